Background: an optimization exercise with open tools, aiming at small area. Do not read the settings as production practice.
RTL that was checked went through simulation tests only; none was proved equivalent to the original.
The runs stand in the order in which they began. Some may have run side by side, so a run need not build on the results above it, and the first need not be the original design.
Not every run is shown, and edits may drop behaviour that the tests do not exercise.
No functional check of the RTL was part of run 2.

$ cat flow/config.mk
export PLATFORM = sky130hd
export DESIGN_NAME = CNN_Two_Layer
export DESIGN_NICKNAME = CNN_Two_Layer
export VERILOG_FILES = /design/flow/design.v
export SDC_FILE = /design/flow/constraint.sdc
export NUM_CORES = 4
export LEC_CHECK = 0
export ABC_AREA = 1
export CAP_MARGIN = 20
export CORE_MARGIN = 2
export CORE_UTILIZATION = 40
export SLEW_MARGIN = 20
$ cat flow/constraint.sdc
create_clock -name core_clock -period 8.0 [get_ports {clk}]
set_input_delay 1.6000 -clock core_clock [delete_from_list [all_inputs] [get_ports {clk}]]
set_output_delay 1.6000 -clock core_clock [all_outputs]
set_load 0.01 [all_outputs]
$ cat flow/design.v
`timescale 1ns / 1ps
module ReLU(d_in, d_out);
  parameter Z = 10;
  input signed [Z-1:0] d_in;
  output [Z-2:0] d_out;
  assign d_out = d_in[Z-1] ? {(Z-1){1'b0}} : d_in[Z-2:0];
endmodule
`timescale 1ns / 1ps
module ADDER(data1, data2, data3, out);
  parameter PW = 8;
  parameter SW = 9;
  input signed [PW-1:0] data1, data2, data3;
  output [SW-1:0] out;
  wire signed [SW:0] sum = data1 + data2 + data3;
  ReLU #(.Z(SW+1)) ReLU (.d_in(sum), .d_out(out));
endmodule
`timescale 1ns / 1ps
module Multiplicator(din0, din1, dout);
  parameter IW = 4;
  parameter FW = 4;
  parameter PW = 8;
  input [IW-1:0] din0;
  input signed [FW-1:0] din1;
  output signed [PW-1:0] dout;
  wire signed [IW+FW:0] full = $signed({1'b0, din0}) * din1;
  assign dout = full[PW-1:0];
endmodule
`timescale 1ns / 1ps
module RegisterFile(clk, Start, WriteState, WriteData, Group, GroupSum);
  parameter PW = 8;
  parameter SW = 9;
  input clk;
  input Start;
  input [3:0] WriteState;
  input signed [PW-1:0] WriteData;
  input [4:0] Group;
  output [SW-1:0] GroupSum;
  function [3:0] entry_state;
    input integer k;
    integer i;
    reg [3:0] s;
    begin
      s = 4'b0001;
      for (i = 0; i < k; i = i + 1) s = {s[2:0], s[3] ^ s[2]};
      entry_state = s;
    end
  endfunction
  reg [PW-1:0] P [0:14];
  reg [PW-1:0] Rd1, Rd2, Rd3;
  genvar k;
  generate
    for (k = 0; k < 15; k = k + 1) begin : entry
      always @(posedge clk)
        if (Start && WriteState == entry_state(k)) P[k] <= WriteData;
    end
  endgenerate
  integer g;
  always @(*) begin
    Rd1 = {PW{1'b0}};
    Rd2 = {PW{1'b0}};
    Rd3 = {PW{1'b0}};
    for (g = 0; g < 5; g = g + 1) begin
      Rd1 = Rd1 | ({PW{Group[g]}} & P[3*g]);
      Rd2 = Rd2 | ({PW{Group[g]}} & P[3*g+1]);
      Rd3 = Rd3 | ({PW{Group[g]}} & P[3*g+2]);
    end
  end
  ADDER #(.PW(PW), .SW(SW)) ADDER (.data1(Rd1), .data2(Rd2), .data3(Rd3), .out(GroupSum));
endmodule
`timescale 1ns / 1ps
module AddressCounter(clk, rst_n, Start, ReadEn, WriteState, Group);
  input clk, rst_n;
  input Start;
  input ReadEn;
  output reg [3:0] WriteState;
  output reg [4:0] Group;
  always @(posedge clk or negedge rst_n) begin
    if (!rst_n) begin
      WriteState <= 4'b0001;
      Group <= 5'b00001;
    end else begin
      if (Start) WriteState <= {WriteState[2:0], WriteState[3] ^ WriteState[2]};
      if (ReadEn) Group <= {Group[3:0], Group[4]};
    end
  end
endmodule
`timescale 1ns / 1ps
module CNN_Single_Layer(clk, rst_n, Start, Image, Filter, ReadEn, ConvResult);
    parameter IW = 4;    
    parameter FW = 4;    
    parameter PW = 8;    
    parameter SW = 9;    
    input clk;
    input rst_n;
    input Start;
    input [IW-1:0] Image;
    input signed [FW-1:0] Filter;
    input ReadEn;
    output [SW-1:0] ConvResult;
    wire [3:0] WriteState;
    wire [4:0] Group;
    wire signed [PW-1:0] MultValue;
    wire [SW-1:0] GroupSum;
    reg  [SW-1:0] T, S;
    Multiplicator #(.IW(IW), .FW(FW), .PW(PW)) Multiplicator (.din0(Image), .din1(Filter), .dout(MultValue));
    AddressCounter AddressCounter (.clk(clk), .rst_n(rst_n), .Start(Start), .ReadEn(ReadEn),
        .WriteState(WriteState), .Group(Group));
    RegisterFile #(.PW(PW), .SW(SW)) RegisterFile (.clk(clk), .Start(Start), .WriteState(WriteState),
        .WriteData(MultValue), .Group(Group), .GroupSum(GroupSum));
    always @(posedge clk or negedge rst_n) begin
        if (!rst_n) begin
            T <= {SW{1'b0}};
            S <= {SW{1'b0}};
        end else begin
            if (ReadEn) T <= GroupSum;
            S <= T;
        end
    end
    assign ConvResult = S;
endmodule
`timescale 1ns / 1ps
module CNN_Two_Layer( 
clk, rst_n,
Start1, Image, Filter1, ReadEn1,
Start2, Filter2, ReadEn2,
ConvResult
    );
    input clk;
    input rst_n;
    input Start1;
    input [3:0] Image;
    input signed [3:0] Filter1;
    input ReadEn1;
    input Start2;
    input signed [9:0] Filter2;
    input ReadEn2;
    output signed [21:0] ConvResult;
    wire [8:0]  layer1_to_layer2;
    wire [18:0] layer2_out;
    CNN_Single_Layer #(.IW(4), .FW(4), .PW(8), .SW(9)) Layer1(.clk(clk), .rst_n(rst_n),
        .Start(Start1), .Image(Image), .Filter(Filter1), .ReadEn(ReadEn1), .ConvResult(layer1_to_layer2));
    CNN_Single_Layer #(.IW(9), .FW(10), .PW(19), .SW(19)) Layer2(.clk(clk), .rst_n(rst_n),
        .Start(Start2), .Image(layer1_to_layer2), .Filter(Filter2), .ReadEn(ReadEn2), .ConvResult(layer2_out));
    assign ConvResult = {3'b000, layer2_out};
endmodule
$ cat flow/run.sh
#!/bin/bash
# synth_recipe.tcl (not shown) runs the flow's synth.tcl, then flattens the netlist and writes it again
# the make line also repeats each setting of config.mk as NAME=value (left out here)
make -C /OpenROAD-flow-scripts/flow DESIGN_CONFIG=/design/flow/config.mk WORK_HOME=/design/flow/orfs CLKGATE_MAP_FILE= SYNTH_SCRIPT=/design/flow/synth_recipe.tcl finish
==> results_dict.tcl, run 1 <==
set metrics [dict create \
    status "finished clean" \
    cts_resized 0 \
    min_from "Layer2.T[17]" \
    worstSetupStartpoint "Filter2[1]" \
    syn_avg_cell_area_sq_um 11.74 \
    cts_buffer_depth 3 \
    dieArea_sq_um 59460 \
    cpLargestDelayFamily "adder cells" \
    setup_tns_ns 0 \
    timing.final.crit_share 0.8388 \
    numPortBuffers 42 \
    crit_type "primary input to flip-flop" \
    clock_sinks 479 \
    cts_setup_buffers 0 \
    cp_num_buf_inv 6 \
    htree_levels 2 \
    grt_pass1_wl_microns 81100 \
    insertion_delay_ns 0.60 \
    ant_nets 0 \
    setup_viol 0 \
    hold_viol 0 \
    worst_slew_pin_slew_ns 1.053 \
    drtPass1Iterations 5 \
    grt_pass1_vias 14490 \
    wire_per_inst_microns 18.55 \
    pin_count 46 \
    cp_cell_sequence "clkdlybuf4s50_1, nand2_1, fa_1, inv_1, fa_1, inv_1, fa_1, inv_1, fa_1, inv_1, fa_1, inv_1, ha_1, a21o_1, a21oi_1, o21ai_0, xor2_1" \
    fillers 5198 \
    ys_seq_area_frac 0.6092 \
    worst_setup_path_start_kind "primary input" \
    yosysTopAreaCell "edfxtp_1" \
    critical_path.reg2reg.startpoint "Layer1.S[7]" \
    finClkSkew_ns 0.03275 \
    root_buffer "clkbuf_16" \
    min_period_ns 6.710 \
    ys_ff_latch 479 \
    path_max_fanout 15 \
    die_y_microns 243.8 \
    clk_pin_slew_worst_paths_ns 0.06 \
    gp_congestion 0.8340 \
    cp.required_ns 8.23 \
    routed_wl_microns 51710 \
    max_clock_freq_mhz 149.0 \
    maxCapViolCount 0 \
    finalNetCount 2214 \
    vias 14100 \
    yosysWarnings 7 \
    vias_per_cell 5.056 \
    dr.first_iter.drc_count 995 \
    cts_tree "built" \
    die_width_microns 243.8 \
    cts_made_buffers 48 \
    rsz0062_at_grt "no" \
    synth_area_sq_um 23010 \
    maxSlewHeadroom 0.2955 \
    antenna_found_initial 2 \
    synth_top_area_frac 0.5285 \
    synthTopCellsByArea "edfxtp_1, nand2_1, fa_1, dfrtp_1, ha_1" \
    postLayoutCellArea_sq_um 25970 \
    num_rows 87 \
    crit_path_top_delay_cell "xor2_1" \
    endpoint_kind "flip-flop" \
    hpwl_microns 32230 \
    drc 0 \
    cts_hold_buf 0 \
    max_stage_delay_ns 0.84 \
    min_path_type "flip-flop to flip-flop" \
    grt_usage 0.1762 \
    slew_viol_final 0 \
    overflow 0 \
    initial_core_util 0.4065 \
    cp.arrival_ns 6.94 \
    design.core.area_sq_um 56600 \
    synth_cells 1960 \
    yosysUniqueCellTypes 38 \
    grt_max_degree 75 \
    syn_to_final_growth_pct 12.87 \
    drive_above_1_share 0.06647 \
    placed_cell_area_sq_um 24310 \
]
-- cell usage after synthesis --
library cell / instances
nand2_1: 561
edfxtp_1: 405
inv_1: 227
ha_1: 110
fa_1: 89
nor2_1: 87
a221oi_1: 81
nand3_1: 77
dfrtp_1: 70
clkbuf_1: 68
a21oi_1: 45
o21ai_0: 33
a22o_1: 26
xor2_1: 16
xnor2_1: 14
or2_2: 7
nor3_1: 5
buf_1: 4
dfstp_2: 4
nand2_2: 4
nand3b_1: 4
o21bai_1: 4
buf_4: 3
and2_2: 2
a211oi_1: 1
a21o_1: 1
a21oi_2: 1
a31oi_1: 1
buf_2: 1
buf_6: 1
clkinv_1: 1
conb_1: 1
nand2_4: 1
nand3_2: 1
nand4_1: 1
nand4_2: 1
nor2_2: 1
nor2_4: 1
-- sequential cells by signal, summed over array words and instances, names as in the netlist --
signal and cells:
Layer1.AddressCounter.WriteState 4, Layer1.S 9, Layer2.RegisterFile.P 285, Layer1.T 9
Layer1.AddressCounter.Group 5, Layer2.T 19, Layer2.S 19, Layer1.RegisterFile.P 120
Layer2.AddressCounter.Group 5, Layer2.AddressCounter.WriteState 4
-- cell usage in the layout, fill, tap and decap left out, types with 7 or more instances in the layout --
cell,n
buf_4,15
clkbuf_1,13
nor2_1,72
clkbuf_16,48
dfrtp_1,66
xor2_1,13
edfxtp_1,405
clkdlybuf4s50_1,41
nand2_1,561
xnor2_1,12
a22o_1,26
inv_1,227
clkinv_2,8
o21ai_0,33
or2_2,7
a221oi_1,81
bufinv_16,7
fa_1,89
ha_1,110
a21oi_1,45
nand3_1,77
nor2_4,16
-- through the flow --
| step | util | cells | hold WS (ns) | worst slack, ns |
|---|---|---|---|---|
| after floorplan | - | 1962 | 0.3540 | 1.654 |
| after global placement | 0.4293 | 2697 | 0.3621 | 0.8656 |
| after detailed placement | 0.4295 | 2697 | 0.3607 | 0.6641 |
| after CTS | 0.4584 | 2787 | 0.3759 | 1.293 |
| after global routing | 0.4588 | 2787 | 0.3854 | 1.011 |
| final | 0.4588 | 2788 | 0.3731 | 1.290 |
-- routing by layer --
metal | part of all wire | wire, microns | up-vias | track usage
met2 | 0.50 | 25710 | 335 | 0.3051
met5 | 0.00025 | 13 | - | 0
met3 | 0.052 | 2701 | 83 | 0.02875
met4 | 0.022 | 1158 | 2 | 0.05291
met1 | 0.43 | 22120 | 6982 | 0.2272
li1 | - | - | 6695 | -
-- kinds of logic (layout without fill, tap and decap cells) --
| group | after synthesis | count (layout) | synth area share |
|---|---|---|---|
| other | 1 | 4 | 0.0001630 |
| buffers and inverters | 305 | 374 | 0.05062 |
| DFF | 479 | 479 | 0.6092 |
| xor gates and xnor gates | 30 | 30 | 0.01142 |
| and+or+nand+nor | 753 | 753 | 0.1310 |
| adders and majority gates | 199 | 199 | 0.1372 |
| AOI/OAI and AO/OA | 193 | 193 | 0.06031 |
-- worst register-to-register path, delay by kind of cell (launching register included) --
family | cells | cell delay [ns]
AOI/OAI and AO/OA | 3 | 0.57
adders and majority gates | 6 | 2.83
DFF | 1 | 0.61
buffers and inverters | 5 | 0.24
xor gates and xnor gates | 1 | 0.84
and+or+nand+nor | 1 | 0.16
-- path summary, 6_finish.rpt --
kind / endpoint / slack (ns) / cells after the start
setup / recovery: Layer2.RegisterFile.P[7][11] / 1.29 / 17
max in group asynchronous: Layer2.AddressCounter.Group[1] / 6.13 / 1
setup reg to reg: Layer2.RegisterFile.P[7][11] / 2.38 / 16
hold / removal: Layer2.S[17] / 0.37 / 0
min in group asynchronous: Layer2.S[0] / 1.18 / 1
hold reg to reg: Layer2.S[17] / 0.37 / 0
-- area by class of cell --
class / count / area [sq um] / area share
well taps: 756 / 945.9 / 0.03642
clock buffers: 64 / 1291 / 0.04972
multi-input cells: 1178 / 7984 / 0.3074
diodes: 1 / 2.502 / 0.00009635
inverters: 228 / 855.8 / 0.03295
flip-flops and latches: 479 / 14020 / 0.5400
clock inverters: 26 / 345.3 / 0.01330
repair buffers: 56 / 523.0 / 0.02014
Power of run 1 is not shown: the default activity estimate is doubtful for this run.
==> run 2: changes to the inputs <==
==> flow/design.v (replaced) <==
`timescale 1ns / 1ps
`timescale 1ns / 1ps
module Add3Relu8(x, y, z, r);
  input [7:0] x, y, z;
  output [8:0] r;
  wire [9:0] s;
  wire n1;
  wire n2;
  wire n3;
  wire n4;
  wire n5;
  wire n6;
  wire n7;
  wire n8;
  wire n9;
  wire n10;
  wire n11;
  wire n12;
  wire n13;
  wire n14;
  wire n15;
  wire n16;
  wire n17;
  wire n18;
  wire n19;
  wire n20;
  wire n21;
  wire n22;
  wire n23;
  wire n24;
  wire n25;
  wire n26;
  wire n27;
  wire n28;
  wire n29;
  wire n30;
  wire n31;
  wire n32;
  wire n33;
  wire n34;
  assign n1 = x[0] ^ y[0] ^ z[0];
  assign n2 = (x[0] & y[0]) | (x[0] & z[0]) | (y[0] & z[0]);
  assign n3 = x[1] ^ y[1] ^ z[1];
  assign n4 = (x[1] & y[1]) | (x[1] & z[1]) | (y[1] & z[1]);
  assign n5 = n2 ^ n3;
  assign n6 = n2 & n3;
  assign n7 = x[2] ^ y[2] ^ z[2];
  assign n8 = (x[2] & y[2]) | (x[2] & z[2]) | (y[2] & z[2]);
  assign n9 = n4 ^ n7 ^ n6;
  assign n10 = (n4 & n7) | (n4 & n6) | (n7 & n6);
  assign n11 = x[3] ^ y[3] ^ z[3];
  assign n12 = (x[3] & y[3]) | (x[3] & z[3]) | (y[3] & z[3]);
  assign n13 = n8 ^ n11 ^ n10;
  assign n14 = (n8 & n11) | (n8 & n10) | (n11 & n10);
  assign n15 = x[4] ^ y[4] ^ z[4];
  assign n16 = (x[4] & y[4]) | (x[4] & z[4]) | (y[4] & z[4]);
  assign n17 = n12 ^ n15 ^ n14;
  assign n18 = (n12 & n15) | (n12 & n14) | (n15 & n14);
  assign n19 = x[5] ^ y[5] ^ z[5];
  assign n20 = (x[5] & y[5]) | (x[5] & z[5]) | (y[5] & z[5]);
  assign n21 = n16 ^ n19 ^ n18;
  assign n22 = (n16 & n19) | (n16 & n18) | (n19 & n18);
  assign n23 = x[6] ^ y[6] ^ z[6];
  assign n24 = (x[6] & y[6]) | (x[6] & z[6]) | (y[6] & z[6]);
  assign n25 = n20 ^ n23 ^ n22;
  assign n26 = (n20 & n23) | (n20 & n22) | (n23 & n22);
  assign n27 = ~x[7] ^ ~y[7] ^ ~z[7];
  assign n28 = (~x[7] & ~y[7]) | (~x[7] & ~z[7]) | (~y[7] & ~z[7]);
  assign n29 = n24 ^ n27 ^ n26;
  assign n30 = (n24 & n27) | (n24 & n26) | (n27 & n26);
  assign n31 = ~n29;
  assign n32 = n28 ^ n30 ^ n29;
  assign n33 = (n28 & n30) | (n28 & n29) | (n30 & n29);
  assign n34 = ~n33;
  assign s = {n34, n32, n31, n25, n21, n17, n13, n9, n5, n1};
  assign r = s[9] ? 9'd0 : s[8:0];
endmodule
module Add3Relu19(x, y, z, r);
  input [18:0] x, y, z;
  output [18:0] r;
  wire [19:0] s;
  wire n1;
  wire n2;
  wire n3;
  wire n4;
  wire n5;
  wire n6;
  wire n7;
  wire n8;
  wire n9;
  wire n10;
  wire n11;
  wire n12;
  wire n13;
  wire n14;
  wire n15;
  wire n16;
  wire n17;
  wire n18;
  wire n19;
  wire n20;
  wire n21;
  wire n22;
  wire n23;
  wire n24;
  wire n25;
  wire n26;
  wire n27;
  wire n28;
  wire n29;
  wire n30;
  wire n31;
  wire n32;
  wire n33;
  wire n34;
  wire n35;
  wire n36;
  wire n37;
  wire n38;
  wire n39;
  wire n40;
  wire n41;
  wire n42;
  wire n43;
  wire n44;
  wire n45;
  wire n46;
  wire n47;
  wire n48;
  wire n49;
  wire n50;
  wire n51;
  wire n52;
  wire n53;
  wire n54;
  wire n55;
  wire n56;
  wire n57;
  wire n58;
  wire n59;
  wire n60;
  wire n61;
  wire n62;
  wire n63;
  wire n64;
  wire n65;
  wire n66;
  wire n67;
  wire n68;
  wire n69;
  wire n70;
  wire n71;
  wire n72;
  wire n73;
  wire n74;
  wire n75;
  wire n76;
  assign n1 = x[0] ^ y[0] ^ z[0];
  assign n2 = (x[0] & y[0]) | (x[0] & z[0]) | (y[0] & z[0]);
  assign n3 = x[1] ^ y[1] ^ z[1];
  assign n4 = (x[1] & y[1]) | (x[1] & z[1]) | (y[1] & z[1]);
  assign n5 = n2 ^ n3;
  assign n6 = n2 & n3;
  assign n7 = x[2] ^ y[2] ^ z[2];
  assign n8 = (x[2] & y[2]) | (x[2] & z[2]) | (y[2] & z[2]);
  assign n9 = n4 ^ n7 ^ n6;
  assign n10 = (n4 & n7) | (n4 & n6) | (n7 & n6);
  assign n11 = x[3] ^ y[3] ^ z[3];
  assign n12 = (x[3] & y[3]) | (x[3] & z[3]) | (y[3] & z[3]);
  assign n13 = n8 ^ n11 ^ n10;
  assign n14 = (n8 & n11) | (n8 & n10) | (n11 & n10);
  assign n15 = x[4] ^ y[4] ^ z[4];
  assign n16 = (x[4] & y[4]) | (x[4] & z[4]) | (y[4] & z[4]);
  assign n17 = n12 ^ n15 ^ n14;
  assign n18 = (n12 & n15) | (n12 & n14) | (n15 & n14);
  assign n19 = x[5] ^ y[5] ^ z[5];
  assign n20 = (x[5] & y[5]) | (x[5] & z[5]) | (y[5] & z[5]);
  assign n21 = n16 ^ n19 ^ n18;
  assign n22 = (n16 & n19) | (n16 & n18) | (n19 & n18);
  assign n23 = x[6] ^ y[6] ^ z[6];
  assign n24 = (x[6] & y[6]) | (x[6] & z[6]) | (y[6] & z[6]);
  assign n25 = n20 ^ n23 ^ n22;
  assign n26 = (n20 & n23) | (n20 & n22) | (n23 & n22);
  assign n27 = x[7] ^ y[7] ^ z[7];
  assign n28 = (x[7] & y[7]) | (x[7] & z[7]) | (y[7] & z[7]);
  assign n29 = n24 ^ n27 ^ n26;
  assign n30 = (n24 & n27) | (n24 & n26) | (n27 & n26);
  assign n31 = x[8] ^ y[8] ^ z[8];
  assign n32 = (x[8] & y[8]) | (x[8] & z[8]) | (y[8] & z[8]);
  assign n33 = n28 ^ n31 ^ n30;
  assign n34 = (n28 & n31) | (n28 & n30) | (n31 & n30);
  assign n35 = x[9] ^ y[9] ^ z[9];
  assign n36 = (x[9] & y[9]) | (x[9] & z[9]) | (y[9] & z[9]);
  assign n37 = n32 ^ n35 ^ n34;
  assign n38 = (n32 & n35) | (n32 & n34) | (n35 & n34);
  assign n39 = x[10] ^ y[10] ^ z[10];
  assign n40 = (x[10] & y[10]) | (x[10] & z[10]) | (y[10] & z[10]);
  assign n41 = n36 ^ n39 ^ n38;
  assign n42 = (n36 & n39) | (n36 & n38) | (n39 & n38);
  assign n43 = x[11] ^ y[11] ^ z[11];
  assign n44 = (x[11] & y[11]) | (x[11] & z[11]) | (y[11] & z[11]);
  assign n45 = n40 ^ n43 ^ n42;
  assign n46 = (n40 & n43) | (n40 & n42) | (n43 & n42);
  assign n47 = x[12] ^ y[12] ^ z[12];
  assign n48 = (x[12] & y[12]) | (x[12] & z[12]) | (y[12] & z[12]);
  assign n49 = n44 ^ n47 ^ n46;
  assign n50 = (n44 & n47) | (n44 & n46) | (n47 & n46);
  assign n51 = x[13] ^ y[13] ^ z[13];
  assign n52 = (x[13] & y[13]) | (x[13] & z[13]) | (y[13] & z[13]);
  assign n53 = n48 ^ n51 ^ n50;
  assign n54 = (n48 & n51) | (n48 & n50) | (n51 & n50);
  assign n55 = x[14] ^ y[14] ^ z[14];
  assign n56 = (x[14] & y[14]) | (x[14] & z[14]) | (y[14] & z[14]);
  assign n57 = n52 ^ n55 ^ n54;
  assign n58 = (n52 & n55) | (n52 & n54) | (n55 & n54);
  assign n59 = x[15] ^ y[15] ^ z[15];
  assign n60 = (x[15] & y[15]) | (x[15] & z[15]) | (y[15] & z[15]);
  assign n61 = n56 ^ n59 ^ n58;
  assign n62 = (n56 & n59) | (n56 & n58) | (n59 & n58);
  assign n63 = x[16] ^ y[16] ^ z[16];
  assign n64 = (x[16] & y[16]) | (x[16] & z[16]) | (y[16] & z[16]);
  assign n65 = n60 ^ n63 ^ n62;
  assign n66 = (n60 & n63) | (n60 & n62) | (n63 & n62);
  assign n67 = x[17] ^ y[17] ^ z[17];
  assign n68 = (x[17] & y[17]) | (x[17] & z[17]) | (y[17] & z[17]);
  assign n69 = n64 ^ n67 ^ n66;
  assign n70 = (n64 & n67) | (n64 & n66) | (n67 & n66);
  assign n71 = ~x[18] ^ ~y[18] ^ ~z[18];
  assign n72 = (~x[18] & ~y[18]) | (~x[18] & ~z[18]) | (~y[18] & ~z[18]);
  assign n73 = n68 ^ n71 ^ n70;
  assign n74 = (n68 & n71) | (n68 & n70) | (n71 & n70);
  assign n75 = ~n73;
  assign n76 = n72 ^ n74 ^ n73;
  assign s = {n76, n75, n69, n65, n61, n57, n53, n49, n45, n41, n37, n33, n29, n25, n21, n17, n13, n9, n5, n1};
  assign r = s[19] ? 19'd0 : s[18:0];
endmodule
`timescale 1ns / 1ps
module MulU4S4(a, b, p);
  input [3:0] a;
  input [3:0] b;
  output [7:0] p;
  wire n1;
  wire n2;
  wire n3;
  wire n4;
  wire n5;
  wire n6;
  wire n7;
  wire n8;
  wire n9;
  wire n10;
  wire n11;
  wire n12;
  wire n13;
  wire n14;
  wire n15;
  wire n16;
  wire n17;
  wire n18;
  wire n19;
  wire n20;
  wire n21;
  wire n22;
  wire n23;
  wire n24;
  wire n25;
  assign n1 = (a[1] & b[0]) ^ (a[0] & b[1]);
  assign n2 = (a[1] & b[0]) & (a[0] & b[1]);
  assign n3 = (a[2] & b[0]) ^ (a[1] & b[1]) ^ (a[0] & b[2]);
  assign n4 = ((a[2] & b[0]) & (a[1] & b[1])) | ((a[2] & b[0]) & (a[0] & b[2])) | ((a[1] & b[1]) & (a[0] & b[2]));
  assign n5 = n2 ^ n3;
  assign n6 = n2 & n3;
  assign n7 = (a[3] & b[0]) ^ (a[2] & b[1]) ^ (a[1] & b[2]);
  assign n8 = ((a[3] & b[0]) & (a[2] & b[1])) | ((a[3] & b[0]) & (a[1] & b[2])) | ((a[2] & b[1]) & (a[1] & b[2]));
  assign n9 = ~(a[0] & b[3]) ^ n4 ^ n7;
  assign n10 = (~(a[0] & b[3]) & n4) | (~(a[0] & b[3]) & n7) | (n4 & n7);
  assign n11 = ~(n6 ^ n9);
  assign n12 = n6 | n9;
  assign n13 = (a[3] & b[1]) ^ (a[2] & b[2]) ^ ~(a[1] & b[3]);
  assign n14 = ((a[3] & b[1]) & (a[2] & b[2])) | ((a[3] & b[1]) & ~(a[1] & b[3])) | ((a[2] & b[2]) & ~(a[1] & b[3]));
  assign n15 = n8 ^ n13 ^ n10;
  assign n16 = (n8 & n13) | (n8 & n10) | (n13 & n10);
  assign n17 = n12 ^ n15;
  assign n18 = n12 & n15;
  assign n19 = (a[3] & b[2]) ^ ~(a[2] & b[3]) ^ n14;
  assign n20 = ((a[3] & b[2]) & ~(a[2] & b[3])) | ((a[3] & b[2]) & n14) | (~(a[2] & b[3]) & n14);
  assign n21 = n19 ^ n16 ^ n18;
  assign n22 = (n19 & n16) | (n19 & n18) | (n16 & n18);
  assign n23 = ~(a[3] & b[3]) ^ n20 ^ n22;
  assign n24 = (~(a[3] & b[3]) & n20) | (~(a[3] & b[3]) & n22) | (n20 & n22);
  assign n25 = ~n24;
  assign p = {n25, n23, n21, n17, n11, n5, n1, (a[0] & b[0])};
endmodule
module MulU9S10(a, b, p);
  input [8:0] a;
  input [9:0] b;
  output [18:0] p;
  wire n1;
  wire n2;
  wire n3;
  wire n4;
  wire n5;
  wire n6;
  wire n7;
  wire n8;
  wire n9;
  wire n10;
  wire n11;
  wire n12;
  wire n13;
  wire n14;
  wire n15;
  wire n16;
  wire n17;
  wire n18;
  wire n19;
  wire n20;
  wire n21;
  wire n22;
  wire n23;
  wire n24;
  wire n25;
  wire n26;
  wire n27;
  wire n28;
  wire n29;
  wire n30;
  wire n31;
  wire n32;
  wire n33;
  wire n34;
  wire n35;
  wire n36;
  wire n37;
  wire n38;
  wire n39;
  wire n40;
  wire n41;
  wire n42;
  wire n43;
  wire n44;
  wire n45;
  wire n46;
  wire n47;
  wire n48;
  wire n49;
  wire n50;
  wire n51;
  wire n52;
  wire n53;
  wire n54;
  wire n55;
  wire n56;
  wire n57;
  wire n58;
  wire n59;
  wire n60;
  wire n61;
  wire n62;
  wire n63;
  wire n64;
  wire n65;
  wire n66;
  wire n67;
  wire n68;
  wire n69;
  wire n70;
  wire n71;
  wire n72;
  wire n73;
  wire n74;
  wire n75;
  wire n76;
  wire n77;
  wire n78;
  wire n79;
  wire n80;
  wire n81;
  wire n82;
  wire n83;
  wire n84;
  wire n85;
  wire n86;
  wire n87;
  wire n88;
  wire n89;
  wire n90;
  wire n91;
  wire n92;
  wire n93;
  wire n94;
  wire n95;
  wire n96;
  wire n97;
  wire n98;
  wire n99;
  wire n100;
  wire n101;
  wire n102;
  wire n103;
  wire n104;
  wire n105;
  wire n106;
  wire n107;
  wire n108;
  wire n109;
  wire n110;
  wire n111;
  wire n112;
  wire n113;
  wire n114;
  wire n115;
  wire n116;
  wire n117;
  wire n118;
  wire n119;
  wire n120;
  wire n121;
  wire n122;
  wire n123;
  wire n124;
  wire n125;
  wire n126;
  wire n127;
  wire n128;
  wire n129;
  wire n130;
  wire n131;
  wire n132;
  wire n133;
  wire n134;
  wire n135;
  wire n136;
  wire n137;
  wire n138;
  wire n139;
  wire n140;
  wire n141;
  wire n142;
  wire n143;
  wire n144;
  wire n145;
  wire n146;
  wire n147;
  wire n148;
  wire n149;
  wire n150;
  wire n151;
  wire n152;
  wire n153;
  wire n154;
  wire n155;
  wire n156;
  wire n157;
  wire n158;
  wire n159;
  wire n160;
  wire n161;
  wire n162;
  assign n1 = (a[1] & b[0]) ^ (a[0] & b[1]);
  assign n2 = (a[1] & b[0]) & (a[0] & b[1]);
  assign n3 = (a[2] & b[0]) ^ (a[1] & b[1]) ^ (a[0] & b[2]);
  assign n4 = ((a[2] & b[0]) & (a[1] & b[1])) | ((a[2] & b[0]) & (a[0] & b[2])) | ((a[1] & b[1]) & (a[0] & b[2]));
  assign n5 = n2 ^ n3;
  assign n6 = n2 & n3;
  assign n7 = (a[3] & b[0]) ^ (a[2] & b[1]) ^ (a[1] & b[2]);
  assign n8 = ((a[3] & b[0]) & (a[2] & b[1])) | ((a[3] & b[0]) & (a[1] & b[2])) | ((a[2] & b[1]) & (a[1] & b[2]));
  assign n9 = (a[0] & b[3]) ^ n4 ^ n7;
  assign n10 = ((a[0] & b[3]) & n4) | ((a[0] & b[3]) & n7) | (n4 & n7);
  assign n11 = n6 ^ n9;
  assign n12 = n6 & n9;
  assign n13 = (a[4] & b[0]) ^ (a[3] & b[1]) ^ (a[2] & b[2]);
  assign n14 = ((a[4] & b[0]) & (a[3] & b[1])) | ((a[4] & b[0]) & (a[2] & b[2])) | ((a[3] & b[1]) & (a[2] & b[2]));
  assign n15 = (a[1] & b[3]) ^ (a[0] & b[4]) ^ n8;
  assign n16 = ((a[1] & b[3]) & (a[0] & b[4])) | ((a[1] & b[3]) & n8) | ((a[0] & b[4]) & n8);
  assign n17 = n13 ^ n10 ^ n15;
  assign n18 = (n13 & n10) | (n13 & n15) | (n10 & n15);
  assign n19 = n12 ^ n17;
  assign n20 = n12 & n17;
  assign n21 = (a[5] & b[0]) ^ (a[4] & b[1]) ^ (a[3] & b[2]);
  assign n22 = ((a[5] & b[0]) & (a[4] & b[1])) | ((a[5] & b[0]) & (a[3] & b[2])) | ((a[4] & b[1]) & (a[3] & b[2]));
  assign n23 = (a[2] & b[3]) ^ (a[1] & b[4]) ^ (a[0] & b[5]);
  assign n24 = ((a[2] & b[3]) & (a[1] & b[4])) | ((a[2] & b[3]) & (a[0] & b[5])) | ((a[1] & b[4]) & (a[0] & b[5]));
  assign n25 = n14 ^ n21 ^ n23;
  assign n26 = (n14 & n21) | (n14 & n23) | (n21 & n23);
  assign n27 = n16 ^ n25 ^ n18;
  assign n28 = (n16 & n25) | (n16 & n18) | (n25 & n18);
  assign n29 = n20 ^ n27;
  assign n30 = n20 & n27;
  assign n31 = (a[6] & b[0]) ^ (a[5] & b[1]) ^ (a[4] & b[2]);
  assign n32 = ((a[6] & b[0]) & (a[5] & b[1])) | ((a[6] & b[0]) & (a[4] & b[2])) | ((a[5] & b[1]) & (a[4] & b[2]));
  assign n33 = (a[3] & b[3]) ^ (a[2] & b[4]) ^ (a[1] & b[5]);
  assign n34 = ((a[3] & b[3]) & (a[2] & b[4])) | ((a[3] & b[3]) & (a[1] & b[5])) | ((a[2] & b[4]) & (a[1] & b[5]));
  assign n35 = (a[0] & b[6]) ^ n22 ^ n24;
  assign n36 = ((a[0] & b[6]) & n22) | ((a[0] & b[6]) & n24) | (n22 & n24);
  assign n37 = n31 ^ n33 ^ n26;
  assign n38 = (n31 & n33) | (n31 & n26) | (n33 & n26);
  assign n39 = n35 ^ n37 ^ n28;
  assign n40 = (n35 & n37) | (n35 & n28) | (n37 & n28);
  assign n41 = n30 ^ n39;
  assign n42 = n30 & n39;
  assign n43 = (a[7] & b[0]) ^ (a[6] & b[1]) ^ (a[5] & b[2]);
  assign n44 = ((a[7] & b[0]) & (a[6] & b[1])) | ((a[7] & b[0]) & (a[5] & b[2])) | ((a[6] & b[1]) & (a[5] & b[2]));
  assign n45 = (a[4] & b[3]) ^ (a[3] & b[4]) ^ (a[2] & b[5]);
  assign n46 = ((a[4] & b[3]) & (a[3] & b[4])) | ((a[4] & b[3]) & (a[2] & b[5])) | ((a[3] & b[4]) & (a[2] & b[5]));
  assign n47 = (a[1] & b[6]) ^ (a[0] & b[7]) ^ n32;
  assign n48 = ((a[1] & b[6]) & (a[0] & b[7])) | ((a[1] & b[6]) & n32) | ((a[0] & b[7]) & n32);
  assign n49 = n34 ^ n43 ^ n45;
  assign n50 = (n34 & n43) | (n34 & n45) | (n43 & n45);
  assign n51 = n36 ^ n47 ^ n49;
  assign n52 = (n36 & n47) | (n36 & n49) | (n47 & n49);
  assign n53 = n38 ^ n51 ^ n40;
  assign n54 = (n38 & n51) | (n38 & n40) | (n51 & n40);
  assign n55 = n42 ^ n53;
  assign n56 = n42 & n53;
  assign n57 = (a[8] & b[0]) ^ (a[7] & b[1]) ^ (a[6] & b[2]);
  assign n58 = ((a[8] & b[0]) & (a[7] & b[1])) | ((a[8] & b[0]) & (a[6] & b[2])) | ((a[7] & b[1]) & (a[6] & b[2]));
  assign n59 = (a[5] & b[3]) ^ (a[4] & b[4]) ^ (a[3] & b[5]);
  assign n60 = ((a[5] & b[3]) & (a[4] & b[4])) | ((a[5] & b[3]) & (a[3] & b[5])) | ((a[4] & b[4]) & (a[3] & b[5]));
  assign n61 = (a[2] & b[6]) ^ (a[1] & b[7]) ^ (a[0] & b[8]);
  assign n62 = ((a[2] & b[6]) & (a[1] & b[7])) | ((a[2] & b[6]) & (a[0] & b[8])) | ((a[1] & b[7]) & (a[0] & b[8]));
  assign n63 = n44 ^ n46 ^ n57;
  assign n64 = (n44 & n46) | (n44 & n57) | (n46 & n57);
  assign n65 = n59 ^ n61 ^ n48;
  assign n66 = (n59 & n61) | (n59 & n48) | (n61 & n48);
  assign n67 = n50 ^ n63 ^ n65;
  assign n68 = (n50 & n63) | (n50 & n65) | (n63 & n65);
  assign n69 = n52 ^ n67 ^ n54;
  assign n70 = (n52 & n67) | (n52 & n54) | (n67 & n54);
  assign n71 = n56 ^ n69;
  assign n72 = n56 & n69;
  assign n73 = (a[8] & b[1]) ^ (a[7] & b[2]) ^ (a[6] & b[3]);
  assign n74 = ((a[8] & b[1]) & (a[7] & b[2])) | ((a[8] & b[1]) & (a[6] & b[3])) | ((a[7] & b[2]) & (a[6] & b[3]));
  assign n75 = (a[5] & b[4]) ^ (a[4] & b[5]) ^ (a[3] & b[6]);
  assign n76 = ((a[5] & b[4]) & (a[4] & b[5])) | ((a[5] & b[4]) & (a[3] & b[6])) | ((a[4] & b[5]) & (a[3] & b[6]));
  assign n77 = (a[2] & b[7]) ^ (a[1] & b[8]) ^ ~(a[0] & b[9]);
  assign n78 = ((a[2] & b[7]) & (a[1] & b[8])) | ((a[2] & b[7]) & ~(a[0] & b[9])) | ((a[1] & b[8]) & ~(a[0] & b[9]));
  assign n79 = n58 ^ n60 ^ n62;
  assign n80 = (n58 & n60) | (n58 & n62) | (n60 & n62);
  assign n81 = n73 ^ n75 ^ n77;
  assign n82 = (n73 & n75) | (n73 & n77) | (n75 & n77);
  assign n83 = n64 ^ n79 ^ n81;
  assign n84 = (n64 & n79) | (n64 & n81) | (n79 & n81);
  assign n85 = n66 ^ n83 ^ n68;
  assign n86 = (n66 & n83) | (n66 & n68) | (n83 & n68);
  assign n87 = n85 ^ n70 ^ n72;
  assign n88 = (n85 & n70) | (n85 & n72) | (n70 & n72);
  assign n89 = ~n87;
  assign n90 = (a[8] & b[2]) ^ (a[7] & b[3]) ^ (a[6] & b[4]);
  assign n91 = ((a[8] & b[2]) & (a[7] & b[3])) | ((a[8] & b[2]) & (a[6] & b[4])) | ((a[7] & b[3]) & (a[6] & b[4]));
  assign n92 = (a[5] & b[5]) ^ (a[4] & b[6]) ^ (a[3] & b[7]);
  assign n93 = ((a[5] & b[5]) & (a[4] & b[6])) | ((a[5] & b[5]) & (a[3] & b[7])) | ((a[4] & b[6]) & (a[3] & b[7]));
  assign n94 = (a[2] & b[8]) ^ ~(a[1] & b[9]) ^ n74;
  assign n95 = ((a[2] & b[8]) & ~(a[1] & b[9])) | ((a[2] & b[8]) & n74) | (~(a[1] & b[9]) & n74);
  assign n96 = n76 ^ n78 ^ n90;
  assign n97 = (n76 & n78) | (n76 & n90) | (n78 & n90);
  assign n98 = n92 ^ n80 ^ n82;
  assign n99 = (n92 & n80) | (n92 & n82) | (n80 & n82);
  assign n100 = n94 ^ n96 ^ n84;
  assign n101 = (n94 & n96) | (n94 & n84) | (n96 & n84);
  assign n102 = n98 ^ n100 ^ n86;
  assign n103 = (n98 & n100) | (n98 & n86) | (n100 & n86);
  assign n104 = n102 ^ n88 ^ n87;
  assign n105 = (n102 & n88) | (n102 & n87) | (n88 & n87);
  assign n106 = (a[8] & b[3]) ^ (a[7] & b[4]) ^ (a[6] & b[5]);
  assign n107 = ((a[8] & b[3]) & (a[7] & b[4])) | ((a[8] & b[3]) & (a[6] & b[5])) | ((a[7] & b[4]) & (a[6] & b[5]));
  assign n108 = (a[5] & b[6]) ^ (a[4] & b[7]) ^ (a[3] & b[8]);
  assign n109 = ((a[5] & b[6]) & (a[4] & b[7])) | ((a[5] & b[6]) & (a[3] & b[8])) | ((a[4] & b[7]) & (a[3] & b[8]));
  assign n110 = ~(a[2] & b[9]) ^ n91 ^ n93;
  assign n111 = (~(a[2] & b[9]) & n91) | (~(a[2] & b[9]) & n93) | (n91 & n93);
  assign n112 = n106 ^ n108 ^ n95;
  assign n113 = (n106 & n108) | (n106 & n95) | (n108 & n95);
  assign n114 = n97 ^ n110 ^ n99;
  assign n115 = (n97 & n110) | (n97 & n99) | (n110 & n99);
  assign n116 = n112 ^ n101 ^ n114;
  assign n117 = (n112 & n101) | (n112 & n114) | (n101 & n114);
  assign n118 = n116 ^ n103 ^ n105;
  assign n119 = (n116 & n103) | (n116 & n105) | (n103 & n105);
  assign n120 = (a[8] & b[4]) ^ (a[7] & b[5]) ^ (a[6] & b[6]);
  assign n121 = ((a[8] & b[4]) & (a[7] & b[5])) | ((a[8] & b[4]) & (a[6] & b[6])) | ((a[7] & b[5]) & (a[6] & b[6]));
  assign n122 = (a[5] & b[7]) ^ (a[4] & b[8]) ^ ~(a[3] & b[9]);
  assign n123 = ((a[5] & b[7]) & (a[4] & b[8])) | ((a[5] & b[7]) & ~(a[3] & b[9])) | ((a[4] & b[8]) & ~(a[3] & b[9]));
  assign n124 = n107 ^ n109 ^ n120;
  assign n125 = (n107 & n109) | (n107 & n120) | (n109 & n120);
  assign n126 = n122 ^ n111 ^ n124;
  assign n127 = (n122 & n111) | (n122 & n124) | (n111 & n124);
  assign n128 = n113 ^ n126 ^ n115;
  assign n129 = (n113 & n126) | (n113 & n115) | (n126 & n115);
  assign n130 = n117 ^ n128 ^ n119;
  assign n131 = (n117 & n128) | (n117 & n119) | (n128 & n119);
  assign n132 = (a[8] & b[5]) ^ (a[7] & b[6]) ^ (a[6] & b[7]);
  assign n133 = ((a[8] & b[5]) & (a[7] & b[6])) | ((a[8] & b[5]) & (a[6] & b[7])) | ((a[7] & b[6]) & (a[6] & b[7]));
  assign n134 = (a[5] & b[8]) ^ ~(a[4] & b[9]) ^ n121;
  assign n135 = ((a[5] & b[8]) & ~(a[4] & b[9])) | ((a[5] & b[8]) & n121) | (~(a[4] & b[9]) & n121);
  assign n136 = n123 ^ n132 ^ n125;
  assign n137 = (n123 & n132) | (n123 & n125) | (n132 & n125);
  assign n138 = n134 ^ n127 ^ n136;
  assign n139 = (n134 & n127) | (n134 & n136) | (n127 & n136);
  assign n140 = n138 ^ n129 ^ n131;
  assign n141 = (n138 & n129) | (n138 & n131) | (n129 & n131);
  assign n142 = (a[8] & b[6]) ^ (a[7] & b[7]) ^ (a[6] & b[8]);
  assign n143 = ((a[8] & b[6]) & (a[7] & b[7])) | ((a[8] & b[6]) & (a[6] & b[8])) | ((a[7] & b[7]) & (a[6] & b[8]));
  assign n144 = ~(a[5] & b[9]) ^ n133 ^ n142;
  assign n145 = (~(a[5] & b[9]) & n133) | (~(a[5] & b[9]) & n142) | (n133 & n142);
  assign n146 = n135 ^ n144 ^ n137;
  assign n147 = (n135 & n144) | (n135 & n137) | (n144 & n137);
  assign n148 = n139 ^ n146 ^ n141;
  assign n149 = (n139 & n146) | (n139 & n141) | (n146 & n141);
  assign n150 = (a[8] & b[7]) ^ (a[7] & b[8]) ^ ~(a[6] & b[9]);
  assign n151 = ((a[8] & b[7]) & (a[7] & b[8])) | ((a[8] & b[7]) & ~(a[6] & b[9])) | ((a[7] & b[8]) & ~(a[6] & b[9]));
  assign n152 = n143 ^ n150 ^ n145;
  assign n153 = (n143 & n150) | (n143 & n145) | (n150 & n145);
  assign n154 = n152 ^ n147 ^ n149;
  assign n155 = (n152 & n147) | (n152 & n149) | (n147 & n149);
  assign n156 = (a[8] & b[8]) ^ ~(a[7] & b[9]) ^ n151;
  assign n157 = ((a[8] & b[8]) & ~(a[7] & b[9])) | ((a[8] & b[8]) & n151) | (~(a[7] & b[9]) & n151);
  assign n158 = n156 ^ n153 ^ n155;
  assign n159 = (n156 & n153) | (n156 & n155) | (n153 & n155);
  assign n160 = ~(a[8] & b[9]) ^ n157 ^ n159;
  assign n161 = (~(a[8] & b[9]) & n157) | (~(a[8] & b[9]) & n159) | (n157 & n159);
  assign n162 = ~n161;
  assign p = {n162, n160, n158, n154, n148, n140, n130, n118, n104, n89, n71, n55, n41, n29, n19, n11, n5, n1, (a[0] & b[0])};
endmodule
`timescale 1ns / 1ps
module RegisterFile(clk, Start, WriteState, WriteData, Group, ReadData1, ReadData2, ReadData3);
  parameter PW = 8;
  input clk;
  input Start;
  input [3:0] WriteState;
  input [PW-1:0] WriteData;
  input [4:0] Group;
  output reg [PW-1:0] ReadData1, ReadData2, ReadData3;
  function [3:0] entry_state;
    input integer k;
    integer i;
    reg [3:0] s;
    begin
      s = 4'b0001;
      for (i = 0; i < k; i = i + 1) s = {s[2:0], s[3] ^ s[2]};
      entry_state = s;
    end
  endfunction
  reg [PW-1:0] P [0:14];
  genvar k;
  generate
    for (k = 0; k < 15; k = k + 1) begin : entry
      always @(posedge clk)
        if (Start && WriteState == entry_state(k)) P[k] <= WriteData;
    end
  endgenerate
  integer g;
  always @(*) begin
    ReadData1 = {PW{1'b0}};
    ReadData2 = {PW{1'b0}};
    ReadData3 = {PW{1'b0}};
    for (g = 0; g < 5; g = g + 1) begin
      ReadData1 = ReadData1 | ({PW{Group[g]}} & P[3*g]);
      ReadData2 = ReadData2 | ({PW{Group[g]}} & P[3*g+1]);
      ReadData3 = ReadData3 | ({PW{Group[g]}} & P[3*g+2]);
    end
  end
endmodule
`timescale 1ns / 1ps
module AddressCounter(clk, rst_n, Start, ReadEn, WriteState, Group);
  input clk, rst_n;
  input Start;
  input ReadEn;
  output reg [3:0] WriteState;
  output reg [4:0] Group;
  always @(posedge clk or negedge rst_n) begin
    if (!rst_n) begin
      WriteState <= 4'b0001;
      Group <= 5'b00001;
    end else begin
      if (Start) WriteState <= {WriteState[2:0], WriteState[3] ^ WriteState[2]};
      if (ReadEn) Group <= {Group[3:0], Group[4]};
    end
  end
endmodule
`timescale 1ns / 1ps
module CNN_Single_Layer(clk, rst_n, Start, Image, Filter, ReadEn, ConvResult);
    parameter L  = 1;
    parameter IW = 4;    
    parameter FW = 4;    
    parameter PW = 8;    
    parameter SW = 9;    
    input clk;
    input rst_n;
    input Start;
    input [IW-1:0] Image;
    input signed [FW-1:0] Filter;
    input ReadEn;
    output [SW-1:0] ConvResult;
    wire [3:0] WriteState;
    wire [4:0] Group;
    wire [PW-1:0] MultValue;
    wire [PW-1:0] Rd1, Rd2, Rd3;
    wire [SW-1:0] GroupSum;
    reg  [SW-1:0] T, S;
    generate
      if (L == 1) begin : l1
        MulU4S4 Multiplicator (.a(Image), .b(Filter), .p(MultValue));
        Add3Relu8 ADDER (.x(Rd1), .y(Rd2), .z(Rd3), .r(GroupSum));
      end else begin : l2
        MulU9S10 Multiplicator (.a(Image), .b(Filter), .p(MultValue));
        Add3Relu19 ADDER (.x(Rd1), .y(Rd2), .z(Rd3), .r(GroupSum));
      end
    endgenerate
    AddressCounter AddressCounter (.clk(clk), .rst_n(rst_n), .Start(Start), .ReadEn(ReadEn),
        .WriteState(WriteState), .Group(Group));
    RegisterFile #(.PW(PW)) RegisterFile (.clk(clk), .Start(Start), .WriteState(WriteState),
        .WriteData(MultValue), .Group(Group), .ReadData1(Rd1), .ReadData2(Rd2), .ReadData3(Rd3));
    always @(posedge clk or negedge rst_n) begin
        if (!rst_n) begin
            T <= {SW{1'b0}};
            S <= {SW{1'b0}};
        end else begin
            if (ReadEn) T <= GroupSum;
            S <= T;
        end
    end
    assign ConvResult = S;
endmodule
`timescale 1ns / 1ps
module CNN_Two_Layer( 
clk, rst_n,
Start1, Image, Filter1, ReadEn1,
Start2, Filter2, ReadEn2,
ConvResult
    );
    input clk;
    input rst_n;
    input Start1;
    input [3:0] Image;
    input signed [3:0] Filter1;
    input ReadEn1;
    input Start2;
    input signed [9:0] Filter2;
    input ReadEn2;
    output signed [21:0] ConvResult;
    wire [8:0]  layer1_to_layer2;
    wire [18:0] layer2_out;
    CNN_Single_Layer #(.L(1), .IW(4), .FW(4), .PW(8), .SW(9)) Layer1(.clk(clk), .rst_n(rst_n),
        .Start(Start1), .Image(Image), .Filter(Filter1), .ReadEn(ReadEn1), .ConvResult(layer1_to_layer2));
    CNN_Single_Layer #(.L(2), .IW(9), .FW(10), .PW(19), .SW(19)) Layer2(.clk(clk), .rst_n(rst_n),
        .Start(Start2), .Image(layer1_to_layer2), .Filter(Filter2), .ReadEn(ReadEn2), .ConvResult(layer2_out));
    assign ConvResult = {3'b000, layer2_out};
endmodule
--- a/flow/config.mk
+++ b/flow/config.mk
@@ -10,3 +10,5 @@
 export CORE_MARGIN = 2
-export CORE_UTILIZATION = 40
+export CORE_UTILIZATION = 60
+export CTS_BUF_LIST = sky130_fd_sc_hd__clkbuf_4 sky130_fd_sc_hd__clkbuf_8
+export CTS_CLUSTER_SIZE = 20
 export SLEW_MARGIN = 20
==> run 2 against run 1 <==
The layout now fails its checks (negative setup slack). Critical endpoint is now Layer2.T[6]. Sequential share of layout area increased by 2.4 points. First-iteration DRC count decreased by 5.8%. Non-clock buffer count increased by 49. Cell area decreased by 4.2%. Cell count decreased by 10%. Via count decreased by 8.9%. Synthesized area decreased by 4.7%. Synthesized cell count decreased by 4.8%. Clock skew decreased by 0.0070 ns.
==> results_dict.tcl, run 2 <==
set metrics [dict create \
    finClkSkew_ns 0.02574 \
    die_width_microns 195.2 \
    hpwl_microns 29700 \
    synth_top_family_by_area "simple AND/OR/NAND/NOR gates" \
    worst_slew_pin_slew_ns 0.9857 \
    ys_ff_latch 479 \
    path_common_cell "fa_2" \
    yosysTopAreaCell "edfxtp_1" \
    yosysUniqueCellTypes 24 \
    cts_tree "built" \
    antenna_found_initial 0 \
    cts_made_buffers 80 \
    largest_reg_flops 285 \
    synthMostInstantiatedCell "nand2_1" \
    top_register "Layer2.RegisterFile.P" \
    min_path_type "flip-flop to flip-flop" \
    synth_cells 1866 \
    drive_above_1_share 0.1450 \
    setup_tns_ns -6.242 \
    numPortBuffers 42 \
    cp.arrival_ns 8.88 \
    synthAdderAreaFrac 0.1327 \
    final_util 0.6860 \
    grt_usage 0.2610 \
    root_buffer "clkbuf_8" \
    dieArea_sq_um 38090 \
    worst_setup_path_start_kind "flip-flop" \
    pin_count 46 \
    timing.final.crit_share 1.046 \
    synthArstFlopShare 0.1545 \
    grt_max_degree 75 \
    endpoint_kind "flip-flop" \
    cp.required_ns 8.51 \
    cts_hold_buf 0 \
    top_regs "Layer2.RegisterFile.P (285), Layer1.RegisterFile.P (120)" \
    initial_core_util 0.6047 \
    rsz0062_at_grt "yes" \
    syn_avg_cell_area_sq_um 11.75 \
    slew_viol_final 0 \
    overflow 0 \
    max_clock_freq_mhz 119.5 \
    setup_viol 19 \
    yosysWarnings 7 \
    synth_area_sq_um 21930 \
    synthTopCellsByArea "edfxtp_1, fa_1, nand2_1, dfrtp_1, inv_1" \
    cpLargestDelayFamily "adder cells" \
    hold_viol 0 \
    max_stage_delay_ns 0.58 \
    vias 12840 \
    dr.first_iter.drc_count 937 \
    crit_type "flip-flop to flip-flop" \
    num_rows 70 \
    hold_ws_ns 0.3671 \
    crit_path_top_delay_cell "dfstp_2" \
    syn_to_final_growth_pct 13.44 \
    die_y_microns 195.2 \
    path_max_fanout 8 \
    min_period_ns 8.371 \
    multiInputGateArea_sq_um 6873 \
    insertion_delay_ns 0.63 \
    violatedChecks "negative setup slack" \
    vias_per_cell 5.114 \
    postLayoutSetupSlackWorst_ns -0.3709 \
    wire_per_inst_microns 18.86 \
    htree_levels 3 \
    status "complete, but fails checks" \
    gp_congestion 0.8289 \
    final_common_cell "nand2_1" \
    synth_ff_type "edfxtp_1" \
    clock_sinks 479 \
    grt_pass1_vias 13000 \
    drc 0 \
    maxSlewHeadroom 0.3404 \
    synth_xor_xnor_area_share 0.0003994 \
    final_cell_mix "nand2_1, edfxtp_1, inv_1" \
    synth_top_area_frac 0.5546 \
    drtPass1Iterations 8 \
    muxShareOfSynthArea 0 \
    synth-edff-count 405 \
    finalNetCount 2154 \
    ys_seq_area_frac 0.6393 \
    grt_pass1_wl_microns 73220 \
    ant_nets 0 \
    maxCapViolCount 0 \
    seq_area_sq_um 14020 \
    routed_wl_microns 47340 \
    fillers 2706 \
    cts_buffer_depth 3 \
    design.core.area_sq_um 36260 \
    synth_compound_area_frac 0.005250 \
    synth-simple-area-share 0.1638 \
    clk_pin_slew_worst_paths_ns 0.06 \
    cp_num_buf_inv 6 \
    synthTopCellsByCount "nand2_1, edfxtp_1, inv_1, fa_1, nor2_1" \
]
==> run 2: cell count changes after synthesis, moves of 26 or more <==
cell and change:
a21oi_1 -45, a221oi_1 -81, a22o_1 -26, buf_2 +38, clkbuf_1 -50, fa_1 +42
ha_1 -87, nand2_1 +137
==> run 2: area by class of cell <==
class / instances / area share
antenna: 1 / 0.0001006
inverter: 223 / 0.03370
tap: 468 / 0.02354
sequential: 479 / 0.5638
clock buffer: 121 / 0.05915
clock inverter: 26 / 0.006841
timing repair buffer: 105 / 0.03662
multi-input combinational: 1087 / 0.2763
==> run 2: worst register-to-register path: cells and delay by family, from the launching register on <==
kind | cells | cell delay, ns
buffers and inverters | 6 | 0.44
AND/OR/NAND/NOR | 5 | 0.32
adder cells (fa/ha/maj) | 20 | 6.93
flip-flops | 1 | 0.58
==> run 2: per-layer routing <==
layer	wire, microns	vias to the layer above	global-route usage
li1	-	6133	-
met1	19780	6257	0.3431
met2	23610	351	0.4369
met5	0	-	0
met3	2530	96	0.05095
met4	1428	0	0.09782
==> run 2: path summary, 6_finish.rpt <==
kind	startpoint	endpoint	slack (ns)	cells past startpoint
max reg2reg	Layer2.AddressCounter.Group[0]	Layer2.T[6]	-0.37	31
min	Layer1.T[2]	Layer1.S[2]	0.37	0
min reg2reg	Layer1.T[2]	Layer1.S[2]	0.37	0
min in group asynchronous	rst_n	Layer2.S[3]	1.12	1
max	Layer2.AddressCounter.Group[0]	Layer2.T[6]	-0.37	31
max in group asynchronous	rst_n	Layer2.AddressCounter.Group[2]	6.19	1
==> run 2: metrics by stage <==
stage	worst slack (ns)	cell area, sq um	instances
final	-0.3709	24880	2510
after global routing	-0.6237	24870	2509
after CTS	-0.4260	24830	2506
after detailed placement	-0.8368	23190	2359
after global placement	-0.7224	23190	2359
after floorplan	-0.2827	22080	1868
==> run 2: repair_timing <==
action / CTS / global route
setup endpoints to repair: 49 / 64
pin swaps: 1 / 3
gates resized for setup: 2 / 9
endpoints found under the hold margin: 0 / 0
buffers inserted: 0 / 3
==> run 2: logic make-up after synthesis <==
| group | after synthesis |
|---|---|
| and+or+nand+nor | 906 |
| DFF | 479 |
| buffers and inverters | 302 |
| adders and majority gates | 154 |
| AOI/OAI and AO/OA | 23 |
| xor gates and xnor gates | 1 |
| other | 1 |
Power of run 2 is not shown: the default activity estimate is doubtful for this run.
==> run 3: changes to the inputs <==
==> flow/design.v (replaced) <==
`timescale 1ns / 1ps
`timescale 1ns / 1ps
module Add3Relu8(x, y, z, r);
  input [7:0] x, y, z;
  output [8:0] r;
  wire [9:0] s;
  wire n1;
  wire n2;
  wire n3;
  wire n4;
  wire n5;
  wire n6;
  wire n7;
  wire n8;
  wire n9;
  wire n10;
  wire n11;
  wire n12;
  wire n13;
  wire n14;
  wire n15;
  wire n16;
  wire n17;
  wire n18;
  wire n19;
  wire n20;
  wire n21;
  wire n22;
  wire n23;
  wire n24;
  wire n25;
  wire n26;
  wire n27;
  wire n28;
  wire n29;
  wire n30;
  wire n31;
  wire n32;
  wire n33;
  wire n34;
  wire n35;
  assign n1 = x[0] ^ y[0] ^ z[0];
  assign n2 = (x[0] & y[0]) | (x[0] & z[0]) | (y[0] & z[0]);
  assign n3 = x[1] ^ y[1] ^ z[1];
  assign n4 = (x[1] & y[1]) | (x[1] & z[1]) | (y[1] & z[1]);
  assign n5 = x[2] ^ y[2] ^ z[2];
  assign n6 = (x[2] & y[2]) | (x[2] & z[2]) | (y[2] & z[2]);
  assign n7 = x[3] ^ y[3] ^ z[3];
  assign n8 = (x[3] & y[3]) | (x[3] & z[3]) | (y[3] & z[3]);
  assign n9 = x[4] ^ y[4] ^ z[4];
  assign n10 = (x[4] & y[4]) | (x[4] & z[4]) | (y[4] & z[4]);
  assign n11 = x[5] ^ y[5] ^ z[5];
  assign n12 = (x[5] & y[5]) | (x[5] & z[5]) | (y[5] & z[5]);
  assign n13 = x[6] ^ y[6] ^ z[6];
  assign n14 = (x[6] & y[6]) | (x[6] & z[6]) | (y[6] & z[6]);
  assign n15 = ~x[7] ^ ~y[7] ^ ~z[7];
  assign n16 = (~x[7] & ~y[7]) | (~x[7] & ~z[7]) | (~y[7] & ~z[7]);
  assign n17 = n14 ^ n15 ^ 1;
  assign n18 = (n14 & n15) | (n14 & 1) | (n15 & 1);
  assign n19 = n2 ^ n3;
  assign n20 = n2 & n3;
  assign n21 = n4 ^ n5 ^ n20;
  assign n22 = (n4 & n5) | (n4 & n20) | (n5 & n20);
  assign n23 = n6 ^ n7 ^ n22;
  assign n24 = (n6 & n7) | (n6 & n22) | (n7 & n22);
  assign n25 = n8 ^ n9 ^ n24;
  assign n26 = (n8 & n9) | (n8 & n24) | (n9 & n24);
  assign n27 = n10 ^ n11 ^ n26;
  assign n28 = (n10 & n11) | (n10 & n26) | (n11 & n26);
  assign n29 = n12 ^ n13 ^ n28;
  assign n30 = (n12 & n13) | (n12 & n28) | (n13 & n28);
  assign n31 = n17 ^ n30;
  assign n32 = n17 & n30;
  assign n33 = n16 ^ n18 ^ n32;
  assign n34 = (n16 & n18) | (n16 & n32) | (n18 & n32);
  assign n35 = 1 ^ n34;
  assign s = {n35, n33, n31, n29, n27, n25, n23, n21, n19, n1};
  assign r = s[9] ? 9'd0 : s[8:0];
endmodule
module Add3Relu19(x, y, z, r);
  input [18:0] x, y, z;
  output [18:0] r;
  wire [19:0] s;
  wire n1;
  wire n2;
  wire n3;
  wire n4;
  wire n5;
  wire n6;
  wire n7;
  wire n8;
  wire n9;
  wire n10;
  wire n11;
  wire n12;
  wire n13;
  wire n14;
  wire n15;
  wire n16;
  wire n17;
  wire n18;
  wire n19;
  wire n20;
  wire n21;
  wire n22;
  wire n23;
  wire n24;
  wire n25;
  wire n26;
  wire n27;
  wire n28;
  wire n29;
  wire n30;
  wire n31;
  wire n32;
  wire n33;
  wire n34;
  wire n35;
  wire n36;
  wire n37;
  wire n38;
  wire n39;
  wire n40;
  wire n41;
  wire n42;
  wire n43;
  wire n44;
  wire n45;
  wire n46;
  wire n47;
  wire n48;
  wire n49;
  wire n50;
  wire n51;
  wire n52;
  wire n53;
  wire n54;
  wire n55;
  wire n56;
  wire n57;
  wire n58;
  wire n59;
  wire n60;
  wire n61;
  wire n62;
  wire n63;
  wire n64;
  wire n65;
  wire n66;
  wire n67;
  wire n68;
  wire n69;
  wire n70;
  wire n71;
  wire n72;
  wire n73;
  wire n74;
  wire n75;
  wire n76;
  wire n77;
  wire n78;
  wire n79;
  wire n80;
  wire n81;
  wire n82;
  wire n83;
  wire n84;
  wire n85;
  wire n86;
  wire n87;
  wire n88;
  wire n89;
  wire n90;
  wire n91;
  wire n92;
  wire n93;
  wire n94;
  wire n95;
  wire n96;
  wire n97;
  wire n98;
  wire n99;
  assign n1 = x[0] ^ y[0] ^ z[0];
  assign n2 = (x[0] & y[0]) | (x[0] & z[0]) | (y[0] & z[0]);
  assign n3 = x[1] ^ y[1] ^ z[1];
  assign n4 = (x[1] & y[1]) | (x[1] & z[1]) | (y[1] & z[1]);
  assign n5 = x[2] ^ y[2] ^ z[2];
  assign n6 = (x[2] & y[2]) | (x[2] & z[2]) | (y[2] & z[2]);
  assign n7 = x[3] ^ y[3] ^ z[3];
  assign n8 = (x[3] & y[3]) | (x[3] & z[3]) | (y[3] & z[3]);
  assign n9 = x[4] ^ y[4] ^ z[4];
  assign n10 = (x[4] & y[4]) | (x[4] & z[4]) | (y[4] & z[4]);
  assign n11 = x[5] ^ y[5] ^ z[5];
  assign n12 = (x[5] & y[5]) | (x[5] & z[5]) | (y[5] & z[5]);
  assign n13 = x[6] ^ y[6] ^ z[6];
  assign n14 = (x[6] & y[6]) | (x[6] & z[6]) | (y[6] & z[6]);
  assign n15 = x[7] ^ y[7] ^ z[7];
  assign n16 = (x[7] & y[7]) | (x[7] & z[7]) | (y[7] & z[7]);
  assign n17 = x[8] ^ y[8] ^ z[8];
  assign n18 = (x[8] & y[8]) | (x[8] & z[8]) | (y[8] & z[8]);
  assign n19 = x[9] ^ y[9] ^ z[9];
  assign n20 = (x[9] & y[9]) | (x[9] & z[9]) | (y[9] & z[9]);
  assign n21 = x[10] ^ y[10] ^ z[10];
  assign n22 = (x[10] & y[10]) | (x[10] & z[10]) | (y[10] & z[10]);
  assign n23 = x[11] ^ y[11] ^ z[11];
  assign n24 = (x[11] & y[11]) | (x[11] & z[11]) | (y[11] & z[11]);
  assign n25 = x[12] ^ y[12] ^ z[12];
  assign n26 = (x[12] & y[12]) | (x[12] & z[12]) | (y[12] & z[12]);
  assign n27 = x[13] ^ y[13] ^ z[13];
  assign n28 = (x[13] & y[13]) | (x[13] & z[13]) | (y[13] & z[13]);
  assign n29 = x[14] ^ y[14] ^ z[14];
  assign n30 = (x[14] & y[14]) | (x[14] & z[14]) | (y[14] & z[14]);
  assign n31 = x[15] ^ y[15] ^ z[15];
  assign n32 = (x[15] & y[15]) | (x[15] & z[15]) | (y[15] & z[15]);
  assign n33 = x[16] ^ y[16] ^ z[16];
  assign n34 = (x[16] & y[16]) | (x[16] & z[16]) | (y[16] & z[16]);
  assign n35 = x[17] ^ y[17] ^ z[17];
  assign n36 = (x[17] & y[17]) | (x[17] & z[17]) | (y[17] & z[17]);
  assign n37 = ~x[18] ^ ~y[18] ^ ~z[18];
  assign n38 = (~x[18] & ~y[18]) | (~x[18] & ~z[18]) | (~y[18] & ~z[18]);
  assign n39 = n36 ^ n37 ^ 1;
  assign n40 = (n36 & n37) | (n36 & 1) | (n37 & 1);
  assign n41 = n2 ^ n3;
  assign n42 = n2 & n3;
  assign n43 = n4 ^ n5 ^ n42;
  assign n44 = (n4 & n5) | (n4 & n42) | (n5 & n42);
  assign n45 = n6 ^ n7 ^ n44;
  assign n46 = (n6 & n7) | (n6 & n44) | (n7 & n44);
  assign n47 = n8 ^ n9 ^ n46;
  assign n48 = (n8 & n9) | (n8 & n46) | (n9 & n46);
  assign n49 = n10 ^ n11 ^ n48;
  assign n50 = (n10 & n11) | (n10 & n48) | (n11 & n48);
  assign n51 = n12 ^ n13 ^ n50;
  assign n52 = (n12 & n13) | (n12 & n50) | (n13 & n50);
  assign n53 = n14 ^ n15 ^ n52;
  assign n54 = (n14 & n15) | (n14 & n52) | (n15 & n52);
  assign n55 = n16 ^ n17 ^ n54;
  assign n56 = (n16 & n17) | (n16 & n54) | (n17 & n54);
  assign n57 = n18 ^ n19;
  assign n58 = n18 & n19;
  assign n59 = n20 ^ n21 ^ n58;
  assign n60 = (n20 & n21) | (n20 & n58) | (n21 & n58);
  assign n61 = n22 ^ n23 ^ n60;
  assign n62 = (n22 & n23) | (n22 & n60) | (n23 & n60);
  assign n63 = n24 ^ n25 ^ n62;
  assign n64 = (n24 & n25) | (n24 & n62) | (n25 & n62);
  assign n65 = n26 ^ n27 ^ n64;
  assign n66 = (n26 & n27) | (n26 & n64) | (n27 & n64);
  assign n67 = n28 ^ n29 ^ n66;
  assign n68 = (n28 & n29) | (n28 & n66) | (n29 & n66);
  assign n69 = n30 ^ n31 ^ n68;
  assign n70 = (n30 & n31) | (n30 & n68) | (n31 & n68);
  assign n71 = n32 ^ n33 ^ n70;
  assign n72 = (n32 & n33) | (n32 & n70) | (n33 & n70);
  assign n73 = n34 ^ n35 ^ n72;
  assign n74 = (n34 & n35) | (n34 & n72) | (n35 & n72);
  assign n75 = n39 ^ n74;
  assign n76 = n39 & n74;
  assign n77 = n38 ^ n40 ^ n76;
  assign n78 = (n38 & n40) | (n38 & n76) | (n40 & n76);
  assign n79 = n57 ^ n56;
  assign n80 = n57 & n56;
  assign n81 = n59 ^ n80;
  assign n82 = n59 & n80;
  assign n83 = n61 ^ n82;
  assign n84 = n61 & n82;
  assign n85 = n63 ^ n84;
  assign n86 = n63 & n84;
  assign n87 = n65 ^ n86;
  assign n88 = n65 & n86;
  assign n89 = n67 ^ n88;
  assign n90 = n67 & n88;
  assign n91 = n69 ^ n90;
  assign n92 = n69 & n90;
  assign n93 = n71 ^ n92;
  assign n94 = n71 & n92;
  assign n95 = n73 ^ n94;
  assign n96 = n73 & n94;
  assign n97 = n75 ^ n96;
  assign n98 = n75 & n96;
  assign n99 = n77 ^ n98;
  assign s = {n99, n97, n95, n93, n91, n89, n87, n85, n83, n81, n79, n55, n53, n51, n49, n47, n45, n43, n41, n1};
  assign r = s[19] ? 19'd0 : s[18:0];
endmodule
`timescale 1ns / 1ps
module MulU4S4(a, b, p);
  input [3:0] a;
  input [3:0] b;
  output [7:0] p;
  wire n1;
  wire n2;
  wire n3;
  wire n4;
  wire n5;
  wire n6;
  wire n7;
  wire n8;
  wire n9;
  wire n10;
  wire n11;
  wire n12;
  wire n13;
  wire n14;
  wire n15;
  wire n16;
  wire n17;
  wire n18;
  wire n19;
  wire n20;
  wire n21;
  wire n22;
  wire n23;
  wire n24;
  wire n25;
  assign n1 = (a[2] & b[0]) ^ (a[1] & b[1]) ^ (a[0] & b[2]);
  assign n2 = ((a[2] & b[0]) & (a[1] & b[1])) | ((a[2] & b[0]) & (a[0] & b[2])) | ((a[1] & b[1]) & (a[0] & b[2]));
  assign n3 = (a[3] & b[0]) ^ (a[2] & b[1]) ^ (a[1] & b[2]);
  assign n4 = ((a[3] & b[0]) & (a[2] & b[1])) | ((a[3] & b[0]) & (a[1] & b[2])) | ((a[2] & b[1]) & (a[1] & b[2]));
  assign n5 = ~(a[0] & b[3]) ^ n2 ^ n3;
  assign n6 = (~(a[0] & b[3]) & n2) | (~(a[0] & b[3]) & n3) | (n2 & n3);
  assign n7 = (a[3] & b[1]) ^ (a[2] & b[2]) ^ ~(a[1] & b[3]);
  assign n8 = ((a[3] & b[1]) & (a[2] & b[2])) | ((a[3] & b[1]) & ~(a[1] & b[3])) | ((a[2] & b[2]) & ~(a[1] & b[3]));
  assign n9 = n4 ^ n7 ^ n6;
  assign n10 = (n4 & n7) | (n4 & n6) | (n7 & n6);
  assign n11 = (a[3] & b[2]) ^ ~(a[2] & b[3]) ^ n8;
  assign n12 = ((a[3] & b[2]) & ~(a[2] & b[3])) | ((a[3] & b[2]) & n8) | (~(a[2] & b[3]) & n8);
  assign n13 = (a[1] & b[0]) ^ (a[0] & b[1]);
  assign n14 = (a[1] & b[0]) & (a[0] & b[1]);
  assign n15 = n1 ^ n14;
  assign n16 = n1 & n14;
  assign n17 = 1 ^ n5 ^ n16;
  assign n18 = (1 & n5) | (1 & n16) | (n5 & n16);
  assign n19 = n9 ^ n18;
  assign n20 = n9 & n18;
  assign n21 = n10 ^ n11 ^ n20;
  assign n22 = (n10 & n11) | (n10 & n20) | (n11 & n20);
  assign n23 = ~(a[3] & b[3]) ^ n12 ^ n22;
  assign n24 = (~(a[3] & b[3]) & n12) | (~(a[3] & b[3]) & n22) | (n12 & n22);
  assign n25 = 1 ^ n24;
  assign p = {n25, n23, n21, n19, n17, n15, n13, (a[0] & b[0])};
endmodule
module MulU9S10(a, b, p);
  input [8:0] a;
  input [9:0] b;
  output [18:0] p;
  wire n1;
  wire n2;
  wire n3;
  wire n4;
  wire n5;
  wire n6;
  wire n7;
  wire n8;
  wire n9;
  wire n10;
  wire n11;
  wire n12;
  wire n13;
  wire n14;
  wire n15;
  wire n16;
  wire n17;
  wire n18;
  wire n19;
  wire n20;
  wire n21;
  wire n22;
  wire n23;
  wire n24;
  wire n25;
  wire n26;
  wire n27;
  wire n28;
  wire n29;
  wire n30;
  wire n31;
  wire n32;
  wire n33;
  wire n34;
  wire n35;
  wire n36;
  wire n37;
  wire n38;
  wire n39;
  wire n40;
  wire n41;
  wire n42;
  wire n43;
  wire n44;
  wire n45;
  wire n46;
  wire n47;
  wire n48;
  wire n49;
  wire n50;
  wire n51;
  wire n52;
  wire n53;
  wire n54;
  wire n55;
  wire n56;
  wire n57;
  wire n58;
  wire n59;
  wire n60;
  wire n61;
  wire n62;
  wire n63;
  wire n64;
  wire n65;
  wire n66;
  wire n67;
  wire n68;
  wire n69;
  wire n70;
  wire n71;
  wire n72;
  wire n73;
  wire n74;
  wire n75;
  wire n76;
  wire n77;
  wire n78;
  wire n79;
  wire n80;
  wire n81;
  wire n82;
  wire n83;
  wire n84;
  wire n85;
  wire n86;
  wire n87;
  wire n88;
  wire n89;
  wire n90;
  wire n91;
  wire n92;
  wire n93;
  wire n94;
  wire n95;
  wire n96;
  wire n97;
  wire n98;
  wire n99;
  wire n100;
  wire n101;
  wire n102;
  wire n103;
  wire n104;
  wire n105;
  wire n106;
  wire n107;
  wire n108;
  wire n109;
  wire n110;
  wire n111;
  wire n112;
  wire n113;
  wire n114;
  wire n115;
  wire n116;
  wire n117;
  wire n118;
  wire n119;
  wire n120;
  wire n121;
  wire n122;
  wire n123;
  wire n124;
  wire n125;
  wire n126;
  wire n127;
  wire n128;
  wire n129;
  wire n130;
  wire n131;
  wire n132;
  wire n133;
  wire n134;
  wire n135;
  wire n136;
  wire n137;
  wire n138;
  wire n139;
  wire n140;
  wire n141;
  wire n142;
  wire n143;
  wire n144;
  wire n145;
  wire n146;
  wire n147;
  wire n148;
  wire n149;
  wire n150;
  wire n151;
  wire n152;
  wire n153;
  wire n154;
  wire n155;
  wire n156;
  wire n157;
  wire n158;
  wire n159;
  wire n160;
  wire n161;
  wire n162;
  wire n163;
  wire n164;
  wire n165;
  wire n166;
  wire n167;
  wire n168;
  wire n169;
  wire n170;
  wire n171;
  wire n172;
  wire n173;
  wire n174;
  wire n175;
  wire n176;
  wire n177;
  assign n1 = (a[2] & b[0]) ^ (a[1] & b[1]) ^ (a[0] & b[2]);
  assign n2 = ((a[2] & b[0]) & (a[1] & b[1])) | ((a[2] & b[0]) & (a[0] & b[2])) | ((a[1] & b[1]) & (a[0] & b[2]));
  assign n3 = (a[3] & b[0]) ^ (a[2] & b[1]) ^ (a[1] & b[2]);
  assign n4 = ((a[3] & b[0]) & (a[2] & b[1])) | ((a[3] & b[0]) & (a[1] & b[2])) | ((a[2] & b[1]) & (a[1] & b[2]));
  assign n5 = (a[0] & b[3]) ^ n2 ^ n3;
  assign n6 = ((a[0] & b[3]) & n2) | ((a[0] & b[3]) & n3) | (n2 & n3);
  assign n7 = (a[4] & b[0]) ^ (a[3] & b[1]) ^ (a[2] & b[2]);
  assign n8 = ((a[4] & b[0]) & (a[3] & b[1])) | ((a[4] & b[0]) & (a[2] & b[2])) | ((a[3] & b[1]) & (a[2] & b[2]));
  assign n9 = (a[1] & b[3]) ^ (a[0] & b[4]) ^ n4;
  assign n10 = ((a[1] & b[3]) & (a[0] & b[4])) | ((a[1] & b[3]) & n4) | ((a[0] & b[4]) & n4);
  assign n11 = n7 ^ n6 ^ n9;
  assign n12 = (n7 & n6) | (n7 & n9) | (n6 & n9);
  assign n13 = (a[5] & b[0]) ^ (a[4] & b[1]) ^ (a[3] & b[2]);
  assign n14 = ((a[5] & b[0]) & (a[4] & b[1])) | ((a[5] & b[0]) & (a[3] & b[2])) | ((a[4] & b[1]) & (a[3] & b[2]));
  assign n15 = (a[2] & b[3]) ^ (a[1] & b[4]) ^ (a[0] & b[5]);
  assign n16 = ((a[2] & b[3]) & (a[1] & b[4])) | ((a[2] & b[3]) & (a[0] & b[5])) | ((a[1] & b[4]) & (a[0] & b[5]));
  assign n17 = n8 ^ n13 ^ n15;
  assign n18 = (n8 & n13) | (n8 & n15) | (n13 & n15);
  assign n19 = n10 ^ n17 ^ n12;
  assign n20 = (n10 & n17) | (n10 & n12) | (n17 & n12);
  assign n21 = (a[6] & b[0]) ^ (a[5] & b[1]) ^ (a[4] & b[2]);
  assign n22 = ((a[6] & b[0]) & (a[5] & b[1])) | ((a[6] & b[0]) & (a[4] & b[2])) | ((a[5] & b[1]) & (a[4] & b[2]));
  assign n23 = (a[3] & b[3]) ^ (a[2] & b[4]) ^ (a[1] & b[5]);
  assign n24 = ((a[3] & b[3]) & (a[2] & b[4])) | ((a[3] & b[3]) & (a[1] & b[5])) | ((a[2] & b[4]) & (a[1] & b[5]));
  assign n25 = (a[0] & b[6]) ^ n14 ^ n16;
  assign n26 = ((a[0] & b[6]) & n14) | ((a[0] & b[6]) & n16) | (n14 & n16);
  assign n27 = n21 ^ n23 ^ n18;
  assign n28 = (n21 & n23) | (n21 & n18) | (n23 & n18);
  assign n29 = n25 ^ n27 ^ n20;
  assign n30 = (n25 & n27) | (n25 & n20) | (n27 & n20);
  assign n31 = (a[7] & b[0]) ^ (a[6] & b[1]) ^ (a[5] & b[2]);
  assign n32 = ((a[7] & b[0]) & (a[6] & b[1])) | ((a[7] & b[0]) & (a[5] & b[2])) | ((a[6] & b[1]) & (a[5] & b[2]));
  assign n33 = (a[4] & b[3]) ^ (a[3] & b[4]) ^ (a[2] & b[5]);
  assign n34 = ((a[4] & b[3]) & (a[3] & b[4])) | ((a[4] & b[3]) & (a[2] & b[5])) | ((a[3] & b[4]) & (a[2] & b[5]));
  assign n35 = (a[1] & b[6]) ^ (a[0] & b[7]) ^ n22;
  assign n36 = ((a[1] & b[6]) & (a[0] & b[7])) | ((a[1] & b[6]) & n22) | ((a[0] & b[7]) & n22);
  assign n37 = n24 ^ n31 ^ n33;
  assign n38 = (n24 & n31) | (n24 & n33) | (n31 & n33);
  assign n39 = n26 ^ n35 ^ n37;
  assign n40 = (n26 & n35) | (n26 & n37) | (n35 & n37);
  assign n41 = n28 ^ n39 ^ n30;
  assign n42 = (n28 & n39) | (n28 & n30) | (n39 & n30);
  assign n43 = (a[8] & b[0]) ^ (a[7] & b[1]) ^ (a[6] & b[2]);
  assign n44 = ((a[8] & b[0]) & (a[7] & b[1])) | ((a[8] & b[0]) & (a[6] & b[2])) | ((a[7] & b[1]) & (a[6] & b[2]));
  assign n45 = (a[5] & b[3]) ^ (a[4] & b[4]) ^ (a[3] & b[5]);
  assign n46 = ((a[5] & b[3]) & (a[4] & b[4])) | ((a[5] & b[3]) & (a[3] & b[5])) | ((a[4] & b[4]) & (a[3] & b[5]));
  assign n47 = (a[2] & b[6]) ^ (a[1] & b[7]) ^ (a[0] & b[8]);
  assign n48 = ((a[2] & b[6]) & (a[1] & b[7])) | ((a[2] & b[6]) & (a[0] & b[8])) | ((a[1] & b[7]) & (a[0] & b[8]));
  assign n49 = n32 ^ n34 ^ n43;
  assign n50 = (n32 & n34) | (n32 & n43) | (n34 & n43);
  assign n51 = n45 ^ n47 ^ n36;
  assign n52 = (n45 & n47) | (n45 & n36) | (n47 & n36);
  assign n53 = n38 ^ n49 ^ n51;
  assign n54 = (n38 & n49) | (n38 & n51) | (n49 & n51);
  assign n55 = n40 ^ n53 ^ n42;
  assign n56 = (n40 & n53) | (n40 & n42) | (n53 & n42);
  assign n57 = (a[8] & b[1]) ^ (a[7] & b[2]) ^ (a[6] & b[3]);
  assign n58 = ((a[8] & b[1]) & (a[7] & b[2])) | ((a[8] & b[1]) & (a[6] & b[3])) | ((a[7] & b[2]) & (a[6] & b[3]));
  assign n59 = (a[5] & b[4]) ^ (a[4] & b[5]) ^ (a[3] & b[6]);
  assign n60 = ((a[5] & b[4]) & (a[4] & b[5])) | ((a[5] & b[4]) & (a[3] & b[6])) | ((a[4] & b[5]) & (a[3] & b[6]));
  assign n61 = (a[2] & b[7]) ^ (a[1] & b[8]) ^ ~(a[0] & b[9]);
  assign n62 = ((a[2] & b[7]) & (a[1] & b[8])) | ((a[2] & b[7]) & ~(a[0] & b[9])) | ((a[1] & b[8]) & ~(a[0] & b[9]));
  assign n63 = n44 ^ n46 ^ n48;
  assign n64 = (n44 & n46) | (n44 & n48) | (n46 & n48);
  assign n65 = n57 ^ n59 ^ n61;
  assign n66 = (n57 & n59) | (n57 & n61) | (n59 & n61);
  assign n67 = n50 ^ n63 ^ n65;
  assign n68 = (n50 & n63) | (n50 & n65) | (n63 & n65);
  assign n69 = n52 ^ n67 ^ n54;
  assign n70 = (n52 & n67) | (n52 & n54) | (n67 & n54);
  assign n71 = n69 ^ n56 ^ 1;
  assign n72 = (n69 & n56) | (n69 & 1) | (n56 & 1);
  assign n73 = (a[8] & b[2]) ^ (a[7] & b[3]) ^ (a[6] & b[4]);
  assign n74 = ((a[8] & b[2]) & (a[7] & b[3])) | ((a[8] & b[2]) & (a[6] & b[4])) | ((a[7] & b[3]) & (a[6] & b[4]));
  assign n75 = (a[5] & b[5]) ^ (a[4] & b[6]) ^ (a[3] & b[7]);
  assign n76 = ((a[5] & b[5]) & (a[4] & b[6])) | ((a[5] & b[5]) & (a[3] & b[7])) | ((a[4] & b[6]) & (a[3] & b[7]));
  assign n77 = (a[2] & b[8]) ^ ~(a[1] & b[9]) ^ n58;
  assign n78 = ((a[2] & b[8]) & ~(a[1] & b[9])) | ((a[2] & b[8]) & n58) | (~(a[1] & b[9]) & n58);
  assign n79 = n60 ^ n62 ^ n73;
  assign n80 = (n60 & n62) | (n60 & n73) | (n62 & n73);
  assign n81 = n75 ^ n64 ^ n66;
  assign n82 = (n75 & n64) | (n75 & n66) | (n64 & n66);
  assign n83 = n77 ^ n79 ^ n68;
  assign n84 = (n77 & n79) | (n77 & n68) | (n79 & n68);
  assign n85 = n81 ^ n83 ^ n70;
  assign n86 = (n81 & n83) | (n81 & n70) | (n83 & n70);
  assign n87 = (a[8] & b[3]) ^ (a[7] & b[4]) ^ (a[6] & b[5]);
  assign n88 = ((a[8] & b[3]) & (a[7] & b[4])) | ((a[8] & b[3]) & (a[6] & b[5])) | ((a[7] & b[4]) & (a[6] & b[5]));
  assign n89 = (a[5] & b[6]) ^ (a[4] & b[7]) ^ (a[3] & b[8]);
  assign n90 = ((a[5] & b[6]) & (a[4] & b[7])) | ((a[5] & b[6]) & (a[3] & b[8])) | ((a[4] & b[7]) & (a[3] & b[8]));
  assign n91 = ~(a[2] & b[9]) ^ n74 ^ n76;
  assign n92 = (~(a[2] & b[9]) & n74) | (~(a[2] & b[9]) & n76) | (n74 & n76);
  assign n93 = n87 ^ n89 ^ n78;
  assign n94 = (n87 & n89) | (n87 & n78) | (n89 & n78);
  assign n95 = n80 ^ n91 ^ n82;
  assign n96 = (n80 & n91) | (n80 & n82) | (n91 & n82);
  assign n97 = n93 ^ n95 ^ n84;
  assign n98 = (n93 & n95) | (n93 & n84) | (n95 & n84);
  assign n99 = (a[8] & b[4]) ^ (a[7] & b[5]) ^ (a[6] & b[6]);
  assign n100 = ((a[8] & b[4]) & (a[7] & b[5])) | ((a[8] & b[4]) & (a[6] & b[6])) | ((a[7] & b[5]) & (a[6] & b[6]));
  assign n101 = (a[5] & b[7]) ^ (a[4] & b[8]) ^ ~(a[3] & b[9]);
  assign n102 = ((a[5] & b[7]) & (a[4] & b[8])) | ((a[5] & b[7]) & ~(a[3] & b[9])) | ((a[4] & b[8]) & ~(a[3] & b[9]));
  assign n103 = n88 ^ n90 ^ n99;
  assign n104 = (n88 & n90) | (n88 & n99) | (n90 & n99);
  assign n105 = n101 ^ n92 ^ n103;
  assign n106 = (n101 & n92) | (n101 & n103) | (n92 & n103);
  assign n107 = n94 ^ n105 ^ n96;
  assign n108 = (n94 & n105) | (n94 & n96) | (n105 & n96);
  assign n109 = (a[8] & b[5]) ^ (a[7] & b[6]) ^ (a[6] & b[7]);
  assign n110 = ((a[8] & b[5]) & (a[7] & b[6])) | ((a[8] & b[5]) & (a[6] & b[7])) | ((a[7] & b[6]) & (a[6] & b[7]));
  assign n111 = (a[5] & b[8]) ^ ~(a[4] & b[9]) ^ n100;
  assign n112 = ((a[5] & b[8]) & ~(a[4] & b[9])) | ((a[5] & b[8]) & n100) | (~(a[4] & b[9]) & n100);
  assign n113 = n102 ^ n109 ^ n104;
  assign n114 = (n102 & n109) | (n102 & n104) | (n109 & n104);
  assign n115 = n111 ^ n106 ^ n113;
  assign n116 = (n111 & n106) | (n111 & n113) | (n106 & n113);
  assign n117 = (a[8] & b[6]) ^ (a[7] & b[7]) ^ (a[6] & b[8]);
  assign n118 = ((a[8] & b[6]) & (a[7] & b[7])) | ((a[8] & b[6]) & (a[6] & b[8])) | ((a[7] & b[7]) & (a[6] & b[8]));
  assign n119 = ~(a[5] & b[9]) ^ n110 ^ n117;
  assign n120 = (~(a[5] & b[9]) & n110) | (~(a[5] & b[9]) & n117) | (n110 & n117);
  assign n121 = n112 ^ n119 ^ n114;
  assign n122 = (n112 & n119) | (n112 & n114) | (n119 & n114);
  assign n123 = (a[8] & b[7]) ^ (a[7] & b[8]) ^ ~(a[6] & b[9]);
  assign n124 = ((a[8] & b[7]) & (a[7] & b[8])) | ((a[8] & b[7]) & ~(a[6] & b[9])) | ((a[7] & b[8]) & ~(a[6] & b[9]));
  assign n125 = n118 ^ n123 ^ n120;
  assign n126 = (n118 & n123) | (n118 & n120) | (n123 & n120);
  assign n127 = (a[8] & b[8]) ^ ~(a[7] & b[9]) ^ n124;
  assign n128 = ((a[8] & b[8]) & ~(a[7] & b[9])) | ((a[8] & b[8]) & n124) | (~(a[7] & b[9]) & n124);
  assign n129 = (a[1] & b[0]) ^ (a[0] & b[1]);
  assign n130 = (a[1] & b[0]) & (a[0] & b[1]);
  assign n131 = n1 ^ n130;
  assign n132 = n1 & n130;
  assign n133 = n5 ^ n132;
  assign n134 = n5 & n132;
  assign n135 = n11 ^ n134;
  assign n136 = n11 & n134;
  assign n137 = n19 ^ n136;
  assign n138 = n19 & n136;
  assign n139 = n29 ^ n138;
  assign n140 = n29 & n138;
  assign n141 = n41 ^ n140;
  assign n142 = n41 & n140;
  assign n143 = n55 ^ n142;
  assign n144 = n55 & n142;
  assign n145 = n71 ^ n144;
  assign n146 = n71 & n144;
  assign n147 = n72 ^ n85 ^ n146;
  assign n148 = (n72 & n85) | (n72 & n146) | (n85 & n146);
  assign n149 = n86 ^ n97 ^ n148;
  assign n150 = (n86 & n97) | (n86 & n148) | (n97 & n148);
  assign n151 = n98 ^ n107;
  assign n152 = n98 & n107;
  assign n153 = n108 ^ n115 ^ n152;
  assign n154 = (n108 & n115) | (n108 & n152) | (n115 & n152);
  assign n155 = n116 ^ n121 ^ n154;
  assign n156 = (n116 & n121) | (n116 & n154) | (n121 & n154);
  assign n157 = n122 ^ n125 ^ n156;
  assign n158 = (n122 & n125) | (n122 & n156) | (n125 & n156);
  assign n159 = n126 ^ n127 ^ n158;
  assign n160 = (n126 & n127) | (n126 & n158) | (n127 & n158);
  assign n161 = ~(a[8] & b[9]) ^ n128 ^ n160;
  assign n162 = (~(a[8] & b[9]) & n128) | (~(a[8] & b[9]) & n160) | (n128 & n160);
  assign n163 = 1 ^ n162;
  assign n164 = 1 & n162;
  assign n165 = n151 ^ n150;
  assign n166 = n151 & n150;
  assign n167 = n153 ^ n166;
  assign n168 = n153 & n166;
  assign n169 = n155 ^ n168;
  assign n170 = n155 & n168;
  assign n171 = n157 ^ n170;
  assign n172 = n157 & n170;
  assign n173 = n159 ^ n172;
  assign n174 = n159 & n172;
  assign n175 = n161 ^ n174;
  assign n176 = n161 & n174;
  assign n177 = n163 ^ n176;
  assign p = {n177, n175, n173, n171, n169, n167, n165, n149, n147, n145, n143, n141, n139, n137, n135, n133, n131, n129, (a[0] & b[0])};
endmodule
`timescale 1ns / 1ps
module RegisterFile(clk, Start, WriteState, WriteData, Group, ReadData1, ReadData2, ReadData3);
  parameter PW = 8;
  input clk;
  input Start;
  input [3:0] WriteState;
  input [PW-1:0] WriteData;
  input [4:0] Group;
  output reg [PW-1:0] ReadData1, ReadData2, ReadData3;
  function [3:0] entry_state;
    input integer k;
    integer i;
    reg [3:0] s;
    begin
      s = 4'b0001;
      for (i = 0; i < k; i = i + 1) s = {s[2:0], s[3] ^ s[2]};
      entry_state = s;
    end
  endfunction
  reg [PW-1:0] P [0:14];
  genvar k;
  generate
    for (k = 0; k < 15; k = k + 1) begin : entry
      always @(posedge clk)
        if (Start && WriteState == entry_state(k)) P[k] <= WriteData;
    end
  endgenerate
  integer g;
  always @(*) begin
    ReadData1 = {PW{1'b0}};
    ReadData2 = {PW{1'b0}};
    ReadData3 = {PW{1'b0}};
    for (g = 0; g < 5; g = g + 1) begin
      ReadData1 = ReadData1 | ({PW{Group[g]}} & P[3*g]);
      ReadData2 = ReadData2 | ({PW{Group[g]}} & P[3*g+1]);
      ReadData3 = ReadData3 | ({PW{Group[g]}} & P[3*g+2]);
    end
  end
endmodule
`timescale 1ns / 1ps
module AddressCounter(clk, rst_n, Start, ReadEn, WriteState, Group);
  input clk, rst_n;
  input Start;
  input ReadEn;
  output reg [3:0] WriteState;
  output reg [4:0] Group;
  always @(posedge clk or negedge rst_n) begin
    if (!rst_n) begin
      WriteState <= 4'b0001;
      Group <= 5'b00001;
    end else begin
      if (Start) WriteState <= {WriteState[2:0], WriteState[3] ^ WriteState[2]};
      if (ReadEn) Group <= {Group[3:0], Group[4]};
    end
  end
endmodule
`timescale 1ns / 1ps
module CNN_Single_Layer(clk, rst_n, Start, Image, Filter, ReadEn, ConvResult);
    parameter L  = 1;
    parameter IW = 4;    
    parameter FW = 4;    
    parameter PW = 8;    
    parameter SW = 9;    
    input clk;
    input rst_n;
    input Start;
    input [IW-1:0] Image;
    input signed [FW-1:0] Filter;
    input ReadEn;
    output [SW-1:0] ConvResult;
    wire [3:0] WriteState;
    wire [4:0] Group;
    wire [PW-1:0] MultValue;
    wire [PW-1:0] Rd1, Rd2, Rd3;
    wire [SW-1:0] GroupSum;
    reg  [SW-1:0] T, S;
    generate
      if (L == 1) begin : l1
        MulU4S4 Multiplicator (.a(Image), .b(Filter), .p(MultValue));
        Add3Relu8 ADDER (.x(Rd1), .y(Rd2), .z(Rd3), .r(GroupSum));
      end else begin : l2
        MulU9S10 Multiplicator (.a(Image), .b(Filter), .p(MultValue));
        Add3Relu19 ADDER (.x(Rd1), .y(Rd2), .z(Rd3), .r(GroupSum));
      end
    endgenerate
    AddressCounter AddressCounter (.clk(clk), .rst_n(rst_n), .Start(Start), .ReadEn(ReadEn),
        .WriteState(WriteState), .Group(Group));
    RegisterFile #(.PW(PW)) RegisterFile (.clk(clk), .Start(Start), .WriteState(WriteState),
        .WriteData(MultValue), .Group(Group), .ReadData1(Rd1), .ReadData2(Rd2), .ReadData3(Rd3));
    always @(posedge clk or negedge rst_n) begin
        if (!rst_n) begin
            T <= {SW{1'b0}};
            S <= {SW{1'b0}};
        end else begin
            if (ReadEn) T <= GroupSum;
            S <= T;
        end
    end
    assign ConvResult = S;
endmodule
`timescale 1ns / 1ps
module CNN_Two_Layer( 
clk, rst_n,
Start1, Image, Filter1, ReadEn1,
Start2, Filter2, ReadEn2,
ConvResult
    );
    input clk;
    input rst_n;
    input Start1;
    input [3:0] Image;
    input signed [3:0] Filter1;
    input ReadEn1;
    input Start2;
    input signed [9:0] Filter2;
    input ReadEn2;
    output signed [21:0] ConvResult;
    wire [8:0]  layer1_to_layer2;
    wire [18:0] layer2_out;
    CNN_Single_Layer #(.L(1), .IW(4), .FW(4), .PW(8), .SW(9)) Layer1(.clk(clk), .rst_n(rst_n),
        .Start(Start1), .Image(Image), .Filter(Filter1), .ReadEn(ReadEn1), .ConvResult(layer1_to_layer2));
    CNN_Single_Layer #(.L(2), .IW(9), .FW(10), .PW(19), .SW(19)) Layer2(.clk(clk), .rst_n(rst_n),
        .Start(Start2), .Image(layer1_to_layer2), .Filter(Filter2), .ReadEn(ReadEn2), .ConvResult(layer2_out));
    assign ConvResult = {3'b000, layer2_out};
endmodule
==> run 3 against run 2 <==
Synthesized area down 0.25%. Critical path depth shrank 6. Worst hold slack better by 0.0031 ns. Non-clock buffer count down 30. Flip-flop and latch count is the same. Critical endpoint is now Layer2.RegisterFile.P[1][18]. Fmax up 11%. Register-to-register slack gained 1.1 ns. Die area is 0.24% lower. Highest routed layer unchanged. Cell area fell by 1.8%. Now clean on timing, DRC and antenna.
==> results_dict.tcl, run 3 <==
set metrics [dict create \
    status "finished clean" \
    path_max_fanout 15 \
    min_from "Layer1.T[4]" \
    grt-busiest-layer "met2" \
    numPortBuffers 42 \
    fillers 2669 \
    maxSlewHeadroom 0.3233 \
    postLayoutCellArea_sq_um 24420 \
    synth_area_sq_um 21870 \
    top_register "Layer2.RegisterFile.P" \
    maxCapViolCount 0 \
    rsz0062_at_grt "no" \
    ant_nets 0 \
    cts_made_buffers 78 \
    cts_setup_buffers 0 \
    clk_pin_slew_worst_paths_ns 0.05 \
    ys_ff_latch 479 \
    die_width_microns 194.9 \
    fin_cells 2390 \
    min_period_ns 7.524 \
    syn_to_final_growth_pct 11.66 \
    synthTopCellsByArea "edfxtp_1, fa_1, nand2_1, dfrtp_1, inv_1" \
    num_rows 69 \
    wire_per_inst_microns 20.28 \
    critical_path.reg2reg.startpoint "Layer2.AddressCounter.Group[0]" \
    initial_core_util 0.6120 \
    timing.final.crit_share 0.9405 \
    vias 12930 \
    dieArea_sq_um 38000 \
    drive_above_1_share 0.09647 \
    dp.cells 2250 \
    synth-edff-count 405 \
    hpwl_microns 30380 \
    synth_ff_type "edfxtp_1" \
    final_util 0.6834 \
    crit_type "primary input to flip-flop" \
    final_common_cell "nand2_1" \
    cp.required_ns 8.33 \
    root_buffer "clkbuf_8" \
    hold_viol 0 \
    antenna_found_initial 0 \
    synthTopCellsByCount "nand2_1, edfxtp_1, inv_1, fa_1, a21oi_1" \
    grt_max_degree 75 \
    setup_viol 0 \
    yosysWarnings 7 \
    synthArstFlopShare 0.1545 \
    cts_hold_buf 0 \
    cp.arrival_ns 7.86 \
    placed_cell_area_sq_um 22810 \
    dr.first_iter.drc_count 861 \
    ys_seq_area_frac 0.6409 \
    worst_slew_pin_slew_ns 1.011 \
    grt_pass1_vias 13210 \
    routed_wl_microns 48480 \
    synthMostInstantiatedCell "nand2_1" \
    gp_congestion 0.8149 \
    pin_count 46 \
    largest_reg_flops 285 \
    overflow 0 \
    worstSetupStartpoint "Filter2[0]" \
    htree_levels 3 \
    cts_tree "built" \
    top_regs "Layer2.RegisterFile.P (285), Layer1.RegisterFile.P (120)" \
    syn_avg_cell_area_sq_um 12.19 \
    grtUsageMet2 0.4415 \
    yosysUniqueCellTypes 25 \
    synth_top_area_frac 0.5560 \
    met1_usage 0.3798 \
    drc 0 \
    insertion_delay_ns 0.64 \
    met3_usage 0.04026 \
    clock_sinks 479 \
    min_path_type "flip-flop to flip-flop" \
    vias_per_cell 5.409 \
    drtPass1Iterations 5 \
    cts_resized 0 \
    finClkSkew_ns 0.02959 \
    slew_viol_final 0 \
    finalNetCount 2066 \
    yosysTopAreaCell "edfxtp_1" \
    grt_usage 0.2693 \
    worst_setup_path_start_kind "primary input" \
    final_cell_mix "nand2_1, edfxtp_1, inv_1" \
    grt_pass1_wl_microns 76510 \
    cts_buffer_depth 3 \
    synth_cells 1794 \
    die_y_microns 194.9 \
    endpoint_kind "flip-flop" \
    max_clock_freq_mhz 132.9 \
    design.core.area_sq_um 35740 \
]
[run 3: cell types whose count changed after synthesis, sizes merged, moves of 2 or more]
| cell | change |
|---|---|
| a21oi | +83 |
| buf | -11 |
| clkbuf | +13 |
| fa | -5 |
| ha | +23 |
| inv | +34 |
| nand2 | -152 |
| nand3 | -37 |
| nand4 | +54 |
| nor2 | -75 |
| o21ai | -3 |
| o22ai | +3 |
| xnor2 | +2 |
[run 3: stage by stage]
step | hold slack, ns | worst slack [ns] | TNS [ns]
2_1_floorplan | 0.3537 | 0.4583 | 0
3_3_place_gp | 0.3595 | -0.4850 | -7.267
4_1_cts | 0.3728 | 0.1106 | 0
5_1_grt | 0.3821 | 0.1827 | 0
3_5_place_dp | 0.3600 | -0.5786 | -8.671
6_report | 0.3702 | 0.4763 | 0
[run 3: metal layers]
metal,vias to the layer above,wire (microns)
met5,-,0
met4,0,951
met3,83,2709
met2,359,23630
met1,6497,21190
li1,5989,-
[run 3: cell families after synthesis]
family | synth area share
buffers and inverters | 0.06252
other | 0.0001714
muxes | 0.0005148
AOI/OAI and AO/OA | 0.02443
and+or+nand+nor | 0.1290
DFF | 0.6409
adders and majority gates | 0.1416
xor gates and xnor gates | 0.0008010
[run 3: worst max-delay path, stage by stage]
cell,delay [ns]
clkdlybuf4s50_1,0.43
nand2_1,0.07
inv_1,0.06
fa_1,0.41
inv_1,0.07
fa_1,0.43
fa_1,0.40
fa_1,0.43
fa_1,0.41
fa_1,0.38
inv_1,0.08
fa_1,0.41
ha_1,0.22
ha_1,0.17
inv_1,0.06
fa_1,0.15
inv_1,0.05
fa_1,0.37
ha_1,0.19
ha_1,0.18
ha_1,0.18
ha_1,0.19
ha_1,0.19
ha_1,0.22
xnor2_2,0.51
[run 3: path summary, 6_finish.rpt]
check | to | slack, ns | depth (start not counted)
max | Layer2.RegisterFile.P[1][18] | 0.48 | 25
min in group asynchronous | Layer2.AddressCounter.Group[2] | 0.94 | 1
min | Layer1.S[4] | 0.37 | 0
max in group asynchronous | Layer1.AddressCounter.WriteState[0] | 6.37 | 2
min reg2reg | Layer1.S[4] | 0.37 | 0
max reg2reg | Layer2.T[13] | 0.68 | 29
[run 3: layout make-up]
cell class                 count  area [sq um]  share of cell area
antenna                        1         2.502           0.0001025
clock buffer                 112          1391             0.05696
clock inverter                26         196.4            0.008043
inverter                     256         960.9             0.03934
multi-input combinational    980          6595              0.2700
sequential                   479         14020              0.5741
tap                          461         576.8             0.02362
timing repair buffer          75         678.2             0.02776
Power of run 3 is not shown: the default activity estimate is doubtful for this run.
==> run 4: changes to the inputs <==
--- a/flow/config.mk
+++ b/flow/config.mk
@@ -10,4 +10,5 @@
 export CORE_MARGIN = 2
-export CORE_UTILIZATION = 60
-export CTS_BUF_LIST = sky130_fd_sc_hd__clkbuf_4 sky130_fd_sc_hd__clkbuf_8
+export CORE_UTILIZATION = 70
+export CTS_BUF_LIST = sky130_fd_sc_hd__clkbuf_8
+export CTS_CLUSTER_DIAMETER = 50
 export CTS_CLUSTER_SIZE = 20
==> run 4 against run 3 <==
Via count shrank 1.3%. Fmax up 0.60%. Cell area fell by 4.0%. Synthesized cell count unchanged. Clock skew up 0.011 ns. Register-to-register slack better by 0.10 ns. Critical path depth is 1 higher.
==> results_dict.tcl, run 4 <==
set metrics [dict create \
    cts_tree "built" \
    overflow 0 \
    synth_top_area_frac 0.5560 \
    antenna_found_initial 0 \
    yosysTopAreaCell "edfxtp_1" \
    htree_levels 2 \
    routed_wl_microns 45840 \
    ant_nets 0 \
    min_path_type "flip-flop to flip-flop" \
    grt_pass1_vias 12860 \
    path_max_fanout 15 \
    root_buffer "clkbuf_8" \
    clock_sinks 479 \
    cts_hold_buf 0 \
    synth_cells 1794 \
    worst_setup_path_start_kind "primary input" \
    syn_avg_cell_area_sq_um 12.19 \
    drive_above_1_share 0.06199 \
    slew_viol_final 0 \
    ys_ff_latch 479 \
    synthTopCellsByCount "nand2_1, edfxtp_1, inv_1, fa_1, a21oi_1" \
    grt_pass1_wl_microns 72310 \
    setup_tns_ns 0 \
    synth_ff_type "edfxtp_1" \
    hold_viol 0 \
    finClkSkew_ns 0.04045 \
    wire_per_inst_microns 20.37 \
    endpoint_kind "flip-flop" \
    design.core.area_sq_um 30670 \
    synth_area_sq_um 21870 \
    worst_slew_pin_slew_ns 0.9973 \
    postLayoutSetupSlackWorst_ns 0.5210 \
    numPortBuffers 42 \
    insertion_delay_ns 0.58 \
    status "finished clean" \
    pin_count 46 \
    num_rows 64 \
    timing.final.crit_share 0.9349 \
    maxCapViolCount 0 \
    dp_slack_ns -0.05433 \
    largest_reg_flops 285 \
    hpwl_microns 29810 \
    yosysUniqueCellTypes 25 \
    gp_congestion 0.8278 \
    synth-edff-count 405 \
    cp.required_ns 8.31 \
    synthArstFlopShare 0.1545 \
    placed_cell_area_sq_um 22720 \
    min_period_ns 7.479 \
    grt_max_degree 75 \
    grt_usage 0.2927 \
    synthTopCellsByArea "edfxtp_1, fa_1, nand2_1, dfrtp_1, inv_1" \
    final_cell_mix "nand2_1, edfxtp_1, inv_1" \
    rsz0062_at_grt "no" \
    drtPass1Iterations 5 \
    cts_made_buffers 36 \
    die_y_microns 180.8 \
    cts_resized 0 \
    clk_pin_slew_worst_paths_ns 0.10 \
    max_clock_freq_mhz 133.7 \
    synthMostInstantiatedCell "nand2_1" \
    drc 0 \
    cp.arrival_ns 7.78 \
    antenna_cells 0 \
    fillers 1933 \
    yosysWarnings 7 \
    top_regs "Layer2.RegisterFile.P (285), Layer1.RegisterFile.P (120)" \
    vias 12770 \
    top_register "Layer2.RegisterFile.P" \
    crit_type "primary input to flip-flop" \
    cts_buffer_depth 3 \
    finalNetCount 2023 \
    die_width_microns 180.8 \
    maxSlewHeadroom 0.3351 \
    cts_setup_buffers 0 \
    initial_core_util 0.7132 \
    postLayoutCellArea_sq_um 23440 \
    dieArea_sq_um 32680 \
    ys_seq_area_frac 0.6409 \
    syn_to_final_growth_pct 7.162 \
    setup_viol 0 \
    vias_per_cell 5.671 \
    dr.first_iter.drc_count 1081 \
    final_common_cell "nand2_1" \
]
## run 4: metal layers
layer | vias up | global-route usage | share of wire
li1 | 5874 | - | -
met1 | 6367 | 0.4101 | 0.41
met2 | 455 | 0.5037 | 0.51
met3 | 70 | 0.03326 | 0.061
met4 | 0 | 0.06839 | 0.021
met5 | - | 0 | 0
## run 4: cells by family after synthesis
family                     count (synthesis)  share of synthesized area
and+or+nand+nor                          696                     0.1290
AOI/OAI and AO/OA                        106                    0.02443
DFF                                      479                     0.6409
buffers and inverters                    337                    0.06252
muxes                                      1                  0.0005148
xor gates and xnor gates                   2                  0.0008010
adders and majority gates                172                     0.1416
other                                      1                  0.0001714
## run 4: layout make-up
class / count / area [sq um] / area share
sequential: 479 / 14020 / 0.5983
multi-input combinational: 980 / 6578 / 0.2806
tap: 396 / 495.5 / 0.02114
clock buffer: 38 / 523.0 / 0.02231
inverter: 256 / 960.9 / 0.04099
clock inverter: 28 / 201.4 / 0.008594
timing repair buffer: 74 / 658.1 / 0.02808
## run 4: worst paths after layout
check / from / endpoint / slack (ns) / cells after the start
min reg2reg: Layer1.T[8] / Layer1.S[8] / 0.37 / 0
min in group asynchronous: rst_n / Layer2.AddressCounter.Group[3] / 1.15 / 1
max reg2reg: Layer2.AddressCounter.Group[0] / Layer2.T[10] / 0.78 / 29
min: Layer1.T[8] / Layer1.S[8] / 0.37 / 0
max: Filter2[0] / Layer2.RegisterFile.P[6][18] / 0.52 / 26
max in group asynchronous: rst_n / Layer1.AddressCounter.Group[4] / 6.15 / 1
## run 4: critical path, cell delays in order
cell,delay (ns)
clkdlybuf4s50_1,0.43
nand2_1,0.07
inv_1,0.06
fa_1,0.41
inv_1,0.07
fa_1,0.42
fa_1,0.40
fa_1,0.42
fa_1,0.44
fa_1,0.38
inv_1,0.09
fa_1,0.42
ha_1,0.21
ha_1,0.18
inv_1,0.06
fa_1,0.15
inv_1,0.05
fa_1,0.39
ha_1,0.21
ha_1,0.18
ha_1,0.23
ha_1,0.20
ha_1,0.18
ha_1,0.20
xnor2_1,0.14
buf_4,0.19
## run 4: metrics by stage
step / std cells / hold WS, ns / util
floorplan: 1796 / 0.3537 / -
global placement: 2185 / 0.3566 / 0.7407
detailed placement: 2185 / 0.3590 / 0.7407
CTS: 2251 / 0.3801 / 0.7643
global route: 2251 / 0.3965 / 0.7643
finish: 2251 / 0.3721 / 0.7643
Power of run 4 is not shown: the default activity estimate is doubtful for this run.
==> run 5: changes to the inputs <==
--- a/flow/config.mk
+++ b/flow/config.mk
@@ -10,6 +10,6 @@
 export CORE_MARGIN = 2
-export CORE_UTILIZATION = 70
+export CORE_UTILIZATION = 60
 export CTS_BUF_LIST = sky130_fd_sc_hd__clkbuf_8
-export CTS_CLUSTER_DIAMETER = 50
-export CTS_CLUSTER_SIZE = 20
+export CTS_CLUSTER_DIAMETER = 60
+export CTS_CLUSTER_SIZE = 16
 export SLEW_MARGIN = 20
==> run 5 against run 4 <==
Cell count is 3.0% higher. Register-to-register slack worse by 0.07 ns. Flip-flop and latch count unchanged. Via count fell by 0.78%. Die area increased by 16%. Synthesized area stayed put. Clock skew shrank 0.0091 ns. Worst setup slack worse by 0.048 ns. First-iteration DRC count is 26% lower. Highest routed layer unchanged.
==> results_dict.tcl, run 5 <==
set metrics [dict create \
    synthTopCellsByArea "edfxtp_1, fa_1, nand2_1, dfrtp_1, inv_1" \
    die_width_microns 194.9 \
    r2r_setup_slack_ns 0.71 \
    cp.arrival_ns 7.87 \
    min_from "Layer2.T[12]" \
    setup_viol 0 \
    insertion_delay_ns 0.63 \
    whs_path_depth 0 \
    synthTopCellsByCount "nand2_1, edfxtp_1, inv_1, fa_1, a21oi_1" \
    die_y_microns 194.9 \
    wire_per_inst_microns 20.62 \
    synthArstFlopShare 0.1545 \
    drive_above_1_share 0.05813 \
    path_common_cell "fa_1" \
    antenna_cells 0 \
    num_rows 69 \
    clk_pin_slew_worst_paths_ns 0.09 \
    syn_to_final_growth_pct 7.499 \
    syn_avg_cell_area_sq_um 12.19 \
    drtPass1Iterations 5 \
    pin_count 46 \
    rsz0062_at_grt "no" \
    crit_type "primary input to flip-flop" \
    routed_wl_microns 47810 \
    grt_pass1_wl_microns 74890 \
    yosysTopAreaCell "edfxtp_1" \
    synth_ff_type "edfxtp_1" \
    synth-edff-count 405 \
    hold_viol 0 \
    vias_per_cell 5.462 \
    worstRegToRegCells 29 \
    crit_path_top_delay_cell "xnor2_2" \
    top_register "Layer2.RegisterFile.P" \
    synth_cells 1794 \
    maxSlewHeadroom 0.3376 \
    vias 12670 \
    synth_area_sq_um 21870 \
    placed_cell_area_sq_um 22810 \
    final_cell_mix "nand2_1, edfxtp_1, inv_1" \
    yosysWarnings 7 \
    htree_levels 2 \
    finalNetCount 2025 \
    cts_setup_buffers 0 \
    drc 0 \
    worst_slew_pin_slew_ns 0.9900 \
    synth_top_area_frac 0.5560 \
    status "finished clean" \
    cts_hold_buf 0 \
    grt_usage 0.2636 \
    final_common_cell "nand2_1" \
    finClkSkew_ns 0.03136 \
    timing.final.crit_share 0.9409 \
    cts_resized 0 \
    design.core.area_sq_um 35740 \
    cts_made_buffers 37 \
    clock_sinks 479 \
    max_stage_delay_ns 0.52 \
    min_period_ns 7.527 \
    max_clock_freq_mhz 132.8 \
    ys_seq_area_frac 0.6409 \
    gp_congestion 0.8149 \
    endpoint_kind "flip-flop" \
    postLayoutCellArea_sq_um 23510 \
    synthMostInstantiatedCell "nand2_1" \
    top_regs "Layer2.RegisterFile.P (285), Layer1.RegisterFile.P (120)" \
    dr.first_iter.drc_count 802 \
    ant_nets 0 \
    yosysUniqueCellTypes 25 \
    hpwl_microns 30380 \
    initial_core_util 0.6120 \
    root_buffer "clkbuf_8" \
    worstHoldEndpoint "Layer2.S[12]" \
    numPortBuffers 42 \
    dieArea_sq_um 38000 \
    cts_buffer_depth 3 \
    slew_viol_final 0 \
    rr_endpoint "Layer2.T[13]" \
    grt_max_degree 75 \
    critical_path.reg2reg.startpoint "Layer2.AddressCounter.Group[0]" \
    min_path_type "flip-flop to flip-flop" \
    cp.required_ns 8.34 \
    overflow 0 \
    largest_reg_flops 285 \
    worst_setup_path_start_kind "primary input" \
    cts_tree "built" \
    grt_pass1_vias 12740 \
    path_max_fanout 15 \
    maxCapViolCount 0 \
    setup_tns_ns 0 \
    ys_ff_latch 479 \
    antenna_found_initial 0 \
]
[run 5: changes by cell type in the layout (fill, tap and decap cells not counted), sizes merged]
cell and change:
inv +6, clkinv -4, clkbuf +2, buf +1, bufinv -1, clkinvlp -1
[run 5: how the worst max path moves through the flow]
stage | from | endpoint | slack, ns | depth (start not counted)
after global placement | Filter2[0] | Layer2.RegisterFile.P[14][18] | -0.49 | 25
after detailed placement | Filter2[0] | Layer2.RegisterFile.P[14][18] | -0.58 | 25
final | Filter2[0] | Layer2.RegisterFile.P[3][18] | 0.47 | 25
after floorplan | Filter2[0] | Layer2.RegisterFile.P[0][18] | 0.46 | 25
after global routing | Filter2[0] | Layer2.RegisterFile.P[3][18] | 0.17 | 25
after CTS | Filter2[0] | Layer2.RegisterFile.P[3][18] | 0.12 | 25
[run 5: layout make-up]
type                    count  area [sq um]
repair buffers             75         678.2
clock buffers              40         550.5
multi-input cells         980          6595
well taps                 461         576.8
flip-flops and latches    479         14020
inverters                 256         960.9
fillers                  2732         12230
clock inverters            28         128.9
[run 5: worst max-delay path, delay by kind of cell]
kind,cells,cell delay [ns]
and+or+nand+nor,1,0.07
xor gates and xnor gates,1,0.52
adders and majority gates,17,4.93
buffers and inverters,6,0.75
[run 5: logic make-up (layout without fill, tap and decap cells)]
kind of cell	after synthesis	count (layout)	share of synthesized area
buffers and inverters	337	399	0.06252
other	1	3	0.0001714
XOR/XNOR	2	2	0.0008010
AND/OR/NAND/NOR	696	696	0.1290
flip-flops	479	479	0.6409
adder cells (fa/ha/maj)	172	172	0.1416
multiplexers	1	1	0.0005148
AO/OA/AOI/OAI	106	106	0.02443
[run 5: metrics by stage]
stage	instances	utilization	setup WS, ns	hold slack (ns)
final	2319	0.6579	0.4726	0.3817
after CTS	2318	0.6571	0.1195	0.3828
after detailed placement	2250	0.6381	-0.5786	0.3600
after global placement	2250	0.6381	-0.4850	0.3595
after floorplan	1796	-	0.4583	0.3537
after global routing	2319	0.6579	0.1678	0.3902
[run 5: metal layers]
metal / vias up / global-route usage / wire length, microns
met5: - / 0 / 0
met4: 0 / 0.06531 / 864
met3: 56 / 0.03141 / 2393
met2: 317 / 0.4366 / 23190
met1: 6421 / 0.3788 / 21360
li1: 5873 / - / -
Power of run 5 is not shown: the default activity estimate is doubtful for this run.
==> run 6: changes to the inputs <==
==> flow/flow/run.sh (new file) <==
#!/bin/bash
# Layout flow: the standard flow, with three changes:
#  * after the standard synthesis, flow/polarity.py removes the inverters that
#    synthesis leaves around full adders (it uses full adders in inverted form
#    where that saves inverters); registers and all other cells are untouched;
#  * ports are buffered with buf_1 cells;
#  * clock tree synthesis inserts no dummy loads.
# Each tool's output goes to a log file of its own in this folder.
set -euo pipefail
cd "$(dirname "$0")/.."
WORK=$(pwd)
RES="$WORK/orfs/results/sky130hd/CNN_Two_Layer/base"

export BUFFER_PORTS_ARGS="-buffer_cell sky130_fd_sc_hd__buf_1"
export CTS_ARGS="-sink_clustering_enable -repair_clock_nets -sink_clustering_size 16 -sink_clustering_max_diameter 60 -buf_list sky130_fd_sc_hd__clkbuf_8 -dont_use_dummy_load"

bash standard.sh "$RES/1_2_yosys.v" > "$WORK/synth.log" 2>&1
cp "$RES/1_2_yosys.v" "$WORK/1_2_yosys.standard.v"
python3 flow/polarity.py "$RES/1_2_yosys.v" > "$WORK/polarity.log" 2>&1
bash standard.sh > "$WORK/layout.log" 2>&1
==> flow/flow/polarity.py (new file) <==
#!/usr/bin/env python3
"""Removes inverters around full adders in a mapped sky130hd netlist.

A full adder is self-dual: FA(~a, ~b, ~c) = (~sum, ~cout). Synthesis often
leaves full adders whose inputs or outputs pass through inverters. This script
collapses every inverter chain to signals with a polarity, chooses for each
full adder whether to use it in inverted form (local search on the number of
inverters needed), and writes the netlist back with one inverter per signal
that some load needs inverted. A NAND2 whose only load is such an inverter
becomes an AND2. Registers and all other cells are kept as they are.

usage: polarity.py netlist.v  (rewrites it in place; prints a summary)
"""
import re
import sys
import random

PFX = "sky130_fd_sc_hd__"
OUT_PINS = {"X", "Y", "Q", "Q_N", "COUT", "SUM", "HI", "LO"}

path = sys.argv[1]
text = open(path).read()

m_mod = re.search(r"^module .*?;\n", text, re.M | re.S)
end = text.rindex("endmodule")
body = text[m_mod.end():end]

# split body into declarations and cell instances
inst_re = re.compile(r"^\s*(" + PFX + r"\w+)\s+(\S+)\s*\((.*?)\);\n", re.M | re.S)
pin_re = re.compile(r"\.(\w+)\(\s*(.*?)\s*\)(?=\s*,|\s*$)", re.S)

cells = []   # dict(type, name, pins{pin: net})
decls = []
pos = 0
for m in inst_re.finditer(body):
    decls.append(body[pos:m.start()])
    pos = m.end()
    pins = {}
    for pm in pin_re.finditer(m.group(3)):
        pins[pm.group(1)] = pm.group(2).strip()
    cells.append({"type": m.group(1)[len(PFX):], "name": m.group(2), "pins": pins})
decls.append(body[pos:])
if any(re.search(r"\bassign\b", d) for d in decls):
    sys.exit("polarity.py: netlist has assign statements; left unchanged")
decl_text = "".join(decls)

port_nets = set()
for m in re.finditer(r"^\s*(input|output)\s+(\[\d+:\d+\]\s+)?(\S+?)\s*;", decl_text, re.M):
    port_nets.add(m.group(3))


def is_port(net):
    base = net.split("[")[0].strip()
    return base in port_nets or net in port_nets


def is_inv(c):
    return c["type"].startswith("inv_") or c["type"].startswith("clkinv_")


driver = {}
loads = {}
for i, c in enumerate(cells):
    for p, n in c["pins"].items():
        if p in OUT_PINS:
            driver[n] = (i, p)
        else:
            loads.setdefault(n, []).append((i, p))

# inverters we may remove: input and output are internal nets, and the output is not a port
removable = set()
for i, c in enumerate(cells):
    if is_inv(c):
        a, y = c["pins"]["A"], c["pins"]["Y"]
        if not is_port(y) and not a.startswith("1'"):
            removable.add(i)


def root_of(net):
    """(root net, polarity): follows removable inverters back to a non-inverter driver."""
    pol = 0
    seen = 0
    while True:
        d = driver.get(net)
        if d is None or d[0] not in removable or seen > 50:
            return net, pol
        net = cells[d[0]]["pins"]["A"]
        pol ^= 1
        seen += 1


fa_ids = [i for i, c in enumerate(cells) if c["type"].startswith("fa_")]
fa_index = {i: k for k, i in enumerate(fa_ids)}

# every load pin of a non-removable cell, expressed against a root
# demand[root] = list of (cell id, pin, polarity wanted relative to root)
demand = {}
for i, c in enumerate(cells):
    if i in removable:
        continue
    for p, n in c["pins"].items():
        if p in OUT_PINS or n.startswith("1'") or n == "":
            continue
        r, pol = root_of(n)
        demand.setdefault(r, []).append((i, p, pol))

roots = list(demand.keys())
# root driven by an FA output?
root_fa = {}
for r in roots:
    d = driver.get(r)
    if d is not None and d[0] in fa_index:
        root_fa[r] = d[0]

flip = [0] * len(fa_ids)


def root_cost(r):
    dpol = flip[fa_index[root_fa[r]]] if r in root_fa else 0
    need = set()
    for (i, p, pol) in demand[r]:
        q = pol ^ (flip[fa_index[i]] if i in fa_index else 0)
        need.add(q ^ dpol)
    return 1 if 1 in need else 0


# roots touching each FA
touch = {k: set() for k in range(len(fa_ids))}
for r in roots:
    if r in root_fa:
        touch[fa_index[root_fa[r]]].add(r)
    for (i, p, pol) in demand[r]:
        if i in fa_index:
            touch[fa_index[i]].add(r)

cost_before = sum(root_cost(r) for r in roots)
before_invs = len(removable)


def local_search():
    improved = True
    while improved:
        improved = False
        for k in range(len(fa_ids)):
            rs = touch[k]
            old = sum(root_cost(r) for r in rs)
            flip[k] ^= 1
            new = sum(root_cost(r) for r in rs)
            if new < old:
                improved = True
            else:
                flip[k] ^= 1


local_search()
best = list(flip)
best_cost = sum(root_cost(r) for r in roots)
rng = random.Random(1)
for _ in range(30):
    # perturb and descend again
    for k in rng.sample(range(len(fa_ids)), max(1, len(fa_ids) // 10)):
        flip[k] ^= 1
    local_search()
    c = sum(root_cost(r) for r in roots)
    if c < best_cost:
        best_cost, best = c, list(flip)
    else:
        flip[:] = best
flip[:] = best

# rebuild: remove removable inverters, then reconnect each demand
new_cells = [c for i, c in enumerate(cells)]
keep = [i not in removable for i in range(len(cells))]
inv_count = 0
and_merges = 0
extra_wires = []


def new_net():
    global inv_count
    inv_count += 1
    n = f"_pol{inv_count}_"
    extra_wires.append(n)
    return n


for r in roots:
    dpol = flip[fa_index[root_fa[r]]] if r in root_fa else 0
    inv_net = None
    want_inv = []
    for (i, p, pol) in demand[r]:
        q = pol ^ (flip[fa_index[i]] if i in fa_index else 0)
        if q ^ dpol:
            want_inv.append((i, p))
        else:
            cells[i]["pins"][p] = r
    if want_inv:
        d = driver.get(r)
        # NAND2 (or NOR2) whose only use is inverted: make it AND2 (OR2)
        only = all(True for _ in want_inv) and len(want_inv) == len(demand[r]) and not is_port(r)
        if only and d is not None and cells[d[0]]["type"] in ("nand2_1", "nor2_1") and keep[d[0]]:
            cells[d[0]]["type"] = "and2_1" if cells[d[0]]["type"] == "nand2_1" else "or2_1"
            cells[d[0]]["pins"]["X"] = cells[d[0]]["pins"].pop("Y")
            for (i, p) in want_inv:
                cells[i]["pins"][p] = r
            and_merges += 1
            continue
        inv_net = new_net()
        cells.append({"type": "inv_1", "name": f"_polinv{inv_count}_",
                      "pins": {"A": r, "Y": inv_net}})
        keep.append(True)
        for (i, p) in want_inv:
            cells[i]["pins"][p] = inv_net

# FA flips: nothing changes in the FA cell itself; its nets now carry the other polarity,
# which the demand wiring above already accounts for.

out = [text[:m_mod.end()], decl_text.rstrip("\n") + "\n"]
for n in extra_wires:
    out.append(f"  wire {n};\n")
for i, c in enumerate(cells):
    if not keep[i]:
        continue
    pins = ",\n".join(f"    .{p}({n}{' ' if n.startswith(chr(92)) else ''})"
                       for p, n in c["pins"].items())
    out.append(f"  {PFX}{c['type']} {c['name']} (\n{pins}\n  );\n")
out.append(text[end:])
open(path, "w").write("".join(out))
after = sum(1 for i, c in enumerate(cells) if keep[i] and is_inv(c))
print(f"polarity.py: {sum(flip)} of {len(fa_ids)} full adders flipped; inverters "
      f"{sum(1 for c in cells[:len(removable)] if False) or before_invs} removable before, "
      f"{inv_count - and_merges if False else inv_count} placed after; {and_merges} NAND2/NOR2 -> AND2/OR2; "
      f"model cost {cost_before} -> {best_cost}; inverters in netlist now {after}")
==> flow/standard.sh (new file) <==
#!/bin/bash
# synth_recipe.tcl (not shown) runs the flow's synth.tcl, then flattens the netlist and writes it again
# the make line also repeats each setting of config.mk as NAME=value (left out here)
make -C /OpenROAD-flow-scripts/flow DESIGN_CONFIG=/design/flow/config.mk WORK_HOME=/design/flow/orfs CLKGATE_MAP_FILE= SYNTH_SCRIPT=/design/flow/synth_recipe.tcl "${@:-finish}"
--- a/flow/config.mk
+++ b/flow/config.mk
@@ -7,3 +7,3 @@
 export LEC_CHECK = 0
-export ABC_AREA = 1
+export ABC_AREA = 0
 export CAP_MARGIN = 20
removed: flow/run.sh
==> run 6 against run 5 <==
Global-route usage fell by 0.17 points. Wire length fell by 2.5%. Cell count fell by 22%. Worst setup slack better by 0.041 ns. Cell area fell by 3.7%. Sequential share of layout area is 2.3 points higher. Highest routed layer unchanged.
==> results_dict.tcl, run 6 <==
set metrics [dict create \
    setup_viol 0 \
    routed_wl_microns 46610 \
    cts_buffer_depth 3 \
    hpwl_microns 29130 \
    rsz0062_at_grt "no" \
    clock_sinks 479 \
    timing.final.crit_share 0.9358 \
    endpoint_kind "flip-flop" \
    ant_nets 0 \
    dieArea_sq_um 37070 \
    top_register "Layer2.RegisterFile.P" \
    maxCapViolCount 0 \
    worst_setup_path_start_kind "primary input" \
    crit_type "primary input to flip-flop" \
    wire_per_inst_microns 25.76 \
    overflow 0 \
    fillers 2580 \
    synth_cells 1292 \
    largest_reg_flops 285 \
    design.core.area_sq_um 35310 \
    grt_pass1_vias 11230 \
    cts_made_buffers 38 \
    min_period_ns 7.486 \
    yosysWarnings 7 \
    syn_to_final_growth_pct 6.207 \
    dr.max_layer_used "met4" \
    num_rows 69 \
    gp_congestion 0.8018 \
    min_path_type "flip-flop to flip-flop" \
    final_common_cell "edfxtp_1" \
    route.layer.met1.wl_microns 20590 \
    antenna_found_initial 0 \
    drive_above_1_share 0.1320 \
    final_cell_mix "edfxtp_1, inv_1, fa_1" \
    slew_viol_final 0 \
    grt_usage 0.2619 \
    cts_hold_buf 0 \
    pin_count 46 \
    path_max_fanout 15 \
    wl_met3_microns 3329 \
    top_regs "Layer2.RegisterFile.P (285), Layer1.RegisterFile.P (120)" \
    die_y_microns 192.5 \
    hold_viol 0 \
    clk_pin_slew_worst_paths_ns 0.09 \
    cp.required_ns 8.31 \
    numPortBuffers 42 \
    drtPass1Iterations 9 \
    status "finished clean" \
    initial_core_util 0.6039 \
    root_buffer "clkbuf_8" \
    insertion_delay_ns 0.63 \
    maxSlewHeadroom 0.2695 \
    syn_avg_cell_area_sq_um 16.51 \
    final_util 0.6414 \
    vias_per_cell 6.154 \
    dr_wl_met2_microns 21910 \
    drc 0 \
    die_width_microns 192.5 \
    cp.arrival_ns 7.80 \
    antenna_cells 0 \
    htree_levels 2 \
    grt_max_degree 65 \
    dr.first_iter.drc_count 1257 \
    synth_area_sq_um 21330 \
    grt_pass1_wl_microns 69740 \
    finClkSkew_ns 0.06745 \
    max_clock_freq_mhz 133.6 \
    finalNetCount 1546 \
    vias 11130 \
    worst_slew_pin_slew_ns 1.096 \
    cts_tree "built" \
]
run 6: cell types whose count changed in the layout (fill, tap and decap cells not counted), sizes merged, moves of 27 or more:
cell           previous run  this run
a21oi                    83         0
a221oi                    0        54
a222oi                    0        81
a22oi                     0        27
and2                      0        85
buf                      34        83
clkdlybuf4s50            41         0
inv                     279       148
nand2                   554        87
nand3                    52         8
nand4                    54         0
run 6: timing repair:
item,in CTS,in global routing
endpoints found under the setup margin,0,9
hold endpoints to repair,0,0
resized for setup,0,1
setup buffers,0,0
run 6: layer usage:
layer,GRT usage,up-vias
met3,0.04546,55
li1,-,4856
met1,0.4032,5832
met2,0.3996,390
met5,0,-
met4,0.05285,0
run 6: worst paths after layout:
check | from | endpoint | slack (ns) | depth (start not counted)
min in group asynchronous | rst_n | Layer2.AddressCounter.WriteState[3] | 0.86 | 1
min | Layer1.T[4] | Layer1.S[4] | 0.38 | 0
max reg2reg | Layer2.AddressCounter.Group[0] | Layer2.T[13] | 0.59 | 29
min reg2reg | Layer1.T[4] | Layer1.S[4] | 0.38 | 0
max | Filter2[0] | Layer2.RegisterFile.P[11][18] | 0.51 | 20
max in group asynchronous | rst_n | Layer2.T[13] | 5.92 | 2
run 6: area by class of cell:
cell class,count,area [sq um],area share
Multi-Input combinational cell,598,6485,0.2863
Timing Repair Buffer,85,485.5,0.02143
Tap cell,461,576.8,0.02547
Clock buffer,38,523.0,0.02309
Inverter,148,555.5,0.02453
Sequential cell,479,14020,0.6192
run 6: worst max-delay path, cell delays in order:
cell and delay, ns:
buf_1 0.11, and2_1 0.16, fa_1 0.52, fa_1 0.41
fa_1 0.42, fa_1 0.41, fa_1 0.40, fa_1 0.39
fa_1 0.45, ha_1 0.21, ha_1 0.18, fa_1 0.38
fa_1 0.38, ha_1 0.20, ha_1 0.18, ha_1 0.18
ha_1 0.18, ha_1 0.19, ha_1 0.21, xnor2_2 0.61
run 6: metrics by stage:
stage / hold slack, ns / setup TNS, ns / worst slack [ns] / area, sq um / std cells
floorplan: 0.3537 / 0 / 0.4416 / 21330 / 1294
global placement: 0.3587 / -6.935 / -0.4625 / 22110 / 1771
detailed placement: 0.3604 / -1.784 / -0.1192 / 22120 / 1771
CTS: 0.3800 / 0 / 0.2762 / 22640 / 1809
global route: 0.3935 / 0 / 0.1938 / 22650 / 1809
finish: 0.3788 / 0 / 0.5139 / 22650 / 1809
Power of run 6 is not shown: the default activity estimate is doubtful for this run.
==> run 7: changes to the inputs <==
==> flow/run.sh (new file) <==
#!/bin/bash
# synth_recipe.tcl (not shown) runs the flow's synth.tcl, then flattens the netlist and writes it again
# the make line also repeats each setting of config.mk as NAME=value (left out here)
make -C /OpenROAD-flow-scripts/flow DESIGN_CONFIG=/design/flow/config.mk WORK_HOME=/design/flow/orfs CLKGATE_MAP_FILE= SYNTH_SCRIPT=/design/flow/synth_recipe.tcl finish
--- a/flow/config.mk
+++ b/flow/config.mk
@@ -8,3 +8,3 @@
 export ABC_AREA = 0
-export CAP_MARGIN = 20
+export CAP_MARGIN = 0
 export CORE_MARGIN = 2
@@ -14,2 +14,2 @@
 export CTS_CLUSTER_SIZE = 16
-export SLEW_MARGIN = 20
+export SLEW_MARGIN = 0
removed: flow/flow/run.sh
removed: flow/flow/polarity.py
removed: flow/standard.sh
==> run 7 against run 6 <==
Still clean on timing, DRC and antenna. Worst setup slack improved by 0.070 ns. Flip-flop and latch count did not move. Utilization rose by 1.7 points. Count of clock-buffer cells in the layout rose by 2. Via count rose by 2.5%. Non-clock buffer count fell by 12. Wire length fell by 2.1%. Clock skew fell by 0.040 ns. Register-to-register slack barely moved. Critical path type is now flip-flop to flip-flop. Critical endpoint is now Layer2.T[0].
==> results_dict.tcl, run 7 <==
set metrics [dict create \
    crit_type "flip-flop to flip-flop" \
    min_period_ns 7.416 \
    worst_slew_pin_slew_ns 1.020 \
    path_max_fanout 27 \
    yosysTopAreaCell "edfxtp_1" \
    ant_nets 0 \
    worst_setup_path_start_kind "flip-flop" \
    synth-edff-count 405 \
    die_y_microns 193.8 \
    root_buffer "clkbuf_8" \
    syn_to_final_growth_pct 7.999 \
    path_common_cell "ha_1" \
    cp.required_ns 8.43 \
    synth_ff_type "edfxtp_1" \
    num_rows 69 \
    gp_congestion 0.8056 \
    yosysUniqueCellTypes 30 \
    min_path_type "flip-flop to flip-flop" \
    drive_above_1_share 0.1250 \
    ys_seq_area_frac 0.6485 \
    hold_viol 0 \
    status "finished clean" \
    rsz0062_at_grt "no" \
    drc 0 \
    final_common_cell "edfxtp_1" \
    setup_viol 0 \
    pin_count 46 \
    final_util 0.6580 \
    vias_per_cell 5.979 \
    cts_made_buffers 39 \
    top_regs "Layer2.RegisterFile.P (285), Layer1.RegisterFile.P (120)" \
    setup_tns_ns 0 \
    endpoint_kind "flip-flop" \
    clock_sinks 479 \
    max_clock_freq_mhz 134.8 \
    top_register "Layer2.RegisterFile.P" \
    synth_cells 1373 \
    maxCapViolCount 0 \
    synthArstFlopShare 0.1545 \
    dr.first_iter.drc_count 1023 \
    clk_pin_slew_worst_paths_ns 0.10 \
    final_cell_mix "edfxtp_1, inv_1, fa_1" \
    fillers 2567 \
    yosysWarnings 7 \
    antenna_cells 0 \
    synthMostInstantiatedCell "edfxtp_1" \
    wire_per_inst_microns 23.90 \
    grt_pass1_vias 12080 \
    cts_buffer_depth 3 \
    cp.arrival_ns 7.85 \
    finClkSkew_ns 0.02723 \
    initial_core_util 0.6092 \
    synthTopCellsByArea "edfxtp_1, fa_1, dfrtp_1, inv_1, a222oi_1" \
    vias 11410 \
    hpwl_microns 28260 \
    die_width_microns 193.8 \
    maxSlewHeadroom 0.3199 \
    cts_tree "built" \
    crit_path_top_delay_cell "dfrtp_2" \
    htree_levels 2 \
    slew_viol_final 0 \
    timing.final.crit_share 0.9270 \
    dieArea_sq_um 37560 \
    numPortBuffers 42 \
    grt_usage 0.2523 \
    routed_wl_microns 45620 \
    grt_pass1_wl_microns 71380 \
    largest_reg_flops 285 \
    ys_ff_latch 479 \
    insertion_delay_ns 0.60 \
    cts_hold_buf 0 \
    grt_max_degree 75 \
    max_stage_delay_ns 0.87 \
    antenna_found_initial 0 \
    design.core.area_sq_um 35480 \
    synth_area_sq_um 21620 \
    synthTopCellsByCount "edfxtp_1, inv_1, fa_1, nand2_1, a222oi_1" \
    drtPass1Iterations 6 \
    overflow 0 \
    finalNetCount 1616 \
    syn_avg_cell_area_sq_um 15.74 \
    synth_top_area_frac 0.5626 \
]
run 7: cell types whose count changed in the layout (fill, tap and decap cells not counted), sizes merged, moves of 6 or more:
cell           change
clkdlybuf4s50     +40
buf               -50
clkinv             +6
inv               +98
run 7: path summary, 6_finish.rpt:
path,from,to,slack [ns],depth (start not counted)
setup / recovery,Layer2.AddressCounter.Group[4],Layer2.T[0],0.58,29
setup reg to reg,Layer2.AddressCounter.Group[4],Layer2.T[0],0.58,29
min in group asynchronous,rst_n,Layer2.T[2],1.16,1
max in group asynchronous,rst_n,Layer2.AddressCounter.Group[4],6.12,1
hold reg to reg,Layer1.T[7],Layer1.S[7],0.37,0
hold / removal,Layer1.T[7],Layer1.S[7],0.37,0
run 7: through the flow:
step	hold WS (ns)	cells	setup WS [ns]	instance area, sq um
after floorplan	0.3537	1375	0.6014	21620
after global placement	0.3589	1840	-0.3053	22600
after detailed placement	0.3635	1840	-0.3802	22600
after CTS	0.3643	1909	0.2585	23340
after global routing	0.3635	1909	0.1721	23350
final	0.3652	1909	0.5838	23350
run 7: area by class of cell:
cell class	instances	area, sq um	area share
Timing Repair Buffer	73	658.1	0.02819
Sequential cell	479	14020	0.6007
Tap cell	461	576.8	0.02471
Inverter	229	859.6	0.03682
Clock inverter	29	191.4	0.008200
Clock buffer	40	550.5	0.02358
Multi-Input combinational cell	598	6486	0.2778
run 7: timing repair:
item | 4_1_cts | 5_1_grt
setup buffers | 0 | 0
endpoints found under the setup margin | 0 | 15
resized for setup | 0 | 1
run 7: metal layers:
metal | share of wire | global-route usage | wire length [microns] | vias up
li1 | - | - | - | 5039
met2 | 0.50 | 0.4313 | 22940 | 364
met3 | 0.053 | 0.03183 | 2409 | 80
met4 | 0.025 | 0.07015 | 1119 | 0
met1 | 0.42 | 0.3469 | 19150 | 5931
met5 | 0 | 0 | 0 | -
run 7: kinds of logic (layout without fill, tap and decap cells):
| group | Yosys count | after routing | synth area share |
|---|---|---|---|
| other | 1 | 3 | 0.0001735 |
| buffers and inverters | 298 | 371 | 0.05678 |
| and+or+nand+nor | 211 | 211 | 0.04850 |
| DFF | 479 | 479 | 0.6485 |
| AOI/OAI and AO/OA | 196 | 196 | 0.09452 |
| muxes | 12 | 12 | 0.006251 |
| xor gates and xnor gates | 4 | 4 | 0.001968 |
| adders and majority gates | 172 | 172 | 0.1433 |
run 7: worst max-delay path: cells and delay by family (launching register included):
family          cells  cell delay [ns]
fa+ha+maj          19             5.20
flops               1             0.87
buf+inv             5             0.50
xor+xnor            2             0.39
compound gates      3             0.29
Power of run 7 is not shown: the default activity estimate is doubtful for this run.
==> run 8: changes to the inputs <==
==> flow/flow/run.sh (new file) <==
#!/bin/bash
# Layout flow: the standard flow, with three changes:
#  * after the standard synthesis, flow/polarity.py removes the inverters that
#    synthesis leaves around full adders (it uses full adders in inverted form
#    where that saves inverters); registers and all other cells are untouched;
#  * ports are buffered with buf_1 cells;
#  * clock tree synthesis inserts no dummy loads.
# Each tool's output goes to a log file of its own in this folder.
set -euo pipefail
cd "$(dirname "$0")/.."
WORK=$(pwd)
RES="$WORK/orfs/results/sky130hd/CNN_Two_Layer/base"

export BUFFER_PORTS_ARGS="-buffer_cell sky130_fd_sc_hd__buf_1"
export CTS_ARGS="-sink_clustering_enable -repair_clock_nets -sink_clustering_size 16 -sink_clustering_max_diameter 60 -buf_list sky130_fd_sc_hd__clkbuf_8 -dont_use_dummy_load"

bash standard.sh "$RES/1_2_yosys.v" > "$WORK/synth.log" 2>&1
cp "$RES/1_2_yosys.v" "$WORK/1_2_yosys.standard.v"
python3 flow/polarity.py "$RES/1_2_yosys.v" > "$WORK/polarity.log" 2>&1
bash standard.sh > "$WORK/layout.log" 2>&1
==> flow/flow/polarity.py: back to that of run 6 <==
==> flow/standard.sh (new file) <==
#!/bin/bash
# synth_recipe.tcl (not shown) runs the flow's synth.tcl, then flattens the netlist and writes it again
# the make line also repeats each setting of config.mk as NAME=value (left out here)
make -C /OpenROAD-flow-scripts/flow DESIGN_CONFIG=/design/flow/config.mk WORK_HOME=/design/flow/orfs CLKGATE_MAP_FILE= SYNTH_SCRIPT=/design/flow/synth_recipe.tcl "${@:-finish}"
--- a/flow/config.mk
+++ b/flow/config.mk
@@ -11,5 +11,2 @@
 export CORE_UTILIZATION = 60
-export CTS_BUF_LIST = sky130_fd_sc_hd__clkbuf_8
-export CTS_CLUSTER_DIAMETER = 60
-export CTS_CLUSTER_SIZE = 16
 export SLEW_MARGIN = 0
removed: flow/run.sh
==> run 8 against run 7 <==
Critical endpoint is now Layer2.RegisterFile.P[0][18]. Cell count down 5.2%. Fmax is 1.5% lower. Worst hold slack better by 0.011 ns. Flip-flop and latch count stayed put. Clock skew rose by 0.059 ns. Largest cell class unchanged.
==> results_dict.tcl, run 8 <==
set metrics [dict create \
    path_common_cell "fa_1" \
    drive_above_1_share 0.1320 \
    num_rows 69 \
    antenna_cells 0 \
    cts_tree "built" \
    slew_viol_final 0 \
    crit_path_top_delay_cell "xnor2_2" \
    rsz0062_at_grt "no" \
    grt_usage 0.2613 \
    finClkSkew_ns 0.08635 \
    cpLargestDelayFamily "adder cells" \
    dp.cells 1771 \
    antenna_found_initial 0 \
    grt_pass1_wl_microns 69700 \
    final_cell_mix "edfxtp_1, inv_1, fa_1" \
    max_stage_delay_ns 0.63 \
    design.core.area_sq_um 35310 \
    syn_avg_cell_area_sq_um 16.51 \
    min_path_type "flip-flop to flip-flop" \
    drc 0 \
    largest_reg_flops 285 \
    vias_per_cell 6.169 \
    top_regs "Layer2.RegisterFile.P (285), Layer1.RegisterFile.P (120)" \
    final_common_cell "edfxtp_1" \
    clk_pin_slew_worst_paths_ns 0.09 \
    hold_viol 0 \
    dieArea_sq_um 37070 \
    dr.first_iter.drc_count 1188 \
    worst_slew_pin_slew_ns 1.066 \
    grt_pass1_vias 11220 \
    die_y_microns 192.5 \
    synth_cells 1292 \
    status "finished clean" \
    max_clock_freq_mhz 132.9 \
    pin_count 46 \
    cp.arrival_ns 7.82 \
    vias 11160 \
    endpoint_kind "flip-flop" \
    top_register "Layer2.RegisterFile.P" \
    fillers 2596 \
    min_period_ns 7.527 \
    htree_levels 2 \
    wire_per_inst_microns 25.52 \
    cp_cell_sequence "buf_1, and2_1, fa_1, fa_1, fa_1, fa_1, fa_1, fa_1, fa_1, ha_1, ha_1, fa_1, fa_1, ha_1, ha_1, ha_1, ha_1, ha_1, ha_1, xnor2_2" \
    setup_tns_ns 0 \
    ant_nets 0 \
    finalNetCount 1546 \
    gp_congestion 0.8018 \
    synth_area_sq_um 21330 \
    drtPass1Iterations 7 \
    maxCapViolCount 0 \
    worst_setup_path_start_kind "primary input" \
    yosysWarnings 7 \
    grt_max_degree 65 \
    initial_core_util 0.6039 \
    routed_wl_microns 46160 \
    maxSlewHeadroom 0.2895 \
    numPortBuffers 42 \
    hpwl_microns 29110 \
    cts_setup_buffers 0 \
    timing.final.crit_share 0.9408 \
    insertion_delay_ns 0.62 \
    fin_cells 1809 \
    syn_to_final_growth_pct 6.207 \
    cp_num_buf_inv 1 \
    clock_sinks 479 \
    die_width_microns 192.5 \
    setup_viol 0 \
    path_max_fanout 15 \
    cp.required_ns 8.30 \
    root_buffer "clkbuf_8" \
    cts_made_buffers 38 \
    cts_buffer_depth 3 \
    crit_type "primary input to flip-flop" \
    overflow 0 \
]
[run 8: cell types whose count changed in the layout (fill, tap and decap cells not counted), moves of 2 or more]
| cell | before | now |
|---|---|---|
| nand2_1 | 92 | 87 |
| nor2_2 | 1 | 6 |
| clkinv_4 | 2 | 0 |
| clkdlybuf4s50_1 | 40 | 0 |
| buf_4 | 31 | 43 |
| inv_1 | 244 | 148 |
| clkinv_2 | 2 | 0 |
| clkbuf_8 | 40 | 38 |
| and2_1 | 80 | 85 |
| nor2_4 | 11 | 6 |
| clkinvlp_4 | 5 | 0 |
| buf_1 | 0 | 40 |
[run 8: path summary, 6_finish.rpt]
path                                                       endpoint  slack, ns  cells past startpoint                      startpoint
worst max-delay path                   Layer2.RegisterFile.P[0][18]       0.47                     20                      Filter2[0]
worst min-delay path                                   Layer2.S[13]       0.38                      0                    Layer2.T[13]
worst max register to register                         Layer2.T[13]       0.64                     29  Layer2.AddressCounter.Group[0]
worst min register to register                         Layer2.S[13]       0.38                      0                    Layer2.T[13]
max in group asynchronous                              Layer2.T[13]       5.91                      2                           rst_n
min in group asynchronous       Layer2.AddressCounter.WriteState[1]       0.88                      1                           rst_n
[run 8: through the flow]
stage | hold WS, ns | worst slack [ns] | utilization | cell area (sq um)
3_5_place_dp | 0.3604 | -0.5767 | 0.6261 | 22110
3_3_place_gp | 0.3587 | -0.4625 | 0.6261 | 22110
6_report | 0.3765 | 0.4734 | 0.6414 | 22650
4_1_cts | 0.3795 | 0.03258 | 0.6409 | 22630
2_1_floorplan | 0.3537 | 0.4416 | - | 21330
5_1_grt | 0.3832 | 0.1847 | 0.6414 | 22650
[run 8: final cells by class]
cell class              instances  area [sq um]  area share
clock buffers                  38         523.0     0.02309
repair buffers                 85         485.5     0.02143
well taps                     461         576.8     0.02547
inverters                     148         555.5     0.02453
multi-input cells             598          6485      0.2863
flip-flops and latches        479         14020      0.6192
[run 8: timing repair]
action                     CTS  global route
hold buffers                 0             0
setup endpoints to repair    0             9
resized for setup            0             1
hold endpoints to repair     0             0
[run 8: routing by layer]
| layer | share of wire | global-route usage |
|---|---|---|
| met5 | 0 | 0 |
| met2 | 0.47 | 0.3955 |
| met3 | 0.070 | 0.04401 |
| met1 | 0.44 | 0.4035 |
| met4 | 0.019 | 0.05960 |
Power of run 8 is not shown: the default activity estimate is doubtful for this run.
==> run 9: changes to the inputs <==
--- a/flow/config.mk
+++ b/flow/config.mk
@@ -7,3 +7,3 @@
 export LEC_CHECK = 0
-export ABC_AREA = 0
+export ABC_AREA = 1
 export CAP_MARGIN = 0
==> run 9 against run 8 <==
Still clean on timing, DRC and antenna. Flip-flop and latch count stayed put. Worst setup slack better by 0.17 ns. Wire length is 1.9% lower. Critical path type unchanged.
==> results_dict.tcl, run 9 <==
set metrics [dict create \
    insertion_delay_ns 0.59 \
    dp.cells 2088 \
    worst_setup_path_start_kind "primary input" \
    slew_viol_final 0 \
    cts_resized 0 \
    maxSlewHeadroom 0.2843 \
    numPortBuffers 42 \
    worstRegToRegCells 20 \
    vias_per_cell 5.583 \
    grt_pass1_wl_microns 68990 \
    final_common_cell "nand2_1" \
    setup_viol 0 \
    maxCapViolCount 0 \
    clk_pin_slew_worst_paths_ns 0.10 \
    vias 11870 \
    largest_reg_flops 285 \
    fin_cells 2126 \
    min_period_ns 7.355 \
    design.core.area_sq_um 35310 \
    status "finished clean" \
    endpoint_kind "flip-flop" \
    cp.arrival_ns 7.64 \
    max_clock_freq_mhz 136.0 \
    cts_tree "built" \
    die_y_microns 192.6 \
    grt_usage 0.2561 \
    dp_slack_ns -0.4047 \
    cts_hold_buf 0 \
    top_register "Layer2.RegisterFile.P" \
    cts_buffer_depth 3 \
    r2r_setup_slack_ns 1.19 \
    synth_cells 1627 \
    ant_nets 0 \
    syn_avg_cell_area_sq_um 13.11 \
    finalNetCount 1862 \
    grt_pass1_vias 11860 \
    min_path_type "flip-flop to flip-flop" \
    htree_levels 2 \
    routed_wl_microns 45290 \
    wire_per_inst_microns 21.30 \
    yosysWarnings 7 \
    num_rows 69 \
    setup_tns_ns 0 \
    timing.final.crit_share 0.9194 \
    worstHoldEndpoint "Layer1.S[8]" \
    dieArea_sq_um 37080 \
    crit_path_top_delay_cell "xnor2_2" \
    fillers 2747 \
    critical_path.reg2reg.startpoint "Layer1.S[2]" \
    min_from "Layer1.T[8]" \
    path_common_cell "fa_1" \
    drive_above_1_share 0.06130 \
    final_util 0.6379 \
    finClkSkew_ns 0.07743 \
    whs_path_depth 0 \
    crit_type "primary input to flip-flop" \
    dr.first_iter.drc_count 858 \
    die_width_microns 192.6 \
    initial_core_util 0.6042 \
    pin_count 46 \
    multiInputGateArea_sq_um 6638 \
    drtPass1Iterations 5 \
    worst_slew_pin_slew_ns 1.073 \
    cp_cell_sequence "buf_1, nand2_1, fa_1, fa_1, fa_1, fa_1, fa_1, fa_1, fa_1, inv_1, ha_1, ha_1, fa_1, fa_1, ha_1, ha_1, ha_1, ha_1, ha_1, ha_1, xnor2_2" \
    cts_setup_buffers 0 \
    final_cell_mix "nand2_1, edfxtp_1, fa_1" \
    max_stage_delay_ns 0.54 \
    synth_area_sq_um 21330 \
    overflow 0 \
    seq_area_sq_um 14020 \
    grt_max_degree 75 \
    rr_endpoint "Layer2.RegisterFile.P[13][18]" \
    cp.required_ns 8.29 \
    gp_congestion 0.8563 \
    top_regs "Layer2.RegisterFile.P (285), Layer1.RegisterFile.P (120)" \
    cts_made_buffers 37 \
    antenna_found_initial 0 \
    syn_to_final_growth_pct 5.572 \
    clock_sinks 479 \
    rsz0062_at_grt "no" \
    root_buffer "clkbuf_8" \
    hpwl_microns 28370 \
    drc 0 \
    postLayoutSetupSlackWorst_ns 0.6450 \
    path_max_fanout 15 \
    hold_viol 0 \
]
## run 9: changes by cell type in the layout (fill, tap and decap cells not counted), moves of 50 or more
cell | previous run | this run
a21oi_1 | 0 | 83
a222oi_1 | 81 | 0
and2_1 | 85 | 35
inv_1 | 148 | 89
nand2_1 | 87 | 517
nand4_1 | 0 | 54
## run 9: cell type report
class,instances,area share
clock buffer,37,0.02261
inverter,89,0.01483
timing repair buffer,79,0.01950
tap,461,0.02561
sequential,479,0.6226
multi-input combinational,980,0.2947
antenna,1,0.0001111
## run 9: worst max path at each step
stage / cells past startpoint / startpoint / end / slack, ns
floorplan: 21 / Filter2[0] / Layer2.RegisterFile.P[0][18] / 0.19
global placement: 21 / Filter2[0] / Layer2.RegisterFile.P[10][18] / -0.26
detailed placement: 21 / Filter2[0] / Layer2.RegisterFile.P[5][18] / -0.40
CTS: 21 / Filter2[0] / Layer2.RegisterFile.P[10][18] / 0.26
global route: 21 / Filter2[0] / Layer2.RegisterFile.P[6][18] / 0.42
finish: 21 / Filter2[0] / Layer2.RegisterFile.P[13][18] / 0.64
## run 9: layer usage
| metal | vias to the layer above | routed length (microns) | share of wire | GRT usage |
|---|---|---|---|---|
| li1 | 5513 | - | - | - |
| met1 | 6004 | 18850 | 0.42 | 0.3384 |
| met2 | 284 | 23300 | 0.51 | 0.4501 |
| met3 | 69 | 2076 | 0.046 | 0.03237 |
| met4 | 0 | 1064 | 0.023 | 0.07252 |
| met5 | - | 0 | 0 | 0 |
## run 9: stage by stage
| stage | hold WS [ns] | cell area [sq um] |
|---|---|---|
| detailed placement | 0.3590 | 22000 |
| global placement | 0.3597 | 22000 |
| floorplan | 0.3537 | 21340 |
| global route | 0.3438 | 22520 |
| finish | 0.3198 | 22520 |
| CTS | 0.3258 | 22510 |
## run 9: worst max-delay path: cells and delay by family
kind | cells | cell delay [ns]
adders and majority gates | 17 | 5.19
xor gates and xnor gates | 1 | 0.54
buffers and inverters | 2 | 0.20
and+or+nand+nor | 1 | 0.10
Power of run 9 is not shown: the default activity estimate is doubtful for this run.
==> run 10: changes to the inputs <==
--- a/flow/flow/run.sh
+++ b/flow/flow/run.sh
@@ -14,3 +14,3 @@
 export BUFFER_PORTS_ARGS="-buffer_cell sky130_fd_sc_hd__buf_1"
-export CTS_ARGS="-sink_clustering_enable -repair_clock_nets -sink_clustering_size 16 -sink_clustering_max_diameter 60 -buf_list sky130_fd_sc_hd__clkbuf_8 -dont_use_dummy_load"
+export CTS_ARGS="-sink_clustering_enable -repair_clock_nets -sink_clustering_size 10 -sink_clustering_max_diameter 50 -buf_list sky130_fd_sc_hd__clkbuf_4 -dont_use_dummy_load"
 
==> run 10 against run 9 <==
Die area stayed put. Via count up 0.56%. Synthesized area did not move. Flip-flop and latch count stayed put. Synthesized cell count unchanged. Fmax is 3.0% lower. Critical path depth grew 1. Count of clock-buffer cells in the layout up 18. Non-clock buffer count unchanged. Clock skew grew 0.012 ns. Highest routed layer unchanged.
==> results_dict.tcl, run 10 <==
set metrics [dict create \
    status "finished clean" \
    grt_max_degree 75 \
    worstRegToRegCells 20 \
    crit_type "primary input to flip-flop" \
    whs_path_depth 0 \
    hpwl_microns 28370 \
    cts_made_buffers 55 \
    die_y_microns 192.6 \
    cp.arrival_ns 8.00 \
    final_common_cell "nand2_1" \
    setup_tns_ns 0 \
    setup_viol 0 \
    cp_cell_sequence "buf_1, buf_4, nand2_1, fa_1, fa_1, fa_1, fa_1, fa_1, fa_1, fa_1, inv_1, ha_1, ha_1, fa_1, fa_1, ha_1, ha_1, ha_1, ha_1, ha_1, ha_1, xnor2_1" \
    maxSlewHeadroom 0.2146 \
    num_rows 69 \
    timing.final.crit_share 0.9474 \
    min_path_type "flip-flop to flip-flop" \
    maxCapViolCount 0 \
    drtPass1Iterations 5 \
    syn_avg_cell_area_sq_um 13.11 \
    min_from "Layer1.T[4]" \
    initial_core_util 0.6042 \
    top_regs "Layer2.RegisterFile.P (285), Layer1.RegisterFile.P (120)" \
    syn_to_final_growth_pct 5.096 \
    vias 11940 \
    max_stage_delay_ns 0.90 \
    min_period_ns 7.579 \
    dp.cells 2088 \
    path_common_cell "fa_1" \
    grt_pass1_vias 12010 \
    cts_hold_buf 0 \
    critical_path.reg2reg.startpoint "Layer1.S[2]" \
    cts_resized 0 \
    r2r_setup_slack_ns 0.75 \
    finClkSkew_ns 0.08937 \
    htree_levels 2 \
    max_clock_freq_mhz 131.9 \
    overflow 0 \
    slew_viol_final 0 \
    worstHoldEndpoint "Layer1.S[4]" \
    ant_nets 0 \
    rr_endpoint "Layer2.RegisterFile.P[3][18]" \
    root_buffer "clkbuf_4" \
    dr.first_iter.drc_count 810 \
    insertion_delay_ns 0.82 \
    gp_congestion 0.8563 \
    cts_buffer_depth 3 \
    yosysWarnings 7 \
    die_width_microns 192.6 \
    cp.required_ns 8.42 \
    clk_pin_slew_worst_paths_ns 0.10 \
    drive_above_1_share 0.07075 \
    rsz0062_at_grt "no" \
    crit_path_top_delay_cell "xnor2_1" \
    hold_ws_ns 0.3475 \
    finalNetCount 1880 \
    dp_slack_ns -0.4047 \
    design.core.area_sq_um 35310 \
    fin_cells 2145 \
    path_max_fanout 15 \
    worst_slew_pin_slew_ns 1.170 \
    top_register "Layer2.RegisterFile.P" \
    grt_pass1_wl_microns 69770 \
    synth_cells 1627 \
    wire_per_inst_microns 21.24 \
    endpoint_kind "flip-flop" \
    synth_area_sq_um 21330 \
    vias_per_cell 5.565 \
    cts_tree "built" \
    final_cell_mix "nand2_1, edfxtp_1, fa_1" \
    dieArea_sq_um 37080 \
    routed_wl_microns 45550 \
    cts_setup_buffers 0 \
    hold_viol 0 \
    numPortBuffers 42 \
    worst_setup_path_start_kind "primary input" \
    clock_sinks 479 \
    drc 0 \
    pin_count 46 \
    grt_usage 0.2599 \
    postLayoutSetupSlackWorst_ns 0.4210 \
    largest_reg_flops 285 \
    antenna_found_initial 1 \
]
run 10: critical path, delay by kind of cell:
family | cells | cell delay (ns)
xor gates and xnor gates | 1 | 0.90
adders and majority gates | 17 | 5.14
and+or+nand+nor | 1 | 0.07
buffers and inverters | 3 | 0.27
run 10: worst max-delay path by stage:
stage	slack [ns]	startpoint	end
after floorplan	0.19	Filter2[0]	Layer2.RegisterFile.P[0][18]
after global placement	-0.26	Filter2[0]	Layer2.RegisterFile.P[10][18]
after detailed placement	-0.40	Filter2[0]	Layer2.RegisterFile.P[5][18]
after CTS	0.52	Filter2[0]	Layer2.RegisterFile.P[14][18]
after global routing	0.20	Filter2[0]	Layer2.RegisterFile.P[14][18]
final	0.42	Filter2[2]	Layer2.RegisterFile.P[3][18]
run 10: layer usage:
| metal | share of wire | track usage | routed length, microns | up-vias |
|---|---|---|---|---|
| li1 | - | - | - | 5568 |
| met1 | 0.41 | 0.3403 | 18580 | 5944 |
| met2 | 0.51 | 0.4495 | 23250 | 343 |
| met3 | 0.056 | 0.04255 | 2533 | 81 |
| met4 | 0.026 | 0.08074 | 1185 | 0 |
| met5 | 0 | 0 | 0 | - |
run 10: area by class of cell:
type | instances | area, sq um
clock buffers | 55 | 412.9
multi-input cells | 980 | 6630
repair buffers | 79 | 439.2
fillers | 2776 | 12890
diodes | 2 | 5.005
inverters | 89 | 334.1
flip-flops and latches | 479 | 14020
well taps | 461 | 576.8
run 10: through the flow:
stage | utilization | area [sq um]
6_report | 0.6350 | 22420
2_1_floorplan | - | 21340
3_3_place_gp | 0.6232 | 22000
3_5_place_dp | 0.6232 | 22000
4_1_cts | 0.6348 | 22420
5_1_grt | 0.6349 | 22420
Power of run 10 is not shown: the default activity estimate is doubtful for this run.
==> run 11: changes to the inputs <==
==> flow/flow/run.sh (replaced) <==
#!/bin/bash
# Layout flow: the standard flow (standard.sh), with these changes:
#  * synthesis is the standard flow's synthesis script (synth_recipe.tcl) unchanged except that
#    its final ABC technology mapping runs flow/abc_map.script (ABC's area mapper
#    amap) in place of ORFS's abc_area.script; registers are mapped before ABC
#    runs, so they are exactly the standard synthesis's;
#  * after synthesis, flow/polarity.py removes the inverters that synthesis leaves
#    around full adders (it uses full adders in inverted form where that saves
#    inverters); registers and all other cells are untouched;
#  * ports are buffered with buf_1 cells;
#  * clock tree synthesis uses clkbuf_8 cells in clusters of up to 16 sinks and
#    inserts no dummy loads.
# Each tool's output goes to a log file of its own in this folder.
set -euo pipefail
cd "$(dirname "$0")/.."
WORK=$(pwd)
RES="$WORK/orfs/results/sky130hd/CNN_Two_Layer/base"

cat > "$WORK/own_synth.tcl" <<EOT
proc abc {args} {
  set i [lsearch \$args -script]
  if {\$i >= 0} { set args [lreplace \$args [expr {\$i + 1}] [expr {\$i + 1}] $WORK/flow/abc_map.script] }
  yosys abc {*}\$args
}
source $WORK/synth_recipe.tcl
EOT
sed "s|SYNTH_SCRIPT=[^ ]*|SYNTH_SCRIPT=$WORK/own_synth.tcl|" standard.sh > "$WORK/own_standard.sh"
grep -q "SYNTH_SCRIPT=$WORK/own_synth.tcl" "$WORK/own_standard.sh"

export BUFFER_PORTS_ARGS="-buffer_cell sky130_fd_sc_hd__buf_1"
export CTS_ARGS="-sink_clustering_enable -repair_clock_nets -sink_clustering_size 16 -sink_clustering_max_diameter 60 -buf_list sky130_fd_sc_hd__clkbuf_8 -dont_use_dummy_load"

bash "$WORK/own_standard.sh" "$RES/1_2_yosys.v" > "$WORK/synth.log" 2>&1
cp "$RES/1_2_yosys.v" "$WORK/1_2_yosys.mapped.v"
python3 flow/polarity.py "$RES/1_2_yosys.v" > "$WORK/polarity.log" 2>&1
bash "$WORK/own_standard.sh" > "$WORK/layout.log" 2>&1
==> flow/flow/abc_map.script (new file) <==
strash
dch -f
amap
topo
stime -c
buffer -c
upsize -c
dnsize -c
==> run 11 against run 10 <==
Still clean. Critical endpoint is now Layer2.RegisterFile.P[6][17]. Fmax grew 3.5%. Worst hold slack is essentially flat. Cell count shrank 15%. Highest routed layer unchanged. Synthesized cell count shrank 18%. Wire length shrank 4.4%. Critical path depth shrank 2. Largest cell class unchanged. Global-route usage shrank 0.75 points. Clock skew shrank 0.012 ns. Count of clock-buffer cells in the layout shrank 18.
==> results_dict.tcl, run 11 <==
set metrics [dict create \
    insertion_delay_ns 0.58 \
    vias 10980 \
    gp_congestion 0.9048 \
    initial_core_util 0.6123 \
    synth_area_sq_um 20580 \
    ant_nets 0 \
    setup_tns_ns 0 \
    hold_viol 0 \
    dieArea_sq_um 35800 \
    crit_type "primary input to flip-flop" \
    finalNetCount 1573 \
    maxSlewHeadroom 0.2914 \
    wire_per_inst_microns 23.88 \
    timing.final.crit_share 0.9156 \
    min_from "Layer1.T[5]" \
    worst_setup_path_start_kind "primary input" \
    pin_count 46 \
    rsz0062_at_grt "no" \
    final_cell_mix "edfxtp_1, nand2_1, fa_1" \
    cts_resized 0 \
    top_regs "Layer2.RegisterFile.P (285), Layer1.RegisterFile.P (120)" \
    grt_usage 0.2524 \
    whs_path_depth 0 \
    die_y_microns 189.2 \
    overflow 0 \
    setup_viol 0 \
    drive_above_1_share 0.06255 \
    cts_hold_buf 0 \
    cp.arrival_ns 7.62 \
    maxCapViolCount 0 \
    top_register "Layer2.RegisterFile.P" \
    design.core.area_sq_um 33620 \
    clk_pin_slew_worst_paths_ns 0.10 \
    num_rows 67 \
    vias_per_cell 6.025 \
    drc 0 \
    finClkSkew_ns 0.07729 \
    cts_made_buffers 37 \
    largest_reg_flops 285 \
    cp.required_ns 8.29 \
    hpwl_microns 27520 \
    syn_avg_cell_area_sq_um 15.51 \
    grt_pass1_wl_microns 66790 \
    grt_max_degree 75 \
    rr_endpoint "Layer2.T[14]" \
    drtPass1Iterations 9 \
    dr.first_iter.drc_count 1055 \
    worstRegToRegCells 31 \
    worst_slew_pin_slew_ns 1.063 \
    final_common_cell "edfxtp_1" \
    routed_wl_microns 43540 \
    slew_viol_final 0 \
    clock_sinks 479 \
    cts_buffer_depth 3 \
    worstHoldEndpoint "Layer1.S[5]" \
    cts_setup_buffers 0 \
    antenna_cells 0 \
    yosysWarnings 7 \
    min_period_ns 7.325 \
    min_path_type "flip-flop to flip-flop" \
    antenna_found_initial 0 \
    critical_path.reg2reg.startpoint "Layer2.AddressCounter.Group[1]" \
    status "finished clean" \
    max_clock_freq_mhz 136.5 \
    path_max_fanout 15 \
    r2r_setup_slack_ns 0.69 \
    endpoint_kind "flip-flop" \
    synth_cells 1327 \
    syn_to_final_growth_pct 6.030 \
    grt_pass1_vias 11400 \
    die_width_microns 189.2 \
    htree_levels 2 \
    numPortBuffers 42 \
    root_buffer "clkbuf_8" \
    cts_tree "built" \
]
## run 11: worst max-delay path by stage
stage                                    endpoint  depth (start not counted)                           start  slack (ns)
floorplan            Layer2.RegisterFile.P[0][18]                         20                      Filter2[0]        0.19
global placement    Layer2.RegisterFile.P[12][18]                         23                      Filter2[0]        0.22
detailed placement   Layer2.RegisterFile.P[6][18]                         23                      Filter2[0]        0.12
CTS                                  Layer2.T[14]                         31  Layer2.AddressCounter.Group[1]        0.68
global route                         Layer2.T[14]                         31  Layer2.AddressCounter.Group[1]        0.25
finish               Layer2.RegisterFile.P[6][17]                         20                      Filter2[0]        0.67
## run 11: area by class of cell
cell class,count,area (sq um)
timing repair buffer,66,341.6
clock buffer,37,509.2
multi-input combinational,688,5995
inverter,105,394.1
sequential,479,14020
fill,2441,11790
tap,448,560.5
## run 11: through the flow
step	area, sq um	hold WS, ns	worst slack, ns	util	cells
global placement	21310	0.3599	0.2242	0.6340	1786
detailed placement	21310	0.3603	0.1205	0.6340	1786
finish	21820	0.3475	0.6748	0.6492	1823
global route	21820	0.3539	0.2543	0.6492	1823
CTS	21820	0.3529	0.6754	0.6492	1823
floorplan	20590	0.3540	0.1915	-	1329
## run 11: routing by layer
metal	vias up	part of all wire	GRT usage
met5	-	0	0
met3	66	0.061	0.03448
met1	5631	0.41	0.3487
met4	0	0.019	0.05665
met2	365	0.51	0.4349
li1	4921	-	-
## run 11: worst max-delay path, stage by stage
cell and delay (ns):
buf_1 0.17, inv_1 0.16, nor2_1 0.19, fa_1 0.43
fa_1 0.40, fa_1 0.42, fa_1 0.39, fa_1 0.40
fa_1 0.41, fa_1 0.45, ha_1 0.21, ha_1 0.19
fa_1 0.38, fa_1 0.37, ha_1 0.19, ha_1 0.18
ha_1 0.18, ha_1 0.18, ha_1 0.18, ha_1 0.52
Power of run 11 is not shown: the default activity estimate is doubtful for this run.
==> run 12: changes to the inputs <==
--- a/flow/flow/run.sh
+++ b/flow/flow/run.sh
@@ -10,3 +10,3 @@
 #  * ports are buffered with buf_1 cells;
-#  * clock tree synthesis uses clkbuf_8 cells in clusters of up to 16 sinks and
+#  * clock tree synthesis uses clkbuf_4 cells in clusters of up to 10 sinks and
 #    inserts no dummy loads.
@@ -30,3 +30,3 @@
 export BUFFER_PORTS_ARGS="-buffer_cell sky130_fd_sc_hd__buf_1"
-export CTS_ARGS="-sink_clustering_enable -repair_clock_nets -sink_clustering_size 16 -sink_clustering_max_diameter 60 -buf_list sky130_fd_sc_hd__clkbuf_8 -dont_use_dummy_load"
+export CTS_ARGS="-sink_clustering_enable -repair_clock_nets -sink_clustering_size 10 -sink_clustering_max_diameter 50 -buf_list sky130_fd_sc_hd__clkbuf_4 -dont_use_dummy_load"
 
==> run 12 against run 11 <==
Still clean. Count of clock-buffer cells in the layout rose by 18. Global-route usage rose by 0.45 points. Utilization fell by 0.28 points. Wire length grew 0.94%. Register-to-register slack better by 0.04 ns. Synthesized area did not move. Cell count is 1.0% higher. Worst setup slack better by 0.053 ns. Worst hold slack improved by 0.011 ns. Sequential share of layout area rose by 0.28 points.
==> results_dict.tcl, run 12 <==
set metrics [dict create \
    syn_to_final_growth_pct 5.575 \
    setup_viol 0 \
    final_common_cell "edfxtp_1" \
    top_register "Layer2.RegisterFile.P" \
    vias 11150 \
    maxSlewHeadroom 0.2989 \
    insertion_delay_ns 0.83 \
    critical_path.reg2reg.startpoint "Layer2.AddressCounter.Group[1]" \
    initial_core_util 0.6123 \
    hold_viol 0 \
    pin_count 46 \
    timing.final.crit_share 0.9090 \
    syn_avg_cell_area_sq_um 15.51 \
    min_path_type "flip-flop to flip-flop" \
    path_common_cell "ha_1" \
    top_regs "Layer2.RegisterFile.P (285), Layer1.RegisterFile.P (120)" \
    wire_per_inst_microns 23.86 \
    max_clock_freq_mhz 137.5 \
    grt_pass1_wl_microns 67450 \
    largest_reg_flops 285 \
    synth_cells 1327 \
    gp_congestion 0.9048 \
    cts_setup_buffers 0 \
    num_rows 67 \
    hpwl_microns 27520 \
    worst_slew_pin_slew_ns 1.052 \
    cts_buffer_depth 3 \
    cts_resized 0 \
    path_max_fanout 17 \
    dieArea_sq_um 35800 \
    final_cell_mix "edfxtp_1, nand2_1, fa_1" \
    root_buffer "clkbuf_4" \
    yosysWarnings 7 \
    worstRegToRegCells 31 \
    antenna_found_initial 1 \
    maxCapViolCount 0 \
    grt_max_degree 75 \
    crit_path_top_delay_cell "dfrtp_2" \
    endpoint_kind "flip-flop" \
    numPortBuffers 42 \
    die_y_microns 189.2 \
    dp.cells 1786 \
    cpLargestDelayFamily "adder cells" \
    clock_sinks 479 \
    vias_per_cell 6.053 \
    cp.arrival_ns 7.95 \
    slew_viol_final 0 \
    die_width_microns 189.2 \
    finalNetCount 1591 \
    setup_tns_ns 0 \
    routed_wl_microns 43950 \
    crit_type "flip-flop to flip-flop" \
    cts_tree "built" \
    drive_above_1_share 0.07466 \
    rr_endpoint "Layer2.T[3]" \
    whs_path_depth 0 \
    min_period_ns 7.272 \
    cp_num_buf_inv 4 \
    grt_pass1_vias 11540 \
    dr.first_iter.drc_count 1173 \
    cts_made_buffers 55 \
    drc 0 \
    drtPass1Iterations 9 \
    worstHoldEndpoint "Layer2.S[0]" \
    ant_nets 0 \
    path_depth 31 \
    max_stage_delay_ns 0.53 \
    design.core.area_sq_um 33620 \
    overflow 0 \
    clk_pin_slew_worst_paths_ns 0.10 \
    rsz0062_at_grt "no" \
    min_from "Layer2.T[0]" \
    synth_area_sq_um 20580 \
    cp.required_ns 8.67 \
    htree_levels 2 \
    fin_cells 1842 \
    finClkSkew_ns 0.1424 \
    status "finished clean" \
    r2r_setup_slack_ns 0.73 \
    cts_hold_buf 0 \
    worst_setup_path_start_kind "flip-flop" \
    grt_usage 0.2569 \
]
-- run 12: worst max-delay path by stage --
stage | from | end
final | Layer2.AddressCounter.Group[1] | Layer2.T[3]
after global routing | Layer2.AddressCounter.Group[1] | Layer2.T[6]
after CTS | Layer2.AddressCounter.Group[1] | Layer2.T[6]
after detailed placement | Filter2[0] | Layer2.RegisterFile.P[6][18]
after global placement | Filter2[0] | Layer2.RegisterFile.P[12][18]
after floorplan | Filter2[0] | Layer2.RegisterFile.P[0][18]
-- run 12: final cells by class --
cell class                 instances  area, sq um
sequential                       479        14020
multi-input combinational        688         5995
timing repair buffer              66        341.6
fill                            2470        11890
antenna                            1        2.502
tap                              448        560.5
inverter                         105        394.1
clock buffer                      55        412.9
-- run 12: through the flow --
stage          hold slack, ns  utilization  worst slack (ns)  cell area, sq um
2_1_floorplan          0.3540            -            0.1915             20590
3_3_place_gp           0.3599       0.6340            0.2242             21310
3_5_place_dp           0.3603       0.6340            0.1205             21310
4_1_cts                0.3716       0.6463            0.6906             21730
5_1_grt                0.3924       0.6464            0.2786             21730
6_report               0.3588       0.6464            0.7277             21730
-- run 12: worst register-to-register path: cells and delay by family, from the launching register on --
family	cells	cell delay [ns]
AND/OR/NAND/NOR	3	0.24
AO/OA/AOI/OAI	5	1.34
buffers and inverters	4	0.55
flip-flops	1	0.53
adder cells (fa/ha/maj)	19	4.50
-- run 12: per-layer routing --
metal | up-vias | track usage | wire [microns]
met5 | - | 0 | 0
met1 | 5702 | 0.3500 | 18160
met2 | 395 | 0.4339 | 22040
met3 | 71 | 0.05079 | 2904
met4 | 0 | 0.06202 | 838
li1 | 4982 | - | -
Power of run 12 is not shown: the default activity estimate is doubtful for this run.
==> run 13: changes to the inputs <==
--- a/flow/config.mk
+++ b/flow/config.mk
@@ -11,2 +11,3 @@
 export CORE_UTILIZATION = 60
+export GPL_TIMING_DRIVEN = 0
 export SLEW_MARGIN = 0
==> run 13 against run 12 <==
Synthesized cell count is the same. Cell area increased by 1.2%. Critical path type unchanged. Clock skew is 0.059 ns lower. Wire length grew 3.4%. Sequential share of layout area shrank 0.79 points. Critical endpoint is now Layer2.T[16]. Worst setup slack lost 0.25 ns. Via count up 1.6%. First-iteration DRC count decreased by 11%. Worst hold slack improved by 0.023 ns. Utilization grew 0.77 points. Flip-flop and latch count unchanged. Global-route usage is 1.1 points higher.
==> results_dict.tcl, run 13 <==
set metrics [dict create \
    status "finished clean" \
    vias 11320 \
    min_from "Layer1.T[2]" \
    cpLargestDelayFamily "adder cells" \
    final_cell_mix "edfxtp_1, nand2_1, fa_1" \
    rr_endpoint "Layer2.T[16]" \
    critical_path.reg2reg.startpoint "Layer2.AddressCounter.Group[0]" \
    slew_viol_final 0 \
    top_regs "Layer2.RegisterFile.P (285), Layer1.RegisterFile.P (120)" \
    routed_wl_microns 45420 \
    drive_above_1_share 0.06899 \
    worst_slew_pin_slew_ns 1.324 \
    final_common_cell "edfxtp_1" \
    hpwl_microns 31340 \
    gp_congestion 0.8259 \
    cts_buffer_depth 3 \
    insertion_delay_ns 0.80 \
    dieArea_sq_um 35800 \
    path_common_cell "ha_1" \
    endpoint_kind "flip-flop" \
    die_width_microns 189.2 \
    setup_viol 0 \
    rsz0062_at_grt "no" \
    die_y_microns 189.2 \
    synth_cells 1327 \
    min_period_ns 7.519 \
    syn_to_final_growth_pct 6.839 \
    timing.final.crit_share 0.9399 \
    path_max_fanout 10 \
    grt_pass1_vias 11920 \
    max_clock_freq_mhz 133.0 \
    cts_tree "built" \
    drtPass1Iterations 6 \
    clk_pin_slew_worst_paths_ns 0.12 \
    htree_levels 2 \
    num_rows 67 \
    overflow 0 \
    maxSlewHeadroom 0.1138 \
    syn_avg_cell_area_sq_um 15.51 \
    numPortBuffers 40 \
    whs_path_depth 0 \
    drc 0 \
    clock_sinks 479 \
    wire_per_inst_microns 24.11 \
    max_stage_delay_ns 0.58 \
    pin_count 46 \
    worstSetupStartpoint "Layer2.AddressCounter.Group[0]" \
    worst_setup_path_start_kind "flip-flop" \
    cts_setup_buffers 0 \
    synth_area_sq_um 20580 \
    dr.first_iter.drc_count 1044 \
    antenna_found_initial 2 \
    grt_usage 0.2675 \
    cp_num_buf_inv 6 \
    grt_max_degree 35 \
    maxCapViolCount 0 \
    initial_core_util 0.6123 \
    finalNetCount 1633 \
    cp.required_ns 8.69 \
    r2r_setup_slack_ns 0.48 \
    design.core.area_sq_um 33620 \
    top_register "Layer2.RegisterFile.P" \
    vias_per_cell 6.010 \
    hold_viol 0 \
    root_buffer "clkbuf_4" \
    hold_ws_ns 0.3815 \
    cp.arrival_ns 8.21 \
    worstRegToRegCells 33 \
    grt_pass1_wl_microns 70070 \
    worstHoldEndpoint "Layer1.S[2]" \
    min_path_type "flip-flop to flip-flop" \
    crit_path_top_delay_cell "dfstp_2" \
    finClkSkew_ns 0.08376 \
    largest_reg_flops 285 \
    yosysWarnings 7 \
    crit_type "flip-flop to flip-flop" \
    ant_nets 0 \
    cts_made_buffers 55 \
]
-- run 13: worst reg2reg max path, delay by kind of cell, from the launching register on --
family	cells	cell delay, ns
buffers and inverters	6	1.17
adders and majority gates	19	4.43
DFF	1	0.58
AOI/OAI and AO/OA	5	0.99
and+or+nand+nor	3	0.25
-- run 13: what timing repair did --
item,in CTS,in global routing
hold buffers,0,0
endpoints found under the setup margin,0,10
gates resized for setup,0,2
-- run 13: cell type report --
class / count / area [sq um]
Timing Repair Buffer: 52 / 359.1
Antenna cell: 1 / 2.502
Multi-Input combinational cell: 688 / 6005
Sequential cell: 479 / 14020
Fill cell: 2472 / 11630
Tap cell: 448 / 560.5
Inverter: 105 / 394.1
Clock buffer: 55 / 412.9
Buffer: 56 / 237.7
-- run 13: per-stage QoR --
step	setup WS [ns]	std cells	utilization	setup TNS, ns	cell area [sq um]
floorplan	0.1915	1329	-	0	20590
global placement	-1.002	1817	0.6336	-15.02	21300
detailed placement	0.003960	1829	0.6419	0	21580
CTS	0.4126	1884	0.6541	0	21990
global route	0.06169	1884	0.6541	0	21990
finish	0.4805	1884	0.6541	0	21990
-- run 13: worst max-delay path by stage --
stage	slack [ns]	cells after the start	end
CTS	0.41	34	Layer2.T[16]
global placement	-1.00	21	Layer2.RegisterFile.P[13][18]
global route	0.06	33	Layer2.T[16]
detailed placement	0.004	23	Layer2.RegisterFile.P[7][18]
finish	0.48	33	Layer2.T[16]
floorplan	0.19	20	Layer2.RegisterFile.P[0][18]
-- run 13: routing by layer --
metal	track usage	share of wire	up-vias
met3	0.04374	0.058	83
met1	0.3612	0.41	5810
met2	0.4587	0.51	362
met4	0.07126	0.023	0
li1	-	-	5068
met5	0	0	-
Power of run 13 is not shown: the default activity estimate is doubtful for this run.
==> run 14: changes to the inputs <==
==> flow/flow/abc_map.script (replaced) <==
strash
dch -f
amap
topo
--- a/flow/config.mk
+++ b/flow/config.mk
@@ -11,3 +11,2 @@
 export CORE_UTILIZATION = 60
-export GPL_TIMING_DRIVEN = 0
 export SLEW_MARGIN = 0
==> run 14 against run 13 <==
Non-clock buffer count down 38. First-iteration DRC count rose by 9.5%. Cell area decreased by 0.96%. Global-route usage down 0.45 points.
==> results_dict.tcl, run 14 <==
set metrics [dict create \
    status "finished clean" \
    min_period_ns 7.511 \
    routed_wl_microns 44840 \
    hold_viol 0 \
    numPortBuffers 42 \
    synth_cells 1273 \
    die_y_microns 188.2 \
    finClkSkew_ns 0.1360 \
    grt_max_degree 66 \
    cts_tree "built" \
    crit_path_top_delay_cell "dfstp_2" \
    insertion_delay_ns 0.82 \
    min_path_type "flip-flop to flip-flop" \
    worst_setup_path_start_kind "flip-flop" \
    rsz0062_at_grt "no" \
    root_buffer "clkbuf_4" \
    synth_area_sq_um 20360 \
    dr.first_iter.drc_count 1143 \
    dieArea_sq_um 35420 \
    worst_slew_pin_slew_ns 1.068 \
    final_common_cell "edfxtp_1" \
    yosysWarnings 7 \
    grt_usage 0.2630 \
    endpoint_kind "flip-flop" \
    critical_path.reg2reg.startpoint "Layer2.AddressCounter.Group[0]" \
    overflow 0 \
    worstSetupStartpoint "Layer2.AddressCounter.Group[0]" \
    initial_core_util 0.6087 \
    gp_congestion 0.8423 \
    finalNetCount 1596 \
    design.core.area_sq_um 33450 \
    drive_above_1_share 0.07725 \
    htree_levels 2 \
    syn_avg_cell_area_sq_um 15.99 \
    slew_viol_final 0 \
    setup_tns_ns 0 \
    postLayoutSetupSlackWorst_ns 0.4894 \
    vias 11230 \
    die_width_microns 188.2 \
    cts_resized 0 \
    vias_per_cell 6.071 \
    cp.required_ns 8.69 \
    setup_viol 0 \
    cts_hold_buf 0 \
    ant_nets 0 \
    final_cell_mix "edfxtp_1, nand2_1, fa_1" \
    grt_pass1_wl_microns 68870 \
    min_from "Layer1.T[8]" \
    cp.arrival_ns 8.20 \
    crit_type "flip-flop to flip-flop" \
    antenna_found_initial 2 \
    clock_sinks 479 \
    largest_reg_flops 285 \
    hpwl_microns 28180 \
    pin_count 46 \
    drc 0 \
    top_regs "Layer2.RegisterFile.P (285), Layer1.RegisterFile.P (120)" \
    maxCapViolCount 0 \
    path_max_fanout 17 \
    top_register "Layer2.RegisterFile.P" \
    syn_to_final_growth_pct 6.963 \
    drtPass1Iterations 9 \
    grt_pass1_vias 11600 \
    cts_setup_buffers 0 \
    dp_slack_ns 0.07794 \
    cts_buffer_depth 3 \
    wire_per_inst_microns 24.25 \
    num_rows 67 \
    path_common_cell "ha_1" \
    max_clock_freq_mhz 133.1 \
    timing.final.crit_share 0.9388 \
    cts_made_buffers 56 \
    max_stage_delay_ns 0.82 \
    fillers 2451 \
    clk_pin_slew_worst_paths_ns 0.10 \
    maxSlewHeadroom 0.2854 \
]
[run 14: cell type report]
cell class / instances / area, sq um / share of cell area
sequential: 479 / 14020 / 0.6439
multi-input combinational: 688 / 6001 / 0.2755
tap: 448 / 560.5 / 0.02574
clock buffer: 56 / 420.4 / 0.01930
inverter: 105 / 394.1 / 0.01810
timing repair buffer: 70 / 371.6 / 0.01706
antenna: 3 / 7.507 / 0.0003447
[run 14: stage by stage]
stage                       util  hold slack [ns]  cells  cell area (sq um)
after global placement    0.6383           0.3604   1790              21350
final                     0.6511           0.3810   1849              21780
after floorplan                -           0.3540   1275              20370
after CTS                 0.6509           0.3842   1846              21770
after detailed placement  0.6383           0.3623   1790              21350
after global routing      0.6511           0.3926   1849              21780
[run 14: metal layers]
metal / global-route usage / vias to the layer above / wire [microns]
met5: 0 / - / 0
met4: 0.06208 / 0 / 842
met3: 0.04340 / 72 / 2644
met2: 0.4395 / 368 / 22330
met1: 0.3694 / 5789 / 19030
li1: - / 4997 / -
[run 14: path summary, 6_finish.rpt]
check / end / slack [ns] / cells past startpoint
setup / recovery: Layer2.T[5] / 0.49 / 29
min in group asynchronous: Layer1.AddressCounter.WriteState[3] / 0.64 / 1
hold reg to reg: Layer1.S[8] / 0.38 / 0
max in group asynchronous: Layer1.S[5] / 6.08 / 2
setup reg to reg: Layer2.T[5] / 0.49 / 29
hold / removal: Layer1.S[8] / 0.38 / 0
[run 14: critical path: cells and delay by family (launching register included)]
family          cells  cell delay (ns)
simple gates        3             0.21
fa+ha+maj          18             4.47
buf+inv             3             0.86
flops               1             0.82
compound gates      5             1.02
Power of run 14 is not shown: the default activity estimate is doubtful for this run.
==> run 15: changes to the inputs <==
==> flow/flow/abc_map.script (replaced) <==
strash
dch -f
amap
topo
stime -c
buffer -c
upsize -c
dnsize -c
--- a/flow/config.mk
+++ b/flow/config.mk
@@ -10,3 +10,3 @@
 export CORE_MARGIN = 2
-export CORE_UTILIZATION = 60
+export CORE_UTILIZATION = 70
 export SLEW_MARGIN = 0
==> run 15 against run 14 <==
Critical path type unchanged. Highest routed layer is now met5. Via count up 1.9%. Synthesized cell count up 4.2%. Worst setup slack gained 0.093 ns. Worst hold slack worse by 0.010 ns. Largest cell class unchanged. First-iteration DRC count grew 19%. Utilization is 10 points higher.
==> results_dict.tcl, run 15 <==
set metrics [dict create \
    maxSlewHeadroom 0.2790 \
    clock_sinks 479 \
    root_buffer "clkbuf_4" \
    dr.first_iter.drc_count 1363 \
    worst_setup_path_start_kind "flip-flop" \
    maxCapViolCount 0 \
    yosysWarnings 7 \
    initial_core_util 0.7132 \
    num_rows 62 \
    hold_viol 0 \
    cts_resized 0 \
    route.layer.met1.wl_microns 16710 \
    syn_avg_cell_area_sq_um 15.51 \
    top_regs "Layer2.RegisterFile.P (285), Layer1.RegisterFile.P (120)" \
    grt_pass1_vias 11570 \
    cts_hold_buf 0 \
    numPortBuffers 42 \
    synth_cells 1327 \
    cp.arrival_ns 7.99 \
    gp_congestion 0.8980 \
    die_width_microns 175.5 \
    cts_setup_buffers 0 \
    cts_buffer_depth 3 \
    max_stage_delay_ns 0.60 \
    wire_per_inst_microns 24.84 \
    largest_reg_flops 285 \
    drive_above_1_share 0.07399 \
    wl_met3_microns 3539 \
    path_common_cell "ha_1" \
    timing.final.crit_share 0.9272 \
    hpwl_microns 28090 \
    antenna_found_initial 2 \
    routed_wl_microns 44140 \
    finalNetCount 1590 \
    status "finished clean" \
    endpoint_kind "flip-flop" \
    setup_viol 0 \
    syn_to_final_growth_pct 5.319 \
    final_common_cell "edfxtp_1" \
    overflow 0 \
    drc 0 \
    crit_type "flip-flop to flip-flop" \
    slew_viol_final 0 \
    rsz0062_at_grt "no" \
    drtPass1Iterations 10 \
    dr.max_layer_used "met5" \
    dr_wl_met2_microns 22640 \
    vias_per_cell 6.436 \
    vias 11440 \
    path_max_fanout 19 \
    grt_pass1_wl_microns 67700 \
    synth_area_sq_um 20580 \
    ant_nets 0 \
    insertion_delay_ns 0.74 \
    r2r_setup_slack_ns 0.58 \
    htree_levels 2 \
    cts_made_buffers 55 \
    max_clock_freq_mhz 134.8 \
    grt_usage 0.2994 \
    fillers 1817 \
    cts_tree "built" \
    dieArea_sq_um 30790 \
    die_y_microns 175.5 \
    final_cell_mix "edfxtp_1, nand2_1, fa_1" \
    crit_path_top_delay_cell "dfrtp_2" \
    grt_max_degree 75 \
    worst_slew_pin_slew_ns 1.082 \
    min_path_type "flip-flop to flip-flop" \
    finClkSkew_ns 0.08799 \
    cp.required_ns 8.58 \
    top_register "Layer2.RegisterFile.P" \
    pin_count 46 \
    clk_pin_slew_worst_paths_ns 0.11 \
    setup_tns_ns 0 \
    min_period_ns 7.418 \
    design.core.area_sq_um 28860 \
]
run 15: area by class of cell:
| cell class | count | area (sq um) | area share |
|---|---|---|---|
| Sequential cell | 479 | 14020 | 0.6469 |
| Multi-Input combinational cell | 688 | 6030 | 0.2782 |
| Tap cell | 384 | 480.5 | 0.02216 |
| Clock buffer | 55 | 412.9 | 0.01905 |
| Inverter | 105 | 394.1 | 0.01818 |
| Timing Repair Buffer | 65 | 334.1 | 0.01541 |
| Antenna cell | 1 | 2.502 | 0.0001154 |
run 15: worst max-delay path: cells and delay by family, from the launching register on:
family,cells,cell delay (ns)
AO/OA/AOI/OAI,5,1.28
adder cells (fa/ha/maj),19,4.64
buffers and inverters,4,0.52
flip-flops,1,0.60
AND/OR/NAND/NOR,3,0.21
run 15: layer usage:
layer	up-vias	global-route usage
met5	-	0
met4	2	0.08574
met3	101	0.04134
met2	548	0.5097
met1	5803	0.4151
li1	4982	-
run 15: path summary, 6_finish.rpt:
kind,start,to,depth (start not counted)
worst max-delay path,Layer2.AddressCounter.Group[1],Layer2.T[15],31
worst min-delay path,Layer2.T[3],Layer2.S[3],0
worst max register to register,Layer2.AddressCounter.Group[1],Layer2.T[15],31
worst min register to register,Layer2.T[3],Layer2.S[3],0
max in group asynchronous,rst_n,Layer1.S[0],2
min in group asynchronous,rst_n,Layer2.AddressCounter.WriteState[1],2
run 15: per-stage QoR:
stage / worst slack [ns] / instance area, sq um / instances / util / hold slack (ns)
2_1_floorplan: 0.1915 / 20590 / 1329 / - / 0.3540
3_3_place_gp: 0.2657 / 21260 / 1721 / 0.7368 / 0.3599
3_5_place_dp: 0.1201 / 21260 / 1721 / 0.7368 / 0.3603
4_1_cts: 0.6148 / 21670 / 1776 / 0.7511 / 0.3770
5_1_grt: 0.1207 / 21680 / 1777 / 0.7512 / 0.3839
6_report: 0.5824 / 21680 / 1777 / 0.7512 / 0.3706
Power of run 15 is not shown: the default activity estimate is doubtful for this run.
==> run 16: changes to the inputs <==
--- a/flow/flow/run.sh
+++ b/flow/flow/run.sh
@@ -29,2 +29,3 @@
 
+export RECOVER_POWER=100
 export BUFFER_PORTS_ARGS="-buffer_cell sky130_fd_sc_hd__buf_1"
--- a/flow/config.mk
+++ b/flow/config.mk
@@ -10,3 +10,3 @@
 export CORE_MARGIN = 2
-export CORE_UTILIZATION = 70
+export CORE_UTILIZATION = 60
 export SLEW_MARGIN = 0
==> run 16 against run 15 <==
Synthesized area did not move. Utilization fell by 11 points. Sequential share of layout area grew 0.13 points. Via count decreased by 2.2%. Critical path depth unchanged. Worst setup slack better by 0.037 ns. Fmax is 0.50% higher. Cell area shrank 0.21%. Non-clock buffer count rose by 1. Synthesized cell count unchanged. Worst hold slack worse by 0.013 ns. Now fails the layout checks on max-capacitance violations, max-slew violations. Cell count rose by 3.7%.
==> results_dict.tcl, run 16 <==
set metrics [dict create \
    min_from "Layer2.T[0]" \
    finClkSkew_ns 0.1463 \
    cts_made_buffers 55 \
    overflow 0 \
    clk_pin_slew_worst_paths_ns 0.10 \
    antenna_found_initial 1 \
    grt_usage 0.2569 \
    endpoint_kind "flip-flop" \
    min_path_type "flip-flop to flip-flop" \
    die_y_microns 189.2 \
    synth_area_sq_um 20580 \
    max_clock_freq_mhz 135.5 \
    critical_path.reg2reg.startpoint "Layer2.AddressCounter.Group[1]" \
    grt_pass1_vias 11540 \
    worstHoldEndpoint "Layer2.S[0]" \
    cts_hold_buf 0 \
    dr.first_iter.drc_count 1142 \
    worstSetupStartpoint "Layer2.AddressCounter.Group[1]" \
    numPortBuffers 42 \
    clock_sinks 479 \
    fillers 2502 \
    worst_setup_path_start_kind "flip-flop" \
    worst_slew_pin_slew_ns 4.239 \
    whs_path_depth 0 \
    htree_levels 2 \
    cts_buffer_depth 3 \
    setup_viol 0 \
    root_buffer "clkbuf_4" \
    top_regs "Layer2.RegisterFile.P (285), Layer1.RegisterFile.P (120)" \
    hold_viol 0 \
    final_common_cell "edfxtp_1" \
    r2r_setup_slack_ns 0.62 \
    syn_to_final_growth_pct 5.094 \
    finalNetCount 1591 \
    wire_per_inst_microns 23.91 \
    cts_resized 0 \
    drc 0 \
    num_rows 67 \
    final_cell_mix "edfxtp_1, nand2_1, fa_1" \
    die_width_microns 189.2 \
    cts_setup_buffers 0 \
    setup_tns_ns 0 \
    grt_pass1_wl_microns 67450 \
    design.core.area_sq_um 33620 \
    hpwl_microns 27520 \
    slew_viol_final 329 \
    pin_count 46 \
    routed_wl_microns 44050 \
    worstRegToRegCells 31 \
    yosysWarnings 7 \
    insertion_delay_ns 0.83 \
    min_period_ns 7.381 \
    drtPass1Iterations 9 \
    status "complete, but fails checks" \
    path_max_fanout 17 \
    path_common_cell "ha_1" \
    maxSlewHeadroom -1.826 \
    top_register "Layer2.RegisterFile.P" \
    gp_congestion 0.9048 \
    drive_above_1_share 0.05599 \
    crit_path_top_delay_cell "dfrtp_1" \
    largest_reg_flops 285 \
    synth_cells 1327 \
    rsz0062_at_grt "no" \
    cts_tree "built" \
    crit_type "flip-flop to flip-flop" \
    timing.final.crit_share 0.9226 \
    cp.arrival_ns 8.06 \
    dieArea_sq_um 35800 \
    grt_max_degree 75 \
    max_stage_delay_ns 0.59 \
    maxCapViolCount 14 \
    vias 11190 \
    rr_endpoint "Layer2.T[3]" \
    ant_nets 0 \
    initial_core_util 0.6123 \
    vias_per_cell 6.073 \
    syn_avg_cell_area_sq_um 15.51 \
    multiInputGateArea_sq_um 5949 \
    violatedChecks "max-capacitance violations, max-slew violations" \
    cp.required_ns 8.68 \
    seq_area_sq_um 14020 \
]
[run 16: per-stage QoR]
step	worst slack (ns)	area [sq um]	cells	hold slack, ns	utilization
floorplan	0.1915	20590	1329	0.3540	-
global placement	0.2242	21310	1786	0.3599	0.6340
detailed placement	0.1205	21310	1786	0.3603	0.6340
CTS	0.6906	21730	1841	0.3716	0.6463
global route	0.1662	21630	1842	0.3924	0.6435
finish	0.6192	21630	1842	0.3580	0.6435
[run 16: worst max path at each step]
stage	end	slack [ns]
finish	Layer2.T[3]	0.62
global route	Layer2.T[6]	0.17
CTS	Layer2.T[6]	0.69
detailed placement	Layer2.RegisterFile.P[6][18]	0.12
global placement	Layer2.RegisterFile.P[12][18]	0.22
floorplan	Layer2.RegisterFile.P[0][18]	0.19
[run 16: worst max-delay path, delay by kind of cell, from the launching register on]
family / cells / cell delay, ns
adders and majority gates: 19 / 4.52
AOI/OAI and AO/OA: 5 / 1.40
DFF: 1 / 0.59
buffers and inverters: 4 / 0.54
and+or+nand+nor: 3 / 0.22
[run 16: metal layers]
| layer | track usage | part of all wire |
|---|---|---|
| met1 | 0.3500 | 0.41 |
| met2 | 0.4339 | 0.50 |
| met3 | 0.05079 | 0.072 |
| met4 | 0.06202 | 0.019 |
| met5 | 0 | 0 |
[run 16: cell type report]
cell class | instances | area share
Clock buffer | 55 | 0.01909
Multi-Input combinational cell | 688 | 0.2750
Inverter | 105 | 0.01822
Antenna cell | 1 | 0.0001157
Tap cell | 448 | 0.02591
Sequential cell | 479 | 0.6483
Timing Repair Buffer | 66 | 0.01336
Power of run 16 is not shown: the default activity estimate is doubtful for this run.
==> run 17: changes to the inputs <==
--- a/flow/flow/run.sh
+++ b/flow/flow/run.sh
@@ -29,5 +29,4 @@
 
-export RECOVER_POWER=100
 export BUFFER_PORTS_ARGS="-buffer_cell sky130_fd_sc_hd__buf_1"
-export CTS_ARGS="-sink_clustering_enable -repair_clock_nets -sink_clustering_size 10 -sink_clustering_max_diameter 50 -buf_list sky130_fd_sc_hd__clkbuf_4 -dont_use_dummy_load"
+export CTS_ARGS="-sink_clustering_enable -repair_clock_nets -sink_clustering_size 11 -sink_clustering_max_diameter 50 -buf_list sky130_fd_sc_hd__clkbuf_4 -dont_use_dummy_load"
 
==> run 17 against run 16 <==
Now clean on timing, DRC and antenna. Critical path depth did not move. Global-route usage barely moved. Cell area rose by 0.32%. Largest cell class unchanged. Cell count fell by 0.22%. Wire length fell by 0.15%. Count of clock-buffer cells in the layout fell by 4. Register-to-register slack improved by 0.11 ns. Flip-flop and latch count did not move. Sequential share of layout area fell by 0.20 points. Synthesized cell count did not move. Worst setup slack improved by 0.11 ns.
==> results_dict.tcl, run 17 <==
set metrics [dict create \
    hpwl_microns 27520 \
    cp.arrival_ns 7.97 \
    min_period_ns 7.275 \
    cp.required_ns 8.69 \
    final_cell_mix "edfxtp_1, nand2_1, fa_1" \
    vias_per_cell 6.039 \
    htree_levels 2 \
    rsz0062_at_grt "no" \
    cpLargestDelayFamily "adder cells" \
    drive_above_1_share 0.07199 \
    initial_core_util 0.6123 \
    grt_max_degree 75 \
    antenna_found_initial 1 \
    hold_viol 0 \
    die_width_microns 189.2 \
    hold_ws_ns 0.3775 \
    syn_avg_cell_area_sq_um 15.51 \
    design.core.area_sq_um 33620 \
    setup_viol 0 \
    timing.final.crit_share 0.9094 \
    grt_pass1_wl_microns 67450 \
    maxCapViolCount 0 \
    synth_area_sq_um 20580 \
    gp_congestion 0.9048 \
    cts_hold_buf 0 \
    num_rows 67 \
    fillers 2469 \
    syn_to_final_growth_pct 5.429 \
    dr.first_iter.drc_count 1227 \
    status "finished clean" \
    maxSlewHeadroom 0.2858 \
    ant_nets 0 \
    routed_wl_microns 43980 \
    crit_type "flip-flop to flip-flop" \
    cts_resized 0 \
    drtPass1Iterations 9 \
    top_register "Layer2.RegisterFile.P" \
    finalNetCount 1587 \
    path_max_fanout 17 \
    setup_tns_ns 0 \
    grt_pass1_vias 11500 \
    pin_count 46 \
    cts_made_buffers 51 \
    cts_setup_buffers 0 \
    overflow 0 \
    path_common_cell "ha_1" \
    wl_met3_microns 3085 \
    synth_cells 1327 \
    yosysWarnings 7 \
    seq_area_sq_um 14020 \
    dr.max_layer_used "met4" \
    worst_setup_path_start_kind "flip-flop" \
    vias 11100 \
    cts_buffer_depth 3 \
    cp_num_buf_inv 4 \
    final_common_cell "edfxtp_1" \
    endpoint_kind "flip-flop" \
    dr_wl_met2_microns 21940 \
    min_path_type "flip-flop to flip-flop" \
    route.layer.met1.wl_microns 17990 \
    multiInputGateArea_sq_um 5995 \
    finClkSkew_ns 0.1239 \
    max_clock_freq_mhz 137.5 \
    insertion_delay_ns 0.81 \
    slew_viol_final 0 \
    worst_slew_pin_slew_ns 1.071 \
    top_regs "Layer2.RegisterFile.P (285), Layer1.RegisterFile.P (120)" \
    numPortBuffers 42 \
    dieArea_sq_um 35800 \
    die_y_microns 189.2 \
    wire_per_inst_microns 23.93 \
    drc 0 \
    cts_tree "built" \
    max_stage_delay_ns 0.54 \
    root_buffer "clkbuf_4" \
    grt_usage 0.2573 \
    clock_sinks 479 \
    largest_reg_flops 285 \
    clk_pin_slew_worst_paths_ns 0.11 \
    crit_path_top_delay_cell "dfrtp_2" \
]
-- run 17: cell count changes in the layout (fill, tap and decap cells not counted) --
cell,previous run,this run
buf_1,37,41
buf_4,10,24
clkbuf_1,18,0
clkbuf_4,56,52
dfrtp_1,67,66
dfrtp_2,3,4
dfstp_1,1,0
dfstp_2,3,4
nor2_1,100,90
nor2_2,5,11
nor2_4,0,4
-- run 17: cell type report --
| class | count | share of cell area |
|---|---|---|
| diodes | 1 | 0.0001153 |
| clock buffers | 51 | 0.01764 |
| inverters | 105 | 0.01816 |
| multi-input cells | 688 | 0.2762 |
| flip-flops and latches | 479 | 0.6463 |
| well taps | 448 | 0.02583 |
| repair buffers | 66 | 0.01574 |
-- run 17: through the flow --
step	cell area [sq um]	worst slack [ns]	util	instances
final	21700	0.7249	0.6455	1838
after detailed placement	21310	0.1205	0.6340	1786
after global placement	21310	0.2242	0.6340	1786
after global routing	21700	0.2575	0.6455	1838
after floorplan	20590	0.1915	-	1329
after CTS	21700	0.6830	0.6454	1837
-- run 17: metal layers --
layer  vias to the layer above  track usage
li1                       4970            -
met1                      5633       0.3494
met2                       423       0.4331
met3                        73      0.04245
met4                         0      0.08110
met5                         -            0
-- run 17: final timing paths --
kind | from | endpoint | slack (ns) | cells past startpoint
max | Layer2.AddressCounter.Group[1] | Layer2.T[3] | 0.72 | 31
min | Layer1.T[1] | Layer1.S[1] | 0.38 | 0
max reg2reg | Layer2.AddressCounter.Group[1] | Layer2.T[3] | 0.72 | 31
min reg2reg | Layer1.T[1] | Layer1.S[1] | 0.38 | 0
max in group asynchronous | rst_n | Layer1.T[4] | 6.16 | 2
min in group asynchronous | rst_n | Layer2.S[3] | 1.06 | 2
Power of run 17 is not shown: the default activity estimate is doubtful for this run.
==> run 18: changes to the inputs <==
--- a/flow/flow/run.sh
+++ b/flow/flow/run.sh
@@ -30,3 +30,3 @@
 export BUFFER_PORTS_ARGS="-buffer_cell sky130_fd_sc_hd__buf_1"
-export CTS_ARGS="-sink_clustering_enable -repair_clock_nets -sink_clustering_size 11 -sink_clustering_max_diameter 50 -buf_list sky130_fd_sc_hd__clkbuf_4 -dont_use_dummy_load"
+export CTS_ARGS="-sink_clustering_enable -repair_clock_nets -sink_clustering_size 7 -sink_clustering_max_diameter 40 -buf_list \"sky130_fd_sc_hd__clkbuf_2 sky130_fd_sc_hd__clkbuf_4\" -dont_use_dummy_load"
 
==> run 18 against run 17 <==
Synthesized area did not move. Fmax fell by 0.22%. Die area did not move. Highest routed layer unchanged. Synthesized cell count did not move. Still clean on timing, DRC and antenna. Sequential share of layout area fell by 0.67 points. Non-clock buffer count did not move. Critical endpoint unchanged. Cell area rose by 1.0%. Global-route usage rose by 0.14 points. Clock skew fell by 0.058 ns. Via count rose by 2.0%. Cell count rose by 1.7%. Register-to-register slack got worse by 0.02 ns.
==> results_dict.tcl, run 18 <==
set metrics [dict create \
    worstRegToRegCells 31 \
    largest_reg_flops 285 \
    crit_path_top_delay_cell "dfrtp_2" \
    drive_above_1_share 0.09161 \
    fillers 2443 \
    wire_per_inst_microns 23.63 \
    clk_pin_slew_worst_paths_ns 0.08 \
    insertion_delay_ns 0.75 \
    cts_made_buffers 81 \
    grt_max_degree 75 \
    setup_viol 0 \
    timing.final.crit_share 0.9114 \
    critical_path.reg2reg.startpoint "Layer2.AddressCounter.Group[1]" \
    cts_hold_buf 0 \
    initial_core_util 0.6123 \
    grt_pass1_wl_microns 67920 \
    r2r_setup_slack_ns 0.71 \
    maxCapViolCount 0 \
    finClkSkew_ns 0.06574 \
    grt-busiest-layer "met2" \
    final_common_cell "edfxtp_1" \
    cp_num_buf_inv 4 \
    met3_usage 0.05042 \
    endpoint_kind "flip-flop" \
    yosysWarnings 7 \
    path_max_fanout 17 \
    cpLargestDelayFamily "adder cells" \
    vias_per_cell 6.059 \
    worstSetupStartpoint "Layer2.AddressCounter.Group[1]" \
    path_depth 31 \
    min_period_ns 7.291 \
    antenna_found_initial 2 \
    grtUsageMet2 0.4373 \
    top_regs "Layer2.RegisterFile.P (285), Layer1.RegisterFile.P (120)" \
    cts_buffer_depth 3 \
    ant_nets 0 \
    num_rows 67 \
    final_cell_mix "edfxtp_1, nand2_1, fa_1" \
    htree_levels 3 \
    root_buffer "clkbuf_4" \
    hpwl_microns 27520 \
    rr_endpoint "Layer2.T[3]" \
    dr.first_iter.drc_count 1075 \
    cts_setup_buffers 0 \
    vias 11330 \
    design.core.area_sq_um 33620 \
    numPortBuffers 42 \
    rsz0062_at_grt "no" \
    crit_type "flip-flop to flip-flop" \
    die_width_microns 189.2 \
    met1_usage 0.3476 \
    drtPass1Iterations 7 \
    gp_congestion 0.9048 \
    syn_avg_cell_area_sq_um 15.51 \
    clock_sinks 479 \
    syn_to_final_growth_pct 6.535 \
    drc 0 \
    worst_setup_path_start_kind "flip-flop" \
    synth_area_sq_um 20580 \
    dieArea_sq_um 35800 \
    grt_pass1_vias 11790 \
    max_clock_freq_mhz 137.2 \
    maxSlewHeadroom 0.3009 \
    cts_tree "built" \
    dp.cells 1786 \
    min_path_type "flip-flop to flip-flop" \
    synth_cells 1327 \
    die_y_microns 189.2 \
    overflow 0 \
    crit_end "Layer2.T[3]" \
    hold_viol 0 \
    status "finished clean" \
    slew_viol_final 0 \
    top_register "Layer2.RegisterFile.P" \
    path_common_cell "ha_1" \
    cts_resized 0 \
    grt_usage 0.2586 \
    cp.required_ns 8.63 \
    fin_cells 1869 \
    pin_count 46 \
    worst_slew_pin_slew_ns 1.049 \
    cp.arrival_ns 7.92 \
    finalNetCount 1617 \
    setup_tns_ns 0 \
    routed_wl_microns 44170 \
    max_stage_delay_ns 0.53 \
]
==> run 18: cell types whose count changed in the layout (fill, tap and decap cells not counted), sizes merged <==
cell	change
clkbuf	+30
diode	+1
==> run 18: per-stage QoR <==
stage          hold slack, ns  utilization  instance area, sq um  setup slack, ns
6_report               0.3709       0.6523                 21930           0.7088
5_1_grt                0.3838       0.6523                 21930           0.2673
4_1_cts                0.3759       0.6521                 21920           0.6944
3_5_place_dp           0.3603       0.6340                 21310           0.1205
3_3_place_gp           0.3599       0.6340                 21310           0.2242
2_1_floorplan          0.3540            -                 20590           0.1915
==> run 18: layout make-up <==
| type | count | area (sq um) | share of cell area |
|---|---|---|---|
| antenna | 2 | 5.005 | 0.0002282 |
| clock buffer | 81 | 608.1 | 0.02773 |
| inverter | 105 | 394.1 | 0.01797 |
| multi-input combinational | 688 | 5995 | 0.2734 |
| sequential | 479 | 14020 | 0.6395 |
| tap | 448 | 560.5 | 0.02556 |
| timing repair buffer | 66 | 341.6 | 0.01558 |
==> run 18: worst min-delay path by stage <==
stage                     cells past startpoint  slack, ns            to    startpoint
after floorplan                               0       0.35   Layer1.S[0]   Layer1.T[0]
after global placement                        0       0.36   Layer2.S[0]   Layer2.T[0]
after detailed placement                      0       0.36  Layer2.S[16]  Layer2.T[16]
after CTS                                     0       0.38   Layer1.S[1]   Layer1.T[1]
after global routing                          0       0.38   Layer1.S[3]   Layer1.T[3]
final                                         0       0.37   Layer1.S[1]   Layer1.T[1]
==> run 18: layer usage <==
metal	vias to the layer above	wire [microns]
li1	5054	-
met1	5715	17600
met2	455	22180
met3	101	3389
met4	0	1005
met5	-	0
Power of run 18 is not shown: the default activity estimate is doubtful for this run.

what the ideal ports hide:
The flow's constraints put no driver on any port. The routed layouts listed below were extracted and timed again, unchanged, in two steps. Step 1 assumes that a clkbuf_16 drives the clock port and a buf_2 every other input. Step 2, shift: input delay + t, output delay - t, t = (earliest + latest rising clock arrival at the registers) / 2. This alone moves slack from input paths to output paths. Three values: ideal ports, drivers, drivers and shift; two values: the first two.
| run | t, ns | slack for setup (ns) | clock arrival spread, ns | pins driven straight from the clock port |
|---|---|---|---|---|
| run 1 | 0.641 | 1.290 / 1.308 / 0.667 | 0.033 / 0.033 | 1 |
| run 2 | 0.669 | -0.371 / -0.371 / -0.435 | 0.026 / 0.027 | 1 |
| run 3 | 0.677 | 0.476 / 0.509 / -0.169 | 0.031 / 0.031 | 1 |
| run 4 | 0.611 | 0.521 / 0.551 / -0.060 | 0.041 / 0.042 | 1 |
| run 5 | 0.668 | 0.473 / 0.502 / -0.166 | 0.032 / 0.032 | 1 |
| run 6 | 0.641 | 0.514 / 0.543 / -0.099 | 0.068 / 0.067 | 1 |
| run 7 | 0.645 | 0.584 / 0.584 / -0.023 | 0.031 / 0.031 | 1 |
| run 8 | 0.625 | 0.473 / 0.501 / -0.125 | 0.088 / 0.087 | 1 |
| run 9 | 0.603 | 0.645 / 0.672 / 0.069 | 0.078 / 0.078 | 1 |
| run 10 | 0.824 | 0.421 / 0.447 / -0.377 | 0.090 / 0.090 | 1 |
| run 11 | 0.587 | 0.675 / 0.687 / 0.111 | 0.078 / 0.077 | 1 |
| run 12 | 0.804 | 0.728 / 0.728 / 0.137 | 0.143 / 0.143 | 1 |
| run 13 | 0.807 | 0.481 / 0.481 / 0.038 | 0.084 / 0.084 | 1 |
| run 14 | 0.802 | 0.489 / 0.489 / 0.110 | 0.136 / 0.136 | 1 |
| run 15 | 0.746 | 0.582 / 0.582 / 0.124 | 0.088 / 0.088 | 1 |
| run 16 | 0.808 | 0.619 / 0.619 / -0.090 | 0.146 / 0.146 | 1 |
| run 17 | 0.800 | 0.725 / 0.725 / 0.132 | 0.124 / 0.124 | 1 |
| run 18 | 0.762 | 0.709 / 0.709 / 0.141 | 0.066 / 0.066 | 1 |
The setup slack of run 10, which loses most, moves by +0.026 ns with the drivers and by -0.798 ns with both steps.
